This is an optimization exercise on Yosys and OpenROAD, whose aim is small area and a short achievable clock period, not a production implementation. Where RTL was checked, it was by simulation tests only, not by an equivalence proof against the original. The runs stand in the order in which they began. Some may have run side by side, so a run need not build on the results above it, and the first need not be the original design. Some runs may be left out. An edit can pass the tests and still lose a function that they never use. Only the layout flow was run in runs 5, 7 to 11, 14 to 16, 25 and 26; the RTL was not checked for function there. Power figures rest on the tool's default switching activity, not on a simulated workload.

[config.mk]
export PLATFORM = sky130hd
export DESIGN_NAME = matrix_multi
export DESIGN_NICKNAME = matrix_multi
export VERILOG_FILES = /design/flow/design.v
export SDC_FILE = /design/flow/constraint.sdc
export NUM_CORES = 8
export LEC_CHECK = 0
export CAP_MARGIN = 20
export CORE_MARGIN = 2
export CORE_UTILIZATION = 25
export SLEW_MARGIN = 20
[constraint.sdc]
create_clock -name core_clock -period 13.0 [get_ports {clk}]
set_input_delay 2.6000 -clock core_clock [delete_from_list [all_inputs] [get_ports {clk}]]
set_output_delay 2.6000 -clock core_clock [all_outputs]
set_load 0.01 [all_outputs]
[design.v]
`timescale 1ns / 1ps
module floating_multiplication(input clk,
input wire [31:0]a,
input wire [31:0]b,
output reg [31:0]product
);
reg [31:0]p;                  
wire [47:0] buff;   
wire [23:0]temp_a; 
wire [23:0]temp_b; 
assign temp_a={1'b1,a[22:0]};
assign temp_b={1'b1,b[22:0]};
assign buff=temp_a*temp_b;      
always@(*)
begin
if(a[30:23]==0)
p=0;
else if(b[30:23]==0)
p=0;
else if(a[30:23]==8'hff)
p=32'h7f800000;
else if(b[30:23]==8'hff)
p=32'h7f800000;
else
begin
p[31] = a[31]^b[31];                
p[30:23] = a[30:23]+b[30:23]-127;  
if(buff[47]==1)
begin
p[22:0] = buff[46:24];
p[30:23] = a[30:23]+b[30:23]-127+1;
end
else if(buff[46]==1)
begin
p[22:0] = buff[45:23];
p[30:23] = a[30:23]+b[30:23]-127;
end
else if(buff[45]==1)
begin
p[22:0] = buff[44:22];
p[30:23] = a[30:23]+b[30:23]-127-1;
end
else if(buff[44]==1)
begin
p[22:0] = buff[43:21];
p[30:23] = a[30:23]+b[30:23]-127-2;
end
else if(buff[43]==1)
begin
p[22:0] = buff[42:20];
p[30:23] = a[30:23]+b[30:23]-127-3;
end
else if(buff[42]==1)
begin
p[22:0] = buff[41:19];
p[30:23] = a[30:23]+b[30:23]-127-4;
end
else if(buff[41]==1)
begin
p[22:0] = buff[40:18];
p[30:23] = a[30:23]+b[30:23]-127-5;
end
else if(buff[40]==1)
begin
p[22:0] = buff[39:17];
p[30:23] = a[30:23]+b[30:23]-127-6;
end
else if(buff[39]==1)
begin
p[22:0] = buff[38:16];
p[30:23] = a[30:23]+b[30:23]-127-7;
end
else if(buff[38]==1)
begin
p[22:0] = buff[37:15];
p[30:23] = a[30:23]+b[30:23]-127-8;
end
else if(buff[37]==1)
begin
p[22:0] = buff[36:14];
p[30:23] = a[30:23]+b[30:23]-127-9;
end
else if(buff[36]==1)
begin
p[22:0] = buff[35:13];
p[30:23] = a[30:23]+b[30:23]-127-10;
end
else if(buff[35]==1)
begin
p[22:0] = buff[34:12];
p[30:23] = a[30:23]+b[30:23]-127-11;
end
else if(buff[34]==1)
begin
p[22:0] = buff[33:11];
p[30:23] = a[30:23]+b[30:23]-127-12;
end
else if(buff[33]==1)
begin
p[22:0] = buff[32:10];
p[30:23] = a[30:23]+b[30:23]-127-13;
end
else if(buff[32]==1)
begin
p[22:0] = buff[31:9];
p[30:23] = a[30:23]+b[30:23]-127-14;
end
else if(buff[31]==1)
begin
p[22:0] = buff[30:8];
p[30:23] = a[30:23]+b[30:23]-127-15;
end
else if(buff[30]==1)
begin
p[22:0] = buff[29:7];
p[30:23] = a[30:23]+b[30:23]-127-16;
end
else if(buff[29]==1)
begin
p[22:0] = buff[28:6];
p[30:23] = a[30:23]+b[30:23]-127-17;
end
else if(buff[28]==1)
begin
p[22:0] = buff[27:5];
p[30:23] = a[30:23]+b[30:23]-127-18;
end
else if(buff[27]==1)
begin
p[22:0] = buff[26:4];
p[30:23] = a[30:23]+b[30:23]-127-19;
end
else if(buff[26]==1)
begin
p[22:0] = buff[25:3];
p[30:23] = a[30:23]+b[30:23]-127-20;
end
else if(buff[25]==1)
begin
p[22:0] = buff[24:2];
p[30:23] = a[30:23]+b[30:23]-127-21;
end
else if(buff[24]==1)
begin
p[22:0] = buff[23:1];
p[30:23] = a[30:23]+b[30:23]-127-22;
end
else
begin
p[22:0] = buff[22:0];
p[30:23] = a[30:23]+b[30:23]-127-23;
end
end
end
always@(posedge clk)
begin
product <= p;
end
endmodule
`timescale 1ns / 1ps
module floating_adder(input clk,
input wire [31:0]a,
input wire [31:0]b,
output reg [31:0]sum
);
reg [31:0]s;                  
reg control;   
reg [24:0]buffer_sum;
reg [23:0]a_buff_m;                    
reg [23:0]b_buff_m;                    
reg [7:0]a_buff_e;                    
reg [7:0]b_buff_e;                    
reg [7:0]expo_compare_agb;          
reg [7:0]expo_compare_bga;          
reg sub_sign_compare_buffer;     
always@(*)
begin
if(a[31]+b[31]==0)
begin
control=0;
end
else if (a[31]+b[31] ==2'b10)
begin
control=0;
end
else
begin
control=1;
end
end
always@(*)
begin
buffer_sum = 0;
s = 0;
expo_compare_agb = a[30:23]-b[30:23];    
expo_compare_bga = b[30:23]-a[30:23];    
a_buff_m = {1'b1,a[22:0]};
b_buff_m = {1'b1,b[22:0]};
a_buff_e = a[30:23];
b_buff_e = b[30:23];
if(control==0)   
begin
s[31]=a[31];           
if(a[30:23]==b[30:23])   
begin
buffer_sum[24:0]=a_buff_m[23:0]+b_buff_m[23:0];
    if(buffer_sum[24]==1)
	begin
	s[22:0]=buffer_sum[23:1];
    s[30:23]=a[30:23]+1;
    end
	else
	begin
    s[22:0]=buffer_sum[22:0];
	s[30:23]=a[30:23];
	end
end
else if(a[30:23]>b[30:23])    
begin
    b_buff_m = b_buff_m>>expo_compare_agb;
    b_buff_e[7:0] = b_buff_e[7:0]+expo_compare_agb;
    buffer_sum[24:0]=a_buff_m[23:0]+b_buff_m[23:0];
	if(buffer_sum[24]==1)
	begin
	s[22:0]=buffer_sum[23:1];
	s[30:23]=a[30:23]+1;
	end
	else
	begin
	s[22:0]=buffer_sum[22:0];
	s[30:23]=a[30:23];
	end
end
else                     
begin
   a_buff_m = a_buff_m>>expo_compare_bga;
   a_buff_e[7:0] = a_buff_e[7:0]+expo_compare_bga;
    buffer_sum[24:0]=a_buff_m[23:0]+b_buff_m[23:0];
    if(buffer_sum[24]==1)
	begin
	s[22:0]=buffer_sum[23:1];
    s[30:23]=b[30:23]+1;
    end
	else
	begin
    s[22:0]=buffer_sum[22:0];
	s[30:23]=b[30:23];
	end
end
end
else         
begin
if(b[30:23]==a[30:23])
	begin
		s[31]=a[31];
	end	
else if(a[30:23]>b[30:23])   		 
	begin
		b_buff_m = b_buff_m>>expo_compare_agb;
		b_buff_e[7:0] = b_buff_e[7:0]+expo_compare_agb;
		s[31]=a[31];
	end
else if(b[30:23]>a[30:23])		 
	begin
		a_buff_m = a_buff_m>>expo_compare_bga;
		a_buff_e[7:0] = a_buff_e[7:0]+expo_compare_bga;
		s[31]=b[31];
   end
	if(a_buff_m>b_buff_m)
	begin
		buffer_sum[23:0]=a_buff_m[23:0]-b_buff_m[23:0];
	end
	else
	begin
		s[31]=b[31];
		buffer_sum[23:0]=b_buff_m[23:0]-a_buff_m[23:0];
	end
	if(buffer_sum[23]==1)
	begin
	s[22:0]=buffer_sum[22:0];
	s[30:23]=b_buff_e[7:0];
	end
	else if (buffer_sum[22]==1)
	begin
	s[30:23]=b_buff_e[7:0]-1;
	s[22:0]=buffer_sum<<1;
	end
	else if (buffer_sum[21]==1)
	begin
	s[30:23]=b_buff_e[7:0]-2;
	s[22:0]=buffer_sum<<2;
	end
	else if (buffer_sum[20]==1)
	begin
	s[30:23]=b_buff_e[7:0]-3;
	s[22:0]=buffer_sum<<3;
	end
	else if (buffer_sum[19]==1)
	begin
	s[30:23]=b_buff_e[7:0]-4;
	s[22:0]=buffer_sum<<4;
	end
	else if (buffer_sum[18]==1)
	begin
	s[30:23]=b_buff_e[7:0]-5;
	s[22:0]=buffer_sum<<5;
	end
	else if (buffer_sum[17]==1)
	begin
	s[30:23]=b_buff_e[7:0]-6;
	s[22:0]=buffer_sum<<6;
	end
	else if (buffer_sum[16]==1)
	begin
	s[30:23]=b_buff_e[7:0]-7;
	s[22:0]=buffer_sum<<7;
	end
	else if (buffer_sum[15]==1)
	begin
	s[30:23]=b_buff_e[7:0]-8;
	s[22:0]=buffer_sum<<8;
	end
	else if (buffer_sum[14]==1)
	begin
	s[30:23]=b_buff_e[7:0]-9;
	s[22:0]=buffer_sum<<9;
	end
	else if (buffer_sum[13]==1)
	begin
	s[30:23]=b_buff_e[7:0]-10;
	s[22:0]=buffer_sum<<10;
	end
	else if (buffer_sum[12]==1)
	begin
	s[30:23]=b_buff_e[7:0]-11;
	s[22:0]=buffer_sum<<11;
	end
	else if (buffer_sum[11]==1)
	begin
	s[30:23]=b_buff_e[7:0]-12;
	s[22:0]=buffer_sum<<12;
	end
	else if (buffer_sum[10]==1)
	begin
	s[30:23]=b_buff_e[7:0]-13;
	s[22:0]=buffer_sum<<13;
	end
	else if (buffer_sum[9]==1)
	begin
	s[30:23]=b_buff_e[7:0]-14;
	s[22:0]=buffer_sum<<14;
	end
	else if (buffer_sum[8]==1)
	begin
	s[30:23]=b_buff_e[7:0]-15;
	s[22:0]=buffer_sum<<15;
	end
	else if (buffer_sum[7]==1)
	begin
	s[30:23]=b_buff_e[7:0]-16;
	s[22:0]=buffer_sum<<16;
	end
	else if (buffer_sum[6]==1)
	begin
	s[30:23]=b_buff_e[7:0]-17;
	s[22:0]=buffer_sum<<17;
	end
	else if (buffer_sum[5]==1)
	begin
	s[30:23]=b_buff_e[7:0]-18;
	s[22:0]=buffer_sum<<18;
	end
	else if (buffer_sum[4]==1)
	begin
	s[30:23]=b_buff_e[7:0]-19;
	s[22:0]=buffer_sum<<19;
	end
	else if (buffer_sum[3]==1)
	begin
	s[30:23]=b_buff_e[7:0]-20;
	s[22:0]=buffer_sum<<20;
	end
	else if (buffer_sum[2]==1)
	begin
	s[30:23]=b_buff_e[7:0]-21;
	s[22:0]=buffer_sum<<21;
	end
	else if (buffer_sum[1]==1)
	begin
	s[30:23]=b_buff_e[7:0]-20;
	s[22:0]=buffer_sum<<20;
	end
	else
	begin
	s[30:23]=b_buff_e[7:0]-21;
	s[22:0]=buffer_sum<<21;
	end
end
end
always@(posedge clk)
begin
sum <= s;
end
endmodule
`timescale 1ns / 1ps
module matrix_multi(input clk,
input wire rst,                  
input wire in_valid,             
input wire[127:0] buff_x,
output wire out_valid,           
output wire[95:0] buff_y);
wire [31:0]A[0:2][0:3];			 
assign A[0][0] = 32'h3f000000;	 
assign A[0][1] = 32'hbfc00000;	 
assign A[0][2] = 32'hbf400000;	 
assign A[0][3] = 32'hbf600000;	 
assign A[1][0] = 32'h3f400000;	 
assign A[1][1] = 32'h3f000000;	 
assign A[1][2] = 32'hbf400000;	 
assign A[1][3] = 32'hbfa00000;	 
assign A[2][0] = 32'h3f400000;	 
assign A[2][1] = 32'hbe000000;	 
assign A[2][2] = 32'h3fb00000;	 
assign A[2][3] = 32'h3e800000;	 
wire [31:0]x1;
wire [31:0]x2;
wire [31:0]x3;
wire [31:0]x4;
assign x1 = buff_x[127:96];
assign x2 = buff_x[95:64];
assign x3 = buff_x[63:32];
assign x4 = buff_x[31:0];
wire [31:0]add00;
wire [31:0]add01;
wire [31:0]add02;
wire [31:0]add10;
wire [31:0]add11;
wire [31:0]add12;
wire [31:0]add20;
wire [31:0]add21;
wire [31:0]add22;
wire [31:0]mul00;
wire [31:0]mul01;
wire [31:0]mul02;
wire [31:0]mul03;
wire [31:0]mul10;
wire [31:0]mul11;
wire [31:0]mul12;
wire [31:0]mul13;
wire [31:0]mul20;
wire [31:0]mul21;
wire [31:0]mul22;
wire [31:0]mul23;
floating_multiplication mult00(clk,A[0][0],x1,mul00);
floating_multiplication mult01(clk,A[0][1],x2,mul01);
floating_multiplication mult02(clk,A[0][2],x3,mul02);
floating_multiplication mult03(clk,A[0][3],x4,mul03);
floating_multiplication mult10(clk,A[1][0],x1,mul10);
floating_multiplication mult11(clk,A[1][1],x2,mul11);
floating_multiplication mult12(clk,A[1][2],x3,mul12);
floating_multiplication mult13(clk,A[1][3],x4,mul13);
floating_multiplication mult20(clk,A[2][0],x1,mul20);
floating_multiplication mult21(clk,A[2][1],x2,mul21);
floating_multiplication mult22(clk,A[2][2],x3,mul22);
floating_multiplication mult23(clk,A[2][3],x4,mul23);
floating_adder ad00(clk,mul00,mul01,add00);
floating_adder ad01(clk,mul02,mul03,add01);
floating_adder ad02(clk,add00,add01,add02);
floating_adder ad10(clk,mul10,mul11,add10);
floating_adder ad11(clk,mul12,mul13,add11);
floating_adder ad12(clk,add10,add11,add12);
floating_adder ad20(clk,mul20,mul21,add20);
floating_adder ad21(clk,mul22,mul23,add21);
floating_adder ad22(clk,add20,add21,add22);
assign buff_y[95:64]=add02;
assign buff_y[63:32]=add12;
assign buff_y[31:0]=add22;
reg [2:0] valid_pipe;
always@(posedge clk)
begin
if(rst)
valid_pipe <= 3'b000;
else
valid_pipe <= {valid_pipe[1:0],in_valid};
end
assign out_valid=valid_pipe[2];
endmodule
[run.sh]
#!/bin/bash
# synth_recipe.tcl (not shown) runs the flow's synth.tcl, then flattens the netlist and writes it again
# the make line also repeats each setting of config.mk as NAME=value (left out here)
make -C /OpenROAD-flow-scripts/flow DESIGN_CONFIG=/design/flow/config.mk WORK_HOME=/design/flow/orfs CLKGATE_MAP_FILE= SYNTH_SCRIPT=/design/flow/synth_recipe.tcl finish
==> notes.md, run 1 <==
outcome finished clean; largest cells by area after synthesis ha_1, a21oi_1, dfxtp_1; RSZ-0062 raised after global routing false; Worst-path clk slew 70 ps; DR pass1 iterations 10; leading cell type by number of instances after synthesis nand2_1; Syn-to-layout area delta 9.96%; synthesized instance count 28000; total CTS buffers 91; vias in the first global route 207000; Yosys top cell area share 0.114; nature of the critical path endpoint register; final period utilization 0.838; Peak Freq 91.7 MHz; Post-CTS Repair Setup Buffers 0; Least-Margin Pin Slew 1330 ps; dominant cell type by area after synthesis ha_1; layout cells sized above 1 0.0761; final WL 1020 mm; CTS sink count 584; commonest cells in the netlist nand2_1, a21oi_1, nor2_1; Avg Inst Size Synth 6.57 um2; GRT Total Usage 0.256; vias after detailed routing 227000; cell area after synthesis 184000 um2; H-tree depth 3; Nets 28800; HP Start valid_pipe[0]$_SDFF_PP0_; crit path max-delay cell type a2111oi_0; CP Class reg -> reg; Critical Path Source mult12.product[23]$_SDFF_PP0_; Resized cells post-CTS 0; clk buf depth 4; Final TNS setup 0 ps; RR Startpoint mult12.product[23]$_SDFF_PP0_; Wirelength per Cell 27.6 um; WP data required 13840 ps; core area 734000 um2; most used cell, CP a21oi_1; pin count of the biggest net entering global routing 64; Worst Skew 124 ps; Root Buffer clkbuf_16; max_cap viols 0; Max-slew headroom 0.107; syn_nets 29900; Async SR Flop Fraction 0; clock latency (worst-skew pair) 990 ps; post-synth cell types 130; register area share after synthesis 0.0636; Final Wtd Congestion 1.04; crit start category register; # port buffers 227; initial antenna violation count 64; Post-synth EDFFs 0; critical path arrival 11740 ps; FP Rows 315; setup violators final 0; DRC viols 0; FF+latch count, synth 584; die area 743000 um2; height of the die 862 um; Initial Utilization 0.250; cts hold-fix bufs 0; Final min period 10900 ps; post-route antenna net violation count 0; Via density 6.16; Starting DRT DRC Count 32800; CTS tree yes; yosys synthesis warning count 3; total gr overflow 0; first-pass GRT wire length 1460 mm; Die X-Extent 862 um; ys flop type dfxtp_1; Final Hold Vio Count 0; Top Ports 228; Hold WC Path Type reg -> reg; post-DP HPWL 772 mm; Crit path largest cell delay 810 ps; Max Slew Vio Count 0; Critical Path Fanout Max 22
==> critical path, delay by kind of cell (launching register included) <==
kind	cells	cell delay, ps
buf+inv	1	290
simple gates	11	3140
fa+ha+maj	3	1090
compound gates	14	5370
flops	1	380
mux	1	530
==> routing by layer <==
metal | part of all wire | GRT usage
met5 | 0.00026 | 0.000320
met4 | 0.067 | 0.140
met3 | 0.11 | 0.0534
met2 | 0.42 | 0.384
met1 | 0.41 | 0.341
==> area by class of cell <==
class | count | area, um2
Fill cell | 81200 | 532000
Multi-Input combinational cell | 23900 | 162000
Tap cell | 9827 | 12300
Sequential cell | 584 | 11700
Timing Repair Buffer | 1100 | 8830
Inverter | 1244 | 4670
Clock buffer | 102 | 2370
Clock inverter | 59 | 719
Antenna cell | 57 | 143
==> through the flow <==
| step | util | cells | hold WS (ps) | setup slack, ps | area (um2) |
|---|---|---|---|---|---|
| after floorplan | - | 28000 | 414 | 5460 | 184000 |
| after global placement | 0.271 | 36600 | 422 | 1760 | 199000 |
| after detailed placement | 0.271 | 36600 | 427 | 2290 | 199000 |
| after CTS | 0.275 | 36800 | 452 | 2310 | 202000 |
| after global routing | 0.275 | 36800 | 453 | 1600 | 202000 |
| final | 0.275 | 36900 | 447 | 2100 | 202000 |
==> layout by cell type (no fill, tap or decap), types with 573 or more instances in the layout <==
cell type,count
inv_1,1202
nand2_1,3050
mux2i_1,742
nand3_1,778
nor2_1,2482
o21ai_0,1929
xnor2_1,946
nor3_1,972
a21o_1,573
dfxtp_1,580
a21oi_1,2795
buf_4,872
ha_1,1661
a211oi_1,698
==> worst paths after layout <==
path | to | slack [ps] | cells past startpoint
setup / recovery | ad01.sum[16]$_DFF_P_ | 2100 | 30
hold / removal | valid_pipe[1]$_SDFF_PP0_ | 450 | 1
setup reg to reg | ad01.sum[16]$_DFF_P_ | 2100 | 30
hold reg to reg | valid_pipe[1]$_SDFF_PP0_ | 450 | 1
==> cell families (layout without fill, tap and decap cells) <==
group	count (synthesis)	count (layout)	share of synthesized area
AO/OA/AOI/OAI	10300	10300	0.369
XOR/XNOR	1489	1489	0.0719
adder cells (fa/ha/maj)	1789	1789	0.127
buffers and inverters	3511	2505	0.0732
flip-flops	584	584	0.0636
multiplexers	1063	1063	0.0675
other	0	57	0
AND/OR/NAND/NOR	9212	9212	0.228
Power of run 1 is left out: the tool's default activity adds up to more than one toggle a clock period on the data nets, which glitch-free logic cannot reach.
==> run 2: changes to the inputs <==
==> design.v (replaced) <==
module fmulc #(parameter [31:0] A = 32'h3f800000, parameter R = 0) (
input  wire clk,
input  wire [31:0] x,
output wire [31:0] p
);
localparam [7:0]  EA = A[30:23];
localparam integer CM  = (A[22:20] == 3'b000) ? 1 :
                         (A[22:20] == 3'b010) ? 5 :
                         (A[22:20] == 3'b100) ? 3 :
                         (A[22:20] == 3'b011) ? 11 : 7;
localparam integer TOP = (CM == 1) ? 24 : (CM == 3) ? 25 : (CM == 11) ? 27 : 26;
localparam [24:0] K = ((64'd1 << TOP) + CM - 1) / CM;
wire [23:0] mx = {1'b1, x[22:0]};
wire [27:0] prod = (CM == 1)  ? {4'd0, mx} :
                   (CM == 3)  ? {3'd0, mx, 1'b0} + {4'd0, mx} :
                   (CM == 5)  ? {2'd0, mx, 2'd0} + {4'd0, mx} :
                   (CM == 11) ? {1'd0, mx, 3'd0} + {3'd0, mx, 1'b0} + {4'd0, mx} :
                                {1'd0, mx, 3'd0} - {4'd0, mx};
wire ovf = ({1'b0, mx} >= K);
wire [22:0] m = ovf ? prod[TOP-1 -: 23] : prod[TOP-2 -: 23];
wire [7:0] e = x[30:23] + (EA - 8'd127) + {7'd0, ovf};
wire [31:0] pp = (x[30:23] == 8'd0) ? 32'd0 :
                 (x[30:23] == 8'hff) ? 32'h7f800000 :
                 {A[31] ^ x[31], e, m};
pipe #(.W(32), .EN(R)) pr(clk, pp, p);
endmodule
module pipe #(parameter W = 1, parameter EN = 1) (
input  wire clk,
input  wire [W-1:0] d,
output wire [W-1:0] q
);
generate
  if (EN) begin : g_reg
    reg [W-1:0] r;
    always @(posedge clk) r <= d;
    assign q = r;
  end else begin : g_wire
    assign q = d;
  end
endgenerate
endmodule
module fadd #(parameter RA = 0, parameter RB = 0, parameter RC = 0, parameter RD = 1) (
input  wire clk,
input  wire [31:0] a,
input  wire [31:0] b,
output wire [31:0] s
);
wire agt = a[30:0] > b[30:0];
wire [7:0] dab = a[30:23] - b[30:23];
wire [7:0] dba = b[30:23] - a[30:23];
wire [7:0] d = agt ? dab : dba;
wire [7:0]  a_emax = agt ? a[30:23] : b[30:23];
wire [22:0] a_mbig = agt ? a[22:0] : b[22:0];
wire [22:0] a_msml = agt ? b[22:0] : a[22:0];
wire a_sgn = agt ? a[31] : b[31];
wire a_sub = a[31] ^ b[31];
wire a_kill = |d[7:5];
wire [4:0] a_sh = d[4:0];
wire [7:0]  b_emax;
wire [22:0] b_mbig, b_msml;
wire b_sgn, b_sub, b_kill;
wire [4:0] b_sh;
pipe #(.W(8+23+23+1+1+1+5), .EN(RA)) pa(clk,
  {a_emax, a_mbig, a_msml, a_sgn, a_sub, a_kill, a_sh},
  {b_emax, b_mbig, b_msml, b_sgn, b_sub, b_kill, b_sh});
wire [23:0] b_msh = (b_kill ? 24'd0 : ({1'b1, b_msml} >> b_sh)) ^ {24{b_sub}};
wire [7:0]  c_emax;
wire [22:0] c_mbig;
wire [23:0] c_msh;
wire c_sgn, c_sub;
pipe #(.W(8+23+24+1+1), .EN(RB)) pb(clk,
  {b_emax, b_mbig, b_msh, b_sgn, b_sub},
  {c_emax, c_mbig, c_msh, c_sgn, c_sub});
wire [24:0] c_r = {2'b01, c_mbig} + {1'b0, c_msh} + {24'd0, c_sub};
wire [7:0]  d_emax;
wire [24:0] d_r;
wire d_sgn, d_sub;
pipe #(.W(8+25+1+1), .EN(RC)) pc(clk,
  {c_emax, c_r, c_sgn, c_sub},
  {d_emax, d_r, d_sgn, d_sub});
wire [22:0] m_add = d_r[24] ? d_r[23:1] : d_r[22:0];
wire [7:0]  e_add = d_emax + {7'd0, d_r[24]};
wire [23:0] r0 = d_r[23:0];
function [4:0] lzc32(input [31:0] v);
  reg [15:0] z1v; reg [15:0] z1c;
  reg [7:0] z2v; reg [15:0] z2c;
  reg [3:0] z3v; reg [11:0] z3c;
  reg [1:0] z4v; reg [7:0] z4c;
  integer k;
  begin
    for (k = 0; k < 16; k = k + 1) begin
      z1v[k] = v[2*k+1] | v[2*k];
      z1c[k] = ~v[2*k+1];
    end
    for (k = 0; k < 8; k = k + 1) begin
      z2v[k] = z1v[2*k+1] | z1v[2*k];
      z2c[2*k+1 -: 2] = z1v[2*k+1] ? {1'b0, z1c[2*k+1]} : {1'b1, z1c[2*k]};
    end
    for (k = 0; k < 4; k = k + 1) begin
      z3v[k] = z2v[2*k+1] | z2v[2*k];
      z3c[3*k+2 -: 3] = z2v[2*k+1] ? {1'b0, z2c[4*k+3 -: 2]} : {1'b1, z2c[4*k+1 -: 2]};
    end
    for (k = 0; k < 2; k = k + 1) begin
      z4v[k] = z3v[2*k+1] | z3v[2*k];
      z4c[4*k+3 -: 4] = z3v[2*k+1] ? {1'b0, z3c[6*k+5 -: 3]} : {1'b1, z3c[6*k+2 -: 3]};
    end
    lzc32 = z4v[1] ? {1'b0, z4c[7:4]} : {1'b1, z4c[3:0]};
  end
endfunction
wire [4:0] lz = lzc32({r0, 8'd0});
wire [23:0] r1 = lz[4] ? {r0[7:0], 16'd0} : r0;
wire [23:0] r2 = lz[3] ? {r1[15:0], 8'd0} : r1;
wire [23:0] r3 = lz[2] ? {r2[19:0], 4'd0} : r2;
wire [23:0] r4 = lz[1] ? {r3[21:0], 2'd0} : r3;
wire [23:0] r5 = lz[0] ? {r4[22:0], 1'b0} : r4;
wire tiny = ~|r0[23:2];
wire [22:0] m_sub = tiny ? (r0[1] ? {1'b0, r0[1:0], 20'd0} : {1'b0, r0[0], 21'd0}) : r5[22:0];
wire [7:0]  e_sub = d_emax - (tiny ? (r0[1] ? 8'd20 : 8'd21) : {3'd0, lz});
wire [31:0] d_s = d_sub ? {d_sgn, e_sub, m_sub} : {d_sgn, e_add, m_add};
pipe #(.W(32), .EN(RD)) pd(clk, d_s, s);
endmodule
module matrix_multi(input clk,
input wire rst,                  
input wire in_valid,             
input wire[127:0] buff_x,
output wire out_valid,           
output wire[95:0] buff_y);
localparam MR = 1;
localparam A1 = 1, B1 = 1, C1 = 1, D1 = 1;
localparam A2 = 1, B2 = 1, C2 = 1, D2 = 1;
localparam LAT = 1 + MR + A1 + B1 + C1 + D1 + A2 + B2 + C2 + D2;
reg [127:0] xr;
always @(posedge clk) xr <= buff_x;
wire [31:0] x1 = xr[127:96];
wire [31:0] x2 = xr[95:64];
wire [31:0] x3 = xr[63:32];
wire [31:0] x4 = xr[31:0];
wire [31:0] mul00, mul01, mul02, mul03;
wire [31:0] mul10, mul11, mul12, mul13;
wire [31:0] mul20, mul21, mul22, mul23;
fmulc #(32'h3f000000, MR) mult00(clk, x1, mul00);   
fmulc #(32'hbfc00000, MR) mult01(clk, x2, mul01);   
fmulc #(32'hbf400000, MR) mult02(clk, x3, mul02);   
fmulc #(32'hbf600000, MR) mult03(clk, x4, mul03);   
fmulc #(32'h3f400000, MR) mult10(clk, x1, mul10);   
fmulc #(32'h3f000000, MR) mult11(clk, x2, mul11);   
assign mul12 = mul02;                                    
fmulc #(32'hbfa00000, MR) mult13(clk, x4, mul13);   
assign mul20 = mul10;                                    
fmulc #(32'hbe000000, MR) mult21(clk, x2, mul21);   
fmulc #(32'h3fb00000, MR) mult22(clk, x3, mul22);   
fmulc #(32'h3e800000, MR) mult23(clk, x4, mul23);   
wire [31:0] s00, s01, s10, s11, s20, s21;
fadd #(A1, B1, C1, D1) ad00(clk, mul00, mul01, s00);
fadd #(A1, B1, C1, D1) ad01(clk, mul02, mul03, s01);
fadd #(A1, B1, C1, D1) ad10(clk, mul10, mul11, s10);
fadd #(A1, B1, C1, D1) ad11(clk, mul12, mul13, s11);
fadd #(A1, B1, C1, D1) ad20(clk, mul20, mul21, s20);
fadd #(A1, B1, C1, D1) ad21(clk, mul22, mul23, s21);
fadd #(A2, B2, C2, D2) ad02(clk, s00, s01, buff_y[95:64]);
fadd #(A2, B2, C2, D2) ad12(clk, s10, s11, buff_y[63:32]);
fadd #(A2, B2, C2, D2) ad22(clk, s20, s21, buff_y[31:0]);
reg [LAT-1:0] valid_pipe;
always @(posedge clk)
  if (rst) valid_pipe <= {LAT{1'b0}};
  else     valid_pipe <= {valid_pipe[LAT-2:0], in_valid};
assign out_valid = valid_pipe[LAT-1];
endmodule
--- a/config.mk
+++ b/config.mk
@@ -5,7 +5,8 @@
 export SDC_FILE = /design/flow/constraint.sdc
 export NUM_CORES = 8
 export LEC_CHECK = 0
+export ABC_AREA = 1
 export CAP_MARGIN = 20
 export CORE_MARGIN = 2
-export CORE_UTILIZATION = 25
+export CORE_UTILIZATION = 40
 export SLEW_MARGIN = 20
==> run 2 against run 1 <==
Against the previous run: sequential share of layout area rose by 28 points; final area decreased by 38%; flip-flop and latch count is 1514 higher; via count is 56% lower; synthesized cell count decreased by 45%; first-iteration DRC count down 75%; final cell count is 48% lower; critical path depth down 29; largest cell class unchanged.
==> notes.md, run 2 <==
outcome finished clean; nature of the critical path endpoint output pin; VDD IR max 0.164 mV; FP Rows 194; initial antenna violation count 31; H-tree depth 4; Top Ports 228; GRT Total Usage 0.236; synthesized instance count 15300; dominant cell type by area after synthesis dfxtp_1; # port buffers 227; Final min period 4420 ps; Critical Path Fanout Max 1; CP top delay family buffers and inverters; cell area after synthesis 113000 um2; area of the multi-input gates 62400 um2; commonest cells in the netlist nand2_1, dfxtp_1, inv_1; post-DP HPWL 278 mm; DR pass1 iterations 7; vias after detailed routing 99400; Via density 5.18; design area 125000 um2; fillcell total 28700; final WL 347 mm; Initial Utilization 0.403; DP Area 117000 um2; ys flop type dfxtp_1; overall power 33900 uW; sequential cell area 42000 um2; DRC viols 0; register area share after synthesis 0.373; Comb power frac 0.477; leading cell type by number of instances after synthesis nand2_1; CP Buf/Inv Count 1; Least-Margin Pin Slew 1110 ps; layout cells sized above 1 0.0466; Max Slew Vio Count 0; Flop pwr share 0.321; RSZ-0062 raised after global routing false; Worst Skew 70.3 ps; Wirelength per Cell 18.0 um; crit start category register; Resized cells post-CTS 0; Worst-path clk slew 60 ps; Leak 0.0584 uW; Post-CTS Repair Setup Buffers 0; core area 280000 um2; Async SR Flop Fraction 0; syn_nets 16300; Final Wtd Congestion 0.987; CP Class reg -> out; Yosys top cell area share 0.373; Max-slew headroom 0.252; switching pwr 15400 uW; Peak Freq 226 MHz; Int Pwr 18500 uW; height of the die 535 um; Nets 16200; Avg Inst Size Synth 7.34 um2; Largest register FFs 128; WP data required 10400 ps; CTS sink count 2098; Crit path largest cell delay 560 ps; yosys synthesis warning count 6; vias in the first global route 93300; total gr overflow 0; Syn-to-layout area delta 11.1%; Post-synth EDFFs 0; FF+latch count, synth 2098; most frequent cells in the layout nand2_1, dfxtp_1, inv_1; Final TNS setup 0 ps; post-synth cell types 67; critical-path cell list clkdlybuf4s50_1; CTS tree yes; Starting DRT DRC Count 8208; Die X-Extent 535 um; Hold WC Path Type reg -> reg; total CTS buffers 227; first-pass GRT wire length 539 mm; cts hold-fix bufs 0; clock power share 0.203; die area 286000 um2; clock latency (worst-skew pair) 930 ps; Pwr Density 271 nW/um2; crit path max-delay cell type clkdlybuf4s50_1; Root Buffer clkbuf_16; setup violators final 0; Final Hold Vio Count 0; post-route antenna net violation count 0; critical path arrival 1820 ps; largest reg by FF count xr; pin count of the biggest net entering global routing 121; largest cells by area after synthesis dfxtp_1, nand2_1, ha_1; sw frac 0.456; final period utilization 0.340; max_cap viols 0; leading cell type in the layout, fill and taps excluded nand2_1; clk buf depth 4
run 2: final cells by class:
cell class,count,area share
clock inverters,126,0.0134
multi-input cells,11200,0.499
well taps,3724,0.0372
diodes,9,0.000180
flip-flops and latches,2098,0.335
clock buffers,296,0.0510
inverters,1426,0.0428
repair buffers,279,0.0213
run 2: logic make-up (layout without fill, tap and decap cells):
kind of cell / after synthesis / after routing / share of synthesized area
simple gates: 6650 / 6650 / 0.251
compound gates: 3056 / 3056 / 0.150
flops: 2098 / 2098 / 0.373
buf+inv: 2006 / 2127 / 0.0737
fa+ha+maj: 842 / 842 / 0.0981
xor+xnor: 664 / 664 / 0.0516
mux: 28 / 28 / 0.00249
other cells: 0 / 9 / 0
run 2: stage by stage:
step | hold WS [ps] | cells | worst slack (ps) | util
after floorplan | 310 | 15300 | 9960 | -
after detailed placement | 312 | 18800 | 8890 | 0.418
after global routing | 315 | 19200 | 8490 | 0.447
after global placement | 310 | 18800 | 8910 | 0.418
final | 315 | 19200 | 8580 | 0.447
after CTS | 312 | 19200 | 8490 | 0.447
run 2: power groups by stage:
stage / Clock (uW) / Sequential (uW) / Combinational, uW
2_1_floorplan: 0 / 9950 / 12000
5_1_grt: 7280 / 11100 / 18300
3_5_place_dp: 0 / 11000 / 16000
6_report: 6870 / 10900 / 16200
3_3_place_gp: 0 / 10900 / 16000
4_1_cts: 7020 / 10800 / 16000
run 2: final timing paths:
path	from	end	slack, ps	depth (start not counted)
min reg2reg	ad00.pa.g_reg.r[34]$_DFF_P_	ad00.pb.g_reg.r[29]$_DFF_P_	320	0
min	ad00.pa.g_reg.r[34]$_DFF_P_	ad00.pb.g_reg.r[29]$_DFF_P_	320	0
max reg2reg	ad10.pc.g_reg.r[22]$_DFF_P_	ad10.pd.g_reg.r[29]$_DFF_P_	8820	16
max	ad02.pd.g_reg.r[30]$_DFF_P_	buff_y[94]	8580	1
run 2: per-layer routing:
metal,global-route usage,vias up,part of all wire,routed length (um)
met2,0.372,2878,0.43,151000
met1,0.333,45400,0.47,164000
met4,0.0752,8,0.034,11700
met3,0.0290,550,0.058,20100
met5,0,-,0.00016,54
li1,-,50600,-,-
==> run 3: changes to the inputs <==
==> flow/run.sh (new file) <==
#!/bin/bash
# Own layout flow: the standard ORFS layout (standard.sh), with port
# buffers of a stronger drive and timing repair aimed below the clock period.
set -euo pipefail
export BUFFER_PORTS_ARGS="-buffer_cell sky130_fd_sc_hd__buf_4"
export SETUP_SLACK_MARGIN=9.2
bash standard.sh > standard.log 2>&1
==> standard.sh (new file) <==
#!/bin/bash
# synth_recipe.tcl (not shown) runs the flow's synth.tcl, then flattens the netlist and writes it again
# the make line also repeats each setting of config.mk as NAME=value (left out here)
make -C /OpenROAD-flow-scripts/flow DESIGN_CONFIG=/design/flow/config.mk WORK_HOME=/design/flow/orfs CLKGATE_MAP_FILE= SYNTH_SCRIPT=/design/flow/synth_recipe.tcl "${@:-finish}"
removed: run.sh
==> run 3 against run 2 <==
Against the previous run: synthesized cell count did not move; highest routed layer unchanged; sequential share of layout area rose by 0.12 points; critical path depth did not move; via count fell by 0.27%; final area fell by 0.11%; clock skew rose by 5.5 ps; wire length fell by 0.94%; register-to-register slack improved by 610 ps; total power fell by 0.29%; maximum frequency rose by 11%; clock power fell by 2%; critical path type unchanged; still clean.
==> notes.md, run 3 <==
outcome finished clean; core area 280000 um2; CTS tree yes; height of the die 535 um; final WL 343 mm; CP top delay family flip-flops; RSZ-0062 raised after global routing true; post-synth cell types 67; first-pass GRT wire length 531 mm; Yosys top cell area share 0.373; RR Startpoint ad10.pc.g_reg.r[20]$_DFF_P_; Starting DRT DRC Count 8104; Setup WS pre-CTS 8970 ps; CP Class reg -> out; layout cells sized above 1 0.0680; commonest cells in the netlist nand2_1, dfxtp_1, inv_1; Leak 0.0587 uW; total CTS buffers 229; register area share after synthesis 0.373; CTS sink count 2098; leading cell type by number of instances after synthesis nand2_1; leading cell type in the layout, fill and taps excluded nand2_1; synthesized instance count 15300; Hold Crit Depth 0; H-tree depth 4; R2R Path End ad10.pd.g_reg.r[29]$_DFF_P_; area of the multi-input gates 62500 um2; initial antenna violation count 28; # port buffers 227; Post-CTS Repair Setup Buffers 0; Final TNS setup 0 ps; FP Rows 194; GRT Total Usage 0.232; WP data required 10400 ps; Avg Inst Size Synth 7.34 um2; post-route antenna net violation count 0; Initial Utilization 0.403; Hold WC Path Type reg -> reg; Max Slew Vio Count 0; cell area after synthesis 113000 um2; critical-path cell list buf_6; Top Ports 228; Root Buffer clkbuf_16; DRC viols 0; Wirelength per Cell 17.9 um; total gr overflow 0; Final min period 4000 ps; pin count of the biggest net entering global routing 121; Final Wtd Congestion 0.988; FF+latch count, synth 2098; die area 286000 um2; final period utilization 0.308; Largest register FFs 128; WHS Endpoint ad00.pb.g_reg.r[27]$_DFF_P_; Post-synth EDFFs 0; largest cells by area after synthesis dfxtp_1, nand2_1, ha_1; post-DP HPWL 275 mm; max_cap viols 0; yosys synthesis warning count 6; setup ws final 9000 ps; crit path max-delay cell type dfxtp_4; reg2reg path depth 16; largest reg by FF count xr; WP depth 1; Critical Path Fanout Max 1; cts hold-fix bufs 0; Worst Skew 75.7 ps; Via density 5.16; Max-slew headroom 0.271; syn_nets 16300; Nets 16300; VDD IR max 0.152 mV; Final Hold Vio Count 0; Layout Cells excl Fill 19200; nature of the critical path endpoint output pin; most frequent cells in the layout nand2_1, dfxtp_1, inv_1; Worst-path clk slew 60 ps; Least-Margin Pin Slew 1090 ps; HP Start ad00.pa.g_reg.r[32]$_DFF_P_; clock latency (worst-skew pair) 950 ps; fillcell total 28500; dominant cell type by area after synthesis dfxtp_1; Peak Freq 250 MHz; Die X-Extent 535 um; clk buf depth 4; Syn-to-layout area delta 11.0%; Reg2Reg Setup Slack 9430 ps; Async SR Flop Fraction 0; CP Buf/Inv Count 1; setup violators final 0; Pwr Density 270 nW/um2; ys flop type dfxtp_1; DR pass1 iterations 6; vias after detailed routing 99100; Crit path largest cell delay 360 ps; sequential cell area 42100 um2; crit start category register; dpl cells 18800; critical path arrival 1400 ps; vias in the first global route 92400
run 3: changes by cell type in the layout (fill, tap and decap cells not counted), sizes merged:
cell and change:
buf +227, clkdlybuf4s50 -227, clkbuf -18, clkinvlp +13, clkinv +8, nor2 +7, bufinv -6, diode -5
inv +2
run 3: power by group:
| group | internal [uW] | total, uW | switching [uW] |
|---|---|---|---|
| sequential | 8880 | 11000 | 2090 |
| clock | 3910 | 6750 | 2840 |
| combinational | 5560 | 16100 | 10500 |
run 3: how the worst max path moves through the flow:
stage                                start                     endpoint
2_1_floorplan                          rst     valid_pipe[0]$_SDFF_PP0_
3_3_place_gp   ad10.pc.g_reg.r[20]$_DFF_P_  ad10.pd.g_reg.r[29]$_DFF_P_
3_5_place_dp   ad10.pc.g_reg.r[18]$_DFF_P_  ad10.pd.g_reg.r[29]$_DFF_P_
4_1_cts        ad02.pd.g_reg.r[31]$_DFF_P_                   buff_y[95]
5_1_grt        ad02.pd.g_reg.r[31]$_DFF_P_                   buff_y[95]
6_report       ad02.pd.g_reg.r[31]$_DFF_P_                   buff_y[95]
run 3: worst reg2reg max path, delay by kind of cell, from the launching register on:
family          cells  cell delay [ps]
flops               1              380
simple gates        8             1190
buf+inv             2              450
fa+ha+maj           2              600
xor+xnor            1              140
compound gates      3              660
run 3: area by class of cell:
class	instances	area share
antenna	4	0.0000800
clock buffer	278	0.0496
clock inverter	142	0.0139
inverter	1426	0.0429
multi-input combinational	11200	0.500
sequential	2098	0.337
tap	3724	0.0373
timing repair buffer	279	0.0197
timing repair inverter	1	0.0000400
run 3: metrics by stage:
stage | hold WS [ps] | utilization | cell area, um2 | total power, uW
finish | 288 | 0.447 | 125000 | 33800
global placement | 310 | 0.416 | 117000 | 26800
floorplan | 310 | - | 113000 | 21900
detailed placement | 312 | 0.416 | 117000 | 26800
global route | 300 | 0.447 | 125000 | 36500
CTS | 285 | 0.446 | 125000 | 33700
run 3: cells by family after synthesis:
family,Yosys count,synth area share
simple gates,6650,0.251
compound gates,3056,0.150
flops,2098,0.373
buf+inv,2006,0.0737
fa+ha+maj,842,0.0981
xor+xnor,664,0.0516
mux,28,0.00249
run 3: metal layers:
layer / GRT usage / wire length, um / vias to the layer above
met4: 0.0733 / 11200 / 14
met3: 0.0275 / 19300 / 546
met5: 0 / 87 / -
met2: 0.365 / 149000 / 2783
li1: - / - / 50500
met1: 0.330 / 163000 / 45300
run 3: what timing repair did:
| action | in CTS | in global routing |
|---|---|---|
| resized for setup | 151 | 43 |
| cloned | 0 | 8 |
| pin swaps | 0 | 7 |
| setup endpoints to repair | 99 | 111 |
==> run 4: changes to the inputs <==
--- a/design.v
+++ b/design.v
@@ -18,7 +18,9 @@
                                 {1'd0, mx, 3'd0} - {4'd0, mx};
 wire ovf = ({1'b0, mx} >= K);
 wire [22:0] m = ovf ? prod[TOP-1 -: 23] : prod[TOP-2 -: 23];
-wire [7:0] e = x[30:23] + (EA - 8'd127) + {7'd0, ovf};
+wire [7:0] e0 = x[30:23] + (EA - 8'd127);
+wire [7:0] e1 = x[30:23] + (EA - 8'd126);
+wire [7:0] e = ovf ? e1 : e0;
 wire [31:0] pp = (x[30:23] == 8'd0) ? 32'd0 :
                  (x[30:23] == 8'hff) ? 32'h7f800000 :
                  {A[31] ^ x[31], e, m};
@@ -71,16 +73,15 @@
 pipe #(.W(8+23+24+1+1), .EN(RB)) pb(clk,
   {b_emax, b_mbig, b_msh, b_sgn, b_sub},
   {c_emax, c_mbig, c_msh, c_sgn, c_sub});
-wire [24:0] c_r = {2'b01, c_mbig} + {1'b0, c_msh} + {24'd0, c_sub};
-wire [7:0]  d_emax;
+wire [25:0] c_rx = {2'b01, c_mbig, 1'b1} + {c_sub, c_msh, c_sub};
+wire [24:0] c_r = c_rx[25:1];
+wire [7:0]  c_emax1 = c_emax + 8'd1;
+wire [7:0]  d_emax1;
 wire [24:0] d_r;
-wire d_sgn, d_sub;
-pipe #(.W(8+25+1+1), .EN(RC)) pc(clk,
-  {c_emax, c_r, c_sgn, c_sub},
-  {d_emax, d_r, d_sgn, d_sub});
-wire [22:0] m_add = d_r[24] ? d_r[23:1] : d_r[22:0];
-wire [7:0]  e_add = d_emax + {7'd0, d_r[24]};
-wire [23:0] r0 = d_r[23:0];
+wire d_sgn;
+pipe #(.W(8+25+1), .EN(RC)) pc(clk,
+  {c_emax1, c_r, c_sgn},
+  {d_emax1, d_r, d_sgn});
 function [4:0] lzc32(input [31:0] v);
   reg [15:0] z1v; reg [15:0] z1c;
   reg [7:0] z2v; reg [15:0] z2c;
@@ -107,16 +108,15 @@
     lzc32 = z4v[1] ? {1'b0, z4c[7:4]} : {1'b1, z4c[3:0]};
   end
 endfunction
-wire [4:0] lz = lzc32({r0, 8'd0});
-wire [23:0] r1 = lz[4] ? {r0[7:0], 16'd0} : r0;
-wire [23:0] r2 = lz[3] ? {r1[15:0], 8'd0} : r1;
-wire [23:0] r3 = lz[2] ? {r2[19:0], 4'd0} : r2;
-wire [23:0] r4 = lz[1] ? {r3[21:0], 2'd0} : r3;
-wire [23:0] r5 = lz[0] ? {r4[22:0], 1'b0} : r4;
-wire tiny = ~|r0[23:2];
-wire [22:0] m_sub = tiny ? (r0[1] ? {1'b0, r0[1:0], 20'd0} : {1'b0, r0[0], 21'd0}) : r5[22:0];
-wire [7:0]  e_sub = d_emax - (tiny ? (r0[1] ? 8'd20 : 8'd21) : {3'd0, lz});
-wire [31:0] d_s = d_sub ? {d_sgn, e_sub, m_sub} : {d_sgn, e_add, m_add};
+wire tiny = ~|d_r[24:2];
+wire [4:0] lz = tiny ? (d_r[1] ? 5'd21 : 5'd22) : lzc32({d_r, 7'd0});
+wire [24:0] r1 = lz[4] ? {d_r[8:0], 16'd0} : d_r;
+wire [24:0] r2 = lz[3] ? {r1[16:0], 8'd0} : r1;
+wire [24:0] r3 = lz[2] ? {r2[20:0], 4'd0} : r2;
+wire [24:0] r4 = lz[1] ? {r3[22:0], 2'd0} : r3;
+wire [24:0] r5 = lz[0] ? {r4[23:0], 1'b0} : r4;
+wire [7:0] e_n = d_emax1 - {3'd0, lz};
+wire [31:0] d_s = {d_sgn, e_n, r5[23:1]};
 pipe #(.W(32), .EN(RD)) pd(clk, d_s, s);
 endmodule
 module matrix_multi(input clk,
@@ -126,8 +126,8 @@
 output wire out_valid,           
 output wire[95:0] buff_y);
 localparam MR = 1;
-localparam A1 = 1, B1 = 1, C1 = 1, D1 = 1;
-localparam A2 = 1, B2 = 1, C2 = 1, D2 = 1;
+localparam A1 = 0, B1 = 1, C1 = 1, D1 = 1;
+localparam A2 = 0, B2 = 1, C2 = 1, D2 = 1;
 localparam LAT = 1 + MR + A1 + B1 + C1 + D1 + A2 + B2 + C2 + D2;
 reg [127:0] xr;
 always @(posedge clk) xr <= buff_x;
--- a/config.mk
+++ b/config.mk
@@ -8,5 +8,7 @@
 export ABC_AREA = 1
 export CAP_MARGIN = 20
 export CORE_MARGIN = 2
-export CORE_UTILIZATION = 40
+export CORE_UTILIZATION = 55
+export CTS_CLUSTER_DIAMETER = 100
+export CTS_CLUSTER_SIZE = 30
 export SLEW_MARGIN = 20
==> run 4 against run 3 <==
Against the previous run: first-iteration DRC count is 35% higher; core utilization is 16 points higher; worst setup slack better by 180 ps; critical path depth stayed put; worst hold slack better by 42 ps; register-to-register slack worse by 120 ps; wire length is 2.0% lower; synthesized cell count is 6.4% lower; clock-buffer cell count is 204 lower; maximum frequency is 4.6% higher; critical path type unchanged; critical endpoint is now buff_y[63]; highest routed layer unchanged.
==> notes.md, run 4 <==
Starting DRT DRC Count 10900; setup violators final 0; Worst Skew 48.2 ps; FP Rows 155; CTS tree yes; clk buf depth 3; multiplexer area fraction after synthesis 0.00702; DRC viols 0; Critical Path Fanout Max 1; DR pass1 iterations 9; Least-Margin Pin Slew 1050 ps; Hold WC Path Type reg -> reg; GRT Total Usage 0.349; final period utilization 0.294; largest family of logic cells by synthesized area simple AND/OR/NAND/NOR gates; critical path arrival 1220 ps; crit start category register; Final Wtd Congestion 1.04; crit path max-delay cell type dfxtp_2; initial antenna violation count 25; H-tree depth 3; Largest register FFs 128; core area 178000 um2; Final Hold Vio Count 0; FF+latch count, synth 1534; Nets 15300; pin count of the biggest net entering global routing 95; Via density 5.87; synthesized instance count 14400; yosys synthesis warning count 5; # port buffers 227; Wirelength per Cell 20.1 um; cts hold-fix bufs 0; leading cell type by number of instances after synthesis nand2_1; Final min period 3820 ps; Post-Synth Simple-Gate Area 0.295; dominant cell type by area after synthesis dfxtp_1; vias in the first global route 89500; largest reg by FF count xr; max_cap viols 0; Syn-to-layout area delta 9.10%; Top Ports 228; final WL 336 mm; Async SR Flop Fraction 0; Avg Inst Size Synth 6.85 um2; critical-path cell list buf_6; post-route antenna net violation count 0; WP data required 10400 ps; die area 182000 um2; Final TNS setup 0 ps; register area share after synthesis 0.312; Crit path largest cell delay 380 ps; Max Slew Vio Count 0; fillcell total 16900; Yosys top cell area share 0.312; ys flop type dfxtp_1; vias after detailed routing 98500; CP Class reg -> out; total gr overflow 0; Initial Utilization 0.552; CTS sink count 1534; RSZ-0062 raised after global routing true; Post-synth EDFFs 0; Synth Area in Compound Gates 0.139; Synth Area in Adders 0.110; most frequent cells in the layout nand2_1, nand3_1, dfxtp_1; Worst-path clk slew 110 ps; height of the die 427 um; clock latency (worst-skew pair) 760 ps; Peak Freq 261 MHz; post-synth cell types 70; cell area after synthesis 98400 um2; leading cell type in the layout, fill and taps excluded nand2_1; total CTS buffers 69; layout cells sized above 1 0.0718; CP top delay family flip-flops; Root Buffer clkbuf_16; first-pass GRT wire length 506 mm; CP Buf/Inv Count 1; largest cells by area after synthesis dfxtp_1, nand2_1, nand3_1; outcome finished clean; Die X-Extent 427 um; commonest cells in the netlist nand2_1, nand3_1, dfxtp_1; Max-slew headroom 0.291; dpl cells 16500; Post-Synth XOR/XNOR Area 0.0581; post-DP HPWL 261 mm; syn_nets 15300; Layout Cells excl Fill 16800; nature of the critical path endpoint output pin
## run 4: changes by cell type after synthesis, moves of 41 or more
cell      change
o221ai_1     +45
clkbuf_1    +118
buf_4        -46
mux2i_1      +41
o21ai_1     -247
inv_1        +63
a22oi_1     -184
o211ai_1    -113
buf_2        -92
dfxtp_1     -564
nand2_1     -284
nor2_1      -199
nand3_1     +731
a21oi_1      -78
## run 4: per-stage QoR
stage / setup slack (ps) / util / instance area, um2 / hold slack (ps)
after floorplan: 9830 / - / 98400 / 310
after global placement: 6890 / 0.569 / 101000 / 312
after detailed placement: 6790 / 0.569 / 101000 / 312
after CTS: 9110 / 0.592 / 105000 / 331
after global routing: 9140 / 0.603 / 107000 / 336
final: 9180 / 0.603 / 107000 / 329
## run 4: per-layer routing
| metal | vias to the layer above | part of all wire | track usage |
|---|---|---|---|
| met1 | 45400 | 0.43 | 0.482 |
| met3 | 737 | 0.088 | 0.0522 |
| met5 | - | 0.00015 | 0 |
| li1 | 47700 | - | - |
| met4 | 8 | 0.040 | 0.116 |
| met2 | 4644 | 0.44 | 0.554 |
## run 4: path summary, 6_finish.rpt
path                                    start                           to  slack, ps  cells past startpoint
max               ad12.pd.g_reg.r[31]$_DFF_P_                   buff_y[63]       9180                      1
min                ad01.pc.g_reg.r[0]$_DFF_P_  ad01.pd.g_reg.r[31]$_DFF_P_        330                      0
max reg2reg  mult01.pr.g_reg.r[23]$_SDFF_PP0_   ad00.pb.g_reg.r[6]$_DFF_P_       9310                     22
min reg2reg        ad01.pc.g_reg.r[0]$_DFF_P_  ad01.pd.g_reg.r[31]$_DFF_P_        330                      0
## run 4: repair_timing
action	4_1_cts	5_1_grt
setup buffers	16	98
gates cloned	32	40
endpoints found under the setup margin	554	390
pin swaps	19	40
hold endpoints to repair	0	0
resized for setup	365	231
## run 4: final cells by class
class,count,area [um2],share of cell area
inverter,1501,5850,0.0545
multi-input combinational,10800,61600,0.574
timing repair buffer,409,3780,0.0353
tap,2355,2950,0.0275
sequential,1534,30800,0.287
antenna,5,12.5,0.000117
timing repair inverter,20,133,0.00124
clock inverter,23,387,0.00360
clock buffer,74,1780,0.0166
## run 4: cell families (layout without fill, tap and decap cells)
logic type | count (synthesis) | in the layout
other | 0 | 5
and+or+nand+nor | 6766 | 6804
muxes | 69 | 69
adders and majority gates | 826 | 826
AOI/OAI and AO/OA | 2492 | 2499
buffers and inverters | 2031 | 2027
xor gates and xnor gates | 649 | 649
DFF | 1534 | 1534
Power of run 4 is not shown: the default activity estimate is doubtful for this run.
==> run 5: changes to the inputs <==
--- a/design.v
+++ b/design.v
@@ -128,9 +128,10 @@
 localparam MR = 1;
 localparam A1 = 0, B1 = 1, C1 = 1, D1 = 1;
 localparam A2 = 0, B2 = 1, C2 = 1, D2 = 1;
-localparam LAT = 1 + MR + A1 + B1 + C1 + D1 + A2 + B2 + C2 + D2;
-reg [127:0] xr;
-always @(posedge clk) xr <= buff_x;
+localparam XR = 0;
+localparam LAT = XR + MR + A1 + B1 + C1 + D1 + A2 + B2 + C2 + D2;
+wire [127:0] xr;
+pipe #(.W(128), .EN(XR)) px(clk, buff_x, xr);
 wire [31:0] x1 = xr[127:96];
 wire [31:0] x2 = xr[95:64];
 wire [31:0] x3 = xr[63:32];
==> run 5 against run 4 <==
Against the previous run: critical path depth increased by 13; largest cell class unchanged; synthesized area fell by 2.2%; worst hold slack about the same; final cell count rose by 0.13%; clock-buffer cell count shrank 9; still clean; die area shrank 2.2%; maximum frequency shrank 13%; global-route usage rose by 0.76 points.
==> notes.md, run 5 <==
outcome finished clean; multiplexer area fraction after synthesis 0.00905; Post-synth EDFFs 0; Starting DRT DRC Count 11700; clk buf depth 3; height of the die 422 um; Layout Cells excl Fill 16800; largest cells by area after synthesis dfxtp_1, nand2_1, nand3_1; critical path arrival 5100 ps; post-route antenna net violation count 0; WP data required 13720 ps; Avg Inst Size Synth 6.75 um2; Worst-path clk slew 120 ps; Max Slew Vio Count 0; Final Hold Vio Count 0; Reg2Reg Setup Slack 9250 ps; Syn-to-layout area delta 14.4%; Worst Setup EP mult22.pr.g_reg.r[21]$_SDFF_PP0_; yosys synthesis warning count 5; total CTS buffers 61; Worst Skew 48.7 ps; DR pass1 iterations 8; crit start category input port; Critical Path Source buff_x[38]; Via density 5.92; Initial Utilization 0.553; pin count of the biggest net entering global routing 84; H-tree depth 2; Synth Area in Adders 0.112; cts hold-fix bufs 0; Async SR Flop Fraction 0; die area 178000 um2; nature of the critical path endpoint register; initial antenna violation count 36; core area 174000 um2; Final Wtd Congestion 1.04; vias after detailed routing 99300; Peak Freq 228 MHz; DRC viols 0; Hold WC Path Type reg -> reg; Post-Synth Simple-Gate Area 0.301; largest family of logic cells by synthesized area simple AND/OR/NAND/NOR gates; syn_nets 15200; max_cap viols 0; layout cells sized above 1 0.120; reg2reg path depth 14; Synth Area in Compound Gates 0.141; commonest cells in the netlist nand2_1, nand3_1, inv_1; final period utilization 0.337; clock latency (worst-skew pair) 800 ps; dominant cell type by area after synthesis dfxtp_1; dpl cells 16300; Yosys top cell area share 0.292; Root Buffer clkbuf_16; most frequent cells in the layout nand2_1, nand3_1, inv_1; R2R Path End ad21.pd.g_reg.r[29]$_DFF_P_; CTS sink count 1405; GRT Total Usage 0.356; post-synth cell types 74; vias in the first global route 90300; Crit path largest cell delay 540 ps; critical-path cell list buf_4, fa_1, ha_4, nand2_1, inv_1, nand4_1, o21ai_2, a21oi_2, o21ai_4, a21boi_2, or2_4, nand3_2, nand2_2, nor2_1; Die X-Extent 422 um; first-pass GRT wire length 512 mm; FP Rows 153; FF+latch count, synth 1405; Final TNS setup 0 ps; RSZ-0062 raised after global routing true; Post-Synth XOR/XNOR Area 0.0592; Least-Margin Pin Slew 1050 ps; Top Ports 228; synthesized instance count 14300; Max-slew headroom 0.297; register area share after synthesis 0.292; cell area after synthesis 96200 um2; Wirelength per Cell 20.3 um; ys flop type dfxtp_1; leading cell type in the layout, fill and taps excluded nand2_1; crit path max-delay cell type fa_1; # port buffers 227; total gr overflow 0; CP Class in -> reg; leading cell type by number of instances after synthesis nand2_1; Nets 15400; Final min period 4380 ps; post-DP HPWL 257 mm; setup violators final 0; Critical Path Fanout Max 6; CTS tree yes; final WL 341 mm; RR Startpoint ad21.pc.g_reg.r[24]$_DFF_P_
## run 5: changes by cell type in the layout (fill, tap and decap cells not counted), moves of 37 or more
cell	before	now
o21ai_0	1171	1058
nand2_1	3332	3225
buf_4	283	368
o21ai_1	19	103
a21oi_1	845	723
a21oi_2	14	80
nand2_2	33	90
ha_4	1	96
dfxtp_1	1428	1292
ha_1	746	639
nor2_1	898	853
inv_2	37	75
buf_6	106	143
## run 5: cells by family after synthesis
family	after synthesis
AO/OA/AOI/OAI	2468
buffers and inverters	2087
XOR/XNOR	650
AND/OR/NAND/NOR	6733
flip-flops	1405
multiplexers	87
adder cells (fa/ha/maj)	826
## run 5: how the worst min path moves through the flow
stage | start | end | slack, ps | depth (start not counted)
floorplan | ad00.pb.g_reg.r[1]$_DFF_P_ | ad00.pc.g_reg.r[0]$_DFF_P_ | 310 | 0
global placement | ad22.pc.g_reg.r[0]$_DFF_P_ | ad22.pd.g_reg.r[31]$_DFF_P_ | 310 | 0
detailed placement | ad12.pc.g_reg.r[0]$_DFF_P_ | ad12.pd.g_reg.r[31]$_DFF_P_ | 310 | 0
CTS | ad02.pc.g_reg.r[0]$_DFF_P_ | ad02.pd.g_reg.r[31]$_DFF_P_ | 330 | 0
global route | ad12.pb.g_reg.r[1]$_DFF_P_ | ad12.pc.g_reg.r[0]$_DFF_P_ | 320 | 0
finish | ad12.pb.g_reg.r[1]$_DFF_P_ | ad12.pc.g_reg.r[0]$_DFF_P_ | 330 | 0
## run 5: final cells by class
class	count	area (um2)
Multi-Input combinational cell	10800	65000
Fill cell	15800	63800
Sequential cell	1405	28300
Inverter	1565	6310
Timing Repair Buffer	559	5450
Tap cell	2325	2910
Clock buffer	65	1540
Clock inverter	23	413
Timing Repair inverter	17	105
Antenna cell	13	32.5
## run 5: worst max-delay path, delay by kind of cell
family / cells / cell delay [ps]
adder cells (fa/ha/maj): 2 / 870
AO/OA/AOI/OAI: 4 / 680
buffers and inverters: 2 / 240
AND/OR/NAND/NOR: 6 / 710
## run 5: routing by layer
layer,GRT usage,routed length [um],vias up
li1,-,-,47600
met1,0.487,144000,45900
met2,0.565,149000,4898
met3,0.0557,30300,930
met4,0.134,16800,32
met5,0,330,-
## run 5: timing repair
action,in CTS,in global routing
cloned,53,33
setup endpoints to repair,780,569
pin swaps,149,227
hold endpoints to repair,0,0
gates resized for setup,592,514
buffers inserted,98,174
## run 5: metrics by stage
step                utilization  hold slack, ps  cell area, um2  setup slack, ps
detailed placement        0.578             312          100000             7120
finish                    0.633             330          110000             8620
global route              0.633             325          110000             8520
CTS                       0.611             331          106000             8810
floorplan                     -             310           98000             8130
global placement          0.578             313          100000             7300
Power of run 5 is not shown: the default activity estimate is doubtful for this run.
==> run 6: changes to the inputs <==
--- a/design.v
+++ b/design.v
@@ -128,10 +128,9 @@
 localparam MR = 1;
 localparam A1 = 0, B1 = 1, C1 = 1, D1 = 1;
 localparam A2 = 0, B2 = 1, C2 = 1, D2 = 1;
-localparam XR = 0;
-localparam LAT = XR + MR + A1 + B1 + C1 + D1 + A2 + B2 + C2 + D2;
-wire [127:0] xr;
-pipe #(.W(128), .EN(XR)) px(clk, buff_x, xr);
+localparam LAT = 1 + MR + A1 + B1 + C1 + D1 + A2 + B2 + C2 + D2;
+reg [127:0] xr;
+always @(posedge clk) xr <= buff_x;
 wire [31:0] x1 = xr[127:96];
 wire [31:0] x2 = xr[95:64];
 wire [31:0] x3 = xr[63:32];
--- a/config.mk
+++ b/config.mk
@@ -10,5 +10,5 @@
 export CORE_MARGIN = 2
 export CORE_UTILIZATION = 55
 export CTS_CLUSTER_DIAMETER = 100
-export CTS_CLUSTER_SIZE = 30
+export CTS_CLUSTER_SIZE = 24
 export SLEW_MARGIN = 20
==> run 6 against run 5 <==
Against the previous run: sequential share of layout area grew 3.0 points; final cell count is essentially flat; via count shrank 0.68%; critical path depth decreased by 13; clock skew decreased by 4.0 ps; largest cell class unchanged.
==> notes.md, run 6 <==
WP depth 1; die area 182000 um2; Crit path largest cell delay 370 ps; height of the die 427 um; Largest register FFs 128; Avg Inst Size Synth 6.85 um2; DR pass1 iterations 10; Critical Path Source ad22.pd.g_reg.r[31]$_DFF_P_; final period utilization 0.294; core area 178000 um2; clock latency (worst-skew pair) 760 ps; first-pass GRT wire length 507 mm; post-synth cell types 70; most frequent cells in the layout nand2_1, nand3_1, dfxtp_1; Final Wtd Congestion 1.04; vias after detailed routing 98700; Worst Setup EP buff_y[31]; R2R Path End ad01.pd.g_reg.r[29]$_DFF_P_; vias in the first global route 89700; Worst-path clk slew 90 ps; Critical Path Fanout Max 1; Async SR Flop Fraction 0; Final Hold Vio Count 0; reg2reg path depth 12; post-DP HPWL 261 mm; DRC viols 0; Least-Margin Pin Slew 1020 ps; FP Rows 155; Final TNS setup 0 ps; Die X-Extent 427 um; Final min period 3820 ps; initial antenna violation count 26; Post-Synth XOR/XNOR Area 0.0581; Synth Area in Compound Gates 0.139; # port buffers 227; max_cap viols 0; fillcell total 16900; Via density 5.88; leading cell type by number of instances after synthesis nand2_1; dominant cell type by area after synthesis dfxtp_1; yosys synthesis warning count 5; WP data required 10400 ps; critical-path cell list buf_6; total gr overflow 0; multiplexer area fraction after synthesis 0.00702; FF+latch count, synth 1534; synthesized instance count 14400; pin count of the biggest net entering global routing 95; Nets 15400; largest cells by area after synthesis dfxtp_1, nand2_1, nand3_1; Hold Crit Depth 0; Top Ports 228; leading cell type in the layout, fill and taps excluded nand2_1; commonest cells in the netlist nand2_1, nand3_1, dfxtp_1; final WL 338 mm; CTS tree yes; Synth Area in Adders 0.110; Hold WC Path Type reg -> reg; critical path arrival 1220 ps; register area share after synthesis 0.312; Syn-to-layout area delta 9.39%; Peak Freq 262 MHz; total CTS buffers 77; clk buf depth 3; CTS sink count 1534; nature of the critical path endpoint output pin; Post-Synth Simple-Gate Area 0.295; setup violators final 0; largest reg by FF count xr; CP Class reg -> out; CP Buf/Inv Count 1; crit path max-delay cell type dfxtp_2; Worst Skew 44.7 ps; Initial Utilization 0.552; Max Slew Vio Count 0; largest family of logic cells by synthesized area simple AND/OR/NAND/NOR gates; cell area after synthesis 98400 um2; Post-synth EDFFs 0; post-route antenna net violation count 0; outcome finished clean; RSZ-0062 raised after global routing true; Yosys top cell area share 0.312; Starting DRT DRC Count 11100; CP top delay family flip-flops; GRT Total Usage 0.349; Root Buffer clkbuf_16; Reg2Reg Setup Slack 9330 ps; RR Startpoint ad01.pc.g_reg.r[8]$_DFF_P_; H-tree depth 3; crit start category register; Max-slew headroom 0.314; ys flop type dfxtp_1; layout cells sized above 1 0.0727; syn_nets 15300; Wirelength per Cell 20.1 um
==> run 6: changes by cell type in the layout (fill, tap and decap cells not counted), moves of 35 or more <==
cell	previous run	this run
dfxtp_1	1292	1430
a21oi_1	723	844
o21ai_0	1058	1172
ha_1	639	749
nand2_1	3225	3333
ha_4	96	2
o21ai_1	103	17
buf_4	368	291
a21oi_2	80	14
nand2_2	90	30
nor2_1	853	900
inv_2	75	36
nor2_2	66	30
buf_6	143	108
==> run 6: worst min path at each step <==
stage	from	to	slack [ps]
6_report	ad22.pc.g_reg.r[0]$_DFF_P_	ad22.pd.g_reg.r[31]$_DFF_P_	330
5_1_grt	ad22.pc.g_reg.r[0]$_DFF_P_	ad22.pd.g_reg.r[31]$_DFF_P_	340
4_1_cts	ad22.pc.g_reg.r[0]$_DFF_P_	ad22.pd.g_reg.r[31]$_DFF_P_	330
3_5_place_dp	ad12.pb.g_reg.r[1]$_DFF_P_	ad12.pc.g_reg.r[0]$_DFF_P_	310
3_3_place_gp	ad12.pc.g_reg.r[0]$_DFF_P_	ad12.pd.g_reg.r[31]$_DFF_P_	310
2_1_floorplan	ad00.pb.g_reg.r[1]$_DFF_P_	ad00.pc.g_reg.r[0]$_DFF_P_	310
==> run 6: cell type report <==
cell class / instances / area (um2) / share of cell area
multi-input cells: 10800 / 61600 / 0.573
well taps: 2355 / 2950 / 0.0274
flip-flops and latches: 1534 / 30800 / 0.287
clock inverters: 11 / 160 / 0.00149
repair buffers: 423 / 3940 / 0.0366
clock buffers: 89 / 2120 / 0.0197
inverters: 1501 / 5850 / 0.0544
repair inverters: 20 / 130 / 0.00121
diodes: 4 / 10.0 / 0.0000930
==> run 6: kinds of logic (layout without fill, tap and decap cells) <==
kind of cell    after synthesis  in the layout
xor+xnor                    649            649
flops                      1534           1534
simple gates               6766           6805
buf+inv                    2031           2044
fa+ha+maj                   826            826
compound gates             2492           2498
mux                          69             69
other cells                   0              4
==> run 6: what timing repair did <==
item / 4_1_cts / 5_1_grt
hold endpoints to repair: 0 / 0
gates resized for setup: 366 / 231
setup buffers: 16 / 110
setup endpoints to repair: 552 / 377
cloned: 31 / 43
pin swaps: 19 / 43
hold buffers: 0 / 0
==> run 6: metal layers <==
layer | track usage | vias to the layer above | wire length (um)
met5 | 0 | - | 219
met4 | 0.115 | 14 | 13400
met3 | 0.0507 | 773 | 29100
met2 | 0.556 | 4574 | 149000
met1 | 0.484 | 45600 | 146000
li1 | - | 47800 | -
==> run 6: through the flow <==
step	std cells	hold slack, ps	util	instance area [um2]	setup slack, ps
detailed placement	16500	312	0.569	101000	6790
finish	16800	331	0.604	108000	9180
CTS	16600	331	0.592	105000	9110
global placement	16500	312	0.569	101000	6890
global route	16800	337	0.604	108000	9140
floorplan	14400	310	-	98400	9830
Power of run 6 is not shown: the default activity estimate is doubtful for this run.
==> run 7: changes to the inputs <==
--- a/design.v
+++ b/design.v
@@ -41,16 +41,70 @@
   end
 endgenerate
 endmodule
+module bkadd #(parameter N = 26) (
+input  wire [N-1:0] a,
+input  wire [N-1:0] b,
+input  wire cin,
+output wire [N-1:0] s,
+output wire cout
+);
+reg [N:0] g, p;
+integer l, i;
+always @(*) begin
+  g = {a & b, cin};
+  p = {a ^ b, 1'b0};
+  for (l = 1; l < 8; l = l + 1) begin
+    for (i = (1 << l) - 1; i <= N; i = i + (1 << l)) begin
+      g[i] = g[i] | (p[i] & g[i - (1 << (l-1))]);
+      p[i] = p[i] & p[i - (1 << (l-1))];
+    end
+  end
+  for (l = 7; l >= 1; l = l - 1) begin
+    for (i = (1 << l) + (1 << (l-1)) - 1; i <= N; i = i + (1 << l)) begin
+      g[i] = g[i] | (p[i] & g[i - (1 << (l-1))]);
+      p[i] = p[i] & p[i - (1 << (l-1))];
+    end
+  end
+end
+assign s = (a ^ b) ^ g[N-1:0];
+assign cout = g[N];
+endmodule
+module cmpgt #(parameter N = 31) (
+input  wire [N-1:0] a,
+input  wire [N-1:0] b,
+output wire gt
+);
+reg [31:0] g, e;
+integer l, i;
+always @(*) begin
+  g = 32'd0;
+  e = {32{1'b1}};
+  for (i = 0; i < N; i = i + 1) begin
+    g[i] = a[i] & ~b[i];
+    e[i] = ~(a[i] ^ b[i]);
+  end
+  for (l = 0; l < 5; l = l + 1)
+    for (i = 0; i < (16 >> l); i = i + 1) begin
+      g[i] = g[2*i+1] | (e[2*i+1] & g[2*i]);
+      e[i] = e[2*i+1] & e[2*i];
+    end
+end
+assign gt = g[0];
+endmodule
 module fadd #(parameter RA = 0, parameter RB = 0, parameter RC = 0, parameter RD = 1) (
 input  wire clk,
 input  wire [31:0] a,
 input  wire [31:0] b,
 output wire [31:0] s
 );
-wire agt = a[30:0] > b[30:0];
-wire [7:0] dab = a[30:23] - b[30:23];
+wire [8:0] dab9 = {1'b0, a[30:23]} - {1'b0, b[30:23]};
 wire [7:0] dba = b[30:23] - a[30:23];
-wire [7:0] d = agt ? dab : dba;
+wire eeq = ~|dab9[7:0];
+wire egt = ~dab9[8] & ~eeq;
+wire mgt;
+cmpgt #(23) cm(a[22:0], b[22:0], mgt);
+wire agt = egt | (eeq & mgt);
+wire [7:0] d = egt ? dab9[7:0] : dba;
 wire [7:0]  a_emax = agt ? a[30:23] : b[30:23];
 wire [22:0] a_mbig = agt ? a[22:0] : b[22:0];
 wire [22:0] a_msml = agt ? b[22:0] : a[22:0];
@@ -73,8 +127,9 @@
 pipe #(.W(8+23+24+1+1), .EN(RB)) pb(clk,
   {b_emax, b_mbig, b_msh, b_sgn, b_sub},
   {c_emax, c_mbig, c_msh, c_sgn, c_sub});
-wire [25:0] c_rx = {2'b01, c_mbig, 1'b1} + {c_sub, c_msh, c_sub};
-wire [24:0] c_r = c_rx[25:1];
+wire [24:0] c_r;
+wire c_co;
+bkadd #(25) cadd({1'b0, 1'b1, c_mbig}, {c_sub, c_msh}, c_sub, c_r, c_co);
 wire [7:0]  c_emax1 = c_emax + 8'd1;
 wire [7:0]  d_emax1;
 wire [24:0] d_r;
@@ -128,9 +183,10 @@
 localparam MR = 1;
 localparam A1 = 0, B1 = 1, C1 = 1, D1 = 1;
 localparam A2 = 0, B2 = 1, C2 = 1, D2 = 1;
-localparam LAT = 1 + MR + A1 + B1 + C1 + D1 + A2 + B2 + C2 + D2;
-reg [127:0] xr;
-always @(posedge clk) xr <= buff_x;
+localparam XR = 1;
+localparam LAT = XR + MR + A1 + B1 + C1 + D1 + A2 + B2 + C2 + D2;
+wire [127:0] xr;
+pipe #(.W(128), .EN(XR)) px(clk, buff_x, xr);
 wire [31:0] x1 = xr[127:96];
 wire [31:0] x2 = xr[95:64];
 wire [31:0] x3 = xr[63:32];
==> flow/run.sh (replaced) <==
#!/bin/bash
# Own layout flow: the standard ORFS layout (standard.sh) with
#  - ABC mapping aimed at a 2.5 ns logic delay (flow/abc_area.script in a
#    copy of the ORFS scripts) instead of minimum delay everywhere,
#  - port buffers of a stronger drive,
#  - timing repair aimed below the clock period.
set -euo pipefail
cp -r "$FLOW_HOME/scripts" scripts
cp flow/abc_area.script scripts/abc_area.script
export SCRIPTS_DIR="$PWD/scripts"
export BUFFER_PORTS_ARGS="-buffer_cell sky130_fd_sc_hd__buf_4"
export SETUP_SLACK_MARGIN=9.2
bash standard.sh > standard.log 2>&1
==> flow/abc_area.script (new file) <==
strash
dch
map -D 2500
topo
stime -c
buffer -c
upsize -D 2500
dnsize -D 2500
==> run 7 against run 6 <==
Against the previous run: critical path type is now reg -> reg; non-clock buffer count grew 446; worst hold slack got worse by 9.2 ps; first-iteration DRC count down 17%; largest cell class unchanged.
==> notes.md, run 7 <==
outcome finished clean; area of the multi-input gates 58900 um2; Root Buffer clkbuf_16; initial antenna violation count 27; Avg Inst Size Synth 7.45 um2; post-route antenna net violation count 0; Initial Utilization 0.554; total CTS buffers 78; DRC viols 0; sequential cell area 31000 um2; most used cell, CP nand2_2; commonest cells in the netlist nand2_1, dfxtp_1, o21ai_0; final WL 301 mm; largest cells by area after synthesis dfxtp_1, ha_1, nand2_1; leading cell type by number of instances after synthesis nand2_1; Die X-Extent 409 um; crit path max-delay cell type fa_2; core area 163000 um2; Final TNS setup 0 ps; yosys synthesis warning count 8; layout cells sized above 1 0.198; Yosys top cell area share 0.341; Top Ports 228; dominant cell type by area after synthesis dfxtp_1; Max-slew headroom 0.127; synthesized instance count 12100; Via density 5.81; Post-synth EDFFs 0; CTS tree yes; nature of the critical path endpoint register; ys flop type dfxtp_1; Async SR Flop Fraction 0; DR pass1 iterations 8; CTS sink count 1534; Final Hold Vio Count 0; most frequent cells in the layout nand2_1, dfxtp_1, inv_1; vias after detailed routing 86100; Worst Skew 47.2 ps; RSZ-0062 raised after global routing true; pin count of the biggest net entering global routing 56; clock latency (worst-skew pair) 740 ps; post-DP HPWL 216 mm; Peak Freq 239 MHz; # port buffers 227; post-synth cell types 69; Starting DRT DRC Count 9235; CP Class reg -> reg; first-pass GRT wire length 439 mm; WP data required 13670 ps; largest reg by FF count px.g_reg.r; Syn-to-layout area delta 21.3%; cell area after synthesis 90100 um2; crit start category register; FP Rows 148; H-tree depth 3; Least-Margin Pin Slew 1310 ps; FF+latch count, synth 1534; Wirelength per Cell 20.3 um; Max Slew Vio Count 0; register area share after synthesis 0.341; GRT Total Usage 0.328; height of the die 409 um; Final Wtd Congestion 0.998; Hold WC Path Type reg -> reg; Critical Path Fanout Max 6; Nets 13700; fillcell total 13400; final period utilization 0.322; Crit path largest cell delay 390 ps; Worst-path clk slew 110 ps; die area 167000 um2; clk buf depth 3; max_cap viols 0; Util after Layout 0.671; Final min period 4180 ps; Largest register FFs 128; setup violators final 0; syn_nets 13100; leading cell type in the layout, fill and taps excluded nand2_1; vias in the first global route 77800; critical path arrival 4850 ps; total gr overflow 0
-- run 7: per-stage QoR --
step	setup WS (ps)	hold WS [ps]	instance area, um2	std cells
global placement	7780	310	93300	14100
CTS	8980	321	102000	14500
global route	8540	335	109000	14800
finish	8820	322	109000	14800
floorplan	9350	310	90100	12100
detailed placement	7750	313	93300	14100
-- run 7: kinds of logic after synthesis --
| family | share of synthesized area |
|---|---|
| buffers and inverters | 0.0770 |
| DFF | 0.341 |
| and+or+nand+nor | 0.183 |
| adders and majority gates | 0.140 |
| muxes | 0.0195 |
| xor gates and xnor gates | 0.0630 |
| AOI/OAI and AO/OA | 0.177 |
-- run 7: area by class of cell --
| cell class | instances | area share |
|---|---|---|
| well taps | 2175 | 0.0249 |
| inverters | 1336 | 0.0485 |
| repair inverters | 34 | 0.00198 |
| multi-input cells | 8771 | 0.539 |
| repair buffers | 869 | 0.0824 |
| clock buffers | 82 | 0.0184 |
| flip-flops and latches | 1534 | 0.283 |
| diodes | 6 | 0.000137 |
| clock inverters | 16 | 0.00167 |
-- run 7: critical path, delay by kind of cell (launching register included) --
family,cells,cell delay [ps]
AO/OA/AOI/OAI,9,1410
AND/OR/NAND/NOR,8,890
buffers and inverters,6,740
adder cells (fa/ha/maj),2,560
flip-flops,1,350
XOR/XNOR,1,140
-- run 7: path summary, 6_finish.rpt --
kind	startpoint	endpoint	slack, ps	cells past startpoint
setup / recovery	mult10.pr.g_reg.r[23]$_SDFF_PP0_	ad10.pb.g_reg.r[7]$_DFF_P_	8820	26
hold / removal	ad21.pc.g_reg.r[0]$_DFF_P_	ad21.pd.g_reg.r[31]$_DFF_P_	320	0
setup reg to reg	mult10.pr.g_reg.r[23]$_SDFF_PP0_	ad10.pb.g_reg.r[7]$_DFF_P_	8820	26
hold reg to reg	ad21.pc.g_reg.r[0]$_DFF_P_	ad21.pd.g_reg.r[31]$_DFF_P_	320	0
-- run 7: layer usage --
metal	vias to the layer above	global-route usage	part of all wire
met5	-	0	0.00054
met4	24	0.102	0.045
met3	922	0.0489	0.082
met2	3979	0.516	0.44
met1	40300	0.463	0.43
li1	40900	-	-
-- run 7: timing repair --
action,4_1_cts,5_1_grt
setup buffers,247,260
pin swaps,193,397
hold buffers,0,0
setup endpoints to repair,635,429
gates cloned,82,29
resized for setup,1190,1299
Power of run 7 is not shown: the default activity estimate is doubtful for this run.
==> run 8: changes to the inputs <==
--- a/design.v
+++ b/design.v
@@ -91,27 +91,46 @@
 end
 assign gt = g[0];
 endmodule
-module fadd #(parameter RA = 0, parameter RB = 0, parameter RC = 0, parameter RD = 1) (
+module fexp (
+input  wire [7:0] ea,
+input  wire [7:0] eb,
+output wire [7:0] x
+);
+wire [8:0] dab9 = {1'b0, ea} - {1'b0, eb};
+wire [7:0] dba = eb - ea;
+wire eeq = ~|dab9[7:0];
+wire egt = ~dab9[8] & ~eeq;
+wire [7:0] d = egt ? dab9[7:0] : dba;
+assign x = {egt, eeq, |d[7:5], d[4:0]};
+endmodule
+module fadd #(parameter RA = 0, parameter RB = 0, parameter RC = 0, parameter RD = 1,
+              parameter PRE = 0) (
 input  wire clk,
 input  wire [31:0] a,
 input  wire [31:0] b,
+input  wire [7:0] xe,
 output wire [31:0] s
 );
-wire [8:0] dab9 = {1'b0, a[30:23]} - {1'b0, b[30:23]};
-wire [7:0] dba = b[30:23] - a[30:23];
-wire eeq = ~|dab9[7:0];
-wire egt = ~dab9[8] & ~eeq;
+wire [7:0] xi;
+generate
+  if (PRE) begin : g_pre
+    assign xi = xe;
+  end else begin : g_exp
+    fexp fe(a[30:23], b[30:23], xi);
+  end
+endgenerate
+wire egt = xi[7];
+wire eeq = xi[6];
 wire mgt;
 cmpgt #(23) cm(a[22:0], b[22:0], mgt);
 wire agt = egt | (eeq & mgt);
-wire [7:0] d = egt ? dab9[7:0] : dba;
 wire [7:0]  a_emax = agt ? a[30:23] : b[30:23];
 wire [22:0] a_mbig = agt ? a[22:0] : b[22:0];
 wire [22:0] a_msml = agt ? b[22:0] : a[22:0];
 wire a_sgn = agt ? a[31] : b[31];
 wire a_sub = a[31] ^ b[31];
-wire a_kill = |d[7:5];
-wire [4:0] a_sh = d[4:0];
+wire a_kill = xi[5];
+wire [4:0] a_sh = xi[4:0];
 wire [7:0]  b_emax;
 wire [22:0] b_mbig, b_msml;
 wire b_sgn, b_sub, b_kill;
@@ -191,31 +210,48 @@
 wire [31:0] x2 = xr[95:64];
 wire [31:0] x3 = xr[63:32];
 wire [31:0] x4 = xr[31:0];
+wire [31:0] mp00, mp01, mp02, mp03, mp10, mp11, mp13, mp21, mp22, mp23;
 wire [31:0] mul00, mul01, mul02, mul03;
 wire [31:0] mul10, mul11, mul12, mul13;
+wire [31:0] mp12, mp20;
 wire [31:0] mul20, mul21, mul22, mul23;
-fmulc #(32'h3f000000, MR) mult00(clk, x1, mul00);   
-fmulc #(32'hbfc00000, MR) mult01(clk, x2, mul01);   
-fmulc #(32'hbf400000, MR) mult02(clk, x3, mul02);   
-fmulc #(32'hbf600000, MR) mult03(clk, x4, mul03);   
-fmulc #(32'h3f400000, MR) mult10(clk, x1, mul10);   
-fmulc #(32'h3f000000, MR) mult11(clk, x2, mul11);   
+fmulc #(32'h3f000000, 0) mult00(clk, x1, mp00);   
+fmulc #(32'hbfc00000, 0) mult01(clk, x2, mp01);   
+fmulc #(32'hbf400000, 0) mult02(clk, x3, mp02);   
+fmulc #(32'hbf600000, 0) mult03(clk, x4, mp03);   
+fmulc #(32'h3f400000, 0) mult10(clk, x1, mp10);   
+fmulc #(32'h3f000000, 0) mult11(clk, x2, mp11);   
+assign mp12 = mp02;
 assign mul12 = mul02;                                    
-fmulc #(32'hbfa00000, MR) mult13(clk, x4, mul13);   
+fmulc #(32'hbfa00000, 0) mult13(clk, x4, mp13);   
+assign mp20 = mp10;
 assign mul20 = mul10;                                    
-fmulc #(32'hbe000000, MR) mult21(clk, x2, mul21);   
-fmulc #(32'h3fb00000, MR) mult22(clk, x3, mul22);   
-fmulc #(32'h3e800000, MR) mult23(clk, x4, mul23);   
+fmulc #(32'hbe000000, 0) mult21(clk, x2, mp21);   
+fmulc #(32'h3fb00000, 0) mult22(clk, x3, mp22);   
+fmulc #(32'h3e800000, 0) mult23(clk, x4, mp23);   
+wire [7:0] xp00, xp01, xp10, xp11, xp20, xp21;
+fexp fe00(mp00[30:23], mp01[30:23], xp00);
+fexp fe01(mp02[30:23], mp03[30:23], xp01);
+fexp fe10(mp10[30:23], mp11[30:23], xp10);
+fexp fe11(mp12[30:23], mp13[30:23], xp11);
+fexp fe20(mp20[30:23], mp21[30:23], xp20);
+fexp fe21(mp22[30:23], mp23[30:23], xp21);
+wire [7:0] xe00, xe01, xe10, xe11, xe20, xe21;
+pipe #(.W(10*32 + 6*8), .EN(MR)) pm(clk,
+  {mp00, mp01, mp02, mp03, mp10, mp11, mp13, mp21, mp22, mp23,
+   xp00, xp01, xp10, xp11, xp20, xp21},
+  {mul00, mul01, mul02, mul03, mul10, mul11, mul13, mul21, mul22, mul23,
+   xe00, xe01, xe10, xe11, xe20, xe21});
 wire [31:0] s00, s01, s10, s11, s20, s21;
-fadd #(A1, B1, C1, D1) ad00(clk, mul00, mul01, s00);
-fadd #(A1, B1, C1, D1) ad01(clk, mul02, mul03, s01);
-fadd #(A1, B1, C1, D1) ad10(clk, mul10, mul11, s10);
-fadd #(A1, B1, C1, D1) ad11(clk, mul12, mul13, s11);
-fadd #(A1, B1, C1, D1) ad20(clk, mul20, mul21, s20);
-fadd #(A1, B1, C1, D1) ad21(clk, mul22, mul23, s21);
-fadd #(A2, B2, C2, D2) ad02(clk, s00, s01, buff_y[95:64]);
-fadd #(A2, B2, C2, D2) ad12(clk, s10, s11, buff_y[63:32]);
-fadd #(A2, B2, C2, D2) ad22(clk, s20, s21, buff_y[31:0]);
+fadd #(A1, B1, C1, D1, 1) ad00(clk, mul00, mul01, xe00, s00);
+fadd #(A1, B1, C1, D1, 1) ad01(clk, mul02, mul03, xe01, s01);
+fadd #(A1, B1, C1, D1, 1) ad10(clk, mul10, mul11, xe10, s10);
+fadd #(A1, B1, C1, D1, 1) ad11(clk, mul12, mul13, xe11, s11);
+fadd #(A1, B1, C1, D1, 1) ad20(clk, mul20, mul21, xe20, s20);
+fadd #(A1, B1, C1, D1, 1) ad21(clk, mul22, mul23, xe21, s21);
+fadd #(A2, B2, C2, D2, 0) ad02(clk, s00, s01, 8'd0, buff_y[95:64]);
+fadd #(A2, B2, C2, D2, 0) ad12(clk, s10, s11, 8'd0, buff_y[63:32]);
+fadd #(A2, B2, C2, D2, 0) ad22(clk, s20, s21, 8'd0, buff_y[31:0]);
 reg [LAT-1:0] valid_pipe;
 always @(posedge clk)
   if (rst) valid_pipe <= {LAT{1'b0}};
==> flow/abc_area.script (replaced) <==
strash
dch
map -D 2200
topo
stime -c
buffer -c
upsize -D 2200
dnsize -D 2200
==> run 8 against run 7 <==
Against the previous run: core utilization fell by 0.97 points; via count fell by 2.2%; synthesized area increased by 1.8%; global-route usage is 0.70 points lower; wire length fell by 1.6%; clock skew decreased by 4.6 ps; clock-buffer cell count up 1; die area rose by 1.7%; final cell count is 0.58% lower; critical path depth up 5; critical path type unchanged; highest routed layer unchanged.
==> notes.md, run 8 <==
outcome finished clean; clock latency (worst-skew pair) 750 ps; Layout Cells excl Fill 14700; initial antenna violation count 30; total CTS buffers 78; critical path arrival 4650 ps; Async SR Flop Fraction 0; Final Hold Vio Count 0; FF+latch count, synth 1581; DRC viols 0; # port buffers 227; post-DP HPWL 219 mm; Initial Utilization 0.555; Max-slew headroom 0.136; Wirelength per Cell 20.1 um; setup violators final 0; Final TNS setup 0 ps; CP Class reg -> reg; FP Rows 149; Largest register FFs 340; largest cells by area after synthesis dfxtp_1, ha_1, nand2_1; Die X-Extent 412 um; CTS tree yes; most frequent cells in the layout nand2_1, dfxtp_1, inv_1; H-tree depth 3; Worst-path clk slew 100 ps; Final min period 4040 ps; Crit path largest cell delay 400 ps; Util after Layout 0.662; register area share after synthesis 0.345; cell area after synthesis 91700 um2; design area 109000 um2; max_cap viols 0; CTS sink count 1581; most used cell, CP buf_6; Max Slew Vio Count 0; WP data required 13610 ps; pin count of the biggest net entering global routing 103; vias after detailed routing 84200; Top Ports 228; ys flop type dfxtp_1; Hold WC Path Type reg -> reg; core area 165000 um2; Nets 13600; dominant cell type by area after synthesis dfxtp_1; nature of the critical path endpoint register; Final Wtd Congestion 1.01; clk buf depth 3; grt met1 use 0.449; Worst Skew 42.6 ps; Yosys top cell area share 0.345; post-synth cell types 75; Critical Path Fanout Max 5; vias in the first global route 76700; final period utilization 0.311; first-pass GRT wire length 433 mm; Starting DRT DRC Count 7857; dpl cells 14100; layout cells sized above 1 0.191; commonest cells in the netlist nand2_1, dfxtp_1, o21ai_0; Syn-to-layout area delta 19.3%; DP Area 94700 um2; GRT Total Usage 0.321; largest registers pm.g_reg.r x340, px.g_reg.r x128; height of the die 412 um; Peak Freq 248 MHz; final WL 296 mm; Avg Inst Size Synth 7.60 um2; crit path max-delay cell type dfxtp_4; met2 usage 0.520; yosys synthesis warning count 10; Root Buffer clkbuf_16; met3 Usage GRT 0.0371; RSZ-0062 raised after global routing true; DR pass1 iterations 8; cts hold-fix bufs 0; post-route antenna net violation count 0; crit start category register; leading cell type by number of instances after synthesis nand2_1; die area 170000 um2; synthesized instance count 12100; Least-Margin Pin Slew 1290 ps; total gr overflow 0; GR peak layer met2; largest reg by FF count pm.g_reg.r; Post-synth EDFFs 0; Via density 5.72; syn_nets 13100; leading cell type in the layout, fill and taps excluded nand2_1
## run 8: cell count changes after synthesis, moves of 36 or more
cell | previous run | this run
dfxtp_1 | 1534 | 1581
nand3_1 | 376 | 412
o21ai_1 | 95 | 57
o211ai_1 | 28 | 82
nand2_1 | 2320 | 2183
mux2i_1 | 176 | 224
mux2_2 | 0 | 47
a21oi_1 | 899 | 827
o21ai_0 | 1483 | 1376
## run 8: layer usage
| metal | vias to the layer above | share of wire |
|---|---|---|
| met5 | - | 0.00037 |
| met4 | 16 | 0.039 |
| met3 | 683 | 0.069 |
| met2 | 3303 | 0.45 |
| met1 | 39400 | 0.44 |
| li1 | 40800 | - |
## run 8: layout make-up
type	count	area [um2]
multi-input cells	8705	58800
fillers	13900	55900
clock inverters	16	205
inverters	1321	5160
flip-flops and latches	1581	32100
repair inverters	12	66.3
well taps	2189	2740
diodes	3	7.51
clock buffers	83	2040
repair buffers	827	8320
## run 8: cells by family after synthesis
group / share of synthesized area
AO/OA/AOI/OAI: 0.171
adder cells (fa/ha/maj): 0.137
multiplexers: 0.0302
XOR/XNOR: 0.0608
AND/OR/NAND/NOR: 0.180
flip-flops: 0.345
buffers and inverters: 0.0754
## run 8: path summary, 6_finish.rpt
path / from / end / slack (ps) / cells past startpoint
setup / recovery: px.g_reg.r[98]$_DFF_P_ / pm.g_reg.r[224]$_SDFF_PP0_ / 8960 / 31
hold / removal: ad20.pc.g_reg.r[0]$_DFF_P_ / ad20.pd.g_reg.r[31]$_DFF_P_ / 330 / 0
setup reg to reg: px.g_reg.r[98]$_DFF_P_ / pm.g_reg.r[224]$_SDFF_PP0_ / 8960 / 31
hold reg to reg: ad20.pc.g_reg.r[0]$_DFF_P_ / ad20.pd.g_reg.r[31]$_DFF_P_ / 330 / 0
## run 8: repair_timing
item,CTS,global route
endpoints found under the setup margin,601,496
gates resized for setup,877,1371
setup buffers,248,236
gates cloned,49,40
pin swaps,183,475
## run 8: per-stage QoR
step | setup slack, ps | hold WS (ps)
2_1_floorplan | 9210 | 310
3_3_place_gp | 7700 | 311
3_5_place_dp | 7630 | 313
4_1_cts | 8950 | 329
5_1_grt | 8800 | 337
6_report | 8960 | 330
## run 8: worst max-delay path, delay by kind of cell, from the launching register on
family                     cells  cell delay [ps]
adders and majority gates      1              140
buffers and inverters         23             2510
AOI/OAI and AO/OA              5              630
DFF                            1              400
and+or+nand+nor                2              210
Power of run 8 is not shown: the default activity estimate is doubtful for this run.
==> run 9: changes to the inputs <==
==> flow/abc_area.script (replaced) <==
strash
dch
map -D 2500
topo
stime -c
buffer -c
upsize -D 2500
dnsize -D 2500
==> run 9 against run 8 <==
Against the previous run: critical path depth is 7 lower; clock-buffer cell count is 2 higher; highest routed layer unchanged; still clean on timing, DRC and antenna; core utilization is 0.40 points higher; sequential share of layout area hardly changed.
==> notes.md, run 9 <==
Detail Route met2 WL 134 mm; Final min period 4240 ps; Final Wtd Congestion 0.995; commonest cells in the netlist nand2_1, dfxtp_1, o21ai_0; Initial Utilization 0.553; Starting DRT DRC Count 7795; Avg Inst Size Synth 7.63 um2; WL met3 21.2 mm; max_cap viols 0; Via density 5.72; layout cells sized above 1 0.207; fillcell total 13700; most used cell, CP nand2_1; initial antenna violation count 26; DR pass1 iterations 8; core area 165000 um2; outcome finished clean; ys flop type dfxtp_1; Worst-path clk slew 90 ps; leading cell type in the layout, fill and taps excluded nand2_1; Peak Freq 236 MHz; cts hold-fix bufs 0; total gr overflow 0; critical path arrival 4900 ps; register area share after synthesis 0.347; Least-Margin Pin Slew 1050 ps; total CTS buffers 78; Util after Layout 0.666; crit path max-delay cell type dfxtp_2; final period utilization 0.326; synthesized instance count 11900; Root Buffer clkbuf_16; Final TNS setup 0 ps; post-route antenna net violation count 0; HP Start ad12.pc.g_reg.r[0]$_DFF_P_; Crit path largest cell delay 370 ps; dominant cell type by area after synthesis dfxtp_1; Yosys top cell area share 0.347; Max Slew Vio Count 0; FP Rows 149; Hold WC Path Type reg -> reg; CP Class reg -> reg; final WL 296 mm; highest metal used met5; crit start category register; CTS sink count 1581; Nets 13500; Max-slew headroom 0.298; Die X-Extent 411 um; CTS tree yes; H-tree depth 3; height of the die 411 um; cell area after synthesis 91100 um2; setup violators final 0; post-synth cell types 78; pin count of the biggest net entering global routing 58; WP data required 13660 ps; die area 169000 um2; yosys synthesis warning count 10; Hold Slack 331 ps; CP top delay family simple AND/OR/NAND/NOR gates; RSZ-0062 raised after global routing true; sequential cell area 32100 um2; vias in the first global route 75800; CP Buf/Inv Count 6; largest cells by area after synthesis dfxtp_1, ha_1, nand2_1; Critical Path Source px.g_reg.r[113]$_DFF_P_; largest registers pm.g_reg.r x340, px.g_reg.r x128; largest reg by FF count pm.g_reg.r; Post-synth EDFFs 0; clock latency (worst-skew pair) 760 ps; Wirelength per Cell 20.2 um; critical-path cell list ha_1, a21oi_1, nor2_1, nor3_2, nand3_2, buf_6, buf_6, buf_12, buf_16, o21ai_4, a21oi_4, nor2_4, inv_2, ha_1, nand2_1, o21ai_1, nand2_1, nand2_1, xor2_1, nor4_4, nand2_1, inv_2, nor2_4, mux2i_1; Final Hold Vio Count 0; first-pass GRT wire length 430 mm; Async SR Flop Fraction 0; FF+latch count, synth 1581; Top Ports 228; most frequent cells in the layout nand2_1, dfxtp_1, inv_1; GRT Total Usage 0.323; Critical Path Fanout Max 8; area of the multi-input gates 59000 um2; nature of the critical path endpoint register; leading cell type by number of instances after synthesis nand2_1; Syn-to-layout area delta 20.4%; post-DP HPWL 220 mm; syn_nets 13000; clk buf depth 3; DRC viols 0; RR Startpoint px.g_reg.r[113]$_DFF_P_; vias after detailed routing 83800; wl on met1 128 mm; Largest register FFs 340; # port buffers 227; Worst Skew 46.2 ps
[run 9: area by class of cell]
class,instances,area share
timing repair inverter,12,0.000684
sequential,1581,0.293
clock buffer,85,0.0189
tap,2189,0.0250
antenna,3,0.0000684
clock inverter,12,0.00162
inverter,1324,0.0475
timing repair buffer,847,0.0763
multi-input combinational,8589,0.537
[run 9: metrics by stage]
step,setup WS (ps),instances,cell area [um2]
final,8760,14600,110000
after global routing,8620,14600,110000
after CTS,8870,14300,102000
after detailed placement,7710,13900,94200
after global placement,7770,13900,94100
after floorplan,9200,11900,91200
[run 9: per-layer routing]
layer	vias up	GRT usage
li1	40400	-
met1	39300	0.445
met2	3419	0.520
met3	646	0.0395
met4	14	0.116
met5	-	0
[run 9: repair_timing]
| item | 4_1_cts | 5_1_grt |
|---|---|---|
| pin swaps | 192 | 474 |
| endpoints found under the setup margin | 624 | 503 |
| gates cloned | 50 | 36 |
| setup buffers | 258 | 257 |
| gates resized for setup | 966 | 1518 |
[run 9: path summary, 6_finish.rpt]
| kind | slack (ps) | end | cells past startpoint |
|---|---|---|---|
| setup reg to reg | 8760 | pm.g_reg.r[11]$_DFF_P_ | 24 |
| setup / recovery | 8760 | pm.g_reg.r[11]$_DFF_P_ | 24 |
| hold / removal | 330 | ad12.pd.g_reg.r[31]$_DFF_P_ | 0 |
| hold reg to reg | 330 | ad12.pd.g_reg.r[31]$_DFF_P_ | 0 |
[run 9: cells by family (layout without fill, tap and decap cells)]
logic type | after synthesis | in the layout | synth area share
simple gates | 3863 | 3881 | 0.173
compound gates | 2845 | 2848 | 0.171
buf+inv | 1792 | 2280 | 0.0755
flops | 1581 | 1581 | 0.347
fa+ha+maj | 910 | 910 | 0.138
xor+xnor | 662 | 662 | 0.0636
mux | 288 | 288 | 0.0323
other cells | 0 | 3 | 0
Power of run 9 is not shown: the default activity estimate is doubtful for this run.
==> run 10: changes to the inputs <==
==> design.v: back to that of run 7 <==
==> flow/run.sh (replaced) <==
#!/bin/bash
# Own layout flow: the standard ORFS layout (standard.sh), with port
# buffers of a stronger drive and timing repair aimed below the clock period.
set -euo pipefail
export BUFFER_PORTS_ARGS="-buffer_cell sky130_fd_sc_hd__buf_4"
export SETUP_SLACK_MARGIN=9.2
bash standard.sh > standard.log 2>&1
removed: flow/abc_area.script
==> run 10 against run 9 <==
Against the previous run: global-route usage rose by 2.2 points; via count rose by 13%; core utilization fell by 5.9 points; critical path type is now reg -> out; worst hold slack improved by 1.3 ps; sequential share of layout area fell by 0.46 points; critical path depth fell by 23; synthesized area rose by 7.7%; clock-buffer cell count rose by 3; highest routed layer unchanged; largest cell class unchanged; worst setup slack improved by 410 ps.
==> notes.md, run 10 <==
outcome finished clean; WP depth 1; Peak Freq 261 MHz; crit path max-delay cell type dfxtp_2; CTS sink count 1534; height of the die 426 um; Least-Margin Pin Slew 1190 ps; leading cell type by number of instances after synthesis nand2_1; RR Startpoint mult10.pr.g_reg.r[23]$_SDFF_PP0_; Final Hold Vio Count 0; total CTS buffers 79; Max Slew Vio Count 0; RSZ-0062 raised after global routing true; Syn-to-layout area delta 9.24%; synthesized instance count 13700; Final Wtd Congestion 1.01; initial antenna violation count 25; Yosys top cell area share 0.313; HP Start ad02.pb.g_reg.r[1]$_DFF_P_; Crit path largest cell delay 340 ps; # port buffers 227; vias after detailed routing 94300; leading cell type in the layout, fill and taps excluded nand2_1; critical path arrival 1240 ps; CP Buf/Inv Count 1; Max-slew headroom 0.201; reg2reg path depth 16; crit start category register; yosys synthesis warning count 8; FP Rows 154; Avg Inst Size Synth 7.16 um2; layout cells sized above 1 0.0869; post-synth cell types 80; Worst-path clk slew 100 ps; Reg2Reg Setup Slack 9280 ps; cts hold-fix bufs 0; Largest register FFs 128; Initial Utilization 0.555; total gr overflow 0; die area 182000 um2; WP data required 10400 ps; Via density 5.85; dominant cell type by area after synthesis dfxtp_1; Final min period 3840 ps; Worst Skew 43.1 ps; WHS Endpoint ad02.pc.g_reg.r[0]$_DFF_P_; Hold WC Path Type reg -> reg; Starting DRT DRC Count 10400; CTS tree yes; CP Class reg -> out; Final TNS setup 0 ps; vias in the first global route 86200; ys flop type dfxtp_1; GRT Total Usage 0.345; setup violators final 0; Top Ports 228; CP top delay family flip-flops; first-pass GRT wire length 494 mm; clock latency (worst-skew pair) 780 ps; Nets 14800; clk buf depth 3; post-DP HPWL 253 mm; post-route antenna net violation count 0; core area 177000 um2; R2R Path End ad10.pb.g_reg.r[16]$_DFF_P_; final period utilization 0.295; register area share after synthesis 0.313; Critical Path Fanout Max 1; critical-path cell list buf_6; Post-synth EDFFs 0; Die X-Extent 426 um; final WL 333 mm; DRC viols 0; Root Buffer clkbuf_16; Async SR Flop Fraction 0; Hold Crit Depth 0; largest reg by FF count px.g_reg.r; pin count of the biggest net entering global routing 77; H-tree depth 3; largest cells by area after synthesis dfxtp_1, nand2_1, nand3_1; nature of the critical path endpoint output pin; most frequent cells in the layout nand2_1, nand3_1, dfxtp_1; DR pass1 iterations 9; max_cap viols 0; commonest cells in the netlist nand2_1, nand3_1, dfxtp_1; syn_nets 14700; Critical Path Source ad12.pd.g_reg.r[12]$_DFF_P_; cell area after synthesis 98100 um2; Wirelength per Cell 20.7 um; FF+latch count, synth 1534
-- run 10: changes by cell type after synthesis, sizes merged, moves of 234 or more --
cell and delta:
a21oi -234, buf +268, nand2 +955, nand3 +1865, nor2 -262, o21ai -426
-- run 10: what timing repair did --
| item | in CTS | in global routing |
|---|---|---|
| gates cloned | 38 | 39 |
| resized for setup | 354 | 247 |
| pin swaps | 26 | 56 |
| setup buffers | 30 | 108 |
| setup endpoints to repair | 671 | 361 |
-- run 10: routing by layer --
layer | track usage | part of all wire | up-vias
met5 | 0 | 0.00027 | -
met4 | 0.116 | 0.040 | 14
met3 | 0.0538 | 0.091 | 702
met2 | 0.537 | 0.43 | 4308
met1 | 0.484 | 0.43 | 43800
li1 | - | - | 45400
-- run 10: through the flow --
| step | worst slack (ps) | hold WS [ps] | util | cells | area, um2 |
|---|---|---|---|---|---|
| after detailed placement | 7720 | 312 | 0.568 | 15800 | 100000 |
| after global placement | 7830 | 311 | 0.568 | 15800 | 100000 |
| final | 9160 | 332 | 0.606 | 16100 | 107000 |
| after CTS | 9110 | 333 | 0.593 | 16000 | 105000 |
| after global routing | 9110 | 336 | 0.606 | 16100 | 107000 |
| after floorplan | 9850 | 310 | - | 13700 | 98100 |
-- run 10: layout make-up --
type / count / area, um2
antenna: 6 / 15.0
sequential: 1534 / 30900
multi-input combinational: 10200 / 60700
fill: 16400 / 69600
inverter: 1495 / 5810
timing repair inverter: 14 / 87.6
clock inverter: 21 / 300
tap: 2340 / 2930
timing repair buffer: 446 / 4420
clock buffer: 88 / 2060
-- run 10: how the worst max path moves through the flow --
stage / end / slack, ps
final: buff_y[44] / 9160
after global routing: mult02.pr.g_reg.r[30]$_SDFF_PP0_ / 9110
after CTS: buff_y[25] / 9110
after detailed placement: ad21.pb.g_reg.r[6]$_DFF_P_ / 7720
after global placement: ad21.pb.g_reg.r[6]$_DFF_P_ / 7830
after floorplan: ad12.pd.g_reg.r[29]$_DFF_P_ / 9850
-- run 10: logic make-up after synthesis --
group	count (synthesis)	share of synthesized area
adder cells (fa/ha/maj)	909	0.128
AND/OR/NAND/NOR	6429	0.288
buffers and inverters	2047	0.0874
XOR/XNOR	554	0.0501
flip-flops	1534	0.313
multiplexers	150	0.0154
AO/OA/AOI/OAI	2077	0.118
Power of run 10 is not shown: the default activity estimate is doubtful for this run.
==> run 11: changes to the inputs <==
==> design.v: back to that of run 8 <==
==> run 11 against run 10 <==
Against the previous run: critical path depth up 24; register-to-register slack worse by 210 ps; clock skew is 9.2 ps lower; non-clock buffer count grew 33; via count down 5.7%; first-iteration DRC count decreased by 14%; core utilization up 0.21 points.
==> notes.md, run 11 <==
outcome finished clean; nature of the critical path endpoint register; leading cell type in the layout, fill and taps excluded nand2_1; design area 106000 um2; Least-Margin Pin Slew 1160 ps; post-synth cell types 71; Starting DRT DRC Count 8951; largest registers pm.g_reg.r x340, px.g_reg.r x128; die area 177000 um2; H-tree depth 3; total CTS buffers 80; Final TNS setup 0 ps; height of the die 421 um; pin count of the biggest net entering global routing 81; Initial Utilization 0.552; post-route antenna net violation count 0; largest reg by FF count pm.g_reg.r; total gr overflow 0; layout cells sized above 1 0.101; Hold Crit Depth 0; most frequent cells in the layout nand2_1, nand3_1, dfxtp_1; Worst-path clk slew 90 ps; Post-synth EDFFs 0; Peak Freq 254 MHz; final period utilization 0.302; first-pass GRT wire length 461 mm; core area 173000 um2; fillcell total 16100; Final Hold Vio Count 0; Hold Slack 332 ps; Worst Skew 33.8 ps; crit start category register; vias in the first global route 82200; syn_nets 14200; DP Area 98500 um2; DR pass1 iterations 6; critical path arrival 4590 ps; vias after detailed routing 88900; Wirelength per Cell 19.2 um; GRT Total Usage 0.322; RSZ-0062 raised after global routing true; post-DP HPWL 235 mm; Nets 14300; leading cell type by number of instances after synthesis nand2_1; Util after Layout 0.608; # port buffers 227; cell area after synthesis 95700 um2; yosys synthesis warning count 10; Avg Inst Size Synth 7.29 um2; Root Buffer clkbuf_16; initial antenna violation count 14; dominant cell type by area after synthesis dfxtp_1; Via density 5.71; Yosys top cell area share 0.331; largest cells by area after synthesis dfxtp_1, nand2_1, ha_1; ys flop type dfxtp_1; WP data required 13660 ps; FP Rows 153; Critical Path Fanout Max 16; sequential cell area 31900 um2; CTS sink count 1581; Final min period 3930 ps; register area share after synthesis 0.331; clk buf depth 3; CTS tree yes; Largest register FFs 340; Syn-to-layout area delta 10.3%; Max Slew Vio Count 0; Async SR Flop Fraction 0; setup violators final 0; commonest cells in the netlist nand2_1, nand3_1, dfxtp_1; area of the multi-input gates 58500 um2; FF+latch count, synth 1581; CP Class reg -> reg; synthesized instance count 13100; DRC viols 0; clock latency (worst-skew pair) 760 ps; Final Wtd Congestion 0.985; max_cap viols 0; reg2reg path depth 25; Hold WC Path Type reg -> reg; Die X-Extent 421 um; Max-slew headroom 0.226; Top Ports 228; final WL 299 mm; cts hold-fix bufs 0
[run 11: cell types whose count changed in the layout (fill, tap and decap cells not counted), sizes merged, moves of 40 or more]
cell	delta
nor2	-44
dfxtp	+47
nand3	-313
o21ai	-59
mux2	+46
inv	-121
nand2	-167
buf	+40
[run 11: logic make-up (layout without fill, tap and decap cells)]
logic type / after synthesis / after routing / share of synthesized area
AO/OA/AOI/OAI: 2080 / 2083 / 0.121
XOR/XNOR: 572 / 572 / 0.0524
adder cells (fa/ha/maj): 910 / 910 / 0.131
buffers and inverters: 1897 / 1989 / 0.0780
flip-flops: 1581 / 1581 / 0.331
multiplexers: 164 / 164 / 0.0178
other: 0 / 4 / 0
AND/OR/NAND/NOR: 5929 / 5946 / 0.269
[run 11: what timing repair did]
item | CTS | global route
hold endpoints to repair | 0 | 0
setup endpoints to repair | 541 | 346
pin swaps | 62 | 115
gates cloned | 20 | 19
gates resized for setup | 467 | 374
buffers inserted | 79 | 119
[run 11: per-stage QoR]
| step | cells | setup slack, ps |
|---|---|---|
| 2_1_floorplan | 13100 | 9200 |
| 3_3_place_gp | 15200 | 7840 |
| 3_5_place_dp | 15200 | 7610 |
| 4_1_cts | 15400 | 9020 |
| 5_1_grt | 15600 | 8810 |
| 6_report | 15600 | 9070 |
[run 11: path summary, 6_finish.rpt]
path	start	to	slack, ps
max	px.g_reg.r[50]$_DFF_P_	pm.g_reg.r[19]$_DFF_P_	9070
min	ad01.pc.g_reg.r[0]$_DFF_P_	ad01.pd.g_reg.r[31]$_DFF_P_	330
max reg2reg	px.g_reg.r[50]$_DFF_P_	pm.g_reg.r[19]$_DFF_P_	9070
min reg2reg	ad01.pc.g_reg.r[0]$_DFF_P_	ad01.pd.g_reg.r[31]$_DFF_P_	330
[run 11: layer usage]
layer / vias up / part of all wire / track usage
met1: 41300 / 0.45 / 0.457
met2: 3345 / 0.44 / 0.510
met5: - / 0.000043 / 0
met4: 2 / 0.033 / 0.0965
li1: 43700 / - / -
met3: 525 / 0.071 / 0.0390
[run 11: critical path, cell delays in order, from the launching register on]
cell and delay (ps):
dfxtp_4 370, inv_1 40, ha_1 200, nand2_1 60, nand2_1 70, nand2_1 70, nand3_1 80, a21oi_2 130
nand2_2 90, buf_12 160, nor3_1 200, nand3_1 140, a21oi_1 160, o21a_2 250, inv_1 140, ha_4 330
nand2_1 90, o21ai_0 210, a21oi_1 80, xor2_1 160, nor4_1 270, nand2_1 100, nand2_2 130, buf_6 120
nor2_2 30, a31oi_1 150
[run 11: final cells by class]
cell class,count,share of cell area
timing repair inverter,12,0.000605
timing repair buffer,479,0.0411
sequential,1581,0.303
clock buffer,87,0.0203
inverter,1393,0.0513
antenna,4,0.0000949
tap,2325,0.0276
clock inverter,18,0.00184
multi-input combinational,9675,0.555
Power of run 11 is not shown: the default activity estimate is doubtful for this run.
==> run 12: changes to the inputs <==
--- a/design.v
+++ b/design.v
@@ -1,6 +1,7 @@
-module fmulc #(parameter [31:0] A = 32'h3f800000, parameter R = 0) (
+module fmulc #(parameter [31:0] A = 32'h3f800000, parameter R = 0, parameter EXT = 0) (
 input  wire clk,
 input  wire [31:0] x,
+input  wire [2:0] fl,      
 output wire [31:0] p
 );
 localparam [7:0]  EA = A[30:23];
@@ -16,15 +17,35 @@
                    (CM == 5)  ? {2'd0, mx, 2'd0} + {4'd0, mx} :
                    (CM == 11) ? {1'd0, mx, 3'd0} + {3'd0, mx, 1'b0} + {4'd0, mx} :
                                 {1'd0, mx, 3'd0} - {4'd0, mx};
-wire ovf = ({1'b0, mx} >= K);
+wire [2:0] fi;
+generate
+  if (EXT) begin : g_ext
+    assign fi = fl;
+  end else begin : g_int
+    fmflag #(A) ff(x, fi);
+  end
+endgenerate
+wire ovf = fi[2];
 wire [22:0] m = ovf ? prod[TOP-1 -: 23] : prod[TOP-2 -: 23];
 wire [7:0] e0 = x[30:23] + (EA - 8'd127);
 wire [7:0] e1 = x[30:23] + (EA - 8'd126);
 wire [7:0] e = ovf ? e1 : e0;
-wire [31:0] pp = (x[30:23] == 8'd0) ? 32'd0 :
-                 (x[30:23] == 8'hff) ? 32'h7f800000 :
+wire [31:0] pp = fi[1] ? 32'd0 :
+                 fi[0] ? 32'h7f800000 :
                  {A[31] ^ x[31], e, m};
 pipe #(.W(32), .EN(R)) pr(clk, pp, p);
+endmodule
+module fmflag #(parameter [31:0] A = 32'h3f800000) (
+input  wire [31:0] x,
+output wire [2:0] f
+);
+localparam integer CM  = (A[22:20] == 3'b000) ? 1 :
+                         (A[22:20] == 3'b010) ? 5 :
+                         (A[22:20] == 3'b100) ? 3 :
+                         (A[22:20] == 3'b011) ? 11 : 7;
+localparam integer TOP = (CM == 1) ? 24 : (CM == 3) ? 25 : (CM == 11) ? 27 : 26;
+localparam [24:0] K = ((64'd1 << TOP) + CM - 1) / CM;
+assign f = {({2'b01, x[22:0]} >= K), x[30:23] == 8'd0, x[30:23] == 8'hff};
 endmodule
 module pipe #(parameter W = 1, parameter EN = 1) (
 input  wire clk,
@@ -206,6 +227,21 @@
 localparam LAT = XR + MR + A1 + B1 + C1 + D1 + A2 + B2 + C2 + D2;
 wire [127:0] xr;
 pipe #(.W(128), .EN(XR)) px(clk, buff_x, xr);
+wire [2:0] g00, g01, g02, g03, g10, g11, g13, g21, g22, g23;
+wire [2:0] f00, f01, f02, f03, f10, f11, f13, f21, f22, f23;
+fmflag #(32'h3f000000) fg00(buff_x[127:96], g00);
+fmflag #(32'hbfc00000) fg01(buff_x[95:64],  g01);
+fmflag #(32'hbf400000) fg02(buff_x[63:32],  g02);
+fmflag #(32'hbf600000) fg03(buff_x[31:0],   g03);
+fmflag #(32'h3f400000) fg10(buff_x[127:96], g10);
+fmflag #(32'h3f000000) fg11(buff_x[95:64],  g11);
+fmflag #(32'hbfa00000) fg13(buff_x[31:0],   g13);
+fmflag #(32'hbe000000) fg21(buff_x[95:64],  g21);
+fmflag #(32'h3fb00000) fg22(buff_x[63:32],  g22);
+fmflag #(32'h3e800000) fg23(buff_x[31:0],   g23);
+pipe #(.W(30), .EN(XR)) pf(clk,
+  {g00, g01, g02, g03, g10, g11, g13, g21, g22, g23},
+  {f00, f01, f02, f03, f10, f11, f13, f21, f22, f23});
 wire [31:0] x1 = xr[127:96];
 wire [31:0] x2 = xr[95:64];
 wire [31:0] x3 = xr[63:32];
@@ -215,20 +251,20 @@
 wire [31:0] mul10, mul11, mul12, mul13;
 wire [31:0] mp12, mp20;
 wire [31:0] mul20, mul21, mul22, mul23;
-fmulc #(32'h3f000000, 0) mult00(clk, x1, mp00);   
-fmulc #(32'hbfc00000, 0) mult01(clk, x2, mp01);   
-fmulc #(32'hbf400000, 0) mult02(clk, x3, mp02);   
-fmulc #(32'hbf600000, 0) mult03(clk, x4, mp03);   
-fmulc #(32'h3f400000, 0) mult10(clk, x1, mp10);   
-fmulc #(32'h3f000000, 0) mult11(clk, x2, mp11);   
+fmulc #(32'h3f000000, 0, XR) mult00(clk, x1, f00, mp00);   
+fmulc #(32'hbfc00000, 0, XR) mult01(clk, x2, f01, mp01);   
+fmulc #(32'hbf400000, 0, XR) mult02(clk, x3, f02, mp02);   
+fmulc #(32'hbf600000, 0, XR) mult03(clk, x4, f03, mp03);   
+fmulc #(32'h3f400000, 0, XR) mult10(clk, x1, f10, mp10);   
+fmulc #(32'h3f000000, 0, XR) mult11(clk, x2, f11, mp11);   
 assign mp12 = mp02;
 assign mul12 = mul02;                                    
-fmulc #(32'hbfa00000, 0) mult13(clk, x4, mp13);   
+fmulc #(32'hbfa00000, 0, XR) mult13(clk, x4, f13, mp13);   
 assign mp20 = mp10;
 assign mul20 = mul10;                                    
-fmulc #(32'hbe000000, 0) mult21(clk, x2, mp21);   
-fmulc #(32'h3fb00000, 0) mult22(clk, x3, mp22);   
-fmulc #(32'h3e800000, 0) mult23(clk, x4, mp23);   
+fmulc #(32'hbe000000, 0, XR) mult21(clk, x2, f21, mp21);   
+fmulc #(32'h3fb00000, 0, XR) mult22(clk, x3, f22, mp22);   
+fmulc #(32'h3e800000, 0, XR) mult23(clk, x4, f23, mp23);   
 wire [7:0] xp00, xp01, xp10, xp11, xp20, xp21;
 fexp fe00(mp00[30:23], mp01[30:23], xp00);
 fexp fe01(mp02[30:23], mp03[30:23], xp01);
==> run 12 against run 11 <==
Against the previous run: still clean; sequential share of layout area increased by 0.68 points; maximum frequency up 3.6%; core utilization fell by 0.99 points; first-iteration DRC count up 3.3%.
==> notes.md, run 12 <==
outcome finished clean; total CTS buffers 81; syn_nets 14100; # port buffers 227; register area share after synthesis 0.334; crit path max-delay cell type dfxtp_2; Critical Path Source ad02.pd.g_reg.r[21]$_DFF_P_; CP Class reg -> out; final WL 297 mm; post-DP HPWL 233 mm; crit start category register; critical path arrival 1190 ps; Wirelength per Cell 19.3 um; clk buf depth 3; Critical Path Fanout Max 1; Root Buffer clkbuf_16; synthesized instance count 13100; Least-Margin Pin Slew 1100 ps; RSZ-0062 raised after global routing true; Syn-to-layout area delta 8.41%; Detail Route met2 WL 130 mm; HP Start ad22.pc.g_reg.r[0]$_DFF_P_; Final Hold Vio Count 0; Max Slew Vio Count 0; CP top delay family flip-flops; Yosys top cell area share 0.334; wl on met1 134 mm; Async SR Flop Fraction 0; Setup WS pre-CTS 7960 ps; most frequent cells in the layout nand2_1, nand3_1, dfxtp_1; setup ws final 9210 ps; cell area after synthesis 95700 um2; Via density 5.76; critical-path cell list buf_6; Die X-Extent 421 um; commonest cells in the netlist nand2_1, nand3_1, dfxtp_1; FP Rows 153; Nets 14100; Max-slew headroom 0.263; Hold Slack 333 ps; max_cap viols 0; height of the die 421 um; largest registers pm.g_reg.r x340, px.g_reg.r x128; highest metal used met5; Post-synth EDFFs 0; Worst Skew 35.6 ps; FF+latch count, synth 1595; nature of the critical path endpoint output pin; post-route antenna net violation count 0; CTS tree yes; CP Buf/Inv Count 1; clock latency (worst-skew pair) 760 ps; Avg Inst Size Synth 7.32 um2; WL met3 22.0 mm; Largest register FFs 340; Final min period 3790 ps; largest cells by area after synthesis dfxtp_1, nand2_1, nand3_1; WP data required 10400 ps; Starting DRT DRC Count 9248; leading cell type by number of instances after synthesis nand2_1; Final TNS setup 0 ps; total gr overflow 0; Hold WC Path Type reg -> reg; Initial Utilization 0.552; dominant cell type by area after synthesis dfxtp_1; DR pass1 iterations 12; largest reg by FF count pm.g_reg.r; RR Startpoint pf.g_reg.r[26]$_DFF_P_; dpl cells 15200; Final Wtd Congestion 0.996; GRT Total Usage 0.318; layout cells sized above 1 0.0786; die area 177000 um2; Peak Freq 264 MHz; yosys synthesis warning count 11; vias in the first global route 81800; ys flop type dfxtp_1; Layout Cells excl Fill 15400; pin count of the biggest net entering global routing 96; core area 173000 um2; Top Ports 228; first-pass GRT wire length 455 mm; final period utilization 0.292; leading cell type in the layout, fill and taps excluded nand2_1; CTS sink count 1595; H-tree depth 3; DRC viols 0; fillcell total 16000; setup violators final 0; initial antenna violation count 19; vias after detailed routing 88800; Crit path largest cell delay 360 ps; post-synth cell types 85; Worst-path clk slew 90 ps
[run 12: worst paths after layout]
check | slack, ps | cells after the start | end
max | 9210 | 1 | buff_y[85]
max reg2reg | 9360 | 18 | pm.g_reg.r[43]$_DFF_P_
min reg2reg | 330 | 0 | ad22.pd.g_reg.r[31]$_DFF_P_
min | 330 | 0 | ad22.pd.g_reg.r[31]$_DFF_P_
[run 12: repair_timing]
| action | CTS | global route |
|---|---|---|
| hold endpoints to repair | 0 | 0 |
| resized for setup | 281 | 222 |
| buffers inserted | 25 | 71 |
| gates cloned | 20 | 27 |
| hold buffers | 0 | 0 |
| pin swaps | 14 | 30 |
| setup endpoints to repair | 512 | 372 |
[run 12: kinds of logic after synthesis]
logic type / Yosys count / synth area share
AND/OR/NAND/NOR: 5838 / 0.266
XOR/XNOR: 556 / 0.0511
buffers and inverters: 1846 / 0.0764
multiplexers: 156 / 0.0170
adder cells (fa/ha/maj): 874 / 0.127
AO/OA/AOI/OAI: 2204 / 0.129
flip-flops: 1595 / 0.334
[run 12: metrics by stage]
step,utilization,instance area (um2)
after detailed placement,0.568,98400
after floorplan,-,95700
final,0.599,104000
after CTS,0.589,102000
after global routing,0.598,104000
after global placement,0.568,98400
[run 12: routing by layer]
metal  GRT usage  vias to the layer above
li1            -                    43500
met1       0.452                    41300
met2       0.498                     3370
met3      0.0443                      517
met4      0.0996                       10
met5           0                        -
[run 12: worst reg2reg max path, cell delays in order, from the launching register on]
cell and delay (ps):
dfxtp_1 320, buf_6 190, a21oi_1 210, o21ai_0 140, nand2_1 190, inv_1 80, ha_1 230, fa_1 480
o21bai_1 170, a21oi_1 110, nor2_1 120, nor2_1 70, o21bai_1 190, xor2_1 110, a211oi_2 210, nand2_1 120
nand2_2 150, o21ai_0 110, o21ai_1 300
[run 12: layout make-up]
cell class	instances	area [um2]	area share
Antenna cell	5	12.5	0.000121
Timing Repair Buffer	386	3590	0.0346
Timing Repair inverter	15	75.1	0.000724
Tap cell	2325	2910	0.0281
Multi-Input combinational cell	9653	57600	0.555
Inverter	1320	5110	0.0493
Clock inverter	20	259	0.00250
Clock buffer	84	2060	0.0199
Sequential cell	1595	32100	0.309
Power of run 12 is not shown: the default activity estimate is doubtful for this run.
==> run 13: changes to the inputs <==
--- a/config.mk
+++ b/config.mk
@@ -8,7 +8,7 @@
 export ABC_AREA = 1
 export CAP_MARGIN = 20
 export CORE_MARGIN = 2
-export CORE_UTILIZATION = 55
+export CORE_UTILIZATION = 70
 export CTS_CLUSTER_DIAMETER = 100
 export CTS_CLUSTER_SIZE = 24
 export SLEW_MARGIN = 20
==> run 13 against run 12 <==
Against the previous run: register-to-register slack worse by 20 ps; worst hold slack is essentially flat; worst setup slack hardly changed; flip-flop and latch count did not move; final cell count is 3.7% lower; sequential share of layout area up 0.30 points; clock-buffer cell count down 1; first-iteration DRC count grew 38%; maximum frequency about the same; via count up 3.8%; clock skew down 10 ps; critical path depth stayed put.
==> notes.md, run 13 <==
largest registers pm.g_reg.r x340, px.g_reg.r x128; DR pass1 iterations 10; clock latency (worst-skew pair) 740 ps; largest reg by FF count pm.g_reg.r; Largest register FFs 340; met3 Usage GRT 0.0611; synthesized instance count 13100; total CTS buffers 78; Least-Margin Pin Slew 1120 ps; CP Buf/Inv Count 1; height of the die 374 um; Final min period 3790 ps; first-pass GRT wire length 444 mm; crit start category register; Max-slew headroom 0.251; fillcell total 10100; grt met1 use 0.527; max_cap viols 0; FF+latch count, synth 1595; H-tree depth 3; leading cell type by number of instances after synthesis nand2_1; setup violators final 0; Worst Skew 25.4 ps; syn_nets 14100; Max Slew Vio Count 0; final WL 291 mm; vias after detailed routing 92200; outcome finished clean; crit path max-delay cell type dfxtp_2; Hold WC Path Type reg -> reg; dpl cells 14600; final period utilization 0.292; CP Class reg -> out; commonest cells in the netlist nand2_1, nand3_1, dfxtp_1; nature of the critical path endpoint output pin; GRT Total Usage 0.390; cell area after synthesis 95700 um2; Crit path largest cell delay 360 ps; Via density 6.21; Avg Inst Size Synth 7.32 um2; Root Buffer clkbuf_16; Critical Path Fanout Max 1; Final TNS setup 0 ps; Layout Cells excl Fill 14800; largest cells by area after synthesis dfxtp_1, nand2_1, nand3_1; total gr overflow 0; FP Rows 135; Peak Freq 264 MHz; clk buf depth 3; CTS sink count 1595; register area share after synthesis 0.334; DRC viols 0; Post-synth EDFFs 0; Yosys top cell area share 0.334; Starting DRT DRC Count 12800; CP top delay family flip-flops; met2 usage 0.627; core area 135000 um2; ys flop type dfxtp_1; GR peak layer met2; most frequent cells in the layout nand2_1, nand3_1, dfxtp_1; critical-path cell list buf_6; leading cell type in the layout, fill and taps excluded nand2_1; Syn-to-layout area delta 7.20%; Final Hold Vio Count 0; Nets 14000; Async SR Flop Fraction 0; die area 140000 um2; RSZ-0062 raised after global routing true; Top Ports 228; CTS tree yes; vias in the first global route 84200; yosys synthesis warning count 11; Wirelength per Cell 19.6 um; initial antenna violation count 18; cts hold-fix bufs 0; critical path arrival 1190 ps; Initial Utilization 0.706; WP data required 10400 ps; post-DP HPWL 223 mm; dominant cell type by area after synthesis dfxtp_1; layout cells sized above 1 0.0739; Die X-Extent 374 um; Worst-path clk slew 90 ps; pin count of the biggest net entering global routing 96; Final Wtd Congestion 1.02; # port buffers 227; post-synth cell types 85; post-route antenna net violation count 0
run 13: worst paths after layout:
kind,startpoint,end,slack (ps),cells past startpoint
max,ad22.pd.g_reg.r[23]$_DFF_P_,buff_y[23],9210,1
min,ad02.pb.g_reg.r[1]$_DFF_P_,ad02.pc.g_reg.r[0]$_DFF_P_,330,0
max reg2reg,pf.g_reg.r[26]$_DFF_P_,pm.g_reg.r[41]$_DFF_P_,9340,17
min reg2reg,ad02.pb.g_reg.r[1]$_DFF_P_,ad02.pc.g_reg.r[0]$_DFF_P_,330,0
run 13: metal layers:
layer / wire length, um / share of wire / up-vias
li1: - / - / 43500
met1: 117000 / 0.40 / 42200
met2: 130000 / 0.45 / 5460
met3: 29800 / 0.10 / 1030
met4: 14600 / 0.050 / 18
met5: 151 / 0.00052 / -
run 13: final cells by class:
| cell class | instances | area (um2) | area share |
|---|---|---|---|
| multi-input combinational | 9648 | 57400 | 0.560 |
| clock inverter | 10 | 106 | 0.00104 |
| sequential | 1595 | 32000 | 0.313 |
| timing repair inverter | 14 | 70.1 | 0.000683 |
| clock buffer | 83 | 2060 | 0.0200 |
| tap | 1781 | 2230 | 0.0217 |
| timing repair buffer | 383 | 3510 | 0.0342 |
| antenna | 3 | 7.51 | 0.0000732 |
| inverter | 1320 | 5100 | 0.0497 |
run 13: timing repair:
action / 4_1_cts / 5_1_grt
gates cloned: 17 / 24
setup endpoints to repair: 403 / 325
buffers inserted: 19 / 75
pin swaps: 13 / 35
gates resized for setup: 181 / 245
run 13: cells by family (layout without fill, tap and decap cells):
| kind of cell | after synthesis | count (layout) | synth area share |
|---|---|---|---|
| flops | 1595 | 1595 | 0.334 |
| xor+xnor | 556 | 556 | 0.0511 |
| simple gates | 5838 | 5852 | 0.266 |
| mux | 156 | 156 | 0.0170 |
| other cells | 0 | 3 | 0 |
| fa+ha+maj | 874 | 874 | 0.127 |
| buf+inv | 1846 | 1810 | 0.0764 |
| compound gates | 2204 | 2210 | 0.129 |
run 13: metrics by stage:
step | setup slack (ps) | util | hold slack (ps) | area [um2]
6_report | 9210 | 0.757 | 333 | 103000
5_1_grt | 9120 | 0.757 | 345 | 103000
4_1_cts | 9130 | 0.744 | 333 | 101000
3_5_place_dp | 7680 | 0.721 | 313 | 97700
3_3_place_gp | 7920 | 0.721 | 310 | 97700
2_1_floorplan | 9290 | - | 310 | 95700
Power of run 13 is not shown: the default activity estimate is doubtful for this run.
==> run 14: changes to the inputs <==
--- a/design.v
+++ b/design.v
@@ -12,11 +12,17 @@
 localparam integer TOP = (CM == 1) ? 24 : (CM == 3) ? 25 : (CM == 11) ? 27 : 26;
 localparam [24:0] K = ((64'd1 << TOP) + CM - 1) / CM;
 wire [23:0] mx = {1'b1, x[22:0]};
-wire [27:0] prod = (CM == 1)  ? {4'd0, mx} :
-                   (CM == 3)  ? {3'd0, mx, 1'b0} + {4'd0, mx} :
-                   (CM == 5)  ? {2'd0, mx, 2'd0} + {4'd0, mx} :
-                   (CM == 11) ? {1'd0, mx, 3'd0} + {3'd0, mx, 1'b0} + {4'd0, mx} :
-                                {1'd0, mx, 3'd0} - {4'd0, mx};
+wire [27:0] x8 = {1'd0, mx, 3'd0};
+wire [27:0] x2 = {3'd0, mx, 1'b0};
+wire [27:0] x1 = {4'd0, mx};
+wire [27:0] csum = x8 ^ x2 ^ x1;
+wire [28:0] ccar = {((x8 & x2) | (x8 & x1) | (x2 & x1)), 1'b0};
+wire [27:0] opa = (CM == 3) ? x2 : (CM == 5) ? {2'd0, mx, 2'd0} : (CM == 11) ? csum : x8;
+wire [27:0] opb = (CM == 7) ? ~x1 : (CM == 11) ? ccar[27:0] : x1;
+wire [27:0] prodc;
+wire pco;
+skadd #(28) madd(opa, opb, (CM == 7), prodc, pco);
+wire [27:0] prod = (CM == 1) ? x1 : prodc;
 wire [2:0] fi;
 generate
   if (EXT) begin : g_ext
@@ -90,6 +96,28 @@
 assign s = (a ^ b) ^ g[N-1:0];
 assign cout = g[N];
 endmodule
+module skadd #(parameter N = 26) (
+input  wire [N-1:0] a,
+input  wire [N-1:0] b,
+input  wire cin,
+output wire [N-1:0] s,
+output wire cout
+);
+reg [N:0] g, p;
+integer l, i;
+always @(*) begin
+  g = {a & b, cin};
+  p = {a ^ b, 1'b0};
+  for (l = 0; l < 6; l = l + 1)
+    for (i = 0; i <= N; i = i + 1)
+      if (i[l]) begin
+        g[i] = g[i] | (p[i] & g[((i >> l) << l) - 1]);
+        p[i] = p[i] & p[((i >> l) << l) - 1];
+      end
+end
+assign s = (a ^ b) ^ g[N-1:0];
+assign cout = g[N];
+endmodule
 module cmpgt #(parameter N = 31) (
 input  wire [N-1:0] a,
 input  wire [N-1:0] b,
@@ -169,7 +197,7 @@
   {c_emax, c_mbig, c_msh, c_sgn, c_sub});
 wire [24:0] c_r;
 wire c_co;
-bkadd #(25) cadd({1'b0, 1'b1, c_mbig}, {c_sub, c_msh}, c_sub, c_r, c_co);
+skadd #(25) cadd({1'b0, 1'b1, c_mbig}, {c_sub, c_msh}, c_sub, c_r, c_co);
 wire [7:0]  c_emax1 = c_emax + 8'd1;
 wire [7:0]  d_emax1;
 wire [24:0] d_r;
==> run 14 against run 13 <==
Against the previous run: sequential share of layout area is 0.30 points higher; final area is 0.91% lower; die area is 1.3% lower; maximum frequency is 0.75% lower; clock skew is 30 ps higher; highest routed layer unchanged.
==> notes.md, run 14 <==
DR pass1 iterations 13; final WL 298 mm; H-tree depth 3; CP Buf/Inv Count 1; Die X-Extent 371 um; cell area after synthesis 94400 um2; Critical Path Fanout Max 1; critical path arrival 1220 ps; synthesized instance count 13200; Initial Utilization 0.707; dominant cell type by area after synthesis dfxtp_1; register area share after synthesis 0.338; height of the die 371 um; Worst-path clk slew 100 ps; CTS sink count 1595; Max-slew headroom 0.300; fillcell total 10000; pin count of the biggest net entering global routing 84; CP Class reg -> out; reg2reg path depth 19; Wirelength per Cell 20.0 um; crit path max-delay cell type dfxtp_2; RR Startpoint pf.g_reg.r[5]$_DFF_P_; Post-Synth XOR/XNOR Area 0.0565; core area 134000 um2; Async SR Flop Fraction 0; Top Ports 228; Starting DRT DRC Count 12300; multiplexer area fraction after synthesis 0.0155; Nets 14100; Via density 6.22; Util after Layout 0.760; Post-Synth Simple-Gate Area 0.276; Final TNS setup 0 ps; Synth Area in Compound Gates 0.118; Peak Freq 262 MHz; Final min period 3820 ps; Final Wtd Congestion 1.04; CTS tree yes; GRT Total Usage 0.407; die area 138000 um2; critical-path cell list buf_6; FP Rows 134; Least-Margin Pin Slew 1040 ps; post-route antenna net violation count 0; Max Slew Vio Count 0; RSZ-0062 raised after global routing true; Crit path largest cell delay 370 ps; Synth Area in Adders 0.116; clock latency (worst-skew pair) 760 ps; max_cap viols 0; R2R Path End pm.g_reg.r[5]$_DFF_P_; vias after detailed routing 92800; setup violators final 0; post-synth cell types 68; post-DP HPWL 224 mm; Reg2Reg Setup Slack 9280 ps; FF+latch count, synth 1595; crit start category register; leading cell type in the layout, fill and taps excluded nand2_1; Root Buffer clkbuf_16; largest reg by FF count pm.g_reg.r; Syn-to-layout area delta 7.62%; total gr overflow 0; largest registers pm.g_reg.r x340, px.g_reg.r x128; WP data required 10400 ps; commonest cells in the netlist nand2_1, nand3_1, dfxtp_1; CP top delay family flip-flops; Critical Path Source ad22.pd.g_reg.r[27]$_DFF_P_; Worst Setup EP buff_y[27]; yosys synthesis warning count 12; vias in the first global route 85900; nature of the critical path endpoint output pin; largest cells by area after synthesis dfxtp_1, nand2_1, nand3_1; Worst Skew 55.0 ps; DRC viols 0; Yosys top cell area share 0.338; cts hold-fix bufs 0; most frequent cells in the layout nand2_1, nand3_1, dfxtp_1; Final Hold Vio Count 0; Hold WC Path Type reg -> reg; Largest register FFs 340; outcome finished clean; # port buffers 227; WP depth 1; final period utilization 0.294; syn_nets 14100; clk buf depth 3; first-pass GRT wire length 453 mm; leading cell type by number of instances after synthesis nand2_1; Avg Inst Size Synth 7.17 um2; total CTS buffers 78; initial antenna violation count 17; largest family of logic cells by synthesized area simple AND/OR/NAND/NOR gates; ys flop type dfxtp_1; layout cells sized above 1 0.0708; Post-synth EDFFs 0
==> run 14: changes by cell type in the layout (fill, tap and decap cells not counted), moves of 26 or more <==
| cell | before | now |
|---|---|---|
| a31o_2 | 26 | 0 |
| inv_1 | 1215 | 1296 |
| nand2_1 | 2753 | 2844 |
| o21ai_1 | 79 | 45 |
| fa_1 | 156 | 113 |
| nor2_1 | 781 | 891 |
| nand3_1 | 1865 | 1908 |
| a221oi_1 | 35 | 8 |
| xor2_1 | 454 | 495 |
==> run 14: through the flow <==
step                      cell area [um2]  setup WS [ps]  cells  hold WS [ps]
after CTS                           99800           9170  14800           318
after global placement              96500           7020  14700           312
after floorplan                     94400           9290  13200           310
final                              102000           9180  14900           317
after detailed placement            96500           7020  14700           312
after global routing               102000           9030  14900           326
==> run 14: how the worst min path moves through the flow <==
stage                     slack [ps]                     endpoint                       start  depth (start not counted)
after floorplan                  310   ad00.pc.g_reg.r[0]$_DFF_P_  ad00.pb.g_reg.r[1]$_DFF_P_                          0
after global placement           310   ad02.pc.g_reg.r[0]$_DFF_P_  ad02.pb.g_reg.r[1]$_DFF_P_                          0
after detailed placement         310  ad12.pd.g_reg.r[31]$_DFF_P_  ad12.pc.g_reg.r[0]$_DFF_P_                          0
after CTS                        320   ad11.pc.g_reg.r[0]$_DFF_P_  ad11.pb.g_reg.r[1]$_DFF_P_                          0
after global routing             330   ad11.pc.g_reg.r[0]$_DFF_P_  ad11.pb.g_reg.r[1]$_DFF_P_                          0
final                            320   ad11.pc.g_reg.r[0]$_DFF_P_  ad11.pb.g_reg.r[1]$_DFF_P_                          0
==> run 14: repair_timing <==
| item | CTS | global route |
|---|---|---|
| setup endpoints to repair | 578 | 336 |
| buffers inserted | 17 | 87 |
| pin swaps | 10 | 21 |
| endpoints found under the hold margin | 0 | 0 |
| gates cloned | 17 | 26 |
| gates resized for setup | 238 | 234 |
==> run 14: final cells by class <==
cell class / count / area (um2) / share of cell area
inverters: 1394 / 5400 / 0.0531
repair inverters: 18 / 92.6 / 0.000911
repair buffers: 391 / 3590 / 0.0353
well taps: 1768 / 2210 / 0.0218
diodes: 7 / 17.5 / 0.000172
clock inverters: 12 / 170 / 0.00167
multi-input cells: 9662 / 56100 / 0.552
clock buffers: 83 / 2010 / 0.0198
flip-flops and latches: 1595 / 32100 / 0.315
==> run 14: per-layer routing <==
metal | part of all wire | GRT usage | up-vias
li1 | - | - | 43400
met2 | 0.45 | 0.653 | 5721
met5 | 0.00038 | 0 | -
met3 | 0.11 | 0.0861 | 1313
met1 | 0.39 | 0.526 | 42400
met4 | 0.056 | 0.186 | 18
==> run 14: cells by family after synthesis <==
logic type      after synthesis
simple gates               6042
flops                      1595
compound gates             2044
fa+ha+maj                   810
mux                         140
buf+inv                    1926
xor+xnor                    608
Power of run 14 is not shown: the default activity estimate is doubtful for this run.
==> run 15: changes to the inputs <==
--- a/config.mk
+++ b/config.mk
@@ -9,6 +9,6 @@
 export CAP_MARGIN = 20
 export CORE_MARGIN = 2
 export CORE_UTILIZATION = 70
-export CTS_CLUSTER_DIAMETER = 100
-export CTS_CLUSTER_SIZE = 24
+export CTS_CLUSTER_DIAMETER = 60
+export CTS_CLUSTER_SIZE = 20
 export SLEW_MARGIN = 20
==> run 15 against run 14 <==
Against the previous run: still clean; die area unchanged; synthesized area unchanged; core utilization up 1.7 points; register-to-register slack worse by 80 ps; sequential share of layout area down 0.66 points; worst hold slack better by 2.0 ps; clock-buffer cell count up 54; first-iteration DRC count up 4.8%; wire length up 2.5%; largest cell class unchanged.
==> notes.md, run 15 <==
outcome finished clean; post-route antenna net violation count 0; Max Slew Vio Count 0; core area 134000 um2; Die X-Extent 371 um; crit path max-delay cell type dfxtp_4; GRT Total Usage 0.415; initial antenna violation count 22; yosys synthesis warning count 12; largest cells by area after synthesis dfxtp_1, nand2_1, nand3_1; clk buf depth 3; total gr overflow 0; Final min period 3850 ps; RSZ-0062 raised after global routing true; Post-synth EDFFs 0; Wirelength per Cell 20.3 um; Final Hold Vio Count 0; synthesized instance count 13200; max_cap viols 0; largest reg by FF count pm.g_reg.r; commonest cells in the netlist nand2_1, nand3_1, dfxtp_1; FF+latch count, synth 1595; vias in the first global route 87200; DR pass1 iterations 8; Initial Utilization 0.707; nature of the critical path endpoint output pin; Final Wtd Congestion 1.04; syn_nets 14100; post-DP HPWL 224 mm; Max-slew headroom 0.292; final WL 305 mm; most frequent cells in the layout nand2_1, nand3_1, dfxtp_1; # port buffers 227; post-synth cell types 68; Avg Inst Size Synth 7.17 um2; dominant cell type by area after synthesis dfxtp_1; Peak Freq 260 MHz; Critical Path Fanout Max 1; total CTS buffers 121; largest registers pm.g_reg.r x340, px.g_reg.r x128; H-tree depth 3; Largest register FFs 340; final period utilization 0.296; vias after detailed routing 94100; CP Class reg -> out; Hold WC Path Type reg -> reg; DRC viols 0; Top Ports 228; CP Buf/Inv Count 1; Worst Skew 65.0 ps; die area 138000 um2; critical-path cell list buf_6; Worst-path clk slew 80 ps; CTS tree yes; CTS sink count 1595; Starting DRT DRC Count 12900; clock latency (worst-skew pair) 820 ps; CP top delay family flip-flops; critical path arrival 1250 ps; crit start category register; Root Buffer clkbuf_16; Syn-to-layout area delta 9.98%; register area share after synthesis 0.338; Nets 14100; first-pass GRT wire length 462 mm; Crit path largest cell delay 360 ps; Final TNS setup 0 ps; layout cells sized above 1 0.0806; cell area after synthesis 94400 um2; FP Rows 134; setup violators final 0; height of the die 371 um; pin count of the biggest net entering global routing 84; ys flop type dfxtp_1; Yosys top cell area share 0.338; leading cell type in the layout, fill and taps excluded nand2_1; Async SR Flop Fraction 0; Least-Margin Pin Slew 1060 ps; Via density 6.25; leading cell type by number of instances after synthesis nand2_1; WP data required 10400 ps
## run 15: cell counts after synthesis
Identical to the previous run, type by type.
## run 15: area by class of cell
class,instances,area [um2]
Timing Repair inverter,18,92.6
Antenna cell,8,20.0
Fill cell,9621,29800
Timing Repair Buffer,395,3700
Clock buffer,137,3210
Inverter,1394,5400
Multi-Input combinational cell,9666,56100
Clock inverter,69,1010
Sequential cell,1595,32100
Tap cell,1768,2210
## run 15: through the flow
step / instance area [um2] / utilization / hold WS (ps) / cells / setup WS [ps]
after floorplan: 94400 / - / 310 / 13200 / 9290
after global placement: 96500 / 0.722 / 312 / 14700 / 7020
after detailed placement: 96500 / 0.722 / 312 / 14700 / 7020
after CTS: 102000 / 0.763 / 317 / 14900 / 9150
after global routing: 104000 / 0.777 / 329 / 15000 / 8950
final: 104000 / 0.777 / 319 / 15100 / 9150
## run 15: worst paths after layout
check        slack, ps  cells after the start                         from                         end
max reg2reg       9200                     18      px.g_reg.r[119]$_DFF_P_      pm.g_reg.r[43]$_DFF_P_
min reg2reg        320                      0   ad11.pb.g_reg.r[1]$_DFF_P_  ad11.pc.g_reg.r[0]$_DFF_P_
max               9150                      1  ad12.pd.g_reg.r[14]$_DFF_P_                  buff_y[46]
min                320                      0   ad11.pb.g_reg.r[1]$_DFF_P_  ad11.pc.g_reg.r[0]$_DFF_P_
## run 15: cells by family after synthesis
logic type,synth area share
compound gates,0.118
xor+xnor,0.0565
fa+ha+maj,0.116
buf+inv,0.0797
flops,0.338
mux,0.0155
simple gates,0.276
## run 15: per-layer routing
layer,routed length (um),part of all wire,track usage
met4,18500,0.061,0.201
met3,34800,0.11,0.0904
met1,117000,0.38,0.531
met2,135000,0.44,0.666
met5,169,0.00055,0
## run 15: repair_timing
action                     in CTS  in global routing
resized for setup             284                224
setup buffers                  16                 91
setup endpoints to repair     604                365
gates cloned                   16                 32
pin swaps                       9                 26
hold buffers                    0                  0
Power of run 15 is not shown: the default activity estimate is doubtful for this run.
==> run 16: changes to the inputs <==
--- a/config.mk
+++ b/config.mk
@@ -9,6 +9,6 @@
 export CAP_MARGIN = 20
 export CORE_MARGIN = 2
 export CORE_UTILIZATION = 70
-export CTS_CLUSTER_DIAMETER = 60
-export CTS_CLUSTER_SIZE = 20
+export CTS_CLUSTER_DIAMETER = 70
+export CTS_CLUSTER_SIZE = 28
 export SLEW_MARGIN = 20
==> run 16 against run 15 <==
Against the previous run: wire length shrank 0.68%; clock skew shrank 17 ps; die area is the same; non-clock buffer count shrank 5.
==> notes.md, run 16 <==
Nets 14100; final period utilization 0.304; largest registers pm.g_reg.r x340, px.g_reg.r x128; CP top delay family compound AO/OA/AOI/OAI gates; pin count of the biggest net entering global routing 84; FF+latch count, synth 1595; syn_nets 14100; Via density 6.24; post-synth cell types 68; height of the die 371 um; Max-slew headroom 0.304; Final TNS setup 0 ps; R2R Path End pm.g_reg.r[101]$_SDFF_PP0_; post-route antenna net violation count 0; total gr overflow 0; Final Hold Vio Count 0; vias after detailed routing 93700; ys flop type dfxtp_1; setup violators final 0; largest cells by area after synthesis dfxtp_1, nand2_1, nand3_1; H-tree depth 3; Least-Margin Pin Slew 1040 ps; post-DP HPWL 224 mm; Avg Inst Size Synth 7.17 um2; die area 138000 um2; initial antenna violation count 22; most frequent cells in the layout nand2_1, nand3_1, dfxtp_1; Peak Freq 253 MHz; Initial Utilization 0.707; RSZ-0062 raised after global routing true; most used cell, CP a21oi_1; Critical Path Fanout Max 6; leading cell type by number of instances after synthesis nand2_1; crit start category register; CP Buf/Inv Count 1; nature of the critical path endpoint register; clk buf depth 3; Reg2Reg Setup Slack 9050 ps; fillcell total 9697; Final Wtd Congestion 1.04; WP data required 13680 ps; # port buffers 227; core area 134000 um2; CTS tree yes; layout cells sized above 1 0.0779; DR pass1 iterations 11; largest reg by FF count pm.g_reg.r; HP Start ad02.pc.g_reg.r[0]$_DFF_P_; Worst Skew 47.8 ps; RR Startpoint px.g_reg.r[39]$_DFF_P_; max_cap viols 0; yosys synthesis warning count 12; Die X-Extent 371 um; FP Rows 134; critical-path cell list fa_1, ha_1, a21oi_1, nor2_1, a211oi_1, nand2_1, inv_1, o21ai_2, a21oi_1, o21ai_0, or2_2, a21oi_1, nor2_1; Hold WC Path Type reg -> reg; Crit path largest cell delay 560 ps; Yosys top cell area share 0.338; Top Ports 228; CTS sink count 1595; first-pass GRT wire length 459 mm; register area share after synthesis 0.338; critical path arrival 4640 ps; Worst-path clk slew 100 ps; commonest cells in the netlist nand2_1, nand3_1, dfxtp_1; Hold Crit Depth 0; leading cell type in the layout, fill and taps excluded nand2_1; synthesized instance count 13200; Wirelength per Cell 20.2 um; final WL 303 mm; vias in the first global route 86700; crit path max-delay cell type dfxtp_1; Post-synth EDFFs 0; Final min period 3950 ps; GRT Total Usage 0.413; dominant cell type by area after synthesis dfxtp_1; reg2reg path depth 13; cell area after synthesis 94400 um2; outcome finished clean; Largest register FFs 340; Max Slew Vio Count 0; Root Buffer clkbuf_16; WHS Endpoint ad02.pd.g_reg.r[31]$_DFF_P_; total CTS buffers 100; CP Class reg -> reg; Syn-to-layout area delta 9.47%; Async SR Flop Fraction 0; clock latency (worst-skew pair) 800 ps; DRC viols 0; Starting DRT DRC Count 12500
[run 16: worst max-delay path by stage]
| stage | startpoint | end | cells after the start |
|---|---|---|---|
| floorplan | buff_x[1] | pf.g_reg.r[11]$_DFF_P_ | 8 |
| global placement | ad10.pd.g_reg.r[23]$_DFF_P_ | ad12.pb.g_reg.r[8]$_DFF_P_ | 20 |
| detailed placement | ad10.pd.g_reg.r[23]$_DFF_P_ | ad12.pb.g_reg.r[4]$_DFF_P_ | 20 |
| CTS | ad12.pd.g_reg.r[30]$_DFF_P_ | buff_y[62] | 1 |
| global route | px.g_reg.r[39]$_DFF_P_ | pm.g_reg.r[101]$_SDFF_PP0_ | 13 |
| finish | px.g_reg.r[39]$_DFF_P_ | pm.g_reg.r[101]$_SDFF_PP0_ | 13 |
[run 16: worst register-to-register path, cell delays in order (launching register included)]
cell and delay (ps):
dfxtp_1 560, fa_1 510, ha_1 380, a21oi_1 360, nor2_1 130, a211oi_1 330, nand2_1 190, inv_1 120
o21ai_2 110, a21oi_1 360, o21ai_0 240, or2_2 340, a21oi_1 140, nor2_1 110
[run 16: routing by layer]
| layer | up-vias | wire [um] | GRT usage |
|---|---|---|---|
| li1 | 43500 | - | - |
| met1 | 42900 | 116000 | 0.527 |
| met2 | 5904 | 135000 | 0.663 |
| met3 | 1428 | 34300 | 0.0910 |
| met4 | 30 | 18100 | 0.198 |
| met5 | - | 264 | 0 |
[run 16: stage by stage]
step                hold slack, ps  area (um2)  std cells  utilization  worst slack [ps]
finish                         331      103000      15000        0.773              9050
global route                   341      103000      15000        0.773              9010
CTS                            333      102000      14900        0.760              9140
detailed placement             312       96500      14700        0.722              7020
global placement               312       96500      14700        0.722              7020
floorplan                      310       94400      13200            -              9290
[run 16: area by class of cell]
| cell class | instances | area, um2 | area share |
|---|---|---|---|
| Multi-Input combinational cell | 9663 | 56100 | 0.543 |
| Clock buffer | 106 | 2580 | 0.0249 |
| Sequential cell | 1595 | 32100 | 0.310 |
| Tap cell | 1768 | 2210 | 0.0214 |
| Inverter | 1394 | 5400 | 0.0523 |
| Timing Repair inverter | 18 | 92.6 | 0.000896 |
| Antenna cell | 6 | 15.0 | 0.000145 |
| Timing Repair Buffer | 390 | 3610 | 0.0350 |
| Clock inverter | 75 | 1300 | 0.0126 |
[run 16: cells by family (layout without fill, tap and decap cells)]
kind of cell             after synthesis  count (layout)  synth area share
buffers and inverters               1926            1983            0.0797
other                                  0               6                 0
multiplexers                         140             140            0.0155
AND/OR/NAND/NOR                     6042            6059             0.276
XOR/XNOR                             608             608            0.0565
AO/OA/AOI/OAI                       2044            2046             0.118
adder cells (fa/ha/maj)              810             810             0.116
flip-flops                          1595            1595             0.338
[run 16: timing repair]
action	in CTS	in global routing
endpoints found under the setup margin	603	365
hold endpoints to repair	0	0
setup buffers	16	88
pin swaps	9	23
resized for setup	286	217
hold buffers	0	0
cloned	17	25
Power of run 16 is not shown: the default activity estimate is doubtful for this run.
==> run 17: changes to the inputs <==
--- a/design.v
+++ b/design.v
@@ -250,7 +250,7 @@
 output wire[95:0] buff_y);
 localparam MR = 1;
 localparam A1 = 0, B1 = 1, C1 = 1, D1 = 1;
-localparam A2 = 0, B2 = 1, C2 = 1, D2 = 1;
+localparam A2 = 1, B2 = 0, C2 = 1, D2 = 1;
 localparam XR = 1;
 localparam LAT = XR + MR + A1 + B1 + C1 + D1 + A2 + B2 + C2 + D2;
 wire [127:0] xr;
--- a/config.mk
+++ b/config.mk
@@ -9,6 +9,6 @@
 export CAP_MARGIN = 20
 export CORE_MARGIN = 2
 export CORE_UTILIZATION = 70
-export CTS_CLUSTER_DIAMETER = 70
-export CTS_CLUSTER_SIZE = 28
+export CTS_CLUSTER_DIAMETER = 100
+export CTS_CLUSTER_SIZE = 24
 export SLEW_MARGIN = 20
==> run 17 against run 16 <==
Against the previous run: critical endpoint is now buff_y[8]; critical path type is now reg -> out; non-clock buffer count up 23; worst hold slack better by 1.4 ps; worst setup slack better by 160 ps; still clean on timing, DRC and antenna; register-to-register slack better by 220 ps; final cell count down 1.7%.
==> notes.md, run 17 <==
DRC viols 0; met3 Usage GRT 0.0647; grt met1 use 0.508; clock power share 0.105; Least-Margin Pin Slew 1050 ps; crit path max-delay cell type dfxtp_2; Setup WS pre-CTS 8290 ps; Final Wtd Congestion 1.05; Pwr Density 260 nW/um2; CTS tree yes; setup violators final 0; most frequent cells in the layout nand2_1, nand3_1, dfxtp_1; Max Slew Vio Count 0; crit start category register; Crit path largest cell delay 360 ps; Int Pwr 13400 uW; post-synth cell types 75; leading cell type by number of instances after synthesis nand2_1; Critical Path Source ad22.pd.g_reg.r[8]$_DFF_P_; CP Buf/Inv Count 1; Util after Layout 0.757; switching pwr 12900 uW; CTS sink count 1610; final WL 276 mm; initial antenna violation count 16; Die X-Extent 370 um; Largest register FFs 340; Syn-to-layout area delta 7.58%; RR Startpoint px.g_reg.r[119]$_DFF_P_; vias after detailed routing 89600; clk buf depth 3; Hold WC Path Type reg -> reg; ys flop type dfxtp_1; layout cells sized above 1 0.0721; Initial Utilization 0.704; DR pass1 iterations 10; Max-slew headroom 0.290; CP top delay family flip-flops; final period utilization 0.292; Top Ports 228; outcome finished clean; Root Buffer clkbuf_16; WP data required 10400 ps; VDD IR max 0.154 mV; Nets 13900; Avg Inst Size Synth 7.23 um2; critical path arrival 1190 ps; Critical Path Fanout Max 1; setup ws final 9210 ps; yosys synthesis warning count 13; GR peak layer met2; commonest cells in the netlist nand2_1, dfxtp_1, nand3_1; total CTS buffers 79; die area 137000 um2; HP Start ad02.pc.g_reg.r[0]$_DFF_P_; GRT Total Usage 0.381; leading cell type in the layout, fill and taps excluded nand2_1; post-DP HPWL 212 mm; Via density 6.07; RSZ-0062 raised after global routing true; FP Rows 134; height of the die 370 um; Wirelength per Cell 18.7 um; total gr overflow 0; syn_nets 13900; Flop pwr share 0.328; pin count of the biggest net entering global routing 82; largest registers pm.g_reg.r x340, px.g_reg.r x128; largest reg by FF count pm.g_reg.r; max_cap viols 0; met2 usage 0.614; cts hold-fix bufs 0; Worst-path clk slew 90 ps; vias in the first global route 81900; dominant cell type by area after synthesis dfxtp_1; H-tree depth 3; Final Hold Vio Count 0; Peak Freq 264 MHz; Final TNS setup 0 ps; nature of the critical path endpoint output pin; core area 133000 um2; Yosys top cell area share 0.344; FF+latch count, synth 1610; # port buffers 227; register area share after synthesis 0.344; cell area after synthesis 93800 um2; Comb power frac 0.567; largest cells by area after synthesis dfxtp_1, nand2_1, ha_1; critical-path cell list buf_6; synthesized instance count 13000; Worst Skew 41.9 ps; post-route antenna net violation count 0; Final min period 3790 ps; Post-synth EDFFs 0; clock latency (worst-skew pair) 740 ps; Async SR Flop Fraction 0; Leak 0.0490 uW; fillcell total 10200; CP Class reg -> out; sw frac 0.490; Starting DRT DRC Count 11400; first-pass GRT wire length 424 mm
-- run 17: cell types whose count changed in the layout (fill, tap and decap cells not counted), moves of 32 or more --
cell,delta
o21ai_0,+77
a21oi_1,+32
nand3b_1,-39
dfxtp_1,+36
nand3_1,-350
nand2_1,-81
buf_4,+50
nor2_1,+35
o211ai_1,+43
-- run 17: layer usage --
metal | part of all wire | vias to the layer above
li1 | - | 42700
met1 | 0.40 | 41000
met4 | 0.048 | 12
met3 | 0.10 | 959
met2 | 0.45 | 4969
met5 | 0.00025 | -
-- run 17: path summary, 6_finish.rpt --
path                                                     to  slack (ps)  cells after the start
worst max register to register       pm.g_reg.r[13]$_DFF_P_        9270                     18
worst min-delay path            ad02.pd.g_reg.r[31]$_DFF_P_         330                      0
worst max-delay path                              buff_y[8]        9210                      1
worst min register to register  ad02.pd.g_reg.r[31]$_DFF_P_         330                      0
-- run 17: power groups by stage --
stage          clock (uW)  combinational (uW)  sequential [uW]
2_1_floorplan           0               10300             7770
3_3_place_gp            0               13100             8520
3_5_place_dp            0               13600             8580
4_1_cts              2770               14000             8500
5_1_grt              2940               16500             8720
6_report             2750               14900             8610
-- run 17: layout make-up --
cell class | count | area (um2) | share of cell area
clock buffers | 85 | 2090 | 0.0208
flip-flops and latches | 1610 | 32300 | 0.321
repair inverters | 26 | 148 | 0.00146
inverters | 1383 | 5360 | 0.0531
multi-input cells | 9466 | 55000 | 0.545
well taps | 1768 | 2210 | 0.0219
repair buffers | 413 | 3620 | 0.0359
clock inverters | 11 | 115 | 0.00114
diodes | 4 | 10.0 | 0.0000992
-- run 17: stage by stage --
| step | area (um2) | hold WS (ps) | power, uW | cells |
|---|---|---|---|---|
| 3_3_place_gp | 96000 | 310 | 21600 | 14500 |
| 4_1_cts | 99100 | 333 | 25200 | 14600 |
| 3_5_place_dp | 96000 | 312 | 22200 | 14500 |
| 5_1_grt | 101000 | 336 | 28100 | 14800 |
| 2_1_floorplan | 93800 | 310 | 18100 | 13000 |
| 6_report | 101000 | 332 | 26200 | 14800 |
-- run 17: timing repair --
action | CTS | global route
buffers inserted | 21 | 113
setup endpoints to repair | 541 | 459
cloned | 18 | 22
gates resized for setup | 207 | 215
pin swaps | 8 | 30
-- run 17: cell families after synthesis --
group | count (synthesis) | synth area share
AND/OR/NAND/NOR | 5639 | 0.256
AO/OA/AOI/OAI | 2246 | 0.132
buffers and inverters | 1905 | 0.0783
flip-flops | 1610 | 0.344
adder cells (fa/ha/maj) | 808 | 0.117
XOR/XNOR | 609 | 0.0569
multiplexers | 154 | 0.0171
==> run 18: changes to the inputs <==
==> flow/run.sh (replaced) <==
#!/bin/bash
# Own layout flow: the standard ORFS layout (standard.sh), with
#  - port buffers: buf_2 on inputs, buf_4 on outputs (a copy of the ORFS
#    scripts with that one change to global_place.tcl),
#  - timing repair aimed below the clock period.
set -euo pipefail
cp -r "$FLOW_HOME/scripts" scripts
sed -i 's/^\(\s*\)buffer_ports {\*}\[env_var_or_empty BUFFER_PORTS_ARGS\]/\1buffer_ports -inputs -buffer_cell sky130_fd_sc_hd__buf_2\n\1buffer_ports -outputs -buffer_cell sky130_fd_sc_hd__buf_4/' scripts/global_place.tcl
grep -n "buffer_ports" scripts/global_place.tcl > buffer_ports.log
export SCRIPTS_DIR="$PWD/scripts"
export SETUP_SLACK_MARGIN=9.3
bash standard.sh > standard.log 2>&1
==> run 18 against run 17 <==
Against the previous run: clock skew increased by 7.1 ps; critical path type unchanged; highest routed layer unchanged; wire length increased by 2.8%; total power increased by 1.6%; combinational power about the same; worst setup slack got worse by 6.1 ps.
==> notes.md, run 18 <==
Async SR Flop Fraction 0; Worst-path clk slew 90 ps; DR pass1 iterations 9; most frequent cells in the layout nand2_1, nand3_1, dfxtp_1; clk buf depth 3; leading cell type by number of instances after synthesis nand2_1; Yosys top cell area share 0.344; sw frac 0.491; Hold WC Path Type reg -> reg; setup ws final 9200 ps; critical path arrival 1200 ps; cell area after synthesis 93800 um2; post-synth cell types 75; register area share after synthesis 0.344; initial antenna violation count 14; Avg Inst Size Synth 7.23 um2; nature of the critical path endpoint output pin; setup violators final 0; die area 137000 um2; max_cap viols 0; post-DP HPWL 214 mm; Critical Path Fanout Max 1; largest reg by FF count pm.g_reg.r; WP depth 1; yosys synthesis warning count 13; final WL 283 mm; GRT Total Usage 0.390; synthesized instance count 13000; largest cells by area after synthesis dfxtp_1, nand2_1, ha_1; Crit path largest cell delay 370 ps; clock power share 0.104; WP data required 10400 ps; layout cells sized above 1 0.0844; Max-slew headroom 0.281; FP Rows 134; Int Pwr 13600 uW; outcome finished clean; H-tree depth 3; CTS sink count 1610; pin count of the biggest net entering global routing 82; reg2reg path depth 25; VDD IR max 0.154 mV; FF+latch count, synth 1610; Post-synth EDFFs 0; final period utilization 0.292; Max Slew Vio Count 0; leading cell type in the layout, fill and taps excluded nand2_1; Largest register FFs 340; Least-Margin Pin Slew 1080 ps; height of the die 370 um; CP Buf/Inv Count 1; post-route antenna net violation count 0; Critical Path Source ad22.pd.g_reg.r[24]$_DFF_P_; Worst Setup EP buff_y[24]; design area 102000 um2; vias in the first global route 83100; Root Buffer clkbuf_16; Nets 14000; CTS tree yes; Final Hold Vio Count 0; DP Area 95700 um2; clock latency (worst-skew pair) 750 ps; Setup WS pre-CTS 7490 ps; Final Wtd Congestion 1.03; core area 133000 um2; crit start category register; Worst Skew 49.1 ps; Starting DRT DRC Count 11900; syn_nets 13900; Die X-Extent 370 um; Peak Freq 263 MHz; Comb power frac 0.572; commonest cells in the netlist nand2_1, dfxtp_1, nand3_1; Final min period 3800 ps; total gr overflow 0; Via density 6.10; critical-path cell list buf_6; Wirelength per Cell 19.1 um; Syn-to-layout area delta 8.42%; Leak 0.0492 uW; DRC viols 0; RSZ-0062 raised after global routing true; R2R Path End ad02.pc.g_reg.r[25]$_DFF_P_; largest registers pm.g_reg.r x340, px.g_reg.r x128; crit path max-delay cell type dfxtp_2; Initial Utilization 0.704; total CTS buffers 79; CP top delay family flip-flops; Top Ports 228; CP Class reg -> out; vias after detailed routing 90300; first-pass GRT wire length 433 mm; switching pwr 13100 uW; RR Startpoint ad02.pa.g_reg.r[0]$_DFF_P_; ys flop type dfxtp_1; Flop pwr share 0.324; dominant cell type by area after synthesis dfxtp_1; # port buffers 227; Pwr Density 262 nW/um2; Reg2Reg Setup Slack 9280 ps; Final TNS setup 0 ps
run 18: cell counts after synthesis:
Identical to the previous run, type by type.
run 18: through the flow:
stage | power (uW) | hold WS (ps) | util | instances
5_1_grt | 28600 | 336 | 0.763 | 14800
6_report | 26600 | 333 | 0.763 | 14800
2_1_floorplan | 18100 | 310 | - | 13000
3_5_place_dp | 22200 | 312 | 0.718 | 14500
4_1_cts | 25400 | 333 | 0.746 | 14700
3_3_place_gp | 21600 | 311 | 0.718 | 14500
run 18: cell type report:
type	instances	area, um2
tap	1768	2210
clock inverter	11	136
multi-input combinational	9468	55500
inverter	1383	5390
timing repair inverter	28	160
sequential	1610	32400
fill	9867	31600
antenna	6	15.0
timing repair buffer	441	3740
clock buffer	86	2100
run 18: logic make-up (layout without fill, tap and decap cells):
family,after synthesis,count (layout),share of synthesized area
buf+inv,1905,1949,0.0783
fa+ha+maj,808,808,0.117
simple gates,5639,5651,0.256
compound gates,2246,2246,0.132
xor+xnor,609,609,0.0569
flops,1610,1610,0.344
mux,154,154,0.0171
other cells,0,6,0
run 18: power by group through the flow:
| stage | Sequential [uW] | Combinational, uW | Clock (uW) |
|---|---|---|---|
| final | 8620 | 15200 | 2780 |
| after global routing | 8730 | 16900 | 2970 |
| after CTS | 8490 | 14100 | 2790 |
| after detailed placement | 8550 | 13700 | 0 |
| after global placement | 8490 | 13100 | 0 |
| after floorplan | 7770 | 10300 | 0 |
run 18: how the worst min path moves through the flow:
stage	from	cells after the start	end
3_5_place_dp	ad20.pc.g_reg.r[0]$_DFF_P_	0	ad20.pd.g_reg.r[31]$_DFF_P_
2_1_floorplan	ad00.pb.g_reg.r[1]$_DFF_P_	0	ad00.pc.g_reg.r[0]$_DFF_P_
3_3_place_gp	ad22.pc.g_reg.r[0]$_DFF_P_	0	ad22.pd.g_reg.r[31]$_DFF_P_
6_report	ad20.pc.g_reg.r[0]$_DFF_P_	0	ad20.pd.g_reg.r[31]$_DFF_P_
4_1_cts	ad20.pc.g_reg.r[0]$_DFF_P_	0	ad20.pd.g_reg.r[31]$_DFF_P_
5_1_grt	ad02.pc.g_reg.r[0]$_DFF_P_	0	ad02.pd.g_reg.r[31]$_DFF_P_
run 18: per-layer routing:
| layer | vias up | GRT usage | share of wire |
|---|---|---|---|
| met1 | 41500 | 0.515 | 0.40 |
| li1 | 42800 | - | - |
| met5 | - | 0 | 0.00049 |
| met4 | 14 | 0.153 | 0.045 |
| met2 | 5127 | 0.635 | 0.45 |
| met3 | 923 | 0.0679 | 0.10 |
run 18: what timing repair did:
item                                    in CTS  in global routing
setup buffers                               39                116
endpoints found under the setup margin     624                498
gates cloned                                29                 19
hold buffers                                 0                  0
endpoints found under the hold margin        0                  0
gates resized for setup                    342                321
pin swaps                                   18                 81
==> run 19: changes to the inputs <==
--- a/flow/run.sh
+++ b/flow/run.sh
@@ -8,5 +8,5 @@
 sed -i 's/^\(\s*\)buffer_ports {\*}\[env_var_or_empty BUFFER_PORTS_ARGS\]/\1buffer_ports -inputs -buffer_cell sky130_fd_sc_hd__buf_2\n\1buffer_ports -outputs -buffer_cell sky130_fd_sc_hd__buf_4/' scripts/global_place.tcl
 grep -n "buffer_ports" scripts/global_place.tcl > buffer_ports.log
 export SCRIPTS_DIR="$PWD/scripts"
-export SETUP_SLACK_MARGIN=9.3
+export SETUP_SLACK_MARGIN=9.2
 bash standard.sh > standard.log 2>&1
==> run 19 against run 18 <==
Against the previous run: worst hold slack got worse by 4.1 ps; final area decreased by 0.98%; global-route usage about the same; final cell count decreased by 0.28%; highest routed layer unchanged; largest cell class unchanged; non-clock buffer count decreased by 35; worst setup slack improved by 2.0 ps.
==> notes.md, run 19 <==
outcome finished clean; GRT Total Usage 0.389; Worst Skew 37.1 ps; R2R Path End ad12.pc.g_reg.r[17]$_DFF_P_; total CTS buffers 80; vias in the first global route 82700; post-route antenna net violation count 0; Comb power frac 0.565; Final Wtd Congestion 1.04; Hold Crit Depth 0; total gr overflow 0; initial antenna violation count 14; Worst-path clk slew 90 ps; height of the die 370 um; largest cells by area after synthesis dfxtp_1, nand2_1, ha_1; register area share after synthesis 0.344; HP Start ad00.pb.g_reg.r[1]$_DFF_P_; syn_nets 13900; Final min period 3800 ps; crit start category register; Avg Inst Size Synth 7.23 um2; overall power 26400 uW; first-pass GRT wire length 433 mm; core area 133000 um2; Largest register FFs 340; commonest cells in the netlist nand2_1, dfxtp_1, nand3_1; Die X-Extent 370 um; Reg2Reg Setup Slack 9260 ps; Peak Freq 263 MHz; FP Rows 134; Syn-to-layout area delta 7.36%; FF+latch count, synth 1610; WHS Endpoint ad00.pc.g_reg.r[0]$_DFF_P_; Hold Slack 329 ps; Async SR Flop Fraction 0; largest reg by FF count pm.g_reg.r; Int Pwr 13400 uW; Yosys top cell area share 0.344; die area 137000 um2; post-DP HPWL 215 mm; clock latency (worst-skew pair) 740 ps; switching pwr 13000 uW; leading cell type by number of instances after synthesis nand2_1; # port buffers 227; crit path max-delay cell type dfxtp_2; Least-Margin Pin Slew 1140 ps; setup violators final 0; post-synth cell types 75; reg2reg path depth 18; Nets 13900; pin count of the biggest net entering global routing 110; Post-synth EDFFs 0; Max Slew Vio Count 0; final period utilization 0.292; Starting DRT DRC Count 11800; clk buf depth 3; largest registers pm.g_reg.r x340, px.g_reg.r x128; Pwr Density 262 nW/um2; Final TNS setup 0 ps; CP Class reg -> out; CTS sink count 1610; DRC viols 0; Initial Utilization 0.704; Crit path largest cell delay 370 ps; nature of the critical path endpoint output pin; leading cell type in the layout, fill and taps excluded nand2_1; Flop pwr share 0.326; critical path arrival 1200 ps; Wirelength per Cell 19.1 um; critical-path cell list buf_6; yosys synthesis warning count 13; clock power share 0.108; cell area after synthesis 93800 um2; Layout Cells excl Fill 14800; Hold WC Path Type reg -> reg; H-tree depth 3; RR Startpoint ad12.pa.g_reg.r[0]$_DFF_P_; final WL 282 mm; vias after detailed routing 90100; DR pass1 iterations 9; dpl cells 14500; CTS tree yes; sequential cell area 32300 um2; Critical Path Fanout Max 1; Top Ports 228; layout cells sized above 1 0.0727; dominant cell type by area after synthesis dfxtp_1; ys flop type dfxtp_1; Max-slew headroom 0.234; sw frac 0.491; CP top delay family flip-flops; Leak 0.0489 uW; RSZ-0062 raised after global routing true; area of the multi-input gates 55100 um2; Root Buffer clkbuf_16; Final Hold Vio Count 0; CP Buf/Inv Count 1; synthesized instance count 13000; most frequent cells in the layout nand2_1, nand3_1, dfxtp_1; WP data required 10400 ps; VDD IR max 0.193 mV; fillcell total 9922; max_cap viols 0; Via density 6.11
-- run 19: cell count changes in the layout (fill, tap and decap cells not counted), sizes merged, moves of 4 or more --
cell	previous run	this run
inv	1329	1340
clkbuf	94	90
buf	433	401
clkinvlp	58	54
clkinv	34	26
-- run 19: layout make-up --
cell class | count | area share
clock inverter | 15 | 0.00208
multi-input combinational | 9464 | 0.547
antenna | 3 | 0.0000746
inverter | 1383 | 0.0533
tap | 1768 | 0.0220
sequential | 1610 | 0.321
clock buffer | 85 | 0.0209
timing repair buffer | 406 | 0.0317
timing repair inverter | 25 | 0.00139
-- run 19: metal layers --
metal  up-vias  GRT usage  share of wire
met5         -          0        0.00013
met4         6      0.167          0.050
met3      1025     0.0637           0.10
met2      5095      0.627           0.45
met1     41300      0.517           0.40
li1      42700          -              -
-- run 19: timing repair --
action / 4_1_cts / 5_1_grt
gates resized for setup: 170 / 276
cloned: 17 / 20
setup buffers: 23 / 102
hold buffers: 0 / 0
endpoints found under the setup margin: 493 / 475
pin swaps: 6 / 40
-- run 19: cell families (layout without fill, tap and decap cells) --
kind of cell	after synthesis	count (layout)	synth area share
adders and majority gates	808	808	0.117
buffers and inverters	1905	1914	0.0783
other	0	3	0
xor gates and xnor gates	609	609	0.0569
AOI/OAI and AO/OA	2246	2246	0.132
DFF	1610	1610	0.344
muxes	154	154	0.0171
and+or+nand+nor	5639	5647	0.256
-- run 19: power by group through the flow --
stage               registers [uW]  clock network (uW)  logic [uW]
floorplan                     7770                   0       10300
global placement              8530                   0       13000
detailed placement            8590                   0       13700
CTS                           8500                2860       13900
global route                  8740                3030       16500
finish                        8610                2860       14900
-- run 19: metrics by stage --
step                area [um2]   util  setup WS (ps)
floorplan                93800      -           9290
global placement         95700  0.718           7820
detailed placement       95700  0.718           7980
CTS                      98800  0.741           9040
global route            101000  0.755           9000
finish                  101000  0.755           9200
-- run 19: worst max path at each step --
stage / startpoint / end / slack, ps / cells after the start
floorplan: buff_x[1] / pf.g_reg.r[11]$_DFF_P_ / 9290 / 8
global route: ad10.pc.g_reg.r[24]$_DFF_P_ / ad10.pd.g_reg.r[30]$_DFF_P_ / 9000 / 19
global placement: ad10.pc.g_reg.r[24]$_DFF_P_ / ad10.pd.g_reg.r[30]$_DFF_P_ / 7820 / 20
detailed placement: ad10.pc.g_reg.r[24]$_DFF_P_ / ad10.pd.g_reg.r[30]$_DFF_P_ / 7980 / 20
finish: ad22.pd.g_reg.r[24]$_DFF_P_ / buff_y[24] / 9200 / 1
CTS: ad10.pc.g_reg.r[24]$_DFF_P_ / ad10.pd.g_reg.r[30]$_DFF_P_ / 9040 / 19
==> run 20: changes to the inputs <==
--- a/config.mk
+++ b/config.mk
@@ -5,7 +5,7 @@
 export SDC_FILE = /design/flow/constraint.sdc
 export NUM_CORES = 8
 export LEC_CHECK = 0
-export ABC_AREA = 1
+export ABC_AREA = 0
 export CAP_MARGIN = 20
 export CORE_MARGIN = 2
 export CORE_UTILIZATION = 70
==> run 20 against run 19 <==
Against the previous run: final area is 7.7% higher; global-route usage is 0.55 points higher; via count is 6.0% lower; synthesized area is 1.2% higher; clock-buffer cell count is 2 lower; clock skew is 0.68 ps higher; register-to-register slack worse by 1100 ps; highest routed layer unchanged.
==> notes.md, run 20 <==
Worst Skew 37.8 ps; outcome finished clean; total CTS buffers 79; ys flop type dfxtp_1; height of the die 372 um; max_cap viols 0; total gr overflow 0; Synth Area in Adders 0.115; largest cells by area after synthesis dfxtp_1, ha_1, mux2i_1; Wirelength per Cell 24.3 um; WP data required 13630 ps; clk buf depth 3; final WL 306 mm; setup violators final 0; Final Hold Vio Count 0; Starting DRT DRC Count 10600; commonest cells in the netlist dfxtp_1, nor2_1, nand2_1; GRT Total Usage 0.395; multiplexer area fraction after synthesis 0.139; die area 139000 um2; crit start category register; Via density 6.71; CP Class reg -> reg; Layout Cells excl Fill 12600; leading cell type by number of instances after synthesis dfxtp_1; # port buffers 227; vias in the first global route 78100; yosys synthesis warning count 13; Critical Path Fanout Max 16; most frequent cells in the layout dfxtp_1, nor2_1, nand2_1; HP Start ad02.pc.g_reg.r[0]$_DFF_P_; FP Rows 135; Hold WC Path Type reg -> reg; Synth Area in Compound Gates 0.158; critical path arrival 5460 ps; Worst-path clk slew 120 ps; design area 108000 um2; CTS sink count 1610; Final Wtd Congestion 1.03; post-route antenna net violation count 0; syn_nets 11500; final period utilization 0.371; dpl cells 12100; largest registers pm.g_reg.r x340, px.g_reg.r x128; RSZ-0062 raised after global routing true; Peak Freq 207 MHz; H-tree depth 3; nature of the critical path endpoint register; Critical Path Source pm.g_reg.r[121]$_SDFF_PP0_; FF+latch count, synth 1610; Post-Synth XOR/XNOR Area 0.0611; CTS tree yes; Avg Inst Size Synth 9.03 um2; Least-Margin Pin Slew 1210 ps; largest reg by FF count pm.g_reg.r; post-synth cell types 95; Root Buffer clkbuf_16; DRC viols 0; first-pass GRT wire length 436 mm; layout cells sized above 1 0.198; Post-Synth Simple-Gate Area 0.141; Initial Utilization 0.703; Async SR Flop Fraction 0; leading cell type in the layout, fill and taps excluded dfxtp_1; Final min period 4820 ps; Top Ports 228; Post-synth EDFFs 0; register area share after synthesis 0.340; largest family of logic cells by synthesized area compound AO/OA/AOI/OAI gates; DR pass1 iterations 9; dominant cell type by area after synthesis dfxtp_1; fillcell total 8184; Nets 11800; Max-slew headroom 0.189; Die X-Extent 372 um; DP Area 97400 um2; clock latency (worst-skew pair) 760 ps; vias after detailed routing 84700; cell area after synthesis 94900 um2; synthesized instance count 10500; Yosys top cell area share 0.340; post-DP HPWL 208 mm; pin count of the biggest net entering global routing 64; Max Slew Vio Count 0; RR Startpoint pm.g_reg.r[121]$_SDFF_PP0_; Final TNS setup 0 ps; Largest register FFs 340; Syn-to-layout area delta 14.2%; initial antenna violation count 26; core area 135000 um2
==> run 20: stage by stage <==
step / worst slack, ps / hold slack (ps) / utilization
global route: 8200 / 338 / 0.803
floorplan: 8610 / 310 / -
detailed placement: 7880 / 312 / 0.722
finish: 8180 / 332 / 0.803
CTS: 8480 / 333 / 0.769
global placement: 7970 / 310 / 0.722
==> run 20: routing by layer <==
| metal | up-vias | global-route usage | wire (um) |
|---|---|---|---|
| met5 | - | 0 | 126 |
| met4 | 20 | 0.173 | 20200 |
| met3 | 1459 | 0.0709 | 31500 |
| met2 | 5574 | 0.646 | 139000 |
| met1 | 39900 | 0.511 | 116000 |
| li1 | 37800 | - | - |
==> run 20: path summary, 6_finish.rpt <==
| kind | end | slack (ps) | cells after the start |
|---|---|---|---|
| setup / recovery | ad20.pb.g_reg.r[3]$_DFF_P_ | 8180 | 15 |
| hold / removal | ad02.pd.g_reg.r[31]$_DFF_P_ | 330 | 0 |
| setup reg to reg | ad20.pb.g_reg.r[3]$_DFF_P_ | 8180 | 15 |
| hold reg to reg | ad02.pd.g_reg.r[31]$_DFF_P_ | 330 | 0 |
==> run 20: timing repair <==
item,4_1_cts,5_1_grt
hold buffers,0,0
setup buffers,185,189
gates resized for setup,541,676
pin swaps,125,205
gates cloned,32,24
setup endpoints to repair,598,498
==> run 20: layout make-up <==
class                   instances  area, um2  share of cell area
diodes                         11       27.5            0.000254
clock buffers                  83       2080              0.0192
clock inverters                13        121             0.00112
inverters                     647       2530              0.0233
multi-input cells            7772      62100               0.573
flip-flops and latches       1610      32500               0.300
well taps                    1781       2230              0.0206
repair buffers                708       6740              0.0622
repair inverters                5       27.5            0.000254
==> run 20: cell families after synthesis <==
group | after synthesis
compound gates | 2310
simple gates | 2891
mux | 1092
xor+xnor | 662
fa+ha+maj | 810
flops | 1610
buf+inv | 1141
==> run 20: critical path: stages (launching register included) <==
cell       delay (ps)
dfxtp_4           400
inv_1              80
ha_1              310
a21oi_1            90
o21ai_0           610
o21ai_2           270
a41oi_4           330
buf_4             190
bufbuf_16         320
mux2i_1           130
mux2i_1           500
a221oi_1          180
o22ai_1           700
nor2b_1           280
o21bai_1          130
xnor2_1           150
Power of run 20 is not shown: the default activity estimate is doubtful for this run.
==> run 21: changes to the inputs <==
--- a/design.v
+++ b/design.v
@@ -146,11 +146,13 @@
 output wire [7:0] x
 );
 wire [8:0] dab9 = {1'b0, ea} - {1'b0, eb};
-wire [7:0] dba = eb - ea;
+wire neg = dab9[8];
 wire eeq = ~|dab9[7:0];
-wire egt = ~dab9[8] & ~eeq;
-wire [7:0] d = egt ? dab9[7:0] : dba;
-assign x = {egt, eeq, |d[7:5], d[4:0]};
+wire egt = ~neg & ~eeq;
+wire [4:0] low = dab9[4:0];
+wire [4:0] sh = neg ? (~low + 5'd1) : low;
+wire kill = neg ? ~(&dab9[7:5] & |low) : |dab9[7:5];
+assign x = {egt, eeq, kill, sh};
 endmodule
 module fadd #(parameter RA = 0, parameter RB = 0, parameter RC = 0, parameter RD = 1,
               parameter PRE = 0) (
--- a/config.mk
+++ b/config.mk
@@ -5,7 +5,7 @@
 export SDC_FILE = /design/flow/constraint.sdc
 export NUM_CORES = 8
 export LEC_CHECK = 0
-export ABC_AREA = 0
+export ABC_AREA = 1
 export CAP_MARGIN = 20
 export CORE_MARGIN = 2
 export CORE_UTILIZATION = 70
==> run 21 against run 20 <==
Against the previous run: still clean; maximum frequency grew 26%; synthesized area shrank 2.9%; register-to-register slack gained 1200 ps; wire length shrank 10%; largest cell class unchanged; highest routed layer unchanged.
==> notes.md, run 21 <==
outcome finished clean; cell area after synthesis 92200 um2; post-DP HPWL 210 mm; FF+latch count, synth 1610; Crit path largest cell delay 400 ps; GRT Total Usage 0.384; ys flop type dfxtp_1; Largest register FFs 340; VDD IR max 0.214 mV; WP depth 1; Least-Margin Pin Slew 1150 ps; largest cells by area after synthesis dfxtp_1, nand2_1, ha_1; most frequent cells in the layout nand2_1, dfxtp_1, nand3_1; Final Hold Vio Count 0; yosys synthesis warning count 13; nature of the critical path endpoint output pin; Peak Freq 261 MHz; FP Rows 133; commonest cells in the netlist nand2_1, dfxtp_1, nand3_1; setup ws final 9160 ps; Setup WS pre-CTS 8270 ps; Post-synth EDFFs 0; initial antenna violation count 8; Max Slew Vio Count 0; height of the die 367 um; dpl cells 14200; final period utilization 0.295; leading cell type in the layout, fill and taps excluded nand2_1; Layout Cells excl Fill 14500; # port buffers 227; area of the multi-input gates 53300 um2; CP top delay family flip-flops; Async SR Flop Fraction 0; Yosys top cell area share 0.350; clk buf depth 3; Final min period 3840 ps; Hold Crit Depth 0; total gr overflow 0; synthesized instance count 12700; core area 131000 um2; Worst-path clk slew 100 ps; fillcell total 10000; DRC viols 0; H-tree depth 3; vias in the first global route 80400; Wirelength per Cell 19.0 um; CTS sink count 1610; register area share after synthesis 0.350; overall power 26100 uW; Pwr Density 265 nW/um2; vias after detailed routing 87500; crit path max-delay cell type dfxtp_4; critical-path cell list buf_6; pin count of the biggest net entering global routing 87; Hold WC Path Type reg -> reg; leading cell type by number of instances after synthesis nand2_1; Leak 0.0482 uW; largest reg by FF count pm.g_reg.r; Syn-to-layout area delta 6.63%; setup violators final 0; Critical Path Fanout Max 1; Starting DRT DRC Count 12000; cts hold-fix bufs 0; Worst Skew 39.6 ps; clock latency (worst-skew pair) 750 ps; Root Buffer clkbuf_16; WP data required 10400 ps; final WL 275 mm; critical path arrival 1240 ps; CP Buf/Inv Count 1; Reg2Reg Setup Slack 9360 ps; dominant cell type by area after synthesis dfxtp_1; layout cells sized above 1 0.0687; die area 135000 um2; largest registers pm.g_reg.r x340, px.g_reg.r x128; Initial Utilization 0.703; post-synth cell types 78; total CTS buffers 78; Final Wtd Congestion 1.00; Final TNS setup 0 ps; Nets 13600; Die X-Extent 367 um; Avg Inst Size Synth 7.25 um2; sequential cell area 32400 um2; crit start category register; Via density 6.05; Top Ports 228; CP Class reg -> out; post-route antenna net violation count 0; CTS tree yes; first-pass GRT wire length 421 mm; RSZ-0062 raised after global routing true; reg2reg path depth 16; max_cap viols 0; Max-slew headroom 0.232; DR pass1 iterations 10; syn_nets 13600
-- run 21: cell count changes in the layout (fill, tap and decap cells not counted), moves of 296 or more --
cell | previous run | this run
nand3_1 | 215 | 1508
mux2i_1 | 516 | 127
nand2_1 | 738 | 2875
o21ai_0 | 450 | 911
inv_1 | 566 | 1293
xnor2_1 | 384 | 88
-- run 21: logic make-up (layout without fill, tap and decap cells) --
| family | after synthesis | after routing | synth area share |
|---|---|---|---|
| simple gates | 5631 | 5641 | 0.260 |
| compound gates | 2067 | 2072 | 0.123 |
| buf+inv | 1881 | 1859 | 0.0802 |
| flops | 1610 | 1610 | 0.350 |
| fa+ha+maj | 757 | 757 | 0.111 |
| xor+xnor | 595 | 595 | 0.0565 |
| mux | 176 | 176 | 0.0198 |
| other cells | 0 | 2 | 0 |
-- run 21: worst register-to-register path: stages (launching register included) --
cell and delay, ps:
dfxtp_1 350, inv_1 160, nand4_1 130, nor4_1 390, nand3_2 250, inv_2 210, nand2_1 270, nand2_4 270
ha_1 270, nand2_1 70, nor2_1 60, a211oi_2 220, nor2_1 70, o21ai_0 140, nand2_1 100, nor3_1 190
xor2_1 370
-- run 21: per-layer routing --
layer | wire (um) | GRT usage
met5 | 36 | 0
met4 | 12900 | 0.153
met3 | 27000 | 0.0591
met2 | 123000 | 0.622
met1 | 111000 | 0.513
-- run 21: stage by stage --
step	util	hold WS [ps]	instance area, um2
after floorplan	-	310	92200
after global placement	0.716	310	93900
after detailed placement	0.716	313	93900
after CTS	0.738	334	96800
after global routing	0.749	342	98300
final	0.749	319	98300
-- run 21: timing repair --
item	CTS	global route
resized for setup	173	197
buffers inserted	15	80
cloned	15	18
pin swaps	5	41
endpoints found under the setup margin	320	368
-- run 21: area by class of cell --
type                       count  area share
clock buffer                  81      0.0201
timing repair inverter        16    0.000917
timing repair buffer         363      0.0289
tap                         1755      0.0223
clock inverter                12     0.00149
inverter                    1387      0.0544
multi-input combinational   9241       0.543
sequential                  1610       0.329
antenna                        2   0.0000509
-- run 21: path summary, 6_finish.rpt --
path,from,endpoint
max reg2reg,ad20.pc.g_reg.r[3]$_DFF_P_,ad20.pd.g_reg.r[30]$_DFF_P_
min,ad01.pb.g_reg.r[1]$_DFF_P_,ad01.pc.g_reg.r[0]$_DFF_P_
min reg2reg,ad01.pb.g_reg.r[1]$_DFF_P_,ad01.pc.g_reg.r[0]$_DFF_P_
max,ad12.pd.g_reg.r[28]$_DFF_P_,buff_y[60]
-- run 21: report_power, final --
part           internal, uW  switching (uW)
clock                  1110            1610
combinational          5210            9490
sequential             6890            1790
==> run 22: changes to the inputs <==
--- a/flow/run.sh
+++ b/flow/run.sh
@@ -8,5 +8,5 @@
 sed -i 's/^\(\s*\)buffer_ports {\*}\[env_var_or_empty BUFFER_PORTS_ARGS\]/\1buffer_ports -inputs -buffer_cell sky130_fd_sc_hd__buf_2\n\1buffer_ports -outputs -buffer_cell sky130_fd_sc_hd__buf_4/' scripts/global_place.tcl
 grep -n "buffer_ports" scripts/global_place.tcl > buffer_ports.log
 export SCRIPTS_DIR="$PWD/scripts"
-export SETUP_SLACK_MARGIN=9.2
+export SETUP_SLACK_MARGIN=9.25
 bash standard.sh > standard.log 2>&1
==> run 22 against run 21 <==
Against the previous run: still clean on timing, DRC and antenna; non-clock buffer count grew 25; die area is the same; via count grew 0.72%; critical path type unchanged; largest cell class unchanged; highest routed layer unchanged.
==> notes.md, run 22 <==
outcome finished clean; CP top delay family flip-flops; nature of the critical path endpoint output pin; CTS sink count 1610; dpl cells 14200; RR Startpoint ad12.pa.g_reg.r[1]$_DFF_P_; register area share after synthesis 0.350; Avg Inst Size Synth 7.25 um2; clk buf depth 3; sequential cell area 32400 um2; Leak 0.0484 uW; Critical Path Source ad12.pd.g_reg.r[28]$_DFF_P_; Via density 6.08; total CTS buffers 78; Worst Setup EP buff_y[60]; final period utilization 0.295; Root Buffer clkbuf_16; commonest cells in the netlist nand2_1, dfxtp_1, nand3_1; final WL 278 mm; Largest register FFs 340; reg2reg path depth 16; most frequent cells in the layout nand2_1, nand3_1, dfxtp_1; area of the multi-input gates 53400 um2; vias after detailed routing 88100; dominant cell type by area after synthesis dfxtp_1; DP Area 93900 um2; post-route antenna net violation count 0; FP Rows 133; Setup WS pre-CTS 8270 ps; R2R Path End ad12.pc.g_reg.r[17]$_DFF_P_; setup violators final 0; Post-synth EDFFs 0; Util after Layout 0.754; Die X-Extent 367 um; design area 98800 um2; crit path max-delay cell type dfxtp_4; Nets 13600; RSZ-0062 raised after global routing true; pin count of the biggest net entering global routing 87; Wirelength per Cell 19.2 um; FF+latch count, synth 1610; largest cells by area after synthesis dfxtp_1, nand2_1, ha_1; vias in the first global route 80800; Critical Path Fanout Max 1; crit start category register; Hold WC Path Type reg -> reg; Starting DRT DRC Count 12200; initial antenna violation count 10; Worst Skew 43.3 ps; DRC viols 0; leading cell type in the layout, fill and taps excluded nand2_1; VDD IR max 0.213 mV; CP Buf/Inv Count 1; Final Hold Vio Count 0; Peak Freq 261 MHz; layout cells sized above 1 0.0751; Layout Cells excl Fill 14500; Final Wtd Congestion 1.00; GRT Total Usage 0.387; critical-path cell list buf_6; largest registers pm.g_reg.r x340, px.g_reg.r x128; CTS tree yes; height of the die 367 um; post-DP HPWL 210 mm; leading cell type by number of instances after synthesis nand2_1; Initial Utilization 0.703; H-tree depth 3; Syn-to-layout area delta 7.21%; CP Class reg -> out; Worst-path clk slew 100 ps; Final TNS setup 0 ps; WP data required 10400 ps; DR pass1 iterations 12; core area 131000 um2; yosys synthesis warning count 13; Yosys top cell area share 0.350; die area 135000 um2; ys flop type dfxtp_1; Async SR Flop Fraction 0; Final min period 3840 ps; fillcell total 9973; WP depth 1; clock latency (worst-skew pair) 760 ps; setup ws final 9160 ps; syn_nets 13600; first-pass GRT wire length 425 mm; Least-Margin Pin Slew 1160 ps; Max Slew Vio Count 0; Top Ports 228; max_cap viols 0; critical path arrival 1240 ps; Crit path largest cell delay 400 ps; post-synth cell types 78; cell area after synthesis 92200 um2; total gr overflow 0; largest reg by FF count pm.g_reg.r; # port buffers 227; synthesized instance count 12700; Pwr Density 266 nW/um2; Max-slew headroom 0.228; Reg2Reg Setup Slack 9390 ps
==> run 22: routing by layer <==
metal,vias to the layer above,global-route usage,share of wire
li1,41800,-,-
met4,6,0.156,0.049
met2,4921,0.629,0.45
met5,-,0,0.00013
met1,40500,0.515,0.41
met3,921,0.0618,0.097
==> run 22: worst min path at each step <==
stage,start,to,slack [ps],depth (start not counted)
after global placement,ad12.pa.g_reg.r[7]$_DFF_P_,ad12.pc.g_reg.r[0]$_DFF_P_,310,0
after CTS,ad12.pc.g_reg.r[0]$_DFF_P_,ad12.pd.g_reg.r[31]$_DFF_P_,330,0
after global routing,ad22.pc.g_reg.r[0]$_DFF_P_,ad22.pd.g_reg.r[31]$_DFF_P_,340,0
final,ad01.pb.g_reg.r[1]$_DFF_P_,ad01.pc.g_reg.r[0]$_DFF_P_,320,0
after floorplan,ad00.pb.g_reg.r[1]$_DFF_P_,ad00.pc.g_reg.r[0]$_DFF_P_,310,0
after detailed placement,ad22.pc.g_reg.r[0]$_DFF_P_,ad22.pd.g_reg.r[31]$_DFF_P_,310,0
==> run 22: cell type report <==
| cell class | count | area share |
|---|---|---|
| diodes | 4 | 0.000101 |
| clock buffers | 81 | 0.0200 |
| clock inverters | 12 | 0.00148 |
| inverters | 1387 | 0.0543 |
| multi-input cells | 9242 | 0.541 |
| flip-flops and latches | 1610 | 0.328 |
| well taps | 1755 | 0.0222 |
| repair buffers | 388 | 0.0323 |
| repair inverters | 18 | 0.00106 |
==> run 22: power by group <==
group          internal [uW]  switching (uW)
Sequential              6900            1820
Clock                   1110            1610
Combinational           5290            9560
==> run 22: what timing repair did <==
item / 4_1_cts / 5_1_grt
setup buffers: 18 / 98
endpoints found under the setup margin: 401 / 409
hold buffers: 0 / 0
gates resized for setup: 275 / 202
cloned: 16 / 23
pin swaps: 7 / 47
endpoints found under the hold margin: 0 / 0
==> run 22: logic make-up after synthesis <==
| family | count (synthesis) | synth area share |
|---|---|---|
| buffers and inverters | 1881 | 0.0802 |
| flip-flops | 1610 | 0.350 |
| multiplexers | 176 | 0.0198 |
| XOR/XNOR | 595 | 0.0565 |
| AND/OR/NAND/NOR | 5631 | 0.260 |
| AO/OA/AOI/OAI | 2067 | 0.123 |
| adder cells (fa/ha/maj) | 757 | 0.111 |
==> run 22: per-stage QoR <==
stage / power (uW) / hold WS (ps)
after CTS: 25300 / 334
after floorplan: 18100 / 310
after global placement: 21700 / 310
after global routing: 28100 / 337
final: 26300 / 320
after detailed placement: 22300 / 313
==> run 23: changes to the inputs <==
--- a/flow/run.sh
+++ b/flow/run.sh
@@ -8,5 +8,5 @@
 sed -i 's/^\(\s*\)buffer_ports {\*}\[env_var_or_empty BUFFER_PORTS_ARGS\]/\1buffer_ports -inputs -buffer_cell sky130_fd_sc_hd__buf_2\n\1buffer_ports -outputs -buffer_cell sky130_fd_sc_hd__buf_4/' scripts/global_place.tcl
 grep -n "buffer_ports" scripts/global_place.tcl > buffer_ports.log
 export SCRIPTS_DIR="$PWD/scripts"
-export SETUP_SLACK_MARGIN=9.25
+export SETUP_SLACK_MARGIN=9.2
 bash standard.sh > standard.log 2>&1
--- a/config.mk
+++ b/config.mk
@@ -8,7 +8,7 @@
 export ABC_AREA = 1
 export CAP_MARGIN = 20
 export CORE_MARGIN = 2
-export CORE_UTILIZATION = 70
+export CORE_UTILIZATION = 78
 export CTS_CLUSTER_DIAMETER = 100
 export CTS_CLUSTER_SIZE = 24
 export SLEW_MARGIN = 20
==> run 23 against run 22 <==
Against the previous run: non-clock buffer count down 24; synthesized area unchanged; flip-flop and latch count unchanged; still clean; wire length down 2.5%; final cell count down 1.7%; critical path type unchanged.
==> notes.md, run 23 <==
outcome finished clean; leading cell type in the layout, fill and taps excluded nand2_1; FP Rows 126; final WL 271 mm; vias in the first global route 82200; syn_nets 13600; CTS sink count 1610; Worst-path clk slew 90 ps; post-DP HPWL 205 mm; Worst Skew 32.1 ps; largest registers pm.g_reg.r x340, px.g_reg.r x128; largest reg by FF count pm.g_reg.r; Starting DRT DRC Count 11900; WP data required 10400 ps; Syn-to-layout area delta 6.04%; Reg2Reg Setup Slack 9280 ps; total gr overflow 0; ys flop type dfxtp_1; FF+latch count, synth 1610; nature of the critical path endpoint output pin; setup violators final 0; HP Start ad12.pc.g_reg.r[0]$_DFF_P_; Hold Slack 330 ps; height of the die 348 um; Via density 6.23; Least-Margin Pin Slew 1120 ps; core area 118000 um2; first-pass GRT wire length 421 mm; Critical Path Source ad12.pd.g_reg.r[28]$_DFF_P_; largest cells by area after synthesis dfxtp_1, nand2_1, ha_1; H-tree depth 3; Final TNS setup 0 ps; Async SR Flop Fraction 0; register area share after synthesis 0.350; max_cap viols 0; fillcell total 7590; clk buf depth 3; Hold WC Path Type reg -> reg; clock latency (worst-skew pair) 720 ps; Detail Route met2 WL 120 mm; crit path max-delay cell type dfxtp_4; vias after detailed routing 88700; Setup WS pre-CTS 8320 ps; Crit path largest cell delay 410 ps; Wirelength per Cell 19.0 um; RSZ-0062 raised after global routing true; highest metal used met5; Die X-Extent 348 um; synthesized instance count 12700; Avg Inst Size Synth 7.25 um2; Peak Freq 261 MHz; crit start category register; DRC viols 0; dominant cell type by area after synthesis dfxtp_1; post-route antenna net violation count 0; RR Startpoint pm.g_reg.r[119]$_SDFF_PP0_; CTS tree yes; commonest cells in the netlist nand2_1, dfxtp_1, nand3_1; Max-slew headroom 0.249; Largest register FFs 340; layout cells sized above 1 0.0656; GRT Total Usage 0.426; Final min period 3830 ps; reg2reg path depth 23; final period utilization 0.295; Final Hold Vio Count 0; pin count of the biggest net entering global routing 87; most frequent cells in the layout nand2_1, dfxtp_1, nand3_1; WHS Endpoint ad12.pd.g_reg.r[31]$_DFF_P_; Top Ports 228; die area 121000 um2; Root Buffer clkbuf_16; Hold Crit Depth 0; yosys synthesis warning count 13; Post-synth EDFFs 0; CP Buf/Inv Count 1; initial antenna violation count 27; R2R Path End ad10.pb.g_reg.r[2]$_DFF_P_; CP top delay family flip-flops; setup ws final 9170 ps; DR pass1 iterations 29; Initial Utilization 0.784; Max Slew Vio Count 0; wl on met1 102 mm; post-synth cell types 78; WP depth 1; cell area after synthesis 92200 um2; # port buffers 227; critical-path cell list buf_6; WL met3 31.8 mm; Critical Path Fanout Max 1; Final Wtd Congestion 1.08; total CTS buffers 78; Nets 13600; Yosys top cell area share 0.350; leading cell type by number of instances after synthesis nand2_1; critical path arrival 1230 ps; CP Class reg -> out
==> run 23: worst max-delay path by stage <==
stage	slack, ps	endpoint
4_1_cts	9080	ad10.pd.g_reg.r[30]$_DFF_P_
3_5_place_dp	8320	ad10.pd.g_reg.r[30]$_DFF_P_
6_report	9170	buff_y[60]
2_1_floorplan	9290	pf.g_reg.r[11]$_DFF_P_
5_1_grt	9040	ad10.pd.g_reg.r[30]$_DFF_P_
3_3_place_gp	8490	ad10.pd.g_reg.r[30]$_DFF_P_
==> run 23: what timing repair did <==
item / in CTS / in global routing
buffers inserted: 15 / 81
gates resized for setup: 115 / 170
endpoints found under the setup margin: 274 / 321
hold buffers: 0 / 0
pin swaps: 4 / 31
gates cloned: 13 / 19
hold endpoints to repair: 0 / 0
==> run 23: layout make-up <==
class                   instances  area, um2  share of cell area
clock buffers                  81       2020              0.0206
inverters                    1387       5350              0.0547
repair inverters               16       90.1            0.000922
multi-input cells            9238      53300               0.546
clock inverters                10        100             0.00102
well taps                    1536       1920              0.0197
repair buffers                364       2620              0.0268
flip-flops and latches       1610      32300               0.330
diodes                          6       15.0            0.000154
==> run 23: logic make-up (layout without fill, tap and decap cells) <==
family                   Yosys count  count (layout)  synth area share
AO/OA/AOI/OAI                   2067            2071             0.123
XOR/XNOR                         595             595            0.0565
adder cells (fa/ha/maj)          757             757             0.111
buffers and inverters           1881            1858            0.0802
flip-flops                      1610            1610             0.350
multiplexers                     176             176            0.0198
other                              0               6                 0
AND/OR/NAND/NOR                 5631            5639             0.260
==> run 23: layer usage <==
| layer | vias to the layer above | global-route usage |
|---|---|---|
| li1 | 41600 | - |
| met2 | 5580 | 0.686 |
| met3 | 1223 | 0.0927 |
| met4 | 30 | 0.211 |
| met5 | - | 0 |
| met1 | 40300 | 0.541 |
==> run 23: per-stage QoR <==
step | std cells | cell area, um2 | utilization
2_1_floorplan | 12700 | 92200 | -
3_3_place_gp | 14000 | 93600 | 0.796
3_5_place_dp | 14000 | 93600 | 0.796
4_1_cts | 14100 | 96300 | 0.819
5_1_grt | 14200 | 97700 | 0.831
6_report | 14200 | 97700 | 0.831
Power of run 23 is not shown: the default activity estimate is doubtful for this run.
==> run 24: changes to the inputs <==
--- a/config.mk
+++ b/config.mk
@@ -8,7 +8,8 @@
 export ABC_AREA = 1
 export CAP_MARGIN = 20
 export CORE_MARGIN = 2
-export CORE_UTILIZATION = 78
+export CORE_UTILIZATION = 70
 export CTS_CLUSTER_DIAMETER = 100
 export CTS_CLUSTER_SIZE = 24
+export GPL_TIMING_DRIVEN = 0
 export SLEW_MARGIN = 20
==> run 24 against run 23 <==
Against the previous run: final cell count up 4.2%; still clean on timing, DRC and antenna; worst hold slack lost 1.2 ps; register-to-register slack lost 40 ps; clock skew increased by 3.6 ps; wire length increased by 9.3%; critical endpoint is now buff_y[29]; flip-flop and latch count unchanged; worst setup slack worse by 4.5 ps; sequential share of layout area fell by 0.57 points; core utilization fell by 7.1 points; final area up 1.9%; via count increased by 2.7%; non-clock buffer count grew 395.
==> notes.md, run 24 <==
Max-slew headroom 0.381; clk buf depth 3; vias after detailed routing 91200; Avg Inst Size Synth 7.25 um2; CTS sink count 1610; largest cells by area after synthesis dfxtp_1, nand2_1, ha_1; Async SR Flop Fraction 0; CP top delay family flip-flops; Via density 6.14; Worst-path clk slew 90 ps; Critical Path Fanout Max 1; core area 131000 um2; Worst Skew 35.7 ps; first-pass GRT wire length 454 mm; nature of the critical path endpoint output pin; largest registers pm.g_reg.r x340, px.g_reg.r x128; Max Slew Vio Count 0; Post-Synth XOR/XNOR Area 0.0565; multiplexer area fraction after synthesis 0.0198; RSZ-0062 raised after global routing true; met2 usage 0.681; Wirelength per Cell 19.9 um; GRT Total Usage 0.418; WP data required 10400 ps; FP Rows 133; cell area after synthesis 92200 um2; sequential cell area 32300 um2; RR Startpoint ad22.pa.g_reg.r[1]$_DFF_P_; Final TNS setup 0 ps; GR peak layer met2; synthesized instance count 12700; final WL 296 mm; Largest register FFs 340; initial antenna violation count 17; crit path max-delay cell type dfxtp_2; clock latency (worst-skew pair) 750 ps; largest family of logic cells by synthesized area simple AND/OR/NAND/NOR gates; Synth Area in Adders 0.111; post-DP HPWL 235 mm; Syn-to-layout area delta 8.07%; Peak Freq 260 MHz; HP Start ad12.pa.g_reg.r[7]$_DFF_P_; die area 135000 um2; FF+latch count, synth 1610; crit start category register; post-route antenna net violation count 0; leading cell type by number of instances after synthesis nand2_1; cts hold-fix bufs 0; yosys synthesis warning count 13; most frequent cells in the layout nand2_1, dfxtp_1, nand3_1; WP depth 1; CTS tree yes; DRC viols 0; WHS Endpoint ad12.pc.g_reg.r[0]$_DFF_P_; Hold Crit Depth 0; post-synth cell types 78; Die X-Extent 367 um; Synth Area in Compound Gates 0.123; Starting DRT DRC Count 12700; dominant cell type by area after synthesis dfxtp_1; Crit path largest cell delay 380 ps; Hold WC Path Type reg -> reg; Final min period 3840 ps; CP Class reg -> out; register area share after synthesis 0.350; met3 Usage GRT 0.0869; Yosys top cell area share 0.350; vias in the first global route 85900; total CTS buffers 79; fillcell total 9587; max_cap viols 0; critical-path cell list buf_6; largest reg by FF count pm.g_reg.r; area of the multi-input gates 53200 um2; Final Hold Vio Count 0; Reg2Reg Setup Slack 9240 ps; syn_nets 13600; CP Buf/Inv Count 1; Post-synth EDFFs 0; ys flop type dfxtp_1; Final Wtd Congestion 1.12; Least-Margin Pin Slew 918 ps; outcome finished clean; grt met1 use 0.531; Top Ports 228; DR pass1 iterations 29; pin count of the biggest net entering global routing 25; final period utilization 0.295; height of the die 367 um; layout cells sized above 1 0.0744; critical path arrival 1240 ps; leading cell type in the layout, fill and taps excluded nand2_1; Initial Utilization 0.703; Root Buffer clkbuf_16; setup violators final 0; # port buffers 226; R2R Path End ad22.pc.g_reg.r[17]$_DFF_P_; commonest cells in the netlist nand2_1, dfxtp_1, nand3_1; Nets 14000; reg2reg path depth 17; Post-Synth Simple-Gate Area 0.260; total gr overflow 0; H-tree depth 3
## run 24: changes by cell type in the layout (fill, tap and decap cells not counted), moves of 15 or more
| cell | delta |
|---|---|
| clkinvlp_4 | -18 |
| o21ai_0 | -15 |
| buf_2 | +98 |
| clkbuf_1 | +225 |
| dfxtp_1 | -57 |
| dfxtp_2 | +64 |
| clkbuf_2 | +30 |
| buf_4 | -129 |
| clkbuf_4 | +19 |
| buf_6 | +88 |
| buf_1 | +72 |
## run 24: what timing repair did
| item | CTS | global route |
|---|---|---|
| pin swaps | 8 | 51 |
| cloned | 0 | 0 |
| setup endpoints to repair | 130 | 184 |
| gates resized for setup | 167 | 342 |
| setup buffers | 4 | 35 |
## run 24: logic make-up (layout without fill, tap and decap cells)
logic type / Yosys count / count (layout)
and+or+nand+nor: 5631 / 5631
xor gates and xnor gates: 595 / 595
DFF: 1610 / 1610
other: 0 / 4
AOI/OAI and AO/OA: 2067 / 2067
muxes: 176 / 176
adders and majority gates: 757 / 757
buffers and inverters: 1881 / 2246
## run 24: routing by layer
metal  routed length, um  part of all wire
met1              115000              0.39
met4               16800             0.057
met5                  55           0.00019
met2              132000              0.45
met3               32200              0.11
## run 24: how the worst max path moves through the flow
stage / start / endpoint / slack, ps
global route: ad22.pa.g_reg.r[0]$_DFF_P_ / ad22.pc.g_reg.r[17]$_DFF_P_ / 9100
detailed placement: pf.g_reg.r[23]$_DFF_P_ / pm.g_reg.r[23]$_DFF_P_ / 8580
CTS: ad22.pa.g_reg.r[0]$_DFF_P_ / ad22.pc.g_reg.r[24]$_DFF_P_ / 9090
floorplan: buff_x[1] / pf.g_reg.r[11]$_DFF_P_ / 9290
finish: ad22.pd.g_reg.r[29]$_DFF_P_ / buff_y[29] / 9160
global placement: buff_x[96] / pf.g_reg.r[17]$_DFF_P_ / 8730
## run 24: layout make-up
class	instances	area share
multi-input cells	9226	0.534
flip-flops and latches	1610	0.325
inverters	1387	0.0526
plain buffers	494	0.0238
well taps	1755	0.0220
clock buffers	87	0.0213
repair buffers	265	0.0201
clock inverters	13	0.00142
diodes	4	0.000100
## run 24: stage by stage
| step | hold WS (ps) | instance area [um2] | std cells | worst slack [ps] | utilization |
|---|---|---|---|---|---|
| 2_1_floorplan | 310 | 92200 | 12700 | 9290 | - |
| 3_3_place_gp | 311 | 95700 | 14700 | 8730 | 0.730 |
| 3_5_place_dp | 312 | 95700 | 14700 | 8580 | 0.730 |
| 4_1_cts | 333 | 98400 | 14800 | 9090 | 0.751 |
| 5_1_grt | 336 | 99600 | 14800 | 9100 | 0.759 |
| 6_report | 329 | 99600 | 14800 | 9160 | 0.760 |
Power of run 24 is not shown: the default activity estimate is doubtful for this run.
==> run 25: changes to the inputs <==
--- a/design.v
+++ b/design.v
@@ -252,7 +252,7 @@
 output wire[95:0] buff_y);
 localparam MR = 1;
 localparam A1 = 0, B1 = 1, C1 = 1, D1 = 1;
-localparam A2 = 1, B2 = 0, C2 = 1, D2 = 1;
+localparam A2 = 0, B2 = 1, C2 = 1, D2 = 1;
 localparam XR = 1;
 localparam LAT = XR + MR + A1 + B1 + C1 + D1 + A2 + B2 + C2 + D2;
 wire [127:0] xr;
--- a/config.mk
+++ b/config.mk
@@ -11,5 +11,4 @@
 export CORE_UTILIZATION = 70
 export CTS_CLUSTER_DIAMETER = 100
 export CTS_CLUSTER_SIZE = 24
-export GPL_TIMING_DRIVEN = 0
 export SLEW_MARGIN = 20
==> run 25 against run 24 <==
Against the previous run: critical endpoint is now buff_y[62]; worst setup slack gained 18 ps; final area fell by 0.84%; register-to-register slack gained 40 ps; final cell count shrank 1.8%; worst hold slack better by 4.9 ps; via count is 1.3% lower; clock skew rose by 7.0 ps; die area is 0.29% higher; first-iteration DRC count down 3.3%; wire length fell by 1.9%; synthesized area up 0.29%; core utilization decreased by 0.74 points; highest routed layer unchanged.
==> notes.md, run 25 <==
outcome finished clean; Max Slew Vio Count 0; RSZ-0062 raised after global routing true; crit path max-delay cell type dfxtp_2; CTS tree yes; Post-synth EDFFs 0; WP depth 1; ys flop type dfxtp_1; Peak Freq 262 MHz; height of the die 367 um; Util after Layout 0.752; nature of the critical path endpoint output pin; die area 135000 um2; largest cells by area after synthesis dfxtp_1, nand2_1, nand3_1; post-DP HPWL 220 mm; design area 98800 um2; Final TNS setup 0 ps; dominant cell type by area after synthesis dfxtp_1; Max-slew headroom 0.239; cts hold-fix bufs 0; Top Ports 228; Nets 13700; post-route antenna net violation count 0; max_cap viols 0; initial antenna violation count 17; R2R Path End pm.g_reg.r[23]$_DFF_P_; Yosys top cell area share 0.345; layout cells sized above 1 0.0663; Via density 6.18; DRC viols 0; Crit path largest cell delay 380 ps; CTS sink count 1595; Syn-to-layout area delta 6.85%; vias in the first global route 83100; critical path arrival 1220 ps; syn_nets 13700; pin count of the biggest net entering global routing 82; H-tree depth 3; FF+latch count, synth 1595; RR Startpoint px.g_reg.r[55]$_DFF_P_; Hold WC Path Type reg -> reg; Final Wtd Congestion 1.04; total gr overflow 0; crit start category register; Worst-path clk slew 100 ps; Largest register FFs 340; largest reg by FF count pm.g_reg.r; Initial Utilization 0.704; first-pass GRT wire length 444 mm; Starting DRT DRC Count 12300; yosys synthesis warning count 12; # port buffers 227; synthesized instance count 12800; total CTS buffers 77; setup violators final 0; leading cell type in the layout, fill and taps excluded nand2_1; Critical Path Source ad12.pd.g_reg.r[30]$_DFF_P_; Root Buffer clkbuf_16; clk buf depth 3; commonest cells in the netlist nand2_1, nand3_1, dfxtp_1; Reg2Reg Setup Slack 9280 ps; largest registers pm.g_reg.r x340, px.g_reg.r x128; cell area after synthesis 92400 um2; reg2reg path depth 20; Worst Setup EP buff_y[62]; leading cell type by number of instances after synthesis nand2_1; Hold Slack 334 ps; CP Buf/Inv Count 1; core area 131000 um2; final period utilization 0.294; Least-Margin Pin Slew 1140 ps; Wirelength per Cell 19.9 um; Die X-Extent 367 um; Final min period 3820 ps; clock latency (worst-skew pair) 770 ps; Worst Skew 42.6 ps; Avg Inst Size Synth 7.22 um2; Critical Path Fanout Max 1; register area share after synthesis 0.345; FP Rows 133; DR pass1 iterations 10; WP data required 10400 ps; CP top delay family flip-flops; DP Area 94400 um2; GRT Total Usage 0.407; CP Class reg -> out; final WL 290 mm; post-synth cell types 72; most frequent cells in the layout nand2_1, nand3_1, dfxtp_1; critical-path cell list buf_6; vias after detailed routing 90000; Final Hold Vio Count 0; Async SR Flop Fraction 0
run 25: per-layer routing:
metal	GRT usage	wire [um]	up-vias
met2	0.649	129000	5358
met5	0	116	-
met1	0.525	112000	41200
met4	0.201	17200	18
li1	-	-	42200
met3	0.0810	31600	1205
run 25: cell type report:
cell class / instances / area, um2
repair inverters: 18 / 92.6
flip-flops and latches: 1595 / 32000
fillers: 9873 / 32500
well taps: 1755 / 2200
multi-input cells: 9334 / 54100
clock inverters: 10 / 96.3
clock buffers: 80 / 1990
repair buffers: 378 / 2970
diodes: 4 / 10.0
inverters: 1396 / 5360
run 25: timing repair:
item,4_1_cts,5_1_grt
pin swaps,8,22
setup endpoints to repair,379,288
setup buffers,13,67
cloned,22,21
gates resized for setup,143,164
run 25: cells by family after synthesis:
kind of cell / Yosys count / share of synthesized area
AO/OA/AOI/OAI: 1979 / 0.117
AND/OR/NAND/NOR: 5831 / 0.272
flip-flops: 1595 / 0.345
buffers and inverters: 1893 / 0.0799
multiplexers: 157 / 0.0177
adder cells (fa/ha/maj): 760 / 0.111
XOR/XNOR: 591 / 0.0568
run 25: metrics by stage:
step	setup WS (ps)	cells
6_report	9180	14600
5_1_grt	9110	14600
4_1_cts	9070	14500
3_5_place_dp	7830	14400
3_3_place_gp	7820	14400
2_1_floorplan	9290	12800
run 25: how the worst min path moves through the flow:
| stage | cells after the start | end | from |
|---|---|---|---|
| floorplan | 0 | ad00.pc.g_reg.r[0]$_DFF_P_ | ad00.pb.g_reg.r[1]$_DFF_P_ |
| global placement | 0 | ad22.pd.g_reg.r[31]$_DFF_P_ | ad22.pc.g_reg.r[0]$_DFF_P_ |
| detailed placement | 0 | ad10.pd.g_reg.r[31]$_DFF_P_ | ad10.pc.g_reg.r[0]$_DFF_P_ |
| CTS | 0 | ad12.pc.g_reg.r[0]$_DFF_P_ | ad12.pb.g_reg.r[1]$_DFF_P_ |
| global route | 0 | ad10.pd.g_reg.r[31]$_DFF_P_ | ad10.pc.g_reg.r[0]$_DFF_P_ |
| finish | 0 | ad12.pc.g_reg.r[0]$_DFF_P_ | ad12.pb.g_reg.r[1]$_DFF_P_ |
Power of run 25 is not shown: the default activity estimate is doubtful for this run.
==> run 26: changes to the inputs <==
==> flow/run.sh (replaced) <==
#!/bin/bash
# Own layout flow: the standard ORFS layout (standard.sh) on a copy of
# the ORFS scripts with two changes:
#  - ABC maps for area under a delay target (flow/abc_area.script) instead
#    of for the least delay everywhere,
#  - port buffers: buf_2 on inputs, buf_4 on outputs;
# and timing repair aimed below the clock period.
set -euo pipefail
cp -r "$FLOW_HOME/scripts" scripts
cp flow/abc_area.script scripts/abc_area.script
sed -i 's/^\(\s*\)buffer_ports {\*}\[env_var_or_empty BUFFER_PORTS_ARGS\]/\1buffer_ports -inputs -buffer_cell sky130_fd_sc_hd__buf_2\n\1buffer_ports -outputs -buffer_cell sky130_fd_sc_hd__buf_4/' scripts/global_place.tcl
grep -n "buffer_ports" scripts/global_place.tcl > buffer_ports.log
export SCRIPTS_DIR="$PWD/scripts"
export SETUP_SLACK_MARGIN=9.2
bash standard.sh > standard.log 2>&1
==> flow/abc_area.script (new file) <==
strash
dch
map -D 2000
topo
stime -c
buffer -c
upsize -D 2000
dnsize -D 2000
==> run 26 against run 25 <==
Against the previous run: clock skew rose by 6.9 ps; critical path type is now reg -> reg; critical path depth rose by 16; maximum frequency is 2.4% lower; clock-buffer cell count grew 2; flip-flop and latch count stayed put.
==> notes.md, run 26 <==
register area share after synthesis 0.353; Hold WC Path Type reg -> reg; vias after detailed routing 87900; max_cap viols 0; setup violators final 0; largest registers pm.g_reg.r x340, px.g_reg.r x128; crit path max-delay cell type fa_1; Final TNS setup 0 ps; Final Hold Vio Count 0; Nets 13200; Die X-Extent 363 um; Synth Area in Adders 0.114; initial antenna violation count 11; critical path arrival 4560 ps; HP Start ad22.pc.g_reg.r[0]$_DFF_P_; height of the die 363 um; commonest cells in the netlist nand2_1, dfxtp_1, inv_1; multiplexer area fraction after synthesis 0.0183; cts hold-fix bufs 0; DRC viols 0; synthesized instance count 12200; # port buffers 227; Post-synth EDFFs 0; syn_nets 13100; Final min period 3920 ps; Hold Crit Depth 0; Synth Area in Compound Gates 0.178; R2R Path End pm.g_reg.r[94]$_SDFF_PP0_; Peak Freq 255 MHz; Wirelength per Cell 20.9 um; Post-Synth Simple-Gate Area 0.203; Post-Synth XOR/XNOR Area 0.0552; vias in the first global route 80600; core area 128000 um2; Root Buffer clkbuf_16; dominant cell type by area after synthesis dfxtp_1; Syn-to-layout area delta 10.4%; Max Slew Vio Count 0; post-synth cell types 74; Top Ports 228; FP Rows 131; final period utilization 0.301; layout cells sized above 1 0.105; Least-Margin Pin Slew 1050 ps; WHS Endpoint ad22.pd.g_reg.r[31]$_DFF_P_; RR Startpoint px.g_reg.r[34]$_DFF_P_; clk buf depth 3; Max-slew headroom 0.293; leading cell type by number of instances after synthesis nand2_1; clock latency (worst-skew pair) 750 ps; Yosys top cell area share 0.353; Avg Inst Size Synth 7.42 um2; total CTS buffers 78; H-tree depth 3; Largest register FFs 340; CTS tree yes; Initial Utilization 0.707; largest cells by area after synthesis dfxtp_1, nand2_1, ha_1; total gr overflow 0; WP data required 13650 ps; first-pass GRT wire length 428 mm; largest family of logic cells by synthesized area simple AND/OR/NAND/NOR gates; crit start category register; Via density 6.29; Worst Skew 49.6 ps; Critical Path Fanout Max 6; RSZ-0062 raised after global routing true; outcome finished clean; pin count of the biggest net entering global routing 104; Worst-path clk slew 100 ps; Starting DRT DRC Count 12500; cell area after synthesis 90400 um2; largest reg by FF count pm.g_reg.r; Async SR Flop Fraction 0; reg2reg path depth 17; CP Class reg -> reg; CTS sink count 1595; Final Wtd Congestion 1.07; FF+latch count, synth 1595; yosys synthesis warning count 12; die area 132000 um2; DR pass1 iterations 12; GRT Total Usage 0.403; critical-path cell list fa_1, ha_1, nand3_1, and2_1, inv_1, a21oi_2, inv_1, a21oi_2, o21ai_2, inv_1, o31ai_4, a31oi_1, nor2_1, nor2_1, xnor2_1, nor2_1, a211oi_1; leading cell type in the layout, fill and taps excluded nand2_1; most frequent cells in the layout nand2_1, dfxtp_1, inv_1; post-DP HPWL 212 mm; post-route antenna net violation count 0; ys flop type dfxtp_1; Crit path largest cell delay 540 ps; final WL 291 mm; nature of the critical path endpoint register; Reg2Reg Setup Slack 9080 ps
run 26: cell types whose count changed after synthesis, moves of 54 or more:
| cell | change |
|---|---|
| a21oi_1 | +77 |
| buf_2 | -54 |
| clkbuf_1 | +108 |
| nand2_1 | -398 |
| nand3_1 | -1288 |
| nor2_1 | +281 |
| o211ai_1 | +169 |
| o21a_1 | +66 |
| o21ai_0 | +257 |
run 26: logic make-up (layout without fill, tap and decap cells):
group,after synthesis,count (layout)
compound gates,2787,2789
xor+xnor,570,570
fa+ha+maj,760,760
buf+inv,1851,1944
flops,1595,1595
mux,161,161
other cells,0,4
simple gates,4465,4478
run 26: worst max path at each step:
stage               slack [ps]                     endpoint                   startpoint  cells past startpoint
floorplan                 9120       pf.g_reg.r[11]$_DFF_P_                    buff_x[1]                      7
global placement          7710  ad22.pd.g_reg.r[30]$_DFF_P_  ad22.pc.g_reg.r[24]$_DFF_P_                     17
detailed placement        7580  ad02.pd.g_reg.r[30]$_DFF_P_  ad02.pc.g_reg.r[24]$_DFF_P_                     17
CTS                       9060  ad02.pd.g_reg.r[30]$_DFF_P_  ad02.pc.g_reg.r[24]$_DFF_P_                     17
global route              8890   pm.g_reg.r[101]$_SDFF_PP0_       px.g_reg.r[38]$_DFF_P_                     15
finish                    9080    pm.g_reg.r[94]$_SDFF_PP0_       px.g_reg.r[34]$_DFF_P_                     17
run 26: critical path: cells and delay by family (launching register included):
kind	cells	cell delay, ps
AOI/OAI and AO/OA	6	1210
xor gates and xnor gates	1	320
adders and majority gates	2	880
buffers and inverters	3	320
DFF	1	390
and+or+nand+nor	5	690
run 26: final cells by class:
type,instances,area [um2]
timing repair buffer,472,4360
fill,8709,28100
clock inverter,14,195
timing repair inverter,15,85.1
antenna,4,10.0
multi-input combinational,8758,53600
sequential,1595,32200
inverter,1361,5300
clock buffer,82,2010
tap,1662,2080
run 26: what timing repair did:
item	CTS	global route
cloned	22	35
resized for setup	325	643
endpoints found under the setup margin	539	407
pin swaps	21	192
buffers inserted	32	133
run 26: routing by layer:
| metal | vias up | GRT usage | part of all wire |
|---|---|---|---|
| met5 | - | 0 | 0.00019 |
| met2 | 5578 | 0.653 | 0.45 |
| li1 | 40700 | - | - |
| met3 | 1423 | 0.0769 | 0.11 |
| met1 | 40200 | 0.512 | 0.38 |
| met4 | 8 | 0.208 | 0.066 |
run 26: per-stage QoR:
step | hold WS (ps) | cells | worst slack (ps) | util | cell area [um2]
finish | 329 | 14000 | 9080 | 0.780 | 99800
global route | 335 | 14000 | 8890 | 0.780 | 99800
CTS | 330 | 13800 | 9060 | 0.752 | 96100
detailed placement | 313 | 13600 | 7580 | 0.722 | 92300
global placement | 309 | 13600 | 7710 | 0.722 | 92300
floorplan | 310 | 12200 | 9120 | - | 90400
Power of run 26 is not shown: the default activity estimate is doubtful for this run.
==> run 27: changes to the inputs <==
--- a/design.v
+++ b/design.v
@@ -252,7 +252,7 @@
 output wire[95:0] buff_y);
 localparam MR = 1;
 localparam A1 = 0, B1 = 1, C1 = 1, D1 = 1;
-localparam A2 = 0, B2 = 1, C2 = 1, D2 = 1;
+localparam A2 = 1, B2 = 0, C2 = 1, D2 = 1;
 localparam XR = 1;
 localparam LAT = XR + MR + A1 + B1 + C1 + D1 + A2 + B2 + C2 + D2;
 wire [127:0] xr;
==> flow/run.sh (replaced) <==
#!/bin/bash
# Own layout flow: the standard ORFS layout (standard.sh), with
#  - port buffers: buf_2 on inputs, buf_4 on outputs (a copy of the ORFS
#    scripts with that one change to global_place.tcl),
#  - timing repair aimed below the clock period.
set -euo pipefail
cp -r "$FLOW_HOME/scripts" scripts
sed -i 's/^\(\s*\)buffer_ports {\*}\[env_var_or_empty BUFFER_PORTS_ARGS\]/\1buffer_ports -inputs -buffer_cell sky130_fd_sc_hd__buf_2\n\1buffer_ports -outputs -buffer_cell sky130_fd_sc_hd__buf_4/' scripts/global_place.tcl
grep -n "buffer_ports" scripts/global_place.tcl > buffer_ports.log
export SCRIPTS_DIR="$PWD/scripts"
export SETUP_SLACK_MARGIN=9.2
bash standard.sh > standard.log 2>&1
--- a/config.mk
+++ b/config.mk
@@ -9,6 +9,7 @@
 export CAP_MARGIN = 20
 export CORE_MARGIN = 2
 export CORE_UTILIZATION = 70
+export CTS_BUF_LIST = sky130_fd_sc_hd__clkbuf_8 sky130_fd_sc_hd__clkbuf_16
 export CTS_CLUSTER_DIAMETER = 100
 export CTS_CLUSTER_SIZE = 24
 export SLEW_MARGIN = 20
removed: flow/abc_area.script
==> run 27 against run 26 <==
Against the previous run: final area down 1.5%; register-to-register slack gained 280 ps; via count decreased by 0.39%; non-clock buffer count decreased by 109; global-route usage fell by 2.0 points; synthesized area rose by 1.9%; die area grew 1.9%; synthesized cell count up 4.3%; core utilization fell by 3.1 points; final cell count rose by 3.6%; critical endpoint is now buff_y[60]; highest routed layer unchanged.
==> notes.md, run 27 <==
Top Ports 228; Hold WC Path Type reg -> reg; CP Class reg -> out; final WL 275 mm; yosys synthesis warning count 13; Worst-path clk slew 100 ps; crit path max-delay cell type dfxtp_4; nature of the critical path endpoint output pin; WP data required 10400 ps; syn_nets 13600; RSZ-0062 raised after global routing true; layout cells sized above 1 0.0687; H-tree depth 3; FP Rows 133; Yosys top cell area share 0.350; largest reg by FF count pm.g_reg.r; clk buf depth 3; critical path arrival 1230 ps; setup violators final 0; Syn-to-layout area delta 6.63%; Nets 13600; setup ws final 9170 ps; Starting DRT DRC Count 12000; Async SR Flop Fraction 0; CP Buf/Inv Count 1; vias in the first global route 80400; total CTS buffers 78; post-route antenna net violation count 0; Final min period 3830 ps; Post-synth EDFFs 0; most frequent cells in the layout nand2_1, dfxtp_1, nand3_1; dominant cell type by area after synthesis dfxtp_1; Largest register FFs 340; Final TNS setup 0 ps; synthesized instance count 12700; Die X-Extent 367 um; DRC viols 0; vias after detailed routing 87500; leading cell type by number of instances after synthesis nand2_1; Hold Slack 320 ps; Crit path largest cell delay 400 ps; largest registers pm.g_reg.r x340, px.g_reg.r x128; final period utilization 0.295; max_cap viols 0; Peak Freq 261 MHz; cts hold-fix bufs 0; Max-slew headroom 0.230; Avg Inst Size Synth 7.25 um2; height of the die 367 um; post-DP HPWL 210 mm; core area 131000 um2; Wirelength per Cell 19.0 um; design area 98300 um2; cell area after synthesis 92200 um2; VDD IR max 0.214 mV; Initial Utilization 0.703; DR pass1 iterations 12; # port buffers 227; total gr overflow 0; Leak 0.0482 uW; dpl cells 14200; Setup WS pre-CTS 8270 ps; initial antenna violation count 8; Via density 6.05; GRT Total Usage 0.384; DP Area 93900 um2; die area 135000 um2; Pwr Density 265 nW/um2; pin count of the biggest net entering global routing 87; FF+latch count, synth 1610; largest cells by area after synthesis dfxtp_1, nand2_1, ha_1; CP top delay family flip-flops; crit start category register; Root Buffer clkbuf_16; Max Slew Vio Count 0; Least-Margin Pin Slew 1150 ps; Final Wtd Congestion 1.00; first-pass GRT wire length 421 mm; ys flop type dfxtp_1; register area share after synthesis 0.350; outcome finished clean; critical-path cell list buf_6; Worst Skew 43.9 ps; CTS tree yes; Layout Cells excl Fill 14500; CTS sink count 1610; clock latency (worst-skew pair) 750 ps; Final Hold Vio Count 0; post-synth cell types 78; Critical Path Fanout Max 1; leading cell type in the layout, fill and taps excluded nand2_1; commonest cells in the netlist nand2_1, dfxtp_1, nand3_1
run 27: changes by cell type after synthesis, sizes merged, moves of 127 or more:
cell,delta
nor2,-243
nand2,+578
o21ai,-253
clkbuf,-127
nand3,+901
o211ai,-161
buf,+131
run 27: area by class of cell:
| cell class | instances | area [um2] |
|---|---|---|
| timing repair inverter | 16 | 90.1 |
| inverter | 1387 | 5350 |
| multi-input combinational | 9241 | 53300 |
| sequential | 1610 | 32400 |
| timing repair buffer | 363 | 2840 |
| antenna | 2 | 5.00 |
| fill | 10000 | 32900 |
| clock buffer | 79 | 1970 |
| tap | 1755 | 2200 |
| clock inverter | 14 | 154 |
run 27: cell families after synthesis:
group / after synthesis / synth area share
simple gates: 5631 / 0.260
compound gates: 2067 / 0.123
buf+inv: 1881 / 0.0802
flops: 1610 / 0.350
fa+ha+maj: 757 / 0.111
xor+xnor: 595 / 0.0565
mux: 176 / 0.0198
run 27: report_power, final:
| part | internal [uW] | switching (uW) |
|---|---|---|
| combinational | 5210 | 9490 |
| clock | 1110 | 1600 |
| sequential | 6890 | 1790 |
| total | 13200 | 12900 |
run 27: per-stage QoR:
stage	power (uW)	utilization
final	26100	0.749
after floorplan	18100	-
after CTS	25200	0.738
after detailed placement	22300	0.716
after global routing	27900	0.749
after global placement	21700	0.716
run 27: routing by layer:
layer	vias to the layer above	routed length [um]	GRT usage
met2	4778	123000	0.622
met4	6	13000	0.153
li1	41700	-	-
met3	883	26900	0.0591
met5	-	36	0
met1	40200	111000	0.513
run 27: worst paths after layout:
kind,from,to,slack [ps],depth (start not counted)
setup / recovery,ad12.pd.g_reg.r[28]$_DFF_P_,buff_y[60],9170,1
hold / removal,ad01.pb.g_reg.r[1]$_DFF_P_,ad01.pc.g_reg.r[0]$_DFF_P_,320,0
setup reg to reg,pm.g_reg.r[126]$_SDFF_PP0_,ad20.pb.g_reg.r[2]$_DFF_P_,9360,24
hold reg to reg,ad01.pb.g_reg.r[1]$_DFF_P_,ad01.pc.g_reg.r[0]$_DFF_P_,320,0
run 27: repair_timing:
item / in CTS / in global routing
resized for setup: 173 / 197
buffers inserted: 15 / 80
cloned: 15 / 18
pin swaps: 5 / 41
endpoints found under the setup margin: 320 / 368
==> run 28: changes to the inputs <==
--- a/config.mk
+++ b/config.mk
@@ -9,7 +9,6 @@
 export CAP_MARGIN = 20
 export CORE_MARGIN = 2
 export CORE_UTILIZATION = 70
-export CTS_BUF_LIST = sky130_fd_sc_hd__clkbuf_8 sky130_fd_sc_hd__clkbuf_16
 export CTS_CLUSTER_DIAMETER = 100
-export CTS_CLUSTER_SIZE = 24
+export CTS_CLUSTER_SIZE = 16
 export SLEW_MARGIN = 20
==> run 28 against run 27 <==
Against the previous run: still clean on timing, DRC and antenna; worst setup slack worse by 2.8 ps; final cell count increased by 0.14%; register-to-register slack got worse by 100 ps; sequential power increased by 0.5%; final area increased by 0.91%; sequential share of layout area down 0.25 points; synthesized cell count unchanged; maximum frequency hardly changed; non-clock buffer count down 5; die area unchanged; synthesized area unchanged; critical path type unchanged; largest power group unchanged.
==> notes.md, run 28 <==
Crit path largest cell delay 370 ps; ys flop type dfxtp_1; cell area after synthesis 92200 um2; Leak 0.0486 uW; leading cell type by number of instances after synthesis nand2_1; CTS tree yes; yosys synthesis warning count 13; height of the die 367 um; VDD IR max 0.205 mV; Worst-path clk slew 70 ps; WP data required 10400 ps; GRT Total Usage 0.390; # port buffers 227; Max-slew headroom 0.234; max_cap viols 0; final WL 278 mm; die area 135000 um2; Final Hold Vio Count 0; Pwr Density 269 nW/um2; Hold Crit Depth 0; Avg Inst Size Synth 7.25 um2; CP top delay family flip-flops; R2R Path End pm.g_reg.r[47]$_DFF_P_; HP Start ad01.pb.g_reg.r[1]$_DFF_P_; Hold Slack 312 ps; Max Slew Vio Count 0; reg2reg path depth 19; WP depth 1; Post-synth EDFFs 0; core area 131000 um2; Peak Freq 261 MHz; syn_nets 13600; vias in the first global route 81400; H-tree depth 3; Nets 13600; Yosys top cell area share 0.350; WHS Endpoint ad01.pc.g_reg.r[0]$_DFF_P_; most frequent cells in the layout nand2_1, nand3_1, dfxtp_1; Largest register FFs 340; Root Buffer clkbuf_16; total CTS buffers 110; DRC viols 0; largest reg by FF count pm.g_reg.r; dpl cells 14200; CP Class reg -> out; critical path arrival 1240 ps; FP Rows 133; post-route antenna net violation count 0; Reg2Reg Setup Slack 9260 ps; Final TNS setup 0 ps; Layout Cells excl Fill 14500; dominant cell type by area after synthesis dfxtp_1; Final min period 3840 ps; vias after detailed routing 87900; Async SR Flop Fraction 0; outcome finished clean; post-DP HPWL 210 mm; Via density 6.07; Critical Path Fanout Max 1; cts hold-fix bufs 0; Least-Margin Pin Slew 1150 ps; crit path max-delay cell type dfxtp_4; crit start category register; nature of the critical path endpoint output pin; RSZ-0062 raised after global routing true; CTS sink count 1610; register area share after synthesis 0.350; CP Buf/Inv Count 1; Starting DRT DRC Count 11700; largest registers pm.g_reg.r x340, px.g_reg.r x128; final period utilization 0.295; layout cells sized above 1 0.0731; Wirelength per Cell 19.2 um; commonest cells in the netlist nand2_1, dfxtp_1, nand3_1; post-synth cell types 78; total gr overflow 0; DR pass1 iterations 14; pin count of the biggest net entering global routing 87; Die X-Extent 367 um; Initial Utilization 0.703; largest cells by area after synthesis dfxtp_1, nand2_1, ha_1; synthesized instance count 12700; clock latency (worst-skew pair) 780 ps; clk buf depth 3; leading cell type in the layout, fill and taps excluded nand2_1; critical-path cell list buf_6; Worst Skew 35.6 ps; initial antenna violation count 16; setup violators final 0; Final Wtd Congestion 1.00; Top Ports 228; RR Startpoint pf.g_reg.r[26]$_DFF_P_; Hold WC Path Type reg -> reg; first-pass GRT wire length 428 mm; FF+latch count, synth 1610; Syn-to-layout area delta 7.60%
## run 28: power by group
part	switching (uW)	internal, uW
combinational	9540	5230
clock	1700	1530
sequential	1820	6900
total	13100	13700
## run 28: layout make-up
type | count | area, um2
clock inverters | 7 | 130
repair buffers | 358 | 2920
clock buffers | 111 | 2770
diodes | 3 | 7.51
multi-input cells | 9241 | 53300
flip-flops and latches | 1610 | 32400
repair inverters | 15 | 85.1
inverters | 1387 | 5360
fillers | 9895 | 32000
well taps | 1755 | 2200
## run 28: what timing repair did
| action | 4_1_cts | 5_1_grt |
|---|---|---|
| gates resized for setup | 264 | 184 |
| endpoints found under the hold margin | 0 | 0 |
| pin swaps | 5 | 37 |
| buffers inserted | 13 | 76 |
| endpoints found under the setup margin | 379 | 415 |
| gates cloned | 15 | 18 |
## run 28: worst max path at each step
stage                                      from                           to
finish              ad12.pd.g_reg.r[28]$_DFF_P_                   buff_y[60]
global route        ad10.pc.g_reg.r[13]$_DFF_P_  ad10.pd.g_reg.r[30]$_DFF_P_
CTS                 ad12.pd.g_reg.r[28]$_DFF_P_                   buff_y[60]
detailed placement  ad10.pc.g_reg.r[24]$_DFF_P_  ad10.pd.g_reg.r[30]$_DFF_P_
global placement    ad10.pc.g_reg.r[24]$_DFF_P_  ad10.pd.g_reg.r[30]$_DFF_P_
floorplan                             buff_x[1]       pf.g_reg.r[11]$_DFF_P_
## run 28: stage by stage
stage          setup WS, ps  power (uW)  cell area (um2)  utilization
3_5_place_dp           8270       22300            93900        0.716
2_1_floorplan          9290       18100            92200            -
4_1_cts                9120       25800            97800        0.746
6_report               9160       26700            99200        0.756
5_1_grt                9030       28600            99200        0.756
3_3_place_gp           8300       21700            93900        0.716
## run 28: kinds of logic (layout without fill, tap and decap cells)
group,count (synthesis),count (layout),share of synthesized area
flip-flops,1610,1610,0.350
AO/OA/AOI/OAI,2067,2072,0.123
AND/OR/NAND/NOR,5631,5641,0.260
adder cells (fa/ha/maj),757,757,0.111
multiplexers,176,176,0.0198
other,0,3,0
XOR/XNOR,595,595,0.0565
buffers and inverters,1881,1878,0.0802
## run 28: layer usage
metal	track usage	vias up	share of wire
met5	0	-	0.00036
met4	0.171	16	0.051
met3	0.0671	1013	0.097
met2	0.628	4913	0.45
met1	0.513	40200	0.41
li1	-	41700	-

==> re-timing with driven ports <==
In the flow no input, the clock included, has a driving cell. The finished layouts below were timed again as built, in two steps.
Step 1, drivers: a clkbuf_16 drives clk and a buf_2 each remaining input, both assumed.
Step 2, shift: input delay + t, output delay - t, t = (earliest + latest rising clock arrival at the registers) / 2. This alone moves slack from input paths to output paths.
Slacks: ideal ports / drivers / drivers and shift; pairs: ideal ports / drivers.
run | t, ns | setup WS [ns] | worst setup path at the end | worst data-port slew with drivers (ns) | cell pins on the clock port's net
run 1 | 1.053 | 2.100 / 2.100 / 2.100 | register to register | 0.12 | 1
run 2 | 0.993 | 8.575 / 8.477 / 8.819 | register to register | 0.06 | 1
run 3 | 0.996 | 8.998 / 8.914 / 9.426 | register to register | 0.07 | 1
run 4 | 0.822 | 9.175 / 9.087 / 9.315 | register to register | 0.07 | 1
run 5 | 0.857 | 8.615 / 8.667 / 7.809 | input to register | 0.16 | 1
run 6 | 0.824 | 9.180 / 9.093 / 9.327 | register to register | 0.07 | 1
run 7 | 0.813 | 8.815 / 8.815 / 8.815 | register to register | 0.07 | 1
run 8 | 0.826 | 8.963 / 8.963 / 8.963 | register to register | 0.05 | 1
run 9 | 0.823 | 8.756 / 8.756 / 8.756 | register to register | 0.07 | 1
run 10 | 0.849 | 9.165 / 9.069 / 9.283 | register to register | 0.13 | 1
run 11 | 0.826 | 9.070 / 9.070 / 9.070 | register to register | 0.06 | 1
run 12 | 0.830 | 9.206 / 9.122 / 8.787 | input to register | 0.05 | 1
run 13 | 0.801 | 9.207 / 9.128 / 8.903 | input to register | 0.06 | 1
run 14 | 0.828 | 9.178 / 9.083 / 8.617 | input to register | 0.06 | 1
run 15 | 0.879 | 9.149 / 9.058 / 8.464 | input to register | 0.06 | 1
run 16 | 0.873 | 9.045 / 9.043 / 8.609 | input to register | 0.06 | 1
run 17 | 0.803 | 9.206 / 9.123 / 8.795 | input to register | 0.05 | 1
run 18 | 0.808 | 9.200 / 9.117 / 8.828 | input to register | 0.04 | 1
run 19 | 0.813 | 9.202 / 9.114 / 8.733 | input to register | 0.05 | 1
run 20 | 0.835 | 8.177 / 8.177 / 8.177 | register to register | 0.05 | 1
run 21 | 0.809 | 9.164 / 9.080 / 8.655 | input to register | 0.05 | 1
run 22 | 0.816 | 9.163 / 9.079 / 8.625 | input to register | 0.05 | 1
run 23 | 0.796 | 9.166 / 9.072 / 8.813 | input to register | 0.06 | 1
run 24 | 0.826 | 9.161 / 9.072 / 8.644 | input to register | 0.06 | 1
run 25 | 0.833 | 9.179 / 9.088 / 8.686 | input to register | 0.05 | 1
run 26 | 0.818 | 9.084 / 9.067 / 8.814 | input to register | 0.09 | 1
run 27 | 0.811 | 9.165 / 9.082 / 8.650 | input to register | 0.05 | 1
run 28 | 0.850 | 9.162 / 9.074 / 8.640 | input to register | 0.05 | 1
After both steps every run listed still meets setup and hold. The setup slack of run 5, which loses most, moves by +0.052 ns with the drivers and by -0.806 ns with both steps.
